What follows belongs to an exercise in optimizing a design on an open flow for small area; a production flow would make more cautious choices. RTL that was checked went through simulation tests only; none was proved equivalent to the original. Order is by start time. A run may have started before the one above it ended, and the first run may already hold edits. Not every run is shown, and edits may drop behaviour that the tests do not exercise. The RTL of run 10 was laid out without a check of its function. In runs 12, 13, 15 to 21, 23 and 24 the design's own scripts or RTL, not TritonCTS, make the clock network. No driver is modelled on the clock port, so clock power and skew are understated where the tree is cut down; a real chip needs a root buffer or a tree.

--- flow/design.v ---
module Deserializador (
    input logic clk,
    input logic en,
    input logic reset,
    input logic data_in,
    input logic write_in,
    input logic ack_in,
    output logic [7:0] data_out,
    output logic data_ready,
    output logic status_out
);
    logic [7:0] buffer;
    logic [2:0] bit_count;
    typedef enum logic [1:0] {
        WAITING = 2'b00,
        RECEBA  = 2'b01,
        READY   = 2'b10
    } state_t;
    state_t state;
    always_ff @(posedge clk or posedge reset) begin
        if (reset) begin
            state       <= WAITING;
            buffer      <= 8'b0;
            bit_count   <= 3'b0;
            data_out    <= 8'b0;
            data_ready  <= 0;
            status_out  <= 0;
        end else if (en) begin
            case (state)
                WAITING: begin
                    status_out <= 0;
                    data_ready <= 0;
                    if (write_in) begin
                        buffer[0]  <= data_in;
                        bit_count  <= 3'd1;
                        state      <= RECEBA;
                    end
                end
                RECEBA: begin
                    if (write_in) begin
                        buffer[bit_count] <= data_in;
                        bit_count <= bit_count + 1;
                        if (bit_count == 3'd7) begin
                            data_out    <= {data_in, buffer[6:0]};
                            data_ready  <= 1;
                            status_out  <= 1;
                            state       <= READY;
                        end
                    end
                end
                READY: begin
                    if (ack_in) begin
                        buffer      <= 8'b0;
                        bit_count   <= 3'd0;
                        data_ready  <= 0;
                        status_out  <= 0;
                        state       <= WAITING;
                    end
                end
                default: state <= WAITING;
            endcase
        end
    end
endmodule
module Fila (
    input logic [7:0] data_in,
    input logic enqueue_in,
    input logic reset,
    input logic dequeue_in,
    input logic clock_10khz,
    input logic en,
    output logic accepted,
    output logic [7:0] len_out,
    output logic [7:0] data_out
);
    typedef enum logic [1:0] { 
        IDLE      = 2'b00,
        ENQUEUE   = 2'b01,
        DEQUEUE   = 2'b10
    } state_t;
    state_t current_state, next_state;
    logic [7:0] fila_mem [7:0];
    logic [7:0] internal_len;  
    logic [7:0] internal_data_out;  
    logic is_full;
    logic is_empty;
    always_comb begin
        is_full = (internal_len == 8);
        is_empty = (internal_len == 0);
    end
    always_comb begin
        next_state = IDLE;
        case (current_state)
            IDLE: begin
                if (enqueue_in && !is_full) begin
                    next_state = ENQUEUE;
                end else if (dequeue_in && !is_empty) begin
                    next_state = DEQUEUE;
                end else begin
                    next_state = IDLE;
                end
            end
            ENQUEUE: next_state = IDLE;
            DEQUEUE: next_state = IDLE;
        endcase
    end
    assign accepted = en && (next_state == ENQUEUE) && !is_full;
    always_ff @(posedge clock_10khz or posedge reset) begin
        if (reset) begin
            current_state <= IDLE;
            internal_len <= 8'b0;
            internal_data_out <= 8'b0;
            for (int i = 0; i < 8; i++) begin
                fila_mem[i] <= 8'b0;
            end
        end else if (en) begin
            current_state <= next_state; 
            case (next_state)
                ENQUEUE: begin
                if(!is_full) begin
                    fila_mem[internal_len[2:0]] <= data_in;
                    internal_len <= internal_len + 1;
                end
            end
                DEQUEUE: begin
                    internal_data_out <= fila_mem[0];
                    for (int i = 0; i < 7; i++) begin
                        fila_mem[i] <= fila_mem[i + 1];
                    end
                    fila_mem[internal_len[2:0] - 3'd1] <= 8'b0;
                    internal_len <= internal_len - 1;
                end
                IDLE: begin
                end
            endcase
        end
    end
    assign data_out = internal_data_out;
    assign len_out = internal_len;
endmodule
module Top (
    input logic clk_1MHz,
    input logic reset,
    input logic data_in,
    input logic write_in,
    input logic dequeue_in,
    output logic [7:0] fila_data_out,
    output logic [7:0] fila_len_out
);
    logic clk_100kHz;
    logic clk_10kHz;
    logic [3:0] clk_div_100kHz;
    logic [6:0] clk_div_10kHz;
    always_ff @(posedge clk_1MHz or posedge reset) begin
        if (reset) begin
            clk_div_100kHz <= 0;
            clk_100kHz <= 0;
        end else begin
            clk_div_100kHz <= clk_div_100kHz + 1;
            if (clk_div_100kHz == 4) begin  
                clk_100kHz <= ~clk_100kHz;
                clk_div_100kHz <= 0;
            end
        end
    end
    always_ff @(posedge clk_1MHz or posedge reset) begin
        if (reset) begin
            clk_div_10kHz <= 0;
            clk_10kHz <= 0;
        end else begin
            clk_div_10kHz <= clk_div_10kHz + 1;
            if (clk_div_10kHz == 49) begin  
                clk_10kHz <= ~clk_10kHz;
                clk_div_10kHz <= 0;
            end
        end
    end
    logic tick_100kHz;
    logic tick_10kHz;
    assign tick_100kHz = (clk_div_100kHz == 4) && !clk_100kHz;
    assign tick_10kHz  = (clk_div_10kHz == 49) && !clk_10kHz;
    logic [7:0] des_data_out;
    logic des_data_ready, des_status;
    logic ack_signal;
    logic enqueue_signal;
    logic fila_accepted;
    logic enq_done;
    always_ff @(posedge clk_1MHz or posedge reset) begin
        if (reset) begin
            enq_done <= 0;
        end else if (fila_accepted) begin
            enq_done <= 1;
        end else if (tick_100kHz && enqueue_signal && enq_done) begin
            enq_done <= 0;
        end
    end
    always_ff @(posedge clk_1MHz or posedge reset) begin
    if (reset) begin
        ack_signal <= 0;
        enqueue_signal <= 0;
    end else if (tick_100kHz) begin
        if (des_data_ready && !enqueue_signal && !ack_signal) begin
            enqueue_signal <= 1;   
        end else if (enqueue_signal && enq_done) begin
            enqueue_signal <= 0;    
            ack_signal <= 1;        
        end else begin
            ack_signal <= 0;
        end
    end
end
    Deserializador des (
        .clk(clk_1MHz),
        .en(tick_100kHz),
        .reset(reset),
        .data_in(data_in),
        .write_in(write_in),
        .ack_in(ack_signal),
        .data_out(des_data_out),
        .data_ready(des_data_ready),
        .status_out(des_status)
    );
    Fila fila (
        .data_in(des_data_out),
        .enqueue_in(enqueue_signal),
        .reset(reset),
        .dequeue_in(dequeue_in),
        .clock_10khz(clk_1MHz),
        .en(tick_10kHz),
        .accepted(fila_accepted),
        .len_out(fila_len_out),
        .data_out(fila_data_out)
    );
endmodule
--- flow/run.sh ---
#!/bin/bash
# synth_recipe.tcl (not shown) runs the flow's synth.tcl, then flattens the netlist and writes it again
# the make line also repeats each setting of config.mk as NAME=value (left out here)
make -C /OpenROAD-flow-scripts/flow DESIGN_CONFIG=/design/flow/config.mk WORK_HOME=/design/flow/orfs CLKGATE_MAP_FILE= SYNTH_SCRIPT=/design/flow/synth_recipe.tcl finish
--- flow/config.mk ---
export PLATFORM = sky130hd
export DESIGN_NAME = Top
export DESIGN_NICKNAME = Top
export VERILOG_FILES = /design/flow/design.v
export SDC_FILE = /design/flow/constraint.sdc
export NUM_CORES = 4
export LEC_CHECK = 0
export CAP_MARGIN = 20
export CORE_MARGIN = 2
export CORE_UTILIZATION = 40
export SLEW_MARGIN = 20
--- flow/constraint.sdc ---
create_clock -name core_clock -period 10.0 [get_ports {clk_1MHz}]
set_input_delay 2.0000 -clock core_clock [delete_from_list [all_inputs] [get_ports {clk_1MHz}]]
set_output_delay 2.0000 -clock core_clock [all_outputs]
set_load 0.01 [all_outputs]
==> metrics.md, run 1 <==
| Metric | Value |
|---|---|
| Root Buffer | `clkbuf_16` |
| Final Non-Filler Cells | `776` |
| Synth top area share | `51.5%` |
| Initial core utilization | `41.3%` |
| Share of cells above drive strength 1 | `12.1%` |
| CTS tree | `done` |
| IO Pins | `21` |
| Die extent in x | `124 um` |
| Synth top area cells | `dfrtp_1 (52%), a21oi_1 (8.3%), o21ai_0 (4.6%)` |
| Synth Instances | `574` |
| Clk latency of the worst-skew pair | `0.43 ns` |
| Sequential Area | `2980 um2` |
| WP data required | `10.28 ns` |
| Largest net degree at the start of global routing | `63` |
| CP Max Fanout | `27` |
| RSZ-0062 raised after global routing | `false` |
| Post-synthesis compound-gate area fraction | `17.9%` |
| XOR/XNOR share of the synthesized area | `1.82%` |
| Clock buffer depth | `2` |
| Post-synthesis mux area share | `6.15%` |
| Syn Std Cell Area | `5780 um2` |
| Fillers | `1296` |
| Hold WC Path Type | `reg2reg` |
| Via count | `4036` |
| Row Count | `43` |
| Worst setup SP type | `input pin` |
| Post-route setup TNS | `0 ns` |
| Worst-Margin Slew | `1.03 ns` |
| Initial DRC Count | `192` |
| Register area share after synthesis | `51.5%` |
| Simple-gate share of the synthesized area | `13.9%` |
| Multi-input logic area | `2580 um2` |
| Main flop type after synthesis | `dfrtp_1` |
| Die Height | `124 um` |
| Final-report hold violation count | `0` |
| Slew Viols, Final | `0` |
| Max Cap Viol | `0` |
| Vias in the first global route | `3985` |
| Layout Area Growth over Synthesis | `15.4%` |
| Worst slack at placement | `5.08 ns` |
| Core area | `14000 um2` |
| Final wirelength | `11300 um` |
| DIE AREA | `15400 um2` |
| Number of synthesized flops with an enable pin | `0` |
| Hold-fix buffers, CTS | `0` |
| Final ANT Viol Nets | `0` |
| TritonRoute pass-1 iters | `4` |
| Port-buffer cells | `20` |
| GP Congestion | `0.833` |
| Gr ovfl total | `0` |
| Yosys reg bits | `119` |
| First-pass GRT wire length | `19800 um` |
| Max-slew headroom | `31.0%` |
| # clock sinks | `119` |
| Largest family of logic cells by synthesized area | `compound AO/OA/AOI/OAI gates` |
| Worst Skew | `0.00958 ns` |
| Data arrival, critical path | `4.79 ns` |
| Post-DP HPWL | `7660 um` |
| Antenna Cells | `0` |
| # DRC | `0` |
| Post-CTS sizing | `0` |
| Fraction of registers with async set/reset | `100%` |
| Critical setup path kind | `in2reg` |
| Post-route cell area | `6670 um2` |
| Initial antenna violation count | `0` |
| Final worst path period need | `4.52 ns` |
| Post-CTS Setup Bufs | `0` |
| Ys Warns | `4` |
| CTS Buf Count | `17` |
| Adder-cell share of the synthesized area | `4.89%` |
| Final nets | `610` |
| Number of distinct library cells after synthesis | `58` |
| Final WS setup | `5.48 ns` |
| # setup viols final | `0` |
| Total GRT Usage | `15.7%` |
| Inst Count DP | `744` |
| Fmax | `0.221 GHz` |
| DR WL/cell | `14.6 um` |
| Drt via density | `5.20` |
| Placed inst area | `6080 um2` |
| Mean Syn Cell Area | `10.1 um2` |
| Fin crit share | `45.2%` |
| Status | `timing/DRC/antenna clean` |
| H-tree Lvls | `4` |
| CP Capture Type | `register` |
| Top cell type by total area after synthesis | `dfrtp_1` |
| Clock Pin Slew Worst Setup and Hold Paths | `0.06 ns` |
## logic make-up after synthesis
group | after synthesis
buffers and inverters | 51
XOR/XNOR | 12
adder cells (fa/ha/maj) | 22
AND/OR/NAND/NOR | 156
flip-flops | 119
multiplexers | 29
AO/OA/AOI/OAI | 185
## metal layers
metal  global-route usage (%)  wire (um)
met2                     25.1       5310
met4                     6.74        249
met1                     20.3       5460
met3                     4.00        290
met5                        0          0
## worst paths after layout
kind	start	to	slack, ns	cells after the start
worst max register to register	fila.internal_len[4]$_DFFE_PP0P_	fila.internal_len[6]$_DFFE_PP0P_	6.15	10
worst min register to register	fila.fila_mem[2][6]$_DFFE_PP0P_	fila.fila_mem[2][6]$_DFFE_PP0P_	0.48	2
worst min-delay path	fila.fila_mem[2][6]$_DFFE_PP0P_	fila.fila_mem[2][6]$_DFFE_PP0P_	0.48	2
max in group asynchronous	reset	fila.fila_mem[4][4]$_DFFE_PP0P_	6.72	3
min in group asynchronous	reset	fila.internal_len[2]$_DFFE_PP0P_	2.05	2
worst max-delay path	dequeue_in	fila.internal_len[6]$_DFFE_PP0P_	5.48	9
## layout make-up
class                           count  share of cell area, %
Multi-Input combinational cell    404                   38.8
Clock inverter                     14                   2.44
Inverter                           19                   1.11
Timing Repair Buffer               22                   3.23
Sequential cell                   119                   44.7
Clock buffer                       18                   6.44
Tap cell                          180                   3.38
## flip-flops by register name, indices dropped and copies added, names as in the netlist, 2 cells and up
signal,count
fila.fila_mem,64
clk_div_10kHz,7
des.buffer,7
des.data_out,8
fila.current_state,2
fila.internal_data_out,8
clk_div_100kHz,4
des.bit_count,3
fila.internal_len,8
des.state,2
## metrics by stage
step                utilization, %  hold slack (ns)
floorplan                        -            0.448
global placement              43.4            0.461
detailed placement            43.4            0.470
CTS                           47.7            0.484
global route                  47.7            0.495
finish                        47.7            0.479
## cells in the final DEF, fill, tap and decap left out, types with 2 or more instances in the layout
cell / instances
o21a_1: 4
inv_1: 18
and2_1: 3
o21bai_1: 3
a21o_1: 5
mux2_4: 8
nand3_1: 15
xor2_1: 6
ha_1: 21
a21oi_1: 96
nand4_1: 6
nand2_1: 53
dfrtp_1: 119
nor3_1: 3
inv_6: 5
nor2_1: 36
nor3b_1: 2
nor2b_1: 11
bufinv_16: 2
xnor2_1: 6
a22o_1: 2
o31ai_1: 2
or3b_2: 2
clkinv_4: 4
mux2_2: 20
clkbuf_16: 17
o211a_1: 2
buf_4: 2
nand2b_1: 7
and3_1: 4
o21ai_0: 53
a31oi_1: 8
clkdlybuf4s50_1: 20
## cell usage after synthesis (9+ instances only)
cell / n
inv_1: 19
a21oi_1: 96
mux2_2: 20
nor2_1: 36
buf_2: 9
o21ai_0: 53
nor2b_1: 11
nand2_1: 53
ha_1: 21
nand3_1: 15
buf_1: 12
dfrtp_1: 119
## worst max-delay path: stages
cell and delay (ns):
clkdlybuf4s50_1 0.46, o211a_1 0.17, ha_1 0.80, ha_1 0.44, a211oi_1 0.30, o21bai_1 0.13, a21oi_1 0.22, xor2_1 0.18
o21ai_0 0.09
Power of run 1 is not shown: the default activity estimate is doubtful for this run.
==> run 2: changes to the inputs <==
==> flow/design.v (replaced) <==
module Top (
    input  logic       clk_1MHz,
    input  logic       reset,
    input  logic       data_in,
    input  logic       write_in,
    input  logic       dequeue_in,
    output logic [7:0] fila_data_out,
    output logic [7:0] fila_len_out
);
    logic [3:0] a, b;
    logic       fast, slow;
    assign fast = a[3] & a[0];
    assign slow = a[2] & ~a[1] & ~a[0] & b[3] & b[0];
    always_ff @(posedge clk_1MHz or posedge reset) begin
        if (reset) begin
            a <= 4'd5;
            b <= 4'd4;
        end else begin
            a <= fast ? 4'd0 : a + 4'd1;
            if (fast) b <= (b[3] & b[0]) ? 4'd0 : b + 4'd1;
        end
    end
    logic [3:0] s;
    logic [7:0] buffer;
    logic       busy;
    logic [3:0] len;
    logic [7:0] mem [8];
    logic [7:0] dout;
    logic recv, req, full, empty, enq, deq, inc;
    assign recv  = ~s[3];
    assign req   = s[3] & ~s[1] & s[0];
    assign full  = len[3];
    assign empty = (len == 4'd0);
    assign enq   = slow & ~busy & req & ~full;
    assign deq   = slow & ~busy & ~(req & ~full) & dequeue_in & ~empty;
    assign inc   = (fast & (recv ? write_in : ~req)) | enq;
    always_ff @(posedge clk_1MHz or posedge reset) begin
        if (reset) begin
            s    <= 4'd0;
            busy <= 1'b0;
            len  <= 4'd0;
            dout <= 8'd0;
        end else begin
            if (inc) s <= (s[3] & s[1] & s[0]) ? 4'd0 : s + 4'd1;
            if (slow) busy <= ~busy & ((req & ~full) | (dequeue_in & ~empty));
            if (enq) len <= len + 4'd1;
            else if (deq) len <= len - 4'd1;
            if (deq) dout <= mem[len[2:0]];
        end
    end
    always_ff @(posedge clk_1MHz) begin
        if (fast & recv & write_in) buffer <= {data_in, buffer[7:1]};
        if (enq) begin
            mem[1] <= buffer;
            for (int i = 2; i < 8; i++) mem[i] <= mem[i - 1];
            mem[0] <= mem[7];
        end
    end
    assign fila_data_out = dout;
    assign fila_len_out  = {4'd0, len};
endmodule
==> run 2 against run 1 <==
Net effect:
- first-iteration DRC count down 39%
- utilization shrank 1.6 points
- final area fell by 33%
- sequential share of layout area grew 18 points
- area after synthesis is 32% lower
- wire length shrank 45%
- clock skew fell by 0.0016 ns
- critical endpoint is now fila_len_out[3]
- highest routed layer unchanged
==> metrics.md, run 2 <==
| Metric | Value |
|---|---|
| Status | `timing/DRC/antenna clean (unchanged)` |
| Antenna Cells | `0 (unchanged)` |
| DIE AREA | `10600 um2 (was 15400 um2)` |
| Final wirelength | `6260 um (was 11300 um)` |
| Root Buffer | `clkbuf_8 (was clkbuf_16)` |
| Final ANT Viol Nets | `0 (unchanged)` |
| Max reg flops | `64 (unchanged)` |
| CTS Buf Count | `9 (was 17)` |
| Total GRT Usage | `13.1% (was 15.7%)` |
| Max Cap Viol | `0 (unchanged)` |
| Initial DRC Count | `118 (was 192)` |
| Number of distinct library cells after synthesis | `41 (was 58)` |
| WP data required | `8.00 ns (was 10.28 ns)` |
| Most frequent cells in the layout | `edfxtp_1 (72), dfrtp_1 (22), clkdlybuf4s50_1 (16) (was dfrtp_1 (119), a21oi_1 (96), o21ai_0 (53), nand2_1 (53), nor2_1 (36))` |
| Most common cell after layout, fill and taps aside | `edfxtp_1 (was dfrtp_1)` |
| Top cell type by total area after synthesis | `edfxtp_1 (was dfrtp_1)` |
| Core area | `9640 um2 (was 14000 um2)` |
| Largest net degree at the start of global routing | `37 (was 63)` |
| Fillers | `857 (was 1296)` |
| Post-DP HPWL | `3960 um (was 7660 um)` |
| CTS tree | `done (unchanged)` |
| Layout Area Growth over Synthesis | `12.9% (was 15.4%)` |
| CP Capture Type | `output pin (was register)` |
| Initial core utilization | `40.8% (was 41.3%)` |
| Vias in the first global route | `1974 (was 3985)` |
| Final nets | `263 (was 610)` |
| Port-buffer cells | `16 (was 20)` |
| Mean Syn Cell Area | `17.0 um2 (was 10.1 um2)` |
| Most frequent cell after synthesis | `edfxtp_1 (was dfrtp_1)` |
| Max incr delay on CP | `0.57 ns (was 0.80 ns)` |
| Data arrival, critical path | `1.35 ns (was 4.79 ns)` |
| Fraction of registers with async set/reset | `25.8% (was 100%)` |
| Worst Skew | `0.00798 ns (was 0.00958 ns)` |
| Die Height | `103 um (was 124 um)` |
| First-pass GRT wire length | `10200 um (was 19800 um)` |
| Fin crit share | `33.5% (was 45.2%)` |
| CP Cell Sequence | `clkdlybuf4s50_1 (was clkdlybuf4s50_1 -> o211a_1 -> ha_1 -> ha_1 -> a211oi_1 -> o21bai_1 -> a21oi_1 -> xor2_1 -> o21ai_0)` |
| Gr ovfl total | `0 (unchanged)` |
| Post-CTS sizing | `0 (unchanged)` |
| Worst setup SP type | `register (was input pin)` |
| Clk latency of the worst-skew pair | `0.35 ns (was 0.43 ns)` |
| Hold-fix buffers, CTS | `0 (unchanged)` |
| GP Congestion | `0.764 (was 0.833)` |
| Share of cells above drive strength 1 | `20.3% (was 12.1%)` |
| IO Pins | `21 (unchanged)` |
| Initial antenna violation count | `0 (unchanged)` |
| CP Max Fanout | `5 (was 27)` |
| Synth top area cells | `edfxtp_1 (55%), dfrtp_1 (14%), mux4_2 (5.7%) (was dfrtp_1 (52%), a21oi_1 (8.3%), o21ai_0 (4.6%))` |
| Worst-Margin Slew | `0.609 ns (was 1.03 ns)` |
| Synth Instances | `232 (was 574)` |
| Drt via density | `4.97 (was 5.20)` |
| Commonest cells in the netlist | `edfxtp_1 (72), dfrtp_1 (22), mux2_2 (14) (was dfrtp_1 (119), a21oi_1 (96), nand2_1 (53), o21ai_0 (53), nor2_1 (36))` |
| RSZ-0062 raised after global routing | `false (unchanged)` |
| Post-route setup TNS | `0 ns (unchanged)` |
| Max-slew headroom | `59.3% (was 31.0%)` |
| Yosys reg bits | `97 (was 119)` |
| # DRC | `0 (unchanged)` |
| Final-report hold violation count | `0 (unchanged)` |
| Fmax | `0.299 GHz (was 0.221 GHz)` |
| Synth top area share | `54.9% (was 51.5%)` |
| Largest regs | `mem: 64 flops, buffer: 8 flops, dout: 8 flops` |
| Syn Std Cell Area | `3940 um2 (was 5780 um2)` |
| H-tree Lvls | `3 (was 4)` |
| Number of synthesized flops with an enable pin | `72 (was 0)` |
| CP Buf/Inv Count | `1 (unchanged)` |
| Row Count | `36 (was 43)` |
| TritonRoute pass-1 iters | `6 (was 4)` |
| # setup viols final | `0 (unchanged)` |
| Clock Pin Slew Worst Setup and Hold Paths | `0.09 ns (was 0.06 ns)` |
| Post-CTS Setup Bufs | `0 (unchanged)` |
| Ys Warns | `2 (was 4)` |
| Critical setup path kind | `reg2out (was in2reg)` |
| Clock buffer depth | `2 (unchanged)` |
| Final worst path period need | `3.35 ns (was 4.52 ns)` |
| Via count | `1935 (was 4036)` |
| Slew Viols, Final | `0 (unchanged)` |
| Critical Path Slowest Stage Cell | `clkdlybuf4s50_1 (was ha_1)` |
| Largest delay contributor family on the critical path | `buffers and inverters (was adder cells)` |
| # clock sinks | `97 (was 119)` |
| DR WL/cell | `16.1 um (was 14.6 um)` |
| Die extent in x | `103 um (was 124 um)` |
| Largest Register | `mem (was fila.fila_mem)` |
| Main flop type after synthesis | `edfxtp_1 (was dfrtp_1)` |
| Hold WC Path Type | `reg2reg (unchanged)` |
| Register area share after synthesis | `70.9% (was 51.5%)` |
## run 2: cell count changes after synthesis, moves of 12 or more
cell | before | now
nor2_1 | 36 | 2
o21ai_0 | 53 | 8
buf_1 | 12 | 0
nand2_1 | 53 | 11
ha_1 | 21 | 5
a21oi_1 | 96 | 5
inv_1 | 19 | 6
dfrtp_1 | 119 | 22
edfxtp_1 | 0 | 72
## run 2: stage by stage
stage               cell area (um2)  setup WS, ns  hold WS, ns  utilization, %  std cells
floorplan                      3950          6.81        0.400               -        235
global placement               4230          6.28        0.411            43.9        374
detailed placement             4230          6.17        0.419            43.9        374
CTS                            4440          6.55        0.432            46.0        389
global route                   4440          6.56        0.446            46.1        389
finish                         4440          6.65        0.430            46.1        389
## run 2: layout make-up
| cell class | instances | area [um2] | area share (%) |
|---|---|---|---|
| Clock inverter | 6 | 83.8 | 1.89 |
| Tap cell | 133 | 166 | 3.75 |
| Timing Repair Buffer | 20 | 190 | 4.28 |
| Inverter | 6 | 22.5 | 0.507 |
| Clock buffer | 9 | 124 | 2.79 |
| Multi-Input combinational cell | 118 | 1060 | 23.9 |
| Sequential cell | 97 | 2790 | 62.8 |
## run 2: cells by family (layout without fill, tap and decap cells)
group | count (synthesis) | after routing | synth area share, %
AO/OA/AOI/OAI | 26 | 26 | 4.29
other | 1 | 4 | 0.0953
adder cells (fa/ha/maj) | 6 | 6 | 2.10
buffers and inverters | 20 | 41 | 2.45
multiplexers | 34 | 34 | 12.3
flip-flops | 97 | 97 | 70.9
AND/OR/NAND/NOR | 42 | 42 | 6.52
XOR/XNOR | 6 | 6 | 1.34
## run 2: worst reg2reg max path: stages, from the launching register on
cell and delay, ns:
dfstp_2 0.56, or3b_1 0.38, nor3_1 0.49, nand2_1 0.26, inv_2 0.51, buf_4 0.53
## run 2: final timing paths
path,cells past startpoint,from,slack (ns),to
setup / recovery,1,len[3]$_DFFE_PP0P_,6.65,fila_len_out[3]
hold / removal,0,buffer[0]$_DFFE_PP_,0.43,mem[1][0]$_DFFE_PP_
setup reg to reg,5,a[2]$_DFF_PP1_,6.90,mem[3][0]$_DFFE_PP_
hold reg to reg,0,buffer[0]$_DFFE_PP_,0.43,mem[1][0]$_DFFE_PP_
max in group asynchronous,2,reset,7.59,dout[1]$_DFFE_PP0P_
min in group asynchronous,2,reset,2.02,b[3]$_DFFE_PP0P_
## run 2: routing by layer
layer	vias to the layer above	GRT usage [%]	share of wire [%]
li1	926	-	-
met1	975	19.1	49
met2	25	18.5	46
met3	9	3.36	3.1
met4	0	5.97	1.4
met5	-	0	0
Power of run 2 is not shown: the default activity estimate is doubtful for this run.
==> run 3: changes to the inputs <==
--- a/flow/config.mk
+++ b/flow/config.mk
@@ -7,5 +7,6 @@
 export LEC_CHECK = 0
 export CAP_MARGIN = 20
 export CORE_MARGIN = 2
-export CORE_UTILIZATION = 40
+export CORE_UTILIZATION = 75
+export PLACE_DENSITY = 0.8
 export SLEW_MARGIN = 20
==> run 3 against run 2 <==
Net effect:
- still clean on timing, DRC and antenna
- critical path depth stayed put
- synthesized cell count stayed put
- clock skew up 0.0029 ns
- global-route usage increased by 14 points
- die area fell by 45%
- area after synthesis did not move
- setup slack worse by 0.51 ns
- non-clock buffer count is 2 lower
- utilization increased by 39 points
- sequential share of layout area is 1.7 points higher
==> metrics.md, run 3 <==
| Metric | Value |
|---|---|
| Status | `timing/DRC/antenna clean (unchanged)` |
| Synth top area share | `54.9% (unchanged)` |
| IO Pins | `21 (unchanged)` |
| Final Non-Filler Cells | `325 (was 389)` |
| CP Buf/Inv Count | `1 (unchanged)` |
| Clock buffer depth | `2 (unchanged)` |
| Critical Path Slowest Stage Cell | `dfrtp_2 (was clkdlybuf4s50_1)` |
| Largest Register | `mem (unchanged)` |
| Synth Instances | `232 (unchanged)` |
| Root Buffer | `clkbuf_8 (unchanged)` |
| TritonRoute pass-1 iters | `5 (was 6)` |
| Syn Std Cell Area | `3940 um2 (unchanged)` |
| Inst Count DP | `309 (was 374)` |
| CP Cell Sequence | `clkdlybuf4s50_1 (unchanged)` |
| Yosys reg bits | `97 (unchanged)` |
| Largest family of logic cells by synthesized area | `multiplexers (unchanged)` |
| H-tree Lvls | `3 (unchanged)` |
| CTS tree | `done (unchanged)` |
| Data arrival, critical path | `1.86 ns (was 1.35 ns)` |
| Worst Skew | `0.0108 ns (was 0.00798 ns)` |
| Worst setup SP type | `register (unchanged)` |
| Worst slack at placement | `6.13 ns (was 6.17 ns)` |
| Fraction of registers with async set/reset | `25.8% (unchanged)` |
| XOR/XNOR share of the synthesized area | `1.34% (unchanged)` |
| Post-CTS Setup Bufs | `0 (unchanged)` |
| Antenna Cells | `0 (unchanged)` |
| CP Capture Type | `output pin (unchanged)` |
| Worst-Margin Slew | `0.782 ns (was 0.609 ns)` |
| Clk latency of the worst-skew pair | `0.36 ns (was 0.35 ns)` |
| Die Height | `76.4 um (was 103 um)` |
| Max incr delay on CP | `0.82 ns (was 0.57 ns)` |
| Most common cell after layout, fill and taps aside | `edfxtp_1 (unchanged)` |
| Post-route setup TNS | `0 ns (unchanged)` |
| Final nets | `261 (was 263)` |
| Critical setup path kind | `reg2out (unchanged)` |
| Max-slew headroom | `47.9% (was 59.3%)` |
| # DRC | `0 (unchanged)` |
| Total GRT Usage | `27.0% (was 13.1%)` |
| DIE AREA | `5840 um2 (was 10600 um2)` |
| Simple-gate share of the synthesized area | `6.52% (unchanged)` |
| First-pass GRT wire length | `11600 um (was 10200 um)` |
| Share of cells above drive strength 1 | `21.2% (was 20.3%)` |
| Top cell type by total area after synthesis | `edfxtp_1 (unchanged)` |
| WP data required | `8.00 ns (about the same)` |
| Core area | `5070 um2 (was 9640 um2)` |
| DR WL/cell | `21.3 um (was 16.1 um)` |
| RSZ-0062 raised after global routing | `false (unchanged)` |
| Ys Warns | `2 (unchanged)` |
| Final WS setup | `6.14 ns (was 6.65 ns)` |
| Adder-cell share of the synthesized area | `2.10% (unchanged)` |
| Number of synthesized flops with an enable pin | `72 (unchanged)` |
| Drt via density | `6.61 (was 4.97)` |
| Clock Pin Slew Worst Setup and Hold Paths | `0.10 ns (was 0.09 ns)` |
| Die extent in x | `76.4 um (was 103 um)` |
| Slew Viols, Final | `0 (unchanged)` |
| Largest net degree at the start of global routing | `65 (was 37)` |
| Most frequent cell after synthesis | `edfxtp_1 (unchanged)` |
| CP Max Fanout | `30 (was 5)` |
| Post-synthesis mux area share | `12.3% (unchanged)` |
| GP Congestion | `0.717 (was 0.764)` |
| Port-buffer cells | `16 (unchanged)` |
| Layout Area Growth over Synthesis | `9.98% (was 12.9%)` |
| Fmax | `0.259 GHz (was 0.299 GHz)` |
| Post-synthesis compound-gate area fraction | `4.29% (unchanged)` |
| Mean Syn Cell Area | `17.0 um2 (unchanged)` |
| Final wirelength | `6910 um (was 6260 um)` |
| Initial DRC Count | `265 (was 118)` |
| Hold WC Path Type | `reg2reg (unchanged)` |
| Row Count | `26 (was 36)` |
| Number of distinct library cells after synthesis | `41 (unchanged)` |
| Via count | `2149 (was 1935)` |
| Largest regs | `mem: 64 flops, buffer: 8 flops, dout: 8 flops (unchanged)` |
| Hold-fix buffers, CTS | `0 (unchanged)` |
| Post-CTS sizing | `0 (unchanged)` |
| Fillers | `245 (was 857)` |
| Final ANT Viol Nets | `0 (unchanged)` |
| CTS Buf Count | `9 (unchanged)` |
| Synth top area cells | `edfxtp_1 (55%), dfrtp_1 (14%), mux4_2 (5.7%) (unchanged)` |
| Commonest cells in the netlist | `edfxtp_1 (72), dfrtp_1 (22), mux2_2 (14) (unchanged)` |
| # clock sinks | `97 (unchanged)` |
| Final-report hold violation count | `0 (unchanged)` |
| Most frequent cells in the layout | `edfxtp_1 (72), dfrtp_1 (20), clkdlybuf4s50_1 (16) (was edfxtp_1 (72), dfrtp_1 (22), clkdlybuf4s50_1 (16))` |
| Main flop type after synthesis | `edfxtp_1 (unchanged)` |
| Post-DP HPWL | `4050 um (was 3960 um)` |
| Gr ovfl total | `0 (unchanged)` |
| Initial antenna violation count | `0 (unchanged)` |
| Max Cap Viol | `0 (unchanged)` |
| Register area share after synthesis | `70.9% (unchanged)` |
| Vias in the first global route | `2225 (was 1974)` |
| Initial core utilization | `77.5% (was 40.8%)` |
| Fin crit share | `38.6% (was 33.5%)` |
| Max reg flops | `64 (unchanged)` |
| Largest delay contributor family on the critical path | `flip-flops (was buffers and inverters)` |
| Final worst path period need | `3.86 ns (was 3.35 ns)` |
| # setup viols final | `0 (unchanged)` |
-- run 3: routing by layer --
layer | vias up | wire, um | GRT usage, %
li1 | 917 | - | -
met1 | 1091 | 2770 | 36.9
met2 | 124 | 3500 | 42.1
met3 | 17 | 497 | 8.41
met4 | 0 | 144 | 9.82
met5 | - | 0 | 0
-- run 3: final timing paths --
kind | start | end | slack, ns | cells after the start
setup / recovery | len[1]$_DFFE_PP0P_ | fila_len_out[1] | 6.14 | 1
hold / removal | buffer[0]$_DFFE_PP_ | mem[1][0]$_DFFE_PP_ | 0.45 | 0
setup reg to reg | a[2]$_DFF_PP1_ | len[3]$_DFFE_PP0P_ | 6.91 | 8
hold reg to reg | buffer[0]$_DFFE_PP_ | mem[1][0]$_DFFE_PP_ | 0.45 | 0
max in group asynchronous | reset | len[0]$_DFFE_PP0P_ | 7.59 | 2
min in group asynchronous | reset | dout[3]$_DFFE_PP0P_ | 2.02 | 2
-- run 3: area by class of cell --
| type | count | area (um2) | share of cell area (%) |
|---|---|---|---|
| Tap cell | 70 | 87.6 | 2.02 |
| Inverter | 6 | 22.5 | 0.520 |
| Sequential cell | 97 | 2790 | 64.6 |
| Multi-Input combinational cell | 118 | 1060 | 24.6 |
| Timing Repair Buffer | 18 | 175 | 4.05 |
| Clock buffer | 9 | 124 | 2.86 |
| Clock inverter | 7 | 61.3 | 1.42 |
-- run 3: cells by family after synthesis --
kind of cell               after synthesis
AOI/OAI and AO/OA                       26
xor gates and xnor gates                 6
adders and majority gates                6
buffers and inverters                   20
DFF                                     97
muxes                                   34
other                                    1
and+or+nand+nor                         42
-- run 3: per-stage QoR --
stage | instance area [um2] | util [%] | hold WS (ns)
2_1_floorplan | 3950 | - | 0.400
3_3_place_gp | 4140 | 81.5 | 0.422
3_5_place_dp | 4140 | 81.5 | 0.417
4_1_cts | 4320 | 85.1 | 0.447
5_1_grt | 4330 | 85.3 | 0.466
6_report | 4330 | 85.3 | 0.450
Power of run 3 is not shown: the default activity estimate is doubtful for this run.
==> run 4: changes to the inputs <==
--- a/flow/design.v
+++ b/flow/design.v
@@ -45,15 +45,18 @@
             if (slow) busy <= ~busy & ((req & ~full) | (dequeue_in & ~empty));
             if (enq) len <= len + 4'd1;
             else if (deq) len <= len - 4'd1;
-            if (deq) dout <= mem[len[2:0]];
+            if (deq) dout <= mem[6];
         end
     end
+    logic win, rot, ins;
+    assign win = s[3] & s[1] & s[0] & ~a[3];
+    assign rot = deq | win;
+    assign ins = win & (a[2:0] == len[2:0]);
     always_ff @(posedge clk_1MHz) begin
         if (fast & recv & write_in) buffer <= {data_in, buffer[7:1]};
-        if (enq) begin
-            mem[1] <= buffer;
-            for (int i = 2; i < 8; i++) mem[i] <= mem[i - 1];
-            mem[0] <= mem[7];
+        if (rot) begin
+            mem[0] <= ins ? buffer : mem[7];
+            for (int i = 1; i < 8; i++) mem[i] <= mem[i - 1];
         end
     end
     assign fila_data_out = dout;
==> run 4 against run 3 <==
Net effect:
- wire length fell by 19%
- critical path depth is 4 higher
- clock skew is essentially flat
==> metrics.md, run 4 <==
| Metric | Value |
|---|---|
| Status | `timing/DRC/antenna clean (unchanged)` |
| DR WL/cell | `20.3 um (was 21.3 um)` |
| Via count | `1685 (was 2149)` |
| Clock Pin Slew Worst Setup and Hold Paths | `0.10 ns (about the same)` |
| Initial DRC Count | `97 (was 265)` |
| Max-slew headroom | `39.9% (was 47.9%)` |
| First-pass GRT wire length | `8840 um (was 11600 um)` |
| Most common cell after layout, fill and taps aside | `edfxtp_1 (unchanged)` |
| Initial antenna violation count | `0 (unchanged)` |
| Die Height | `73.1 um (was 76.4 um)` |
| CTS Buf Count | `9 (unchanged)` |
| Drt via density | `6.08 (was 6.61)` |
| Share of cells above drive strength 1 | `21.5% (was 21.2%)` |
| Mean Syn Cell Area | `18.5 um2 (was 17.0 um2)` |
| TritonRoute pass-1 iters | `4 (was 5)` |
| Worst-Margin Slew | `0.896 ns (was 0.782 ns)` |
| Most frequent cells in the layout | `edfxtp_1 (72), dfrtp_1 (22), mux2_2 (20) (was edfxtp_1 (72), dfrtp_1 (20), clkdlybuf4s50_1 (16))` |
| Gr ovfl total | `0 (unchanged)` |
| Register area share after synthesis | `77.8% (was 70.9%)` |
| Vias in the first global route | `1734 (was 2225)` |
| Hold-fix buffers, CTS | `0 (unchanged)` |
| CTS tree | `done (unchanged)` |
| Final-report hold violation count | `0 (unchanged)` |
| Critical setup path kind | `in2reg (was reg2out)` |
| Top cell type by total area after synthesis | `edfxtp_1 (unchanged)` |
| Die extent in x | `73.1 um (was 76.4 um)` |
| Largest Register | `mem (unchanged)` |
| Synth Instances | `194 (was 232)` |
| Max reg flops | `64 (unchanged)` |
| Port-buffer cells | `16 (unchanged)` |
| Final nets | `229 (was 261)` |
| Clock buffer depth | `2 (unchanged)` |
| Syn Std Cell Area | `3590 um2 (was 3940 um2)` |
| Core area | `4660 um2 (was 5070 um2)` |
| Final ANT Viol Nets | `0 (unchanged)` |
| Row Count | `25 (was 26)` |
| H-tree Lvls | `3 (unchanged)` |
| Clk latency of the worst-skew pair | `0.37 ns (was 0.36 ns)` |
| Main flop type after synthesis | `edfxtp_1 (unchanged)` |
| Synth top area share | `60.3% (was 54.9%)` |
| # clock sinks | `97 (unchanged)` |
| Post-CTS sizing | `0 (unchanged)` |
| Most frequent cell after synthesis | `edfxtp_1 (unchanged)` |
| Initial core utilization | `76.9% (was 77.5%)` |
| Post-layout util | `86.1% (was 85.3%)` |
| CP Max Fanout | `33 (was 30)` |
| Post-route setup TNS | `0 ns (unchanged)` |
| Data arrival, critical path | `4.02 ns (was 1.86 ns)` |
| Number of distinct library cells after synthesis | `37 (was 41)` |
| Largest net degree at the start of global routing | `34 (was 65)` |
| Number of synthesized flops with an enable pin | `72 (unchanged)` |
| Layout Area Growth over Synthesis | `11.9% (was 9.98%)` |
| Total GRT Usage | `24.0% (was 27.0%)` |
| DIE AREA | `5350 um2 (was 5840 um2)` |
| # setup viols final | `0 (unchanged)` |
| # DRC | `0 (unchanged)` |
| Final worst path period need | `3.98 ns (was 3.86 ns)` |
| Root Buffer | `clkbuf_8 (unchanged)` |
| Commonest cells in the netlist | `edfxtp_1 (72), dfrtp_1 (22), mux2_2 (20) (was edfxtp_1 (72), dfrtp_1 (22), mux2_2 (14))` |
| Synth top area cells | `edfxtp_1 (60%), dfrtp_1 (15%), mux2_2 (6.3%) (was edfxtp_1 (55%), dfrtp_1 (14%), mux4_2 (5.7%))` |
| WP data required | `10.04 ns (was 8.00 ns)` |
| IO Pins | `21 (unchanged)` |
| Slew Viols, Final | `0 (unchanged)` |
| Yosys reg bits | `97 (unchanged)` |
| RSZ-0062 raised after global routing | `false (unchanged)` |
| Worst Skew | `0.0108 ns (about the same)` |
| Final wirelength | `5630 um (was 6910 um)` |
| Largest regs | `mem: 64 flops, buffer: 8 flops, dout: 8 flops (unchanged)` |
| Worst setup SP type | `input pin (was register)` |
| Post-CTS Setup Bufs | `0 (unchanged)` |
| Max Cap Viol | `0 (unchanged)` |
| Antenna Cells | `0 (unchanged)` |
| Fraction of registers with async set/reset | `25.8% (unchanged)` |
| Post-DP HPWL | `3460 um (was 4050 um)` |
| Fin crit share | `39.8% (was 38.6%)` |
| Ys Warns | `2 (unchanged)` |
| Hold WC Path Type | `reg2reg (unchanged)` |
| GP Congestion | `0.794 (was 0.717)` |
| Fmax | `0.251 GHz (was 0.259 GHz)` |
| CP Capture Type | `register (was output pin)` |
==> run 4: cell count changes after synthesis, moves of 4 or more <==
cell      before  now
o21ai_0        8    4
clkbuf_1       7    1
mux2i_1       10    1
mux2_2        14   20
mux4_2        10    0
==> run 4: layout make-up <==
type	instances	area (um2)
clock buffer	9	124
clock inverter	7	92.6
fill	195	648
inverter	3	11.3
multi-input combinational	90	758
sequential	97	2790
tap	54	67.6
timing repair buffer	17	168
==> run 4: path summary, 6_finish.rpt <==
kind / startpoint / cells after the start / to / slack, ns
hold reg to reg: mem[2][5]$_DFFE_PP_ / 0 / mem[3][5]$_DFFE_PP_ / 0.42
max in group asynchronous: reset / 2 / busy$_DFFE_PP0N_ / 7.57
hold / removal: mem[2][5]$_DFFE_PP_ / 0 / mem[3][5]$_DFFE_PP_ / 0.42
setup / recovery: dequeue_in / 5 / mem[6][3]$_DFFE_PP_ / 6.02
setup reg to reg: a[2]$_DFF_PP1_ / 5 / mem[6][3]$_DFFE_PP_ / 7.26
min in group asynchronous: reset / 2 / dout[1]$_DFFE_PP0P_ / 2.01
==> run 4: cells by family (layout without fill, tap and decap cells) <==
logic type                 Yosys count  count (layout)  share of synthesized area [%]
AOI/OAI and AO/OA                   13              13                           2.58
DFF                                 97              97                           77.8
and+or+nand+nor                     38              38                           6.87
other                                1               4                          0.105
adders and majority gates            6               6                           2.30
buffers and inverters               10              36                           1.78
xor gates and xnor gates             8               8                           1.95
muxes                               21              21                           6.56
==> run 4: critical path: stages <==
cell and delay, ns:
clkdlybuf4s50_1 0.48, o41ai_2 0.12, nor3_4 0.43, o21bai_4 0.48
buf_4 0.49
==> run 4: metal layers <==
metal	track usage, %	up-vias	part of all wire, %
met1	31.0	857	42
met4	9.67	0	1.8
met2	36.5	48	51
met3	9.81	10	5.3
met5	0	-	0
li1	-	770	-
==> run 4: metrics by stage <==
stage	hold slack, ns	std cells	area, um2	setup slack (ns)
finish	0.422	277	4010	6.02
global route	0.432	277	4010	5.86
CTS	0.430	277	4010	6.00
detailed placement	0.405	261	3790	5.56
global placement	0.401	261	3790	5.67
floorplan	0.400	197	3600	5.41
Power of run 4 is not shown: the default activity estimate is doubtful for this run.
==> run 5: changes to the inputs <==
--- a/flow/design.v
+++ b/flow/design.v
@@ -45,19 +45,22 @@
             if (slow) busy <= ~busy & ((req & ~full) | (dequeue_in & ~empty));
             if (enq) len <= len + 4'd1;
             else if (deq) len <= len - 4'd1;
-            if (deq) dout <= mem[6];
+            if (deq) dout <= head;
         end
     end
-    logic win, rot, ins;
-    assign win = s[3] & s[1] & s[0] & ~a[3];
-    assign rot = deq | win;
-    assign ins = win & (a[2:0] == len[2:0]);
+    logic [2:0] q;
+    logic [7:0] head;
+    logic       ins;
+    assign ins = ({1'b0, q} == len);
+    always_ff @(posedge clk_1MHz or posedge reset) begin
+        if (reset) q <= 3'd0;
+        else if (!deq) q <= q + 3'd1;
+    end
     always_ff @(posedge clk_1MHz) begin
         if (fast & recv & write_in) buffer <= {data_in, buffer[7:1]};
-        if (rot) begin
-            mem[0] <= ins ? buffer : mem[7];
-            for (int i = 1; i < 8; i++) mem[i] <= mem[i - 1];
-        end
+        mem[0] <= ins ? buffer : mem[7];
+        for (int i = 1; i < 8; i++) mem[i] <= mem[i - 1];
+        if (q == 3'd0) head <= mem[7];
     end
     assign fila_data_out = dout;
     assign fila_len_out  = {4'd0, len};
==> run 5 against run 4 <==
Net effect:
- synthesized cell count up 9.8%
- global-route usage decreased by 0.53 points
- critical endpoint is now fila_len_out[3]
- utilization about the same
- still clean
- largest cell class unchanged
- clock skew is 0.0018 ns lower
- critical path depth shrank 4
==> metrics.md, run 5 <==
| Metric | Value |
|---|---|
| # clock sinks | `108 (was 97)` |
| Worst Hold Slack | `0.334 ns (was 0.422 ns)` |
| Worst hold endpoint | `mem[6][5]$_DFF_P_ (was mem[3][5]$_DFFE_PP_)` |
| Register area share after synthesis | `73.8% (was 77.8%)` |
| XOR/XNOR share of the synthesized area | `2.62% (was 1.95%)` |
| Largest delay contributor family on the critical path | `buffers and inverters (unchanged)` |
| Die Height | `70.7 um (was 73.1 um)` |
| CP Buf/Inv Count | `1 (was 2)` |
| R2R depth | `7 (was 5)` |
| Total GRT Usage | `23.4% (was 24.0%)` |
| Largest Register | `mem (unchanged)` |
| Port-buffer cells | `16 (unchanged)` |
| Die extent in x | `70.7 um (was 73.1 um)` |
| Final ANT Viol Nets | `0 (unchanged)` |
| # setup viols final | `0 (unchanged)` |
| Hold Path Stages | `0 (unchanged)` |
| First-pass GRT wire length | `8540 um (was 8840 um)` |
| Final Non-Filler Cells | `295 (was 277)` |
| IO Pins | `21 (unchanged)` |
| CP Capture Type | `output pin (was register)` |
| Final nets | `251 (was 229)` |
| Largest family of logic cells by synthesized area | `simple AND/OR/NAND/NOR gates (unchanged)` |
| Layout Area Growth over Synthesis | `11.5% (was 11.9%)` |
| CTS Buf Count | `9 (unchanged)` |
| # DRC | `0 (unchanged)` |
| CP Max Fanout | `8 (was 33)` |
| Vias in the first global route | `1715 (was 1734)` |
| Clk latency of the worst-skew pair | `0.37 ns (about the same)` |
| Row Count | `24 (was 25)` |
| TritonRoute pass-1 iters | `4 (unchanged)` |
| Synth Instances | `213 (was 194)` |
| Hold-fix buffers, CTS | `0 (unchanged)` |
| Initial DRC Count | `91 (was 97)` |
| Clock buffer depth | `2 (unchanged)` |
| Syn Std Cell Area | `3340 um2 (was 3590 um2)` |
| Worst setup SP type | `register (was input pin)` |
| Synth top area cells | `dfxtp_1 (38%), dfrtp_1 (19%), edfxtp_1 (14%) (was edfxtp_1 (60%), dfrtp_1 (15%), mux2_2 (6.3%))` |
| Hold_sp | `mem[5][5]$_DFF_P_ (was mem[2][5]$_DFFE_PP_)` |
| Slew Viols, Final | `0 (unchanged)` |
| Share of cells above drive strength 1 | `21.0% (was 21.5%)` |
| Inst Count DP | `279 (was 261)` |
| Number of synthesized flops with an enable pin | `16 (was 72)` |
| Status | `timing/DRC/antenna clean (unchanged)` |
| WP data required | `8.00 ns (was 10.04 ns)` |
| Post-DP HPWL | `3520 um (was 3460 um)` |
| Initial antenna violation count | `0 (unchanged)` |
| Synth top area share | `38.4% (was 60.3%)` |
| Max incr delay on CP | `0.60 ns (was 0.49 ns)` |
| Antenna Cells | `0 (unchanged)` |
| CP Cell Sequence | `clkdlybuf4s50_1 (was clkdlybuf4s50_1 -> o41ai_2 -> nor3_4 -> o21bai_4 -> buf_4)` |
| Post-synthesis compound-gate area fraction | `3.82% (was 2.58%)` |
| DIE AREA | `5000 um2 (was 5350 um2)` |
| Critical Path Slowest Stage Cell | `clkdlybuf4s50_1 (was buf_4)` |
| GP Congestion | `0.735 (was 0.794)` |
| Fraction of registers with async set/reset | `25.9% (was 25.8%)` |
| Gr ovfl total | `0 (unchanged)` |
| Data arrival, critical path | `1.51 ns (was 4.02 ns)` |
| Initial core utilization | `77.2% (was 76.9%)` |
| Critical setup path kind | `reg2out (was in2reg)` |
| Post-synthesis mux area share | `6.86% (was 6.56%)` |
| Max Cap Viol | `0 (unchanged)` |
| Most common cell after layout, fill and taps aside | `dfxtp_1 (was edfxtp_1)` |
| Fmax | `0.285 GHz (was 0.251 GHz)` |
| RSZ-0062 raised after global routing | `false (unchanged)` |
| Max-slew headroom | `45.5% (was 39.9%)` |
| Main flop type after synthesis | `dfxtp_1 (was edfxtp_1)` |
| Via count | `1657 (was 1685)` |
| Adder-cell share of the synthesized area | `3.22% (was 2.30%)` |
| Yosys reg bits | `108 (was 97)` |
| Final wirelength | `5110 um (was 5630 um)` |
| Max reg flops | `64 (unchanged)` |
| Final worst path period need | `3.51 ns (was 3.98 ns)` |
| Top cell type by total area after synthesis | `dfxtp_1 (was edfxtp_1)` |
| RR Endpoint | `len[3]$_DFFE_PP0P_ (was mem[6][3]$_DFFE_PP_)` |
| Simple-gate share of the synthesized area | `7.72% (was 6.87%)` |
| Fin crit share | `35.1% (was 39.8%)` |
| Largest net degree at the start of global routing | `29 (was 34)` |
| Post-route setup TNS | `0 ns (unchanged)` |
| Clock Pin Slew Worst Setup and Hold Paths | `0.10 ns (about the same)` |
| Most frequent cells in the layout | `dfxtp_1 (64), dfrtp_1 (25), mux2_2 (19) (was edfxtp_1 (72), dfrtp_1 (22), mux2_2 (20))` |
| Commonest cells in the netlist | `dfxtp_1 (64), dfrtp_1 (25), mux2_2 (19) (was edfxtp_1 (72), dfrtp_1 (22), mux2_2 (20))` |
| Worst-Margin Slew | `0.815 ns (was 0.896 ns)` |
| Post-CTS Setup Bufs | `0 (unchanged)` |
| Mean Syn Cell Area | `15.7 um2 (was 18.5 um2)` |
| H-tree Lvls | `3 (unchanged)` |
| Number of distinct library cells after synthesis | `43 (was 37)` |
| Most frequent cell after synthesis | `dfxtp_1 (was edfxtp_1)` |
| CTS tree | `done (unchanged)` |
| Root Buffer | `clkbuf_8 (unchanged)` |
| Drt via density | `5.62 (was 6.08)` |
| Reg2reg start | `len[3]$_DFFE_PP0P_ (was a[2]$_DFF_PP1_)` |
| Post-CTS sizing | `0 (unchanged)` |
| DR WL/cell | `17.3 um (was 20.3 um)` |
| Ys Warns | `2 (unchanged)` |
| Hold WC Path Type | `reg2reg (unchanged)` |
| Worst Skew | `0.00897 ns (was 0.0108 ns)` |
| Core area | `4320 um2 (was 4660 um2)` |
| Flop-to-flop setup slack | `7.66 ns (was 7.26 ns)` |
| Final-report hold violation count | `0 (unchanged)` |
## run 5: cell types whose count changed in the layout (fill, tap and decap cells not counted), moves of 3 or more
cell / before / now
inv_1: 2 / 5
xor2_1: 1 / 5
edfxtp_1: 72 / 16
nand3b_1: 4 / 1
dfxtp_1: 0 / 64
dfrtp_1: 22 / 25
## run 5: layer usage
layer / up-vias / routed length [um] / part of all wire, % / GRT usage (%)
met2: 46 / 2540 / 50 / 37.5
met1: 816 / 2200 / 43 / 28.9
met4: 0 / 149 / 2.9 / 11.3
met5: - / 0 / 0 / 0
met3: 16 / 227 / 4.4 / 7.98
li1: 779 / - / - / -
## run 5: area by class of cell
class,count,area (um2)
sequential,108,2470
multi-input combinational,97,830
fill,181,599
timing repair buffer,16,160
clock buffer,10,128
tap,52,65.1
clock inverter,6,53.8
inverter,6,22.5
## run 5: kinds of logic after synthesis
logic type / Yosys count
adder cells (fa/ha/maj): 8
XOR/XNOR: 10
buffers and inverters: 11
AO/OA/AOI/OAI: 18
multiplexers: 20
AND/OR/NAND/NOR: 37
other: 1
flip-flops: 108
## run 5: how the worst max path moves through the flow
stage	startpoint	endpoint	slack, ns	cells past startpoint
after floorplan	write_in	buffer[0]$_DFFE_PP_	6.94	1
after global placement	write_in	buffer[4]$_DFFE_PP_	6.18	2
after detailed placement	write_in	buffer[6]$_DFFE_PP_	6.14	2
after CTS	len[3]$_DFFE_PP0P_	fila_len_out[3]	6.49	1
after global routing	len[3]$_DFFE_PP0P_	fila_len_out[3]	6.44	1
final	len[3]$_DFFE_PP0P_	fila_len_out[3]	6.49	1
## run 5: stage by stage
step / util [%] / worst slack [ns] / cell area, um2
detailed placement: 81.8 / 6.14 / 3540
CTS: 86.0 / 6.49 / 3720
global placement: 81.8 / 6.18 / 3540
floorplan: - / 6.94 / 3350
global route: 86.1 / 6.44 / 3720
finish: 86.1 / 6.49 / 3720
Power of run 5 is not shown: the default activity estimate is doubtful for this run.
==> run 6: changes to the inputs <==
==> flow/flow/run.sh (new file) <==
#!/bin/bash
# Standard ORFS layout with three changes: 1-drive port buffers, no CTS
# dummy loads, and downsizing of non-critical gates after global route.
set -euo pipefail
bash standard.sh \
  "BUFFER_PORTS_ARGS=-buffer_cell sky130_fd_sc_hd__buf_1" \
  "CTS_ARGS=-sink_clustering_enable -repair_clock_nets -dont_use_dummy_load" \
  RECOVER_POWER=100 \
  finish > make.log 2>&1
==> flow/standard.sh (new file) <==
#!/bin/bash
# synth_recipe.tcl (not shown) runs the flow's synth.tcl, then flattens the netlist and writes it again
# the make line also repeats each setting of config.mk as NAME=value (left out here)
make -C /OpenROAD-flow-scripts/flow DESIGN_CONFIG=/design/flow/config.mk WORK_HOME=/design/flow/orfs CLKGATE_MAP_FILE= SYNTH_SCRIPT=/design/flow/synth_recipe.tcl "${@:-finish}"
removed: flow/run.sh
==> run 6 against run 5 <==
Net effect:
- the layout now fails its checks (capacitance limit, slew limit)
- fmax up 4.7%
- critical path depth up 4
- first-iteration DRC count down 31%
- global-route usage down 0.71 points
- area after synthesis unchanged
- final area down 5.7%
- sequential cell count unchanged
- hold slack worse by 0.0088 ns
- setup slack better by 0.16 ns
- critical path type is now in2reg
- critical endpoint is now q[1]$_DFFE_PP0N_
- largest cell class unchanged
- highest routed layer unchanged
==> metrics.md, run 6 <==
| Metric | Value |
|---|---|
| CP Capture Type | `register (was output pin)` |
| GR Util met2 | `36.9% (was 37.5%)` |
| # clock sinks | `108 (unchanged)` |
| Post-CTS Setup Bufs | `0 (unchanged)` |
| Most frequent cell after synthesis | `dfxtp_1 (unchanged)` |
| CP Max Fanout | `10 (was 8)` |
| Synth Instances | `213 (unchanged)` |
| Final wirelength | `4970 um (was 5110 um)` |
| Post-route setup TNS | `0 ns (unchanged)` |
| Max incr delay on CP | `0.73 ns (was 0.60 ns)` |
| H-tree Lvls | `3 (unchanged)` |
| Worst setup SP type | `input pin (was register)` |
| Vias in the first global route | `1734 (was 1715)` |
| Yosys reg bits | `108 (unchanged)` |
| CTS tree | `done (unchanged)` |
| Root Buffer | `clkbuf_8 (unchanged)` |
| # setup viols final | `0 (unchanged)` |
| Max Cap Viol | `1 (was 0)` |
| Die Height | `70.7 um (unchanged)` |
| Final worst path period need | `3.35 ns (was 3.51 ns)` |
| Die extent in x | `70.7 um (unchanged)` |
| DIE AREA | `5000 um2 (unchanged)` |
| WP data required | `10.21 ns (was 8.00 ns)` |
| Antenna Cells | `0 (unchanged)` |
| Total GRT Usage | `22.7% (was 23.4%)` |
| Final ANT Viol Nets | `0 (unchanged)` |
| Port-buffer cells | `16 (unchanged)` |
| Worst-Margin Slew | `1.72 ns (was 0.815 ns)` |
| First-pass GRT wire length | `8450 um (was 8540 um)` |
| Clock buffer depth | `2 (unchanged)` |
| TritonRoute pass-1 iters | `4 (unchanged)` |
| Post-layout util | `81.2% (was 86.1%)` |
| Layout Area Growth over Synthesis | `5.17% (was 11.5%)` |
| Mean Syn Cell Area | `15.7 um2 (unchanged)` |
| Met1 Use GR | `29.7% (was 28.9%)` |
| Critical Path Slowest Stage Cell | `nor2_1 (was clkdlybuf4s50_1)` |
| Post-CTS sizing | `0 (unchanged)` |
| Data arrival, critical path | `3.56 ns (was 1.51 ns)` |
| Largest net degree at the start of global routing | `29 (unchanged)` |
| CP Cell Sequence | `buf_1 -> o41a_1 -> nand3_1 -> nor2_1 -> mux2_2 (was clkdlybuf4s50_1)` |
| IO Pins | `21 (unchanged)` |
| GRT Max-Usage Layer | `met2 (unchanged)` |
| Most common cell after layout, fill and taps aside | `dfxtp_1 (unchanged)` |
| Largest Register | `mem (unchanged)` |
| Via count | `1590 (was 1657)` |
| Fillers | `226 (was 181)` |
| Max-slew headroom | `-15.8% (was 45.5%)` |
| Gr ovfl total | `0 (unchanged)` |
| CTS Buf Count | `9 (unchanged)` |
| GRT met3 Usage | `7.41% (was 7.98%)` |
| Fraction of registers with async set/reset | `25.9% (unchanged)` |
| CP Buf/Inv Count | `1 (unchanged)` |
| Final-report hold violation count | `0 (unchanged)` |
| Clk latency of the worst-skew pair | `0.35 ns (was 0.37 ns)` |
| Hold-fix buffers, CTS | `0 (unchanged)` |
| # DRC | `0 (unchanged)` |
| Initial DRC Count | `63 (was 91)` |
| Number of synthesized flops with an enable pin | `16 (unchanged)` |
| Drt via density | `5.52 (was 5.62)` |
| DR WL/cell | `17.3 um (about the same)` |
| Fin crit share | `33.5% (was 35.1%)` |
| Initial core utilization | `77.2% (unchanged)` |
| Critical setup path kind | `in2reg (was reg2out)` |
| Largest delay contributor family on the critical path | `simple AND/OR/NAND/NOR gates (was buffers and inverters)` |
| Initial antenna violation count | `0 (unchanged)` |
| Final nets | `251 (unchanged)` |
| Row Count | `24 (unchanged)` |
| Fmax | `0.299 GHz (was 0.285 GHz)` |
| Most frequent cells in the layout | `dfxtp_1 (64), dfrtp_1 (25), mux2_2 (16), edfxtp_1 (16), buf_1 (16) (was dfxtp_1 (64), dfrtp_1 (25), mux2_2 (19))` |
| Synth top area share | `38.4% (unchanged)` |
| Share of cells above drive strength 1 | `14.4% (was 21.0%)` |
| Status | `complete, but fails checks (was timing/DRC/antenna clean)` |
| RSZ-0062 raised after global routing | `false (unchanged)` |
| Hold WC Path Type | `reg2reg (unchanged)` |
| Ys Warns | `2 (unchanged)` |
| Top cell type by total area after synthesis | `dfxtp_1 (unchanged)` |
| Clock Pin Slew Worst Setup and Hold Paths | `0.07 ns (was 0.10 ns)` |
| Commonest cells in the netlist | `dfxtp_1 (64), dfrtp_1 (25), mux2_2 (19) (unchanged)` |
| Violated Checks | `capacitance limit, slew limit` |
| Main flop type after synthesis | `dfxtp_1 (unchanged)` |
| Syn Std Cell Area | `3340 um2 (unchanged)` |
| Slew Viols, Final | `9 (was 0)` |
| Post-DP HPWL | `3500 um (was 3520 um)` |
| Core area | `4320 um2 (unchanged)` |
| Register area share after synthesis | `73.8% (unchanged)` |
| Number of distinct library cells after synthesis | `43 (unchanged)` |
| Max reg flops | `64 (unchanged)` |
| Synth top area cells | `dfxtp_1 (38%), dfrtp_1 (19%), edfxtp_1 (14%) (unchanged)` |
| GP Congestion | `0.777 (was 0.735)` |
| Worst Skew | `0.0259 ns (was 0.00897 ns)` |
## run 6: cell count changes in the layout (fill, tap and decap cells not counted), moves of 3 or more
cell | before | now
and2_1 | 3 | 0
and2_0 | 0 | 3
mux2_2 | 19 | 16
buf_1 | 0 | 16
mux2_1 | 0 | 4
clkdlybuf4s50_1 | 16 | 0
## run 6: cell type report
| type | count | area (um2) | area share (%) |
|---|---|---|---|
| multi-input cells | 97 | 774 | 22.1 |
| clock buffers | 9 | 124 | 3.53 |
| well taps | 52 | 65.1 | 1.85 |
| flip-flops and latches | 108 | 2470 | 70.2 |
| inverters | 6 | 22.5 | 0.641 |
| repair buffers | 16 | 60.1 | 1.71 |
## run 6: path summary, 6_finish.rpt
path | from | end | slack (ns) | cells after the start
setup / recovery | dequeue_in | q[1]$_DFFE_PP0N_ | 6.65 | 5
setup reg to reg | len[0]$_DFFE_PP0P_ | mem[0][0]$_DFF_P_ | 7.40 | 3
min in group asynchronous | reset | a[1]$_DFF_PP0_ | 1.89 | 2
max in group asynchronous | reset | dout[2]$_DFFE_PP0P_ | 7.44 | 2
hold reg to reg | mem[1][1]$_DFF_P_ | mem[2][1]$_DFF_P_ | 0.33 | 0
hold / removal | mem[1][1]$_DFF_P_ | mem[2][1]$_DFF_P_ | 0.33 | 0
## run 6: worst reg2reg max path, delay by kind of cell, from the launching register on
family / cells / cell delay [ns]
and+or+nand+nor: 1 / 1.40
xor gates and xnor gates: 1 / 0.18
muxes: 1 / 0.44
DFF: 1 / 0.48
## run 6: logic make-up (layout without fill, tap and decap cells)
family                     count (synthesis)  count (layout)  synth area share [%]
DFF                                      108             108                  73.8
and+or+nand+nor                           37              37                  7.72
muxes                                     20              20                  6.86
AOI/OAI and AO/OA                         18              18                  3.82
buffers and inverters                     11              31                  1.80
xor gates and xnor gates                  10              10                  2.62
adders and majority gates                  8               8                  3.22
other                                      1               4                 0.112
## run 6: routing by layer
metal	part of all wire, %	up-vias	wire length, um
met5	0	-	0
met4	1.4	0	70
met3	3.4	9	171
met2	50	37	2500
met1	45	777	2220
li1	-	767	-
## run 6: per-stage QoR
step	cells	instance area, um2	setup slack, ns	hold WS [ns]
after floorplan	216	3350	6.94	0.310
after global routing	288	3510	6.56	0.330
after CTS	288	3560	6.89	0.324
after global placement	279	3440	6.58	0.311
final	288	3510	6.65	0.325
after detailed placement	279	3440	6.53	0.312
Power of run 6 is not shown: the default activity estimate is doubtful for this run.
==> run 7: changes to the inputs <==
==> flow/flow/run.sh (replaced) <==
#!/bin/bash
# Standard ORFS layout with 1-drive port buffers and no CTS dummy loads.
set -euo pipefail
bash standard.sh \
  "BUFFER_PORTS_ARGS=-buffer_cell sky130_fd_sc_hd__buf_1" \
  "CTS_ARGS=-sink_clustering_enable -repair_clock_nets -dont_use_dummy_load -buf_list sky130_fd_sc_hd__clkbuf_8 -sink_clustering_size 30 -sink_clustering_max_diameter 100" \
  finish > make.log 2>&1
==> run 7 against run 6 <==
Net effect:
- the run now finishes clean
- wire length fell by 0.12%
- utilization rose by 1.3 points
- die area did not move
- critical path type is now reg2out
- cell count did not move
- fmax rose by 10%
- highest routed layer unchanged
- via count rose by 0.50%
- first-iteration DRC count did not move
- final area rose by 1.6%
==> metrics.md, run 7 <==
| Metric | Value |
|---|---|
| Status | `timing/DRC/antenna clean (was complete, but fails checks)` |
| CTS Buf Count | `9 (unchanged)` |
| Fin crit share | `30.4% (was 33.5%)` |
| Row Count | `24 (unchanged)` |
| Clock Pin Slew Worst Setup and Hold Paths | `0.07 ns (about the same)` |
| RR Endpoint | `len[3]$_DFFE_PP0P_ (was mem[0][0]$_DFF_P_)` |
| IO Pins | `21 (unchanged)` |
| Largest Register | `mem (unchanged)` |
| Slew Viols, Final | `0 (was 9)` |
| Drt via density | `5.55 (was 5.52)` |
| Post-CTS sizing | `0 (unchanged)` |
| Worst Skew | `0.0268 ns (was 0.0259 ns)` |
| Data arrival, critical path | `1.04 ns (was 3.56 ns)` |
| First-pass GRT wire length | `8450 um (unchanged)` |
| Max incr delay on CP | `0.52 ns (was 0.73 ns)` |
| Number of synthesized flops with an enable pin | `16 (unchanged)` |
| Post-CTS Setup Bufs | `0 (unchanged)` |
| Number of distinct library cells after synthesis | `43 (unchanged)` |
| Worst-Margin Slew | `0.749 ns (was 1.72 ns)` |
| Root Buffer | `clkbuf_8 (unchanged)` |
| Most frequent cell after synthesis | `dfxtp_1 (unchanged)` |
| Flop-to-flop setup slack | `7.72 ns (was 7.40 ns)` |
| Initial DRC Count | `63 (unchanged)` |
| Critical Path Slowest Stage Cell | `dfrtp_1 (was nor2_1)` |
| Syn Std Cell Area | `3340 um2 (unchanged)` |
| Worst setup SP type | `register (was input pin)` |
| Main flop type after synthesis | `dfxtp_1 (unchanged)` |
| Largest delay contributor family on the critical path | `flip-flops (was simple AND/OR/NAND/NOR gates)` |
| CP Capture Type | `output pin (was register)` |
| WP data required | `8.00 ns (was 10.21 ns)` |
| DR WL/cell | `17.2 um (was 17.3 um)` |
| Final worst path period need | `3.04 ns (was 3.35 ns)` |
| Total GRT Usage | `22.7% (unchanged)` |
| GP Congestion | `0.777 (unchanged)` |
| Core area | `4320 um2 (unchanged)` |
| TritonRoute pass-1 iters | `4 (unchanged)` |
| Most frequent cells in the layout | `dfxtp_1 (64), dfrtp_1 (25), mux2_2 (19) (was dfxtp_1 (64), dfrtp_1 (25), mux2_2 (16), edfxtp_1 (16), buf_1 (16))` |
| Max Cap Viol | `0 (was 1)` |
| Post-route setup TNS | `0 ns (unchanged)` |
| Top cell type by total area after synthesis | `dfxtp_1 (unchanged)` |
| Via count | `1598 (was 1590)` |
| RSZ-0062 raised after global routing | `false (unchanged)` |
| Most common cell after layout, fill and taps aside | `dfxtp_1 (unchanged)` |
| DIE AREA | `5000 um2 (unchanged)` |
| Critical setup path kind | `reg2out (was in2reg)` |
| Die Height | `70.7 um (unchanged)` |
| Final wirelength | `4970 um (about the same)` |
| Initial antenna violation count | `0 (unchanged)` |
| Worst hold endpoint | `mem[2][1]$_DFF_P_ (unchanged)` |
| Port-buffer cells | `16 (unchanged)` |
| Layout Area Growth over Synthesis | `6.82% (was 5.17%)` |
| # clock sinks | `108 (unchanged)` |
| Hold Path Stages | `0 (unchanged)` |
| Commonest cells in the netlist | `dfxtp_1 (64), dfrtp_1 (25), mux2_2 (19) (unchanged)` |
| Share of cells above drive strength 1 | `19.1% (was 14.4%)` |
| Synth top area cells | `dfxtp_1 (38%), dfrtp_1 (19%), edfxtp_1 (14%) (unchanged)` |
| CP Buf/Inv Count | `1 (unchanged)` |
| Gr ovfl total | `0 (unchanged)` |
| Fraction of registers with async set/reset | `25.9% (unchanged)` |
| Stages on the worst setup path | `1 (was 5)` |
| Fmax | `0.329 GHz (was 0.299 GHz)` |
| CP Max Fanout | `8 (was 10)` |
| Final ANT Viol Nets | `0 (unchanged)` |
| Synth top area share | `38.4% (unchanged)` |
| CP Cell Sequence | `buf_1 (was buf_1 -> o41a_1 -> nand3_1 -> nor2_1 -> mux2_2)` |
| Yosys reg bits | `108 (unchanged)` |
| Max reg flops | `64 (unchanged)` |
| Hold WC Path Type | `reg2reg (unchanged)` |
| # DRC | `0 (unchanged)` |
| Max-slew headroom | `50.0% (was -15.8%)` |
| Mean Syn Cell Area | `15.7 um2 (unchanged)` |
| Vias in the first global route | `1734 (unchanged)` |
| Hold_sp | `mem[1][1]$_DFF_P_ (unchanged)` |
| Register area share after synthesis | `73.8% (unchanged)` |
| Clk latency of the worst-skew pair | `0.35 ns (about the same)` |
| Reg2reg start | `a[2]$_DFF_PP1_ (was len[0]$_DFFE_PP0P_)` |
| Die extent in x | `70.7 um (unchanged)` |
| R2R depth | `6 (was 3)` |
| Initial core utilization | `77.2% (unchanged)` |
| Post-DP HPWL | `3500 um (unchanged)` |
| H-tree Lvls | `3 (unchanged)` |
| CTS tree | `done (unchanged)` |
| Antenna Cells | `0 (unchanged)` |
| Final nets | `251 (unchanged)` |
| # setup viols final | `0 (unchanged)` |
| Clock buffer depth | `2 (unchanged)` |
| Final-report hold violation count | `0 (unchanged)` |
| Hold-fix buffers, CTS | `0 (unchanged)` |
| Largest net degree at the start of global routing | `29 (unchanged)` |
| Synth Instances | `213 (unchanged)` |
| Ys Warns | `2 (unchanged)` |
## run 7: cell counts after synthesis
Identical to the previous run, type by type.
## run 7: layout make-up
type / instances / area, um2
fillers: 217 / 757
inverters: 6 / 22.5
well taps: 52 / 65.1
repair buffers: 16 / 60.1
clock buffers: 9 / 124
flip-flops and latches: 108 / 2470
multi-input cells: 97 / 830
## run 7: worst reg2reg max path, delay by kind of cell, from the launching register on
kind / cells / cell delay [ns]
AND/OR/NAND/NOR: 3 / 0.68
flip-flops: 1 / 0.57
AO/OA/AOI/OAI: 2 / 0.50
adder cells (fa/ha/maj): 1 / 0.39
## run 7: logic make-up after synthesis
kind of cell	count (synthesis)	share of synthesized area, %
compound gates	18	3.82
xor+xnor	10	2.62
fa+ha+maj	8	3.22
buf+inv	11	1.80
flops	108	73.8
mux	20	6.86
other cells	1	0.112
simple gates	37	7.72
## run 7: through the flow
stage | hold slack (ns) | utilization [%] | instance area [um2] | cells | setup slack [ns]
floorplan | 0.310 | - | 3350 | 216 | 6.94
global placement | 0.311 | 79.5 | 3440 | 279 | 6.58
detailed placement | 0.312 | 79.5 | 3440 | 279 | 6.53
CTS | 0.324 | 82.4 | 3560 | 288 | 6.89
global route | 0.330 | 82.5 | 3570 | 288 | 6.88
finish | 0.324 | 82.5 | 3570 | 288 | 6.96
## run 7: per-layer routing
metal  share of wire (%)  vias up  track usage, %
li1                    -      769               -
met1                  44      781            29.7
met2                  51       37            36.9
met3                 3.3       11            7.41
met4                 1.7        0            6.92
met5                   0        -               0
## run 7: how the worst max path moves through the flow
stage                             from                  end
finish              len[3]$_DFFE_PP0P_      fila_len_out[3]
global route        len[3]$_DFFE_PP0P_      fila_len_out[3]
CTS                           write_in  buffer[0]$_DFFE_PP_
detailed placement            write_in  buffer[0]$_DFFE_PP_
global placement              write_in  buffer[4]$_DFFE_PP_
floorplan                     write_in  buffer[0]$_DFFE_PP_
Power of run 7 is not shown: the default activity estimate is doubtful for this run.
==> run 8: changes to the inputs <==
==> flow/flow/run.sh (replaced) <==
#!/bin/bash
# Standard ORFS layout with 1-drive port buffers and no CTS dummy loads.
set -euo pipefail
bash standard.sh \
  "BUFFER_PORTS_ARGS=-buffer_cell sky130_fd_sc_hd__buf_1" \
  "CTS_ARGS=-sink_clustering_enable -repair_clock_nets -dont_use_dummy_load -buf_list sky130_fd_sc_hd__clkbuf_16 -sink_clustering_size 50 -sink_clustering_max_diameter 200" \
  finish > make.log 2>&1
==> run 8 against run 7 <==
Net effect:
- area after synthesis unchanged
- first-iteration DRC count increased by 29%
- setup slack gained 0.014 ns
- clock skew down 0.0067 ns
- fmax grew 0.45%
- non-clock buffer count unchanged
- die area unchanged
- via count grew 3.2%
- global-route usage is 2.6 points higher
==> metrics.md, run 8 <==
| Metric | Value |
|---|---|
| Reg2reg start | `a[2]$_DFF_PP1_ (unchanged)` |
| Total GRT Usage | `25.3% (was 22.7%)` |
| Simple-gate share of the synthesized area | `7.72% (unchanged)` |
| Core area | `4320 um2 (unchanged)` |
| Critical setup path kind | `reg2out (unchanged)` |
| Largest Register | `mem (unchanged)` |
| Sequential Area | `2470 um2 (unchanged)` |
| Mean Syn Cell Area | `15.7 um2 (unchanged)` |
| # clock sinks | `108 (unchanged)` |
| Vias in the first global route | `1814 (was 1734)` |
| Final nets | `251 (unchanged)` |
| Worst Skew | `0.0200 ns (was 0.0268 ns)` |
| Number of synthesized flops with an enable pin | `16 (unchanged)` |
| TritonRoute pass-1 iters | `4 (unchanged)` |
| RR Endpoint | `len[3]$_DFFE_PP0P_ (unchanged)` |
| Max reg flops | `64 (unchanged)` |
| Clk latency of the worst-skew pair | `0.33 ns (was 0.35 ns)` |
| GP Congestion | `0.777 (unchanged)` |
| Post-synthesis mux area share | `6.86% (unchanged)` |
| Most common cell after layout, fill and taps aside | `dfxtp_1 (unchanged)` |
| Synth top area share | `38.4% (unchanged)` |
| Post-CTS sizing | `0 (unchanged)` |
| Synth top area cells | `dfxtp_1 (38%), dfrtp_1 (19%), edfxtp_1 (14%) (unchanged)` |
| Initial DRC Count | `81 (was 63)` |
| Port-buffer cells | `16 (unchanged)` |
| Most frequent cell after synthesis | `dfxtp_1 (unchanged)` |
| Worst Setup EP | `fila_len_out[3] (unchanged)` |
| Initial antenna violation count | `0 (unchanged)` |
| IO Pins | `21 (unchanged)` |
| Adder-cell share of the synthesized area | `3.22% (unchanged)` |
| Drt via density | `5.73 (was 5.55)` |
| First-pass GRT wire length | `9190 um (was 8450 um)` |
| Layout Area Growth over Synthesis | `9.85% (was 6.82%)` |
| Post-route setup TNS | `0 ns (unchanged)` |
| Final worst path period need | `3.03 ns (was 3.04 ns)` |
| # setup viols final | `0 (unchanged)` |
| Root Buffer | `clkbuf_16 (was clkbuf_8)` |
| Fillers | `190 (was 217)` |
| Largest net degree at the start of global routing | `29 (unchanged)` |
| Largest family of logic cells by synthesized area | `simple AND/OR/NAND/NOR gates (unchanged)` |
| Placed inst area | `3440 um2 (unchanged)` |
| Yosys reg bits | `108 (unchanged)` |
| # DRC | `0 (unchanged)` |
| Fmax | `0.330 GHz (was 0.329 GHz)` |
| Stages on the worst setup path | `1 (unchanged)` |
| H-tree Lvls | `3 (unchanged)` |
| Ys Warns | `2 (unchanged)` |
| Largest delay contributor family on the critical path | `flip-flops (unchanged)` |
| Clock buffer depth | `2 (unchanged)` |
| Antenna Cells | `0 (unchanged)` |
| Hold WC Path Type | `reg2reg (unchanged)` |
| Max incr delay on CP | `0.52 ns (about the same)` |
| CP Max Fanout | `8 (unchanged)` |
| Worst-Margin Slew | `0.773 ns (was 0.749 ns)` |
| Fin crit share | `30.3% (was 30.4%)` |
| Commonest cells in the netlist | `dfxtp_1 (64), dfrtp_1 (25), mux2_2 (19) (unchanged)` |
| CP Cell Sequence | `buf_1 (unchanged)` |
| Initial core utilization | `77.2% (unchanged)` |
| WP data required | `8.00 ns (about the same)` |
| Clock Pin Slew Worst Setup and Hold Paths | `0.06 ns (was 0.07 ns)` |
| CTS Buf Count | `9 (unchanged)` |
| DIE AREA | `5000 um2 (unchanged)` |
| CP Buf/Inv Count | `1 (unchanged)` |
| DR WL/cell | `19.1 um (was 17.2 um)` |
| Max Cap Viol | `0 (unchanged)` |
| Flop-to-flop setup slack | `7.66 ns (was 7.72 ns)` |
| Fraction of registers with async set/reset | `25.9% (unchanged)` |
| Max-slew headroom | `48.4% (was 50.0%)` |
| Synth Instances | `213 (unchanged)` |
| Main flop type after synthesis | `dfxtp_1 (unchanged)` |
| RSZ-0062 raised after global routing | `false (unchanged)` |
| Final wirelength | `5510 um (was 4970 um)` |
| Final ANT Viol Nets | `0 (unchanged)` |
| CTS tree | `done (unchanged)` |
| Post-DP HPWL | `3500 um (unchanged)` |
| Worst setup SP type | `register (unchanged)` |
| Multi-input logic area | `830 um2 (unchanged)` |
| Post-synthesis compound-gate area fraction | `3.82% (unchanged)` |
| Critical Path Slowest Stage Cell | `dfrtp_1 (unchanged)` |
| Number of distinct library cells after synthesis | `43 (unchanged)` |
| Data arrival, critical path | `1.03 ns (was 1.04 ns)` |
| Row Count | `24 (unchanged)` |
| Slew Viols, Final | `0 (unchanged)` |
| Gr ovfl total | `0 (unchanged)` |
| Post-route cell area | `3670 um2 (was 3570 um2)` |
| R2R depth | `6 (unchanged)` |
| Die Height | `70.7 um (unchanged)` |
| Final-report hold violation count | `0 (unchanged)` |
| Status | `timing/DRC/antenna clean (unchanged)` |
| Die extent in x | `70.7 um (unchanged)` |
| Syn Std Cell Area | `3340 um2 (unchanged)` |
| Most frequent cells in the layout | `dfxtp_1 (64), dfrtp_1 (25), mux2_2 (19) (unchanged)` |
| Register area share after synthesis | `73.8% (unchanged)` |
| Post-CTS Setup Bufs | `0 (unchanged)` |
| Hold Path Stages | `0 (unchanged)` |
| Top cell type by total area after synthesis | `dfxtp_1 (unchanged)` |
| Via count | `1649 (was 1598)` |
| Critical path origin | `len[3]$_DFFE_PP0P_ (unchanged)` |
| XOR/XNOR share of the synthesized area | `2.62% (unchanged)` |
| Hold-fix buffers, CTS | `0 (unchanged)` |
| CP Capture Type | `output pin (unchanged)` |
| Share of cells above drive strength 1 | `19.1% (unchanged)` |
run 8: cell counts after synthesis:
Identical to the previous run, type by type.
run 8: worst min path at each step:
| stage | from | endpoint | slack, ns |
|---|---|---|---|
| finish | mem[2][0]$_DFF_P_ | mem[3][0]$_DFF_P_ | 0.33 |
| global route | mem[0][0]$_DFF_P_ | mem[1][0]$_DFF_P_ | 0.32 |
| CTS | mem[0][0]$_DFF_P_ | mem[1][0]$_DFF_P_ | 0.32 |
| detailed placement | mem[2][7]$_DFF_P_ | mem[3][7]$_DFF_P_ | 0.31 |
| global placement | mem[6][4]$_DFF_P_ | mem[7][4]$_DFF_P_ | 0.31 |
| floorplan | mem[0][0]$_DFF_P_ | mem[1][0]$_DFF_P_ | 0.31 |
run 8: layout make-up:
type                    count  share of cell area (%)
flip-flops and latches    108                    67.2
multi-input cells          97                    22.6
clock buffers               9                    6.14
well taps                  52                    1.77
repair buffers             16                    1.64
inverters                   6                   0.614
run 8: cell families after synthesis:
logic type / after synthesis
DFF: 108
and+or+nand+nor: 37
muxes: 20
AOI/OAI and AO/OA: 18
buffers and inverters: 11
xor gates and xnor gates: 10
adders and majority gates: 8
other: 1
run 8: per-layer routing:
metal  vias to the layer above  global-route usage (%)  routed length [um]
met4                         0                    12.2                 176
met1                       816                    30.3                2240
met3                        17                    7.83                 183
li1                        771                       -                   -
met2                        45                    42.1                2920
met5                         -                       0                   0
run 8: per-stage QoR:
step / std cells / setup slack [ns] / hold WS [ns] / utilization, %
CTS: 288 / 6.85 / 0.323 / 84.7
global placement: 279 / 6.58 / 0.311 / 79.5
floorplan: 216 / 6.94 / 0.310 / -
global route: 288 / 6.90 / 0.324 / 84.8
detailed placement: 279 / 6.53 / 0.312 / 79.5
finish: 288 / 6.97 / 0.325 / 84.8
Power of run 8 is not shown: the default activity estimate is doubtful for this run.
==> run 9: changes to the inputs <==
==> flow/flow/run.sh (replaced) <==
#!/bin/bash
# Standard ORFS layout with 1-drive port buffers, no CTS dummy loads, and
# every gate shrunk to its smallest size before the placement repair (which
# then resizes or buffers what needs it).
set -euo pipefail
here=$(pwd)
bash standard.sh \
  "BUFFER_PORTS_ARGS=-buffer_cell sky130_fd_sc_hd__buf_1" \
  "CTS_ARGS=-sink_clustering_enable -repair_clock_nets -dont_use_dummy_load" \
  "PRE_RESIZE_TCL=$here/flow/downsize.tcl" \
  finish > make.log 2>&1
==> flow/flow/downsize.tcl (new file) <==
# Swap every combinational cell for the smallest-footprint cell of the same
# function (same name up to the drive suffix). Registers and clock cells stay.
proc my_downsize {} {
  set db [ord::get_db]
  set block [ord::get_db_block]
  set n 0
  foreach inst [$block getInsts] {
    set m [$inst getMaster]
    set name [$m getName]
    if {![regexp {^(sky130_fd_sc_hd__([a-z0-9]+))_([0-9]+)$} $name -> base func drv]} { continue }
    if {[regexp {^(df|edf|sdf|dl|clk|tap|fill|decap|conb|lpflow|probe|diode)} $func]} { continue }
    set best $m
    foreach d {0 1 2} {
      set c [$db findMaster ${base}_$d]
      if {$c eq "NULL" || $c eq ""} { continue }
      if {[$c getWidth] < [$best getWidth]} { set best $c }
    }
    if {$best ne $m} {
      $inst swapMaster $best
      incr n
    }
  }
  puts "my_downsize: swapped $n cells"
}
my_downsize
==> run 9 against run 8 <==
Net effect:
- global-route usage down 2.6 points
- utilization down 3.6 points
- setup slack worse by 0.27 ns
- final area down 4.2%
- area after synthesis unchanged
- die area unchanged
- critical path type is now in2reg
- critical endpoint is now dout[2]$_DFFE_PP0P_
- largest cell class unchanged
- highest routed layer unchanged
==> metrics.md, run 9 <==
| Metric | Value |
|---|---|
| Core area | `4320 um2 (unchanged)` |
| Worst-Margin Slew | `0.892 ns (was 0.773 ns)` |
| Row Count | `24 (unchanged)` |
| Ys Warns | `2 (unchanged)` |
| Post-route setup TNS | `0 ns (unchanged)` |
| Die extent in x | `70.7 um (unchanged)` |
| Synth Instances | `213 (unchanged)` |
| Largest delay contributor family on the critical path | `simple AND/OR/NAND/NOR gates (was flip-flops)` |
| Mean Syn Cell Area | `15.7 um2 (unchanged)` |
| Final wirelength | `4930 um (was 5510 um)` |
| Reg2reg start | `a[2]$_DFF_PP1_ (unchanged)` |
| Top cell type by total area after synthesis | `dfxtp_1 (unchanged)` |
| Fmax | `0.303 GHz (was 0.330 GHz)` |
| Hold WC Path Type | `reg2reg (unchanged)` |
| Synth top area share | `38.4% (unchanged)` |
| Vias in the first global route | `1669 (was 1814)` |
| Fraction of registers with async set/reset | `25.9% (unchanged)` |
| RSZ-0062 raised after global routing | `false (unchanged)` |
| Most frequent cell after synthesis | `dfxtp_1 (unchanged)` |
| Layout Area Growth over Synthesis | `5.21% (was 9.85%)` |
| Slew Viols, Final | `0 (unchanged)` |
| CP Buf/Inv Count | `1 (unchanged)` |
| XOR/XNOR share of the synthesized area | `2.62% (unchanged)` |
| WP data required | `10.22 ns (was 8.00 ns)` |
| Clk latency of the worst-skew pair | `0.35 ns (was 0.33 ns)` |
| Max reg flops | `64 (unchanged)` |
| CTS Buf Count | `9 (unchanged)` |
| Clock buffer depth | `2 (unchanged)` |
| # clock sinks | `108 (unchanged)` |
| Die Height | `70.7 um (unchanged)` |
| # setup viols final | `0 (unchanged)` |
| Largest net degree at the start of global routing | `29 (unchanged)` |
| Syn Std Cell Area | `3340 um2 (unchanged)` |
| Initial antenna violation count | `0 (unchanged)` |
| Max incr delay on CP | `0.73 ns (was 0.52 ns)` |
| Largest family of logic cells by synthesized area | `simple AND/OR/NAND/NOR gates (unchanged)` |
| Most common cell after layout, fill and taps aside | `dfxtp_1 (unchanged)` |
| Synth top area cells | `dfxtp_1 (38%), dfrtp_1 (19%), edfxtp_1 (14%) (unchanged)` |
| DR WL/cell | `17.0 um (was 19.1 um)` |
| Final nets | `252 (was 251)` |
| IO Pins | `21 (unchanged)` |
| CP Max Fanout | `10 (was 8)` |
| Simple-gate share of the synthesized area | `7.72% (unchanged)` |
| Critical setup path kind | `in2reg (was reg2out)` |
| CP Capture Type | `register (was output pin)` |
| Initial core utilization | `77.2% (unchanged)` |
| CP Cell Sequence | `buf_1 -> o41a_1 -> nand3_1 -> nor2_1 -> mux2_2 (was buf_1)` |
| # DRC | `0 (unchanged)` |
| Gr ovfl total | `0 (unchanged)` |
| Most frequent cells in the layout | `dfxtp_1 (64), dfrtp_1 (25), mux2_2 (19) (unchanged)` |
| GP Congestion | `0.777 (unchanged)` |
| Critical path origin | `dequeue_in (was len[3]$_DFFE_PP0P_)` |
| Final-report hold violation count | `0 (unchanged)` |
| Antenna Cells | `0 (unchanged)` |
| Via count | `1623 (was 1649)` |
| Hold-fix buffers, CTS | `0 (unchanged)` |
| TritonRoute pass-1 iters | `4 (unchanged)` |
| Commonest cells in the netlist | `dfxtp_1 (64), dfrtp_1 (25), mux2_2 (19) (unchanged)` |
| Max Cap Viol | `0 (unchanged)` |
| Initial DRC Count | `79 (was 81)` |
| Final ANT Viol Nets | `0 (unchanged)` |
| Register area share after synthesis | `73.8% (unchanged)` |
| Data arrival, critical path | `3.52 ns (was 1.03 ns)` |
| Clock Pin Slew Worst Setup and Hold Paths | `0.08 ns (was 0.06 ns)` |
| Root Buffer | `clkbuf_8 (was clkbuf_16)` |
| CTS tree | `done (unchanged)` |
| Worst setup SP type | `input pin (was register)` |
| Worst Skew | `0.0274 ns (was 0.0200 ns)` |
| DIE AREA | `5000 um2 (unchanged)` |
| Post-synthesis compound-gate area fraction | `3.82% (unchanged)` |
| Post-CTS Setup Bufs | `0 (unchanged)` |
| Hold_sp | `mem[0][0]$_DFF_P_ (was mem[2][0]$_DFF_P_)` |
| Post-CTS sizing | `0 (unchanged)` |
| Adder-cell share of the synthesized area | `3.22% (unchanged)` |
| Largest Register | `mem (unchanged)` |
| H-tree Lvls | `3 (unchanged)` |
| Post-DP HPWL | `3450 um (was 3500 um)` |
| Placed inst area | `3380 um2 (was 3440 um2)` |
| Critical Path Slowest Stage Cell | `nor2_1 (was dfrtp_1)` |
| Final worst path period need | `3.30 ns (was 3.03 ns)` |
| Yosys reg bits | `108 (unchanged)` |
| Max-slew headroom | `40.3% (was 48.4%)` |
| Post-route cell area | `3510 um2 (was 3670 um2)` |
| Port-buffer cells | `16 (unchanged)` |
| Status | `timing/DRC/antenna clean (unchanged)` |
| Number of synthesized flops with an enable pin | `16 (unchanged)` |
| First-pass GRT wire length | `8340 um (was 9190 um)` |
| Post-synthesis mux area share | `6.86% (unchanged)` |
| Main flop type after synthesis | `dfxtp_1 (unchanged)` |
| Number of distinct library cells after synthesis | `43 (unchanged)` |
| Share of cells above drive strength 1 | `15.6% (was 19.1%)` |
| Total GRT Usage | `22.8% (was 25.3%)` |
| Drt via density | `5.62 (was 5.73)` |
| Fin crit share | `33.0% (was 30.3%)` |
[run 9: cell count changes in the layout (fill, tap and decap cells not counted), sizes merged]
| cell | previous run | this run |
|---|---|---|
| buf | 16 | 17 |
[run 9: path summary, 6_finish.rpt]
check / cells past startpoint / slack, ns / to
hold / removal: 0 / 0.33 / mem[1][0]$_DFF_P_
setup reg to reg: 4 / 7.41 / dout[2]$_DFFE_PP0P_
min in group asynchronous: 2 / 1.68 / a[3]$_DFF_PP0_
setup / recovery: 5 / 6.70 / dout[2]$_DFFE_PP0P_
max in group asynchronous: 2 / 7.90 / len[2]$_DFFE_PP0P_
hold reg to reg: 0 / 0.33 / mem[1][0]$_DFF_P_
[run 9: logic make-up after synthesis]
group / after synthesis
AO/OA/AOI/OAI: 18
XOR/XNOR: 10
adder cells (fa/ha/maj): 8
buffers and inverters: 11
flip-flops: 108
multiplexers: 20
other: 1
AND/OR/NAND/NOR: 37
[run 9: metrics by stage]
stage / setup WS, ns / utilization (%) / instances / hold slack, ns
after CTS: 6.69 / 81.1 / 289 / 0.330
after detailed placement: 6.33 / 78.3 / 280 / 0.312
after global routing: 6.56 / 81.3 / 289 / 0.334
after global placement: 6.58 / 79.5 / 279 / 0.311
final: 6.70 / 81.3 / 289 / 0.329
after floorplan: 6.94 / - / 216 / 0.310
[run 9: cell type report]
type | instances | area (um2)
timing repair buffer | 17 | 67.6
fill | 234 | 811
tap | 52 | 65.1
multi-input combinational | 97 | 768
clock buffer | 9 | 124
sequential | 108 | 2470
inverter | 6 | 22.5
[run 9: per-layer routing]
layer	up-vias	track usage [%]	routed length (um)
met3	9	8.69	262
met5	-	0	0
met1	795	29.6	2080
met4	0	7.97	82
met2	51	35.6	2500
li1	768	-	-
[run 9: worst reg2reg max path, stage by stage, from the launching register on]
cell	delay, ns
dfstp_2	0.56
nor3b_1	0.52
nand3_1	0.24
nor2_1	0.73
mux2_2	0.42
Power of run 9 is not shown: the default activity estimate is doubtful for this run.
==> run 10: changes to the inputs <==
--- a/flow/design.v
+++ b/flow/design.v
@@ -9,15 +9,18 @@
 );
     logic [3:0] a, b;
     logic       fast, slow;
-    assign fast = a[3] & a[0];
-    assign slow = a[2] & ~a[1] & ~a[0] & b[3] & b[0];
+    function automatic logic [3:0] step(input logic [3:0] v);
+        step = {v[2:0], v[3] ? ~(v[0] | v[1]) : v[0]};
+    endfunction
+    assign fast = ~a[2] & ~a[1] & ~a[0];
+    assign slow = a[2] & a[1] & ~a[0] & ~b[2] & ~b[1] & ~b[0];
     always_ff @(posedge clk_1MHz or posedge reset) begin
         if (reset) begin
-            a <= 4'd5;
-            b <= 4'd4;
+            a <= 4'd12;
+            b <= 4'd14;
         end else begin
-            a <= fast ? 4'd0 : a + 4'd1;
-            if (fast) b <= (b[3] & b[0]) ? 4'd0 : b + 4'd1;
+            a <= step(a);
+            if (fast) b <= step(b);
         end
     end
     logic [3:0] s;
==> run 10 against run 9 <==
Net effect:
- still clean on timing, DRC and antenna
- fmax grew 6.6%
- utilization shrank 0.73 points
- critical path depth shrank 1
==> metrics.md, run 10 <==
| Metric | Value |
|---|---|
| Status | `timing/DRC/antenna clean (unchanged)` |
| Clk latency of the worst-skew pair | `0.36 ns (was 0.35 ns)` |
| Synth top area share | `38.0% (was 38.4%)` |
| Fillers | `232 (was 234)` |
| Register area share after synthesis | `73.2% (was 73.8%)` |
| Post-layout util | `80.5% (was 81.3%)` |
| Worst-Margin Slew | `0.754 ns (was 0.892 ns)` |
| Commonest cells in the netlist | `dfxtp_1 (64), dfrtp_1 (23), mux2_2 (18) (was dfxtp_1 (64), dfrtp_1 (25), mux2_2 (19))` |
| Final WS setup | `6.90 ns (was 6.70 ns)` |
| Top cell type by total area after synthesis | `dfxtp_1 (unchanged)` |
| CTS Buf Count | `9 (unchanged)` |
| Highest routed layer | `met4 (unchanged)` |
| Critical setup path kind | `in2reg (unchanged)` |
| Sequential Area | `2470 um2 (about the same)` |
| CP Max Fanout | `12 (was 10)` |
| # clock sinks | `108 (unchanged)` |
| Clock buffer depth | `2 (unchanged)` |
| Ys Warns | `2 (unchanged)` |
| Port-buffer cells | `16 (unchanged)` |
| # DRC | `0 (unchanged)` |
| Hold WC Path Type | `reg2reg (unchanged)` |
| Initial core utilization | `77.5% (was 77.2%)` |
| Syn Std Cell Area | `3370 um2 (was 3340 um2)` |
| Final nets | `243 (was 252)` |
| GP Congestion | `0.806 (was 0.777)` |
| Most frequent cell after synthesis | `dfxtp_1 (unchanged)` |
| Drt via density | `5.57 (was 5.62)` |
| Number of distinct library cells after synthesis | `45 (was 43)` |
| Slew Viols, Final | `0 (unchanged)` |
| Row Count | `24 (unchanged)` |
| Critical Path Slowest Stage Cell | `mux2_1 (was nor2_1)` |
| Post-DP HPWL | `3220 um (was 3450 um)` |
| Max reg flops | `64 (unchanged)` |
| Max-slew headroom | `49.6% (was 40.3%)` |
| H-tree Lvls | `3 (unchanged)` |
| Max Cap Viol | `0 (unchanged)` |
| DIE AREA | `5050 um2 (was 5000 um2)` |
| Fmax | `0.323 GHz (was 0.303 GHz)` |
| Met2 wire len | `2450 um (was 2500 um)` |
| Fin crit share | `31.0% (was 33.0%)` |
| Yosys reg bits | `108 (unchanged)` |
| Post-route setup TNS | `0 ns (unchanged)` |
| Hold_sp | `mem[2][1]$_DFF_P_ (was mem[0][0]$_DFF_P_)` |
| Vias in the first global route | `1651 (was 1669)` |
| Data arrival, critical path | `3.31 ns (was 3.52 ns)` |
| Number of synthesized flops with an enable pin | `16 (unchanged)` |
| Root Buffer | `clkbuf_8 (unchanged)` |
| Hold-fix buffers, CTS | `0 (unchanged)` |
| Die extent in x | `71.1 um (was 70.7 um)` |
| Most frequent cells in the layout | `dfxtp_1 (64), dfrtp_1 (23), mux2_2 (18) (was dfxtp_1 (64), dfrtp_1 (25), mux2_2 (19))` |
| CP Capture Type | `register (unchanged)` |
| Via count | `1571 (was 1623)` |
| Core area | `4350 um2 (was 4320 um2)` |
| Die Height | `71.1 um (was 70.7 um)` |
| Initial DRC Count | `105 (was 79)` |
| Final wirelength | `4820 um (was 4930 um)` |
| Multi-input logic area | `753 um2 (was 768 um2)` |
| TritonRoute pass-1 iters | `4 (unchanged)` |
| Synth top area cells | `dfxtp_1 (38%), dfrtp_1 (17%), edfxtp_1 (14%) (was dfxtp_1 (38%), dfrtp_1 (19%), edfxtp_1 (14%))` |
| Antenna Cells | `0 (unchanged)` |
| Share of cells above drive strength 1 | `16.5% (was 15.6%)` |
| IO Pins | `21 (unchanged)` |
| Most common cell after layout, fill and taps aside | `dfxtp_1 (unchanged)` |
| Post-route cell area | `3510 um2 (about the same)` |
| Total GRT Usage | `22.0% (was 22.8%)` |
| # setup viols final | `0 (unchanged)` |
| Final ANT Viol Nets | `0 (unchanged)` |
| CP Cell Sequence | `buf_1 -> o41a_1 -> nand4b_1 -> mux2_1 (was buf_1 -> o41a_1 -> nand3_1 -> nor2_1 -> mux2_2)` |
| Worst slack at placement | `6.52 ns (was 6.33 ns)` |
| Synth Instances | `207 (was 213)` |
| RSZ-0062 raised after global routing | `false (unchanged)` |
| Largest net degree at the start of global routing | `29 (unchanged)` |
| Critical path origin | `dequeue_in (unchanged)` |
| Largest Register | `mem (unchanged)` |
| Main flop type after synthesis | `dfxtp_1 (unchanged)` |
| Reg2reg start | `a[0]$_DFFE_PP0P_ (was a[2]$_DFF_PP1_)` |
| Post-Route M1 WL | `2120 um (was 2080 um)` |
| First-pass GRT wire length | `8070 um (was 8340 um)` |
| Layout Area Growth over Synthesis | `3.93% (was 5.21%)` |
| Mean Syn Cell Area | `16.3 um2 (was 15.7 um2)` |
| Final-report hold violation count | `0 (unchanged)` |
| Initial antenna violation count | `0 (unchanged)` |
| Clock Pin Slew Worst Setup and Hold Paths | `0.08 ns (about the same)` |
| Post-CTS sizing | `0 (unchanged)` |
| WP data required | `10.21 ns (was 10.22 ns)` |
| CTS tree | `done (unchanged)` |
| Max incr delay on CP | `0.52 ns (was 0.73 ns)` |
| DR WL/cell | `17.1 um (was 17.0 um)` |
| Placed inst area | `3370 um2 (was 3380 um2)` |
| Worst Skew | `0.0274 ns (about the same)` |
| Final worst path period need | `3.10 ns (was 3.30 ns)` |
| Post-CTS Setup Bufs | `0 (unchanged)` |
| WL met3 | `191 um (was 262 um)` |
| Worst setup SP type | `input pin (unchanged)` |
| Gr ovfl total | `0 (unchanged)` |
| Fraction of registers with async set/reset | `25.9% (unchanged)` |
-- run 10: cell families after synthesis --
group | share of synthesized area, %
compound gates | 3.82
simple gates | 6.68
mux | 8.98
xor+xnor | 2.30
flops | 73.2
fa+ha+maj | 2.45
other cells | 0.111
buf+inv | 2.49
-- run 10: worst paths after layout --
check	endpoint	slack (ns)	cells after the start
worst min-delay path	mem[3][1]$_DFF_P_	0.33	0
worst min register to register	mem[3][1]$_DFF_P_	0.33	0
worst max-delay path	dout[7]$_DFFE_PP0P_	6.90	4
max in group asynchronous	a[3]$_DFF_PP1_	7.88	3
min in group asynchronous	dout[4]$_DFFE_PP0P_	1.59	2
worst max register to register	s[1]$_DFFE_PP0P_	7.75	4
-- run 10: through the flow --
stage / instances / hold WS (ns)
floorplan: 210 / 0.310
global placement: 271 / 0.310
detailed placement: 272 / 0.313
CTS: 281 / 0.326
global route: 282 / 0.338
finish: 282 / 0.328
-- run 10: per-layer routing --
layer / vias up / track usage, %
met5: - / 0
met1: 774 / 27.0
met2: 36 / 36.6
met3: 7 / 7.55
li1: 754 / -
met4: 0 / 7.76
-- run 10: final cells by class --
type,count,share of cell area [%]
clock buffer,9,3.53
sequential,108,70.4
inverter,4,0.428
multi-input combinational,91,21.5
timing repair buffer,18,2.28
tap,52,1.86
-- run 10: critical path: cells and delay by family --
kind / cells / cell delay, ns
mux: 1 / 0.52
simple gates: 1 / 0.50
compound gates: 1 / 0.17
buf+inv: 1 / 0.11
Power of run 10 is not shown: the default activity estimate is doubtful for this run.
==> run 11: changes to the inputs <==
--- a/flow/design.v
+++ b/flow/design.v
@@ -37,6 +37,18 @@
     assign enq   = slow & ~busy & req & ~full;
     assign deq   = slow & ~busy & ~(req & ~full) & dequeue_in & ~empty;
     assign inc   = (fast & (recv ? write_in : ~req)) | enq;
+    logic [3:0] ts, tl;
+    logic [2:0] tq;
+    logic       tb;
+    assign ts[0] = inc;
+    assign ts[1] = inc & s[0];
+    assign ts[2] = inc & s[0] & s[1] & ~s[3];
+    assign ts[3] = inc & s[0] & s[1] & (s[2] | s[3]);
+    assign tl[0] = enq | deq;
+    assign tl[1] = (enq & len[0]) | (deq & ~len[0]);
+    assign tl[2] = (enq & len[0] & len[1]) | (deq & ~len[0] & ~len[1]);
+    assign tl[3] = (enq & len[0] & len[1] & len[2]) | (deq & ~len[0] & ~len[1] & ~len[2]);
+    assign tb = slow & (busy | (req & ~full) | (dequeue_in & ~empty));
     always_ff @(posedge clk_1MHz or posedge reset) begin
         if (reset) begin
             s    <= 4'd0;
@@ -44,10 +56,9 @@
             len  <= 4'd0;
             dout <= 8'd0;
         end else begin
-            if (inc) s <= (s[3] & s[1] & s[0]) ? 4'd0 : s + 4'd1;
-            if (slow) busy <= ~busy & ((req & ~full) | (dequeue_in & ~empty));
-            if (enq) len <= len + 4'd1;
-            else if (deq) len <= len - 4'd1;
+            s    <= s ^ ts;
+            busy <= busy ^ tb;
+            len  <= len ^ tl;
             if (deq) dout <= head;
         end
     end
@@ -55,9 +66,12 @@
     logic [7:0] head;
     logic       ins;
     assign ins = ({1'b0, q} == len);
+    assign tq[0] = ~deq;
+    assign tq[1] = ~deq & q[0];
+    assign tq[2] = ~deq & q[0] & q[1];
     always_ff @(posedge clk_1MHz or posedge reset) begin
         if (reset) q <= 3'd0;
-        else if (!deq) q <= q + 3'd1;
+        else q <= q ^ tq;
     end
     always_ff @(posedge clk_1MHz) begin
         if (fast & recv & write_in) buffer <= {data_in, buffer[7:1]};
==> run 11 against run 10 <==
Net effect:
- still clean
- setup slack worse by 0.016 ns
- area after synthesis is 7.2% lower
- via count fell by 12%
- count of clock-buffer cells in the layout did not move
- die area decreased by 6.8%
- clock skew rose by 0.0051 ns
- utilization rose by 2.8 points
- final area decreased by 4.9%
- critical path type unchanged
- largest cell class unchanged
- highest routed layer unchanged
==> metrics.md, run 11 <==
| Metric | Value |
|---|---|
| CP Max Fanout | `11 (was 12)` |
| Port-buffer cells | `16 (unchanged)` |
| Clock Pin Slew Worst Setup and Hold Paths | `0.10 ns (was 0.08 ns)` |
| Antenna Cells | `0 (unchanged)` |
| Ys Warns | `2 (unchanged)` |
| Worst setup SP type | `input pin (unchanged)` |
| Top cell type by total area after synthesis | `dfxtp_1 (unchanged)` |
| Final wirelength | `4400 um (was 4820 um)` |
| Clock buffer depth | `2 (unchanged)` |
| TritonRoute pass-1 iters | `4 (unchanged)` |
| Fin crit share | `31.1% (was 31.0%)` |
| Max reg flops | `64 (unchanged)` |
| Initial antenna violation count | `0 (unchanged)` |
| Initial core utilization | `78.2% (was 77.5%)` |
| Via count | `1388 (was 1571)` |
| DIE AREA | `4710 um2 (was 5050 um2)` |
| Post-CTS Setup Bufs | `0 (unchanged)` |
| WP data required | `10.26 ns (was 10.21 ns)` |
| CTS Buf Count | `9 (unchanged)` |
| Number of distinct library cells after synthesis | `33 (was 45)` |
| Initial DRC Count | `61 (was 105)` |
| Final-report hold violation count | `0 (unchanged)` |
| Register area share after synthesis | `78.9% (was 73.2%)` |
| Hold WC Path Type | `reg2reg (unchanged)` |
| Data arrival, critical path | `3.37 ns (was 3.31 ns)` |
| Main flop type after synthesis | `dfxtp_1 (unchanged)` |
| # DRC | `0 (unchanged)` |
| Layout Area Growth over Synthesis | `6.56% (was 3.93%)` |
| Largest Register | `mem (unchanged)` |
| Worst-Margin Slew | `0.957 ns (was 0.754 ns)` |
| Mean Syn Cell Area | `17.0 um2 (was 16.3 um2)` |
| Critical setup path kind | `in2reg (unchanged)` |
| Syn Std Cell Area | `3130 um2 (was 3370 um2)` |
| Final ANT Viol Nets | `0 (unchanged)` |
| Most common cell after layout, fill and taps aside | `dfxtp_1 (unchanged)` |
| IO Pins | `21 (unchanged)` |
| # clock sinks | `108 (unchanged)` |
| Fmax | `0.321 GHz (was 0.323 GHz)` |
| Die Height | `68.6 um (was 71.1 um)` |
| Status | `timing/DRC/antenna clean (unchanged)` |
| Vias in the first global route | `1450 (was 1651)` |
| Most frequent cells in the layout | `dfxtp_1 (64), dfrtp_1 (23), mux2_2 (21) (was dfxtp_1 (64), dfrtp_1 (23), mux2_2 (18))` |
| Worst Skew | `0.0325 ns (was 0.0274 ns)` |
| Clk latency of the worst-skew pair | `0.36 ns (about the same)` |
| Synth Instances | `184 (was 207)` |
| Total GRT Usage | `22.5% (was 22.0%)` |
| Root Buffer | `clkbuf_8 (unchanged)` |
| H-tree Lvls | `3 (unchanged)` |
| Hold-fix buffers, CTS | `0 (unchanged)` |
| DR WL/cell | `17.2 um (was 17.1 um)` |
| Share of cells above drive strength 1 | `19.9% (was 16.5%)` |
| Largest net degree at the start of global routing | `29 (unchanged)` |
| Drt via density | `5.42 (was 5.57)` |
| Most frequent cell after synthesis | `dfxtp_1 (unchanged)` |
| Synth top area share | `40.9% (was 38.0%)` |
| RSZ-0062 raised after global routing | `false (unchanged)` |
| CTS tree | `done (unchanged)` |
| Synth top area cells | `dfxtp_1 (41%), dfrtp_1 (18%), edfxtp_1 (15%) (was dfxtp_1 (38%), dfrtp_1 (17%), edfxtp_1 (14%))` |
| Fraction of registers with async set/reset | `25.9% (unchanged)` |
| Slew Viols, Final | `0 (unchanged)` |
| Post-CTS sizing | `0 (unchanged)` |
| Number of synthesized flops with an enable pin | `16 (unchanged)` |
| Final nets | `217 (was 243)` |
| Row Count | `23 (was 24)` |
| Max-slew headroom | `35.8% (was 49.6%)` |
| Gr ovfl total | `0 (unchanged)` |
| Post-DP HPWL | `3040 um (was 3220 um)` |
| GP Congestion | `0.706 (was 0.806)` |
| Core area | `4000 um2 (was 4350 um2)` |
| Yosys reg bits | `108 (unchanged)` |
| First-pass GRT wire length | `7070 um (was 8070 um)` |
| Max Cap Viol | `0 (unchanged)` |
| Die extent in x | `68.6 um (was 71.1 um)` |
| Post-route setup TNS | `0 ns (unchanged)` |
| CP Capture Type | `register (unchanged)` |
| Commonest cells in the netlist | `dfxtp_1 (64), dfrtp_1 (23), mux2_2 (21) (was dfxtp_1 (64), dfrtp_1 (23), mux2_2 (18))` |
| Final worst path period need | `3.11 ns (was 3.10 ns)` |
| # setup viols final | `0 (unchanged)` |
-- run 11: cell types whose count changed in the layout (fill, tap and decap cells not counted), sizes merged, moves of 2 or more --
cell / delta
nor3: +2
nand2: -5
mux2: -3
nand4b: -2
a211oi: -2
inv: -2
o21ai: -4
nand3: -2
-- run 11: critical path: stages --
cell and delay [ns]:
buf_1 0.12, o41a_1 0.19, nand4_1 0.49, o22ai_1 0.42, xnor2_1 0.16
-- run 11: per-layer routing --
metal  vias up  routed length [um]  GRT usage, %
li1        665                   -             -
met1       682                1910          27.0
met2        37                2250          35.9
met3         4                 206          10.4
met4         0                  29          7.50
met5         -                   0             0
-- run 11: cell families (layout without fill, tap and decap cells) --
group / after synthesis / count (layout) / share of synthesized area (%)
flops: 108 / 108 / 78.9
simple gates: 24 / 24 / 5.16
mux: 23 / 23 / 8.20
buf+inv: 9 / 28 / 2.04
xor+xnor: 8 / 8 / 2.24
compound gates: 7 / 7 / 1.76
fa+ha+maj: 4 / 4 / 1.60
other cells: 1 / 4 / 0.120
-- run 11: layout make-up --
| type | instances | area (um2) |
|---|---|---|
| Fill cell | 198 | 666 |
| Tap cell | 50 | 62.6 |
| Inverter | 2 | 7.51 |
| Multi-Input combinational cell | 70 | 604 |
| Timing Repair Buffer | 17 | 67.6 |
| Clock buffer | 9 | 124 |
| Sequential cell | 108 | 2470 |
-- run 11: worst paths after layout --
check	from	to	slack [ns]	cells past startpoint
min in group asynchronous	reset	s[0]$_DFF_PP0_	1.72	2
max reg2reg	len[0]$_DFF_PP0_	mem[0][4]$_DFF_P_	7.98	4
min reg2reg	mem[6][3]$_DFF_P_	mem[7][3]$_DFF_P_	0.31	0
max	dequeue_in	len[2]$_DFF_PP0_	6.89	5
max in group asynchronous	reset	dout[6]$_DFFE_PP0P_	7.81	2
min	mem[6][3]$_DFF_P_	mem[7][3]$_DFF_P_	0.31	0
-- run 11: metrics by stage --
step | cell area, um2 | hold slack, ns | std cells | utilization [%] | setup slack [ns]
2_1_floorplan | 3140 | 0.310 | 187 | - | 7.08
3_3_place_gp | 3210 | 0.311 | 246 | 80.2 | 6.74
3_5_place_dp | 3210 | 0.312 | 247 | 80.1 | 6.57
4_1_cts | 3330 | 0.315 | 256 | 83.2 | 6.92
5_1_grt | 3330 | 0.317 | 256 | 83.4 | 6.79
6_report | 3330 | 0.314 | 256 | 83.4 | 6.89
Power of run 11 is not shown: the default activity estimate is doubtful for this run.
==> run 12: changes to the inputs <==
==> flow/flow/run.sh (replaced) <==
#!/bin/bash
# Standard ORFS layout with 1-drive port buffers, every gate shrunk to its
# smallest size before the placement repair (which then resizes or buffers
# what needs it), and CTS's tree replaced by a flat one of a few large
# clock buffers, each driving an equal share of the registers.
set -euo pipefail
here=$(pwd)
bash standard.sh \
  "BUFFER_PORTS_ARGS=-buffer_cell sky130_fd_sc_hd__buf_1" \
  "CTS_ARGS=-sink_clustering_enable -repair_clock_nets -dont_use_dummy_load" \
  "PRE_RESIZE_TCL=$here/flow/downsize.tcl" \
  "POST_CTS_TCL=$here/flow/handtree.tcl" \
  finish > make.log 2>&1
==> flow/flow/handtree.tcl (new file) <==
# Replace the clock tree that CTS built with a flat one: the clock port
# drives NX*NY clock buffers of type CELL, each driving the registers in one
# cell of an NX by NY grid that splits the registers into equal groups
# (columns by x, then rows by y within each column).
proc my_collect_clock {net bufs_var sinks_var} {
  upvar $bufs_var bufs
  upvar $sinks_var sinks
  foreach it [$net getITerms] {
    if {[$it isOutputSignal]} { continue }
    set inst [$it getInst]
    set m [[$inst getMaster] getName]
    if {[regexp {__clk(buf|inv)} $m] || [string match clkload* [$inst getName]]} {
      lappend bufs $inst
      foreach o [$inst getITerms] {
        if {[$o isOutputSignal] && [$o getNet] ne "NULL"} {
          my_collect_clock [$o getNet] bufs sinks
        }
      }
    } else {
      lappend sinks $it
    }
  }
}

proc my_hand_tree {nx ny cell} {
  set db [ord::get_db]
  set block [ord::get_db_block]
  set root [[$block findBTerm clk_1MHz] getNet]
  set bufs {}
  set sinks {}
  my_collect_clock $root bufs sinks
  foreach inst $bufs {
    foreach o [$inst getITerms] {
      set n [$o getNet]
      if {$n ne "NULL" && [$o isOutputSignal]} {
        $o disconnect
        if {[llength [$n getITerms]] == 0 || [$n getName] ne [$root getName]} {
          foreach x [$n getITerms] { $x disconnect }
          odb::dbNet_destroy $n
        }
      }
    }
    odb::dbInst_destroy $inst
  }
  set pts {}
  foreach it $sinks {
    $it connect $root
    set xy [$it getAvgXY]
    lappend pts [list [lindex $xy 1] [lindex $xy 2] $it]
  }
  set master [$db findMaster $cell]
  set pts [lsort -real -index 0 $pts]
  set n [llength $pts]
  set b 0
  for {set i 0} {$i < $nx} {incr i} {
    set col [lrange $pts [expr {$i * $n / $nx}] [expr {($i + 1) * $n / $nx - 1}]]
    set col [lsort -real -index 1 $col]
    set m [llength $col]
    for {set j 0} {$j < $ny} {incr j} {
      set grp [lrange $col [expr {$j * $m / $ny}] [expr {($j + 1) * $m / $ny - 1}]]
      set net [odb::dbNet_create $block clknet_hand_$b]
      $net setSigType CLOCK
      set inst [odb::dbInst_create $block $master clkbuf_hand_$b]
      set sx 0
      set sy 0
      foreach s $grp {
        set it [lindex $s 2]
        $it disconnect
        $it connect $net
        set sx [expr {$sx + [lindex $s 0]}]
        set sy [expr {$sy + [lindex $s 1]}]
      }
      set k [llength $grp]
      $inst setLocation [expr {int($sx / $k)}] [expr {int($sy / $k)}]
      $inst setPlacementStatus PLACED
      [$inst findITerm A] connect $root
      [$inst findITerm X] connect $net
      incr b
    }
  }
  puts "my_hand_tree: removed [llength $bufs] CTS cells, $n sinks on $b x $cell"
  detailed_placement
  check_placement
}
my_hand_tree 1 3 sky130_fd_sc_hd__clkbuf_16
==> run 12 against run 11 <==
Net effect:
- first-iteration DRC count fell by 39%
- critical path depth did not move
- utilization fell by 1.2 points
- highest routed layer unchanged
==> metrics.md, run 12 <==
| Metric | Value |
|---|---|
| Vias in the first global route | `1414 (was 1450)` |
| Largest Register | `mem (unchanged)` |
| Die extent in x | `68.6 um (unchanged)` |
| Share of cells above drive strength 1 | `17.5% (was 19.9%)` |
| Antenna Cells | `0 (unchanged)` |
| Final nets | `211 (was 217)` |
| Main flop type after synthesis | `dfxtp_1 (unchanged)` |
| Drt via density | `5.48 (was 5.42)` |
| Row Count | `23 (unchanged)` |
| Syn Std Cell Area | `3130 um2 (unchanged)` |
| Commonest cells in the netlist | `dfxtp_1 (64), dfrtp_1 (23), mux2_2 (21) (unchanged)` |
| Worst-Margin Slew | `0.955 ns (was 0.957 ns)` |
| Max-slew headroom | `35.9% (was 35.8%)` |
| Final Non-Filler Cells | `250 (was 256)` |
| Fmax | `0.306 GHz (was 0.321 GHz)` |
| Die Height | `68.6 um (unchanged)` |
| GP Congestion | `0.706 (unchanged)` |
| Final ANT Viol Nets | `0 (unchanged)` |
| Sequential Area | `2470 um2 (unchanged)` |
| Worst setup SP type | `input pin (unchanged)` |
| Slew Viols, Final | `0 (unchanged)` |
| # DRC | `0 (unchanged)` |
| Max reg flops | `64 (unchanged)` |
| Multi-input logic area | `604 um2 (unchanged)` |
| Register area share after synthesis | `78.9% (unchanged)` |
| Data arrival, critical path | `3.38 ns (was 3.37 ns)` |
| Gr ovfl total | `0 (unchanged)` |
| # setup viols final | `0 (unchanged)` |
| Post-DP HPWL | `3040 um (unchanged)` |
| Final wirelength | `4590 um (was 4400 um)` |
| Synth top area share | `40.9% (unchanged)` |
| Number of distinct library cells after synthesis | `33 (unchanged)` |
| Initial core utilization | `78.2% (unchanged)` |
| Synth top area cells | `dfxtp_1 (41%), dfrtp_1 (18%), edfxtp_1 (15%) (unchanged)` |
| WP data required | `10.11 ns (was 10.26 ns)` |
| Inst Count DP | `247 (unchanged)` |
| Hold WC Path Type | `reg2reg (unchanged)` |
| Total GRT Usage | `21.6% (was 22.5%)` |
| Synth Instances | `184 (unchanged)` |
| Fillers | `204 (was 198)` |
| First-pass GRT wire length | `7100 um (was 7070 um)` |
| Most frequent cells in the layout | `dfxtp_1 (64), dfrtp_1 (23), mux2_2 (21) (unchanged)` |
| Initial antenna violation count | `0 (unchanged)` |
| Core area | `4000 um2 (unchanged)` |
| Port-buffer cells | `16 (unchanged)` |
| Most common cell after layout, fill and taps aside | `dfxtp_1 (unchanged)` |
| Status | `timing/DRC/antenna clean (unchanged)` |
| DIE AREA | `4710 um2 (unchanged)` |
| CP Capture Type | `register (unchanged)` |
| Post-route setup TNS | `0 ns (unchanged)` |
| Worst Skew | `0.00533 ns (was 0.0325 ns)` |
| Top cell type by total area after synthesis | `dfxtp_1 (unchanged)` |
| TritonRoute pass-1 iters | `4 (unchanged)` |
| Via count | `1371 (was 1388)` |
| # clock sinks | `108 (unchanged)` |
| Clk latency of the worst-skew pair | `0.18 ns (was 0.36 ns)` |
| Most frequent cell after synthesis | `dfxtp_1 (unchanged)` |
| Fin crit share | `32.7% (was 31.1%)` |
| Critical setup path kind | `in2reg (unchanged)` |
| Yosys reg bits | `108 (unchanged)` |
| Clock Pin Slew Worst Setup and Hold Paths | `0.12 ns (was 0.10 ns)` |
| Final worst path period need | `3.27 ns (was 3.11 ns)` |
| Largest net degree at the start of global routing | `37 (was 29)` |
| Fraction of registers with async set/reset | `25.9% (unchanged)` |
| DR WL/cell | `18.3 um (was 17.2 um)` |
| RSZ-0062 raised after global routing | `false (unchanged)` |
| Layout Area Growth over Synthesis | `5.00% (was 6.56%)` |
| Initial DRC Count | `37 (was 61)` |
| Max Cap Viol | `0 (unchanged)` |
| CP Max Fanout | `11 (unchanged)` |
| Mean Syn Cell Area | `17.0 um2 (unchanged)` |
| Final-report hold violation count | `0 (unchanged)` |
| Ys Warns | `2 (unchanged)` |
| IO Pins | `21 (unchanged)` |
| Number of synthesized flops with an enable pin | `16 (unchanged)` |
==> run 12: worst paths after layout <==
| path | startpoint | end | slack [ns] | cells past startpoint |
|---|---|---|---|---|
| hold / removal | mem[6][3]$_DFF_P_ | mem[7][3]$_DFF_P_ | 0.34 | 0 |
| hold reg to reg | mem[6][3]$_DFF_P_ | mem[7][3]$_DFF_P_ | 0.34 | 0 |
| max in group asynchronous | reset | s[3]$_DFF_PP0_ | 7.68 | 2 |
| min in group asynchronous | reset | dout[2]$_DFFE_PP0P_ | 1.88 | 2 |
| setup / recovery | dequeue_in | len[2]$_DFF_PP0_ | 6.73 | 5 |
| setup reg to reg | len[0]$_DFF_PP0_ | mem[0][4]$_DFF_P_ | 7.89 | 4 |
==> run 12: final cells by class <==
type,count,share of cell area [%]
Multi-Input combinational cell,70,18.4
Sequential cell,108,75.1
Buffer,3,2.28
Tap cell,50,1.90
Timing Repair Buffer,17,2.06
Inverter,2,0.228
==> run 12: metal layers <==
metal	global-route usage, %	share of wire, %	vias to the layer above
li1	-	-	652
met1	28.5	46	684
met2	37.3	49	28
met3	2.44	2.8	7
met4	7.50	2.1	0
met5	0	0	-
==> run 12: critical path, stage by stage <==
cell and delay (ns):
buf_1 0.11, o41a_1 0.18, nand4_1 0.50, o22ai_1 0.42, xnor2_1 0.16
==> run 12: cell families after synthesis <==
kind of cell,share of synthesized area [%]
xor+xnor,2.24
compound gates,1.76
mux,8.20
simple gates,5.16
fa+ha+maj,1.60
flops,78.9
other cells,0.120
buf+inv,2.04
==> run 12: metrics by stage <==
stage	area, um2	hold WS (ns)	setup slack (ns)	util (%)
global route	3290	0.345	6.59	82.1
global placement	3210	0.311	6.74	80.2
finish	3290	0.340	6.73	82.1
detailed placement	3210	0.312	6.57	80.1
floorplan	3140	0.310	7.08	-
Power of run 12 is not shown: the default activity estimate is doubtful for this run.
==> run 13: changes to the inputs <==
--- a/flow/flow/handtree.tcl
+++ b/flow/flow/handtree.tcl
@@ -82,4 +82,4 @@
   detailed_placement
   check_placement
 }
-my_hand_tree 1 3 sky130_fd_sc_hd__clkbuf_16
+my_hand_tree 2 2 sky130_fd_sc_hd__clkbuf_16
==> run 13 against run 12 <==
Net effect:
- largest cell class unchanged
- hold slack worse by 0.013 ns
- critical path depth stayed put
- wire length is 1.2% higher
- global-route usage is 0.39 points higher
- still clean
- first-iteration DRC count is 92% higher
- sequential cell count stayed put
- register-to-register slack better by 0.02 ns
- die area stayed put
- cell count is 0.80% higher
==> metrics.md, run 13 <==
| Metric | Value |
|---|---|
| Layout Area Growth over Synthesis | `6.60% (was 5.00%)` |
| Worst Skew | `0.00940 ns (was 0.00533 ns)` |
| Total GRT Usage | `22.0% (was 21.6%)` |
| Clk latency of the worst-skew pair | `0.16 ns (was 0.18 ns)` |
| Largest Register | `mem (unchanged)` |
| RSZ-0062 raised after global routing | `false (unchanged)` |
| Final Non-Filler Cells | `252 (was 250)` |
| Worst setup SP type | `input pin (unchanged)` |
| Post-DP HPWL | `3040 um (unchanged)` |
| Status | `timing/DRC/antenna clean (unchanged)` |
| R2R depth | `4 (unchanged)` |
| Drt via density | `5.61 (was 5.48)` |
| Worst slack at placement | `6.57 ns (unchanged)` |
| Final-report hold violation count | `0 (unchanged)` |
| # setup viols final | `0 (unchanged)` |
| Via count | `1414 (was 1371)` |
| Fmax | `0.299 GHz (was 0.306 GHz)` |
| Flop-to-flop setup slack | `7.91 ns (was 7.89 ns)` |
| Synth top area share | `40.9% (unchanged)` |
| Number of synthesized flops with an enable pin | `16 (unchanged)` |
| Final wirelength | `4640 um (was 4590 um)` |
| Largest delay contributor family on the critical path | `compound AO/OA/AOI/OAI gates (unchanged)` |
| Die extent in x | `68.6 um (unchanged)` |
| Max-slew headroom | `52.4% (was 35.9%)` |
| Die Height | `68.6 um (unchanged)` |
| Register area share after synthesis | `78.9% (unchanged)` |
| Most frequent cell after synthesis | `dfxtp_1 (unchanged)` |
| Critical setup path kind | `in2reg (unchanged)` |
| Max incr delay on CP | `0.49 ns (was 0.50 ns)` |
| IO Pins | `21 (unchanged)` |
| Clock Pin Slew Worst Setup and Hold Paths | `0.10 ns (was 0.12 ns)` |
| Worst-Margin Slew | `0.707 ns (was 0.955 ns)` |
| RR Endpoint | `mem[0][4]$_DFF_P_ (unchanged)` |
| CP Buf/Inv Count | `1 (unchanged)` |
| CP Cell Sequence | `buf_1 -> o41a_1 -> nand4_1 -> o22ai_1 -> xnor2_1 (unchanged)` |
| Hold WC Path Type | `reg2reg (unchanged)` |
| Critical Path Slowest Stage Cell | `nand4_1 (unchanged)` |
| Most frequent cells in the layout | `dfxtp_1 (64), dfrtp_1 (23), mux2_2 (21) (unchanged)` |
| Final WS setup | `6.66 ns (was 6.73 ns)` |
| CP Max Fanout | `11 (unchanged)` |
| Initial core utilization | `78.2% (unchanged)` |
| # DRC | `0 (unchanged)` |
| DIE AREA | `4710 um2 (unchanged)` |
| First-pass GRT wire length | `7210 um (was 7100 um)` |
| Yosys reg bits | `108 (unchanged)` |
| Synth top area cells | `dfxtp_1 (41%), dfrtp_1 (18%), edfxtp_1 (15%) (unchanged)` |
| # clock sinks | `108 (unchanged)` |
| Slew Viols, Final | `0 (unchanged)` |
| Hold_sp | `mem[3][7]$_DFF_P_ (was mem[6][3]$_DFF_P_)` |
| Placed inst area | `3210 um2 (unchanged)` |
| Max reg flops | `64 (unchanged)` |
| GP Congestion | `0.706 (unchanged)` |
| Main flop type after synthesis | `dfxtp_1 (unchanged)` |
| Commonest cells in the netlist | `dfxtp_1 (64), dfrtp_1 (23), mux2_2 (21) (unchanged)` |
| Final nets | `213 (was 211)` |
| Initial antenna violation count | `0 (unchanged)` |
| Hold Path Stages | `0 (unchanged)` |
| WP data required | `10.08 ns (was 10.11 ns)` |
| Largest net degree at the start of global routing | `29 (was 37)` |
| Gr ovfl total | `0 (unchanged)` |
| Top cell type by total area after synthesis | `dfxtp_1 (unchanged)` |
| Most common cell after layout, fill and taps aside | `dfxtp_1 (unchanged)` |
| Ys Warns | `2 (unchanged)` |
| CP Capture Type | `register (unchanged)` |
| Fraction of registers with async set/reset | `25.9% (unchanged)` |
| Initial DRC Count | `71 (was 37)` |
| Inst Count DP | `247 (unchanged)` |
| Post-route cell area | `3340 um2 (was 3290 um2)` |
| Max Cap Viol | `0 (unchanged)` |
| Final worst path period need | `3.34 ns (was 3.27 ns)` |
| Data arrival, critical path | `3.42 ns (was 3.38 ns)` |
| Fillers | `183 (was 204)` |
| Fin crit share | `33.4% (was 32.7%)` |
| Share of cells above drive strength 1 | `18.3% (was 17.5%)` |
| Synth Instances | `184 (unchanged)` |
| DR WL/cell | `18.4 um (was 18.3 um)` |
| Port-buffer cells | `16 (unchanged)` |
| Reg2reg start | `len[0]$_DFF_PP0_ (unchanged)` |
| Vias in the first global route | `1408 (was 1414)` |
| Syn Std Cell Area | `3130 um2 (unchanged)` |
| Final ANT Viol Nets | `0 (unchanged)` |
| Row Count | `23 (unchanged)` |
| Post-route setup TNS | `0 ns (unchanged)` |
| Number of distinct library cells after synthesis | `33 (unchanged)` |
| Worst hold endpoint | `mem[4][7]$_DFF_P_ (was mem[7][3]$_DFF_P_)` |
| Mean Syn Cell Area | `17.0 um2 (unchanged)` |
| TritonRoute pass-1 iters | `4 (unchanged)` |
| Antenna Cells | `0 (unchanged)` |
| Core area | `4000 um2 (unchanged)` |
[run 13: kinds of logic after synthesis]
kind of cell,Yosys count,synth area share [%]
xor+xnor,8,2.24
fa+ha+maj,4,1.60
mux,23,8.20
compound gates,7,1.76
simple gates,24,5.16
other cells,1,0.120
flops,108,78.9
buf+inv,9,2.04
[run 13: area by class of cell]
class	count	area (um2)	share of cell area (%)
inverter	2	7.51	0.225
buffer	4	100	3.00
multi-input combinational	70	604	18.1
sequential	108	2470	74.0
timing repair buffer	18	92.6	2.78
tap	50	62.6	1.88
[run 13: routing by layer]
metal,GRT usage [%],part of all wire (%),vias to the layer above
li1,-,-,658
met1,28.1,44,715
met2,38.6,52,37
met3,4.87,3.3,4
met4,4.75,1.1,0
met5,0,0,-
[run 13: how the worst max path moves through the flow]
stage,start,to,slack [ns],cells after the start
after floorplan,dequeue_in,q[2]$_DFF_PP0_,7.08,5
final,dequeue_in,len[2]$_DFF_PP0_,6.66,5
after global routing,dequeue_in,len[2]$_DFF_PP0_,6.57,5
after global placement,dequeue_in,len[2]$_DFF_PP0_,6.74,5
after detailed placement,dequeue_in,len[2]$_DFF_PP0_,6.57,5
[run 13: metrics by stage]
step	hold slack (ns)	utilization (%)
after floorplan	0.310	-
after global placement	0.311	80.2
after detailed placement	0.312	80.1
after global routing	0.334	83.4
final	0.327	83.4
Power of run 13 is not shown: the default activity estimate is doubtful for this run.
==> run 14: changes to the inputs <==
--- a/flow/design.v
+++ b/flow/design.v
@@ -10,14 +10,14 @@
     logic [3:0] a, b;
     logic       fast, slow;
     function automatic logic [3:0] step(input logic [3:0] v);
-        step = {v[2:0], v[3] ? ~(v[0] | v[1]) : v[0]};
+        step = {v[2:0], v[3] ? v[0] : ~(v[0] & v[1])};
     endfunction
-    assign fast = ~a[2] & ~a[1] & ~a[0];
-    assign slow = a[2] & a[1] & ~a[0] & ~b[2] & ~b[1] & ~b[0];
+    assign fast = a[3] & a[2] & a[0];
+    assign slow = a[3] & ~a[2] & ~a[0] & b[3] & b[1] & b[0];
     always_ff @(posedge clk_1MHz or posedge reset) begin
         if (reset) begin
-            a <= 4'd12;
-            b <= 4'd14;
+            a <= 4'd0;
+            b <= 4'd0;
         end else begin
             a <= step(a);
             if (fast) b <= step(b);
--- a/flow/flow/handtree.tcl
+++ b/flow/flow/handtree.tcl
@@ -82,4 +82,4 @@
   detailed_placement
   check_placement
 }
-my_hand_tree 2 2 sky130_fd_sc_hd__clkbuf_16
+my_hand_tree 1 3 sky130_fd_sc_hd__clkbuf_16
--- a/flow/config.mk
+++ b/flow/config.mk
@@ -7,6 +7,6 @@
 export LEC_CHECK = 0
 export CAP_MARGIN = 20
 export CORE_MARGIN = 2
-export CORE_UTILIZATION = 75
-export PLACE_DENSITY = 0.8
+export CORE_UTILIZATION = 88
+export PLACE_DENSITY = 0.92
 export SLEW_MARGIN = 20
==> run 14 against run 13 <==
Net effect:
- the run now fails in detailed placement
- area after synthesis barely moved
- synthesized cell count fell by 0.54%
==> metrics.md, run 14 <==
| Metric | Value |
|---|---|
| Status | `did not finish (was timing/DRC/antenna clean)` |
| Failed at | `detailed placement` |
| First Err | `Error: detail_place.tcl, 38 bad optional access` |
| Fraction of registers with async set/reset | `25.9% (unchanged)` |
| Syn Std Cell Area | `3130 um2 (about the same)` |
| Yosys reg bits | `108 (unchanged)` |
| Port-buffer cells | `16 (unchanged)` |
| Synth top area share | `40.9% (about the same)` |
| IO Pins | `21 (unchanged)` |
| Most frequent cell after synthesis | `dfxtp_1 (unchanged)` |
| Synth top area cells | `dfxtp_1 (41%), dfrtp_1 (22%), edfxtp_1 (15%) (was dfxtp_1 (41%), dfrtp_1 (18%), edfxtp_1 (15%))` |
| Main flop type after synthesis | `dfxtp_1 (unchanged)` |
| Die Height | `63.6 um (was 68.6 um)` |
| Number of synthesized flops with an enable pin | `16 (unchanged)` |
| Top cell type by total area after synthesis | `dfxtp_1 (unchanged)` |
| Number of distinct library cells after synthesis | `32 (was 33)` |
| GP Congestion | `0.778 (was 0.706)` |
| Register area share after synthesis | `78.7% (was 78.9%)` |
| Commonest cells in the netlist | `dfxtp_1 (64), dfrtp_1 (28), mux2_2 (21) (was dfxtp_1 (64), dfrtp_1 (23), mux2_2 (21))` |
| Ys Warns | `2 (unchanged)` |
| Mean Syn Cell Area | `17.1 um2 (was 17.0 um2)` |
| Row Count | `21 (was 23)` |
| Die extent in x | `63.6 um (was 68.6 um)` |
| Initial core utilization | `92.4% (was 78.2%)` |
| Synth Instances | `183 (was 184)` |
-- run 14: worst max-delay path by stage --
stage / from / end / slack, ns / cells after the start
after floorplan: dequeue_in / q[2]$_DFF_PP0_ / 6.84 / 7
after global placement: dequeue_in / q[2]$_DFF_PP0_ / 6.76 / 8
-- run 14: metrics by stage --
stage                   worst slack (ns)  hold WS [ns]  instances
after floorplan                     6.84         0.310        186
after global placement              6.76         0.311        243
-- run 14: cells by family after synthesis --
group,Yosys count,share of synthesized area (%)
compound gates,7,1.56
xor+xnor,8,2.24
fa+ha+maj,4,1.60
buf+inv,9,2.16
flops,108,78.7
mux,23,8.19
other cells,1,0.120
simple gates,23,5.48
==> run 15: changes to the inputs <==
--- a/flow/config.mk
+++ b/flow/config.mk
@@ -7,6 +7,6 @@
 export LEC_CHECK = 0
 export CAP_MARGIN = 20
 export CORE_MARGIN = 2
-export CORE_UTILIZATION = 88
-export PLACE_DENSITY = 0.92
+export CORE_UTILIZATION = 75
+export PLACE_DENSITY = 0.8
 export SLEW_MARGIN = 20
==> run 15 against run 14 <==
Net effect:
- the run now finishes clean
- area after synthesis did not move
- synthesized cell count did not move
==> metrics.md, run 15 <==
| Metric | Value |
|---|---|
| Mean Syn Cell Area | `17.1 um2 (unchanged)` |
| CP Buf/Inv Count | `3` |
| Synth Instances | `183 (unchanged)` |
| Most common cell after layout, fill and taps aside | `dfxtp_1` |
| Gr ovfl total | `0` |
| Worst hold endpoint | `mem[4][2]$_DFF_P_` |
| Ys Warns | `2 (unchanged)` |
| Synth top area share | `40.9% (unchanged)` |
| IO Pins | `21 (unchanged)` |
| Register area share after synthesis | `78.7% (unchanged)` |
| Drt via density | `5.49` |
| Share of cells above drive strength 1 | `13.4%` |
| GP Congestion | `0.688 (was 0.778)` |
| Status | `timing/DRC/antenna clean (was did not finish)` |
| Post-route setup TNS | `0 ns` |
| Total GRT Usage | `21.4%` |
| Die extent in x | `68.6 um (was 63.6 um)` |
| Final-report hold violation count | `0` |
| Final worst path period need | `3.62 ns` |
| # setup viols final | `0` |
| Critical Path Slowest Stage Cell | `buf_1` |
| Most frequent cell after synthesis | `dfxtp_1 (unchanged)` |
| Final ANT Viol Nets | `0` |
| Clk latency of the worst-skew pair | `0.18 ns` |
| Hold_sp | `mem[3][2]$_DFF_P_` |
| Antenna Cells | `0` |
| First-pass GRT wire length | `7090 um` |
| Post-DP HPWL | `3030 um` |
| Syn Std Cell Area | `3130 um2 (unchanged)` |
| CP Max Fanout | `12` |
| Largest net degree at the start of global routing | `37` |
| Flop-to-flop setup slack | `7.56 ns` |
| Layout Area Growth over Synthesis | `4.88%` |
| Max reg flops | `64` |
| Max-slew headroom | `36.7%` |
| Final nets | `212` |
| # DRC | `0` |
| DR WL/cell | `18.2 um` |
| Die Height | `68.6 um (was 63.6 um)` |
| CP Cell Sequence | `buf_1 -> nand4b_1 -> nor4_1 -> buf_1 -> inv_1 -> ha_1 -> ha_1 -> xor2_1` |
| Worst-Margin Slew | `0.944 ns` |
| WP data required | `10.08 ns` |
| Vias in the first global route | `1382` |
| Fin crit share | `36.2%` |
| RR Endpoint | `q[2]$_DFF_PP0_` |
| Row Count | `23 (was 21)` |
| Port-buffer cells | `16 (unchanged)` |
| Main flop type after synthesis | `dfxtp_1 (unchanged)` |
| Largest Register | `mem` |
| Via count | `1379` |
| Number of synthesized flops with an enable pin | `16 (unchanged)` |
| Initial antenna violation count | `0` |
| Largest delay contributor family on the critical path | `buffers and inverters` |
| R2R depth | `7` |
| Hold Path Stages | `0` |
| # clock sinks | `108` |
| Placed inst area | `3200 um2` |
| Max Cap Viol | `0` |
| Reg2reg start | `a[0]$_DFFE_PP0N_` |
| Most frequent cells in the layout | `dfxtp_1 (64), dfrtp_1 (28), mux2_2 (21)` |
| Clock Pin Slew Worst Setup and Hold Paths | `0.12 ns` |
| Fillers | `192` |
| Fmax | `0.276 GHz` |
| Worst setup SP type | `input pin` |
| Initial DRC Count | `101` |
| Hold WC Path Type | `reg2reg` |
| CP Capture Type | `register` |
| Critical setup path kind | `in2reg` |
| Final wirelength | `4560 um` |
| TritonRoute pass-1 iters | `4` |
| Post-route cell area | `3280 um2` |
| Data arrival, critical path | `3.70 ns` |
| Max incr delay on CP | `0.57 ns` |
| Commonest cells in the netlist | `dfxtp_1 (64), dfrtp_1 (28), mux2_2 (21) (unchanged)` |
| Synth top area cells | `dfxtp_1 (41%), dfrtp_1 (22%), edfxtp_1 (15%) (unchanged)` |
| Number of distinct library cells after synthesis | `32 (unchanged)` |
| Worst Skew | `0.00529 ns` |
| Initial core utilization | `78.3% (was 92.4%)` |
| Core area | `4000 um2` |
| Fraction of registers with async set/reset | `25.9% (unchanged)` |
| DIE AREA | `4710 um2` |
| Yosys reg bits | `108 (unchanged)` |
| Slew Viols, Final | `0` |
| Top cell type by total area after synthesis | `dfxtp_1 (unchanged)` |
| RSZ-0062 raised after global routing | `false` |
-- run 15: cell families after synthesis --
family | after synthesis | synth area share (%)
buf+inv | 9 | 2.16
other cells | 1 | 0.120
compound gates | 7 | 1.56
xor+xnor | 8 | 2.24
flops | 108 | 78.7
simple gates | 23 | 5.48
fa+ha+maj | 4 | 1.60
mux | 23 | 8.19
-- run 15: cell type report --
class                      count  area, um2  area share [%]
multi-input combinational     69        601            18.3
timing repair buffer          19       75.1            2.29
tap                           50       62.6            1.91
inverter                       2       7.51           0.229
sequential                   108       2460            75.0
buffer                         3       75.1            2.29
-- run 15: worst max-delay path by stage --
stage,cells after the start,to,slack [ns],startpoint
after floorplan,7,q[2]$_DFF_PP0_,6.84,dequeue_in
after global placement,8,q[2]$_DFF_PP0_,6.76,dequeue_in
after global routing,8,q[2]$_DFF_PP0_,6.27,dequeue_in
final,8,q[2]$_DFF_PP0_,6.38,dequeue_in
after detailed placement,8,q[2]$_DFF_PP0_,6.28,dequeue_in
-- run 15: worst register-to-register path: cells and delay by family (launching register included) --
kind / cells / cell delay, ns
adders and majority gates: 2 / 0.45
DFF: 1 / 0.43
xor gates and xnor gates: 1 / 0.15
buffers and inverters: 2 / 0.74
and+or+nand+nor: 2 / 0.58
-- run 15: stage by stage --
stage | utilization [%] | hold WS, ns | setup slack, ns | std cells
after detailed placement | 80.1 | 0.312 | 6.28 | 248
after global routing | 82.1 | 0.340 | 6.27 | 251
after floorplan | - | 0.310 | 6.84 | 186
final | 82.1 | 0.340 | 6.38 | 251
after global placement | 80.5 | 0.311 | 6.76 | 247
-- run 15: metal layers --
| layer | wire (um) | vias up | global-route usage (%) | part of all wire (%) |
|---|---|---|---|---|
| met4 | 48 | 0 | 5.25 | 1.1 |
| met2 | 2400 | 34 | 38.5 | 53 |
| met3 | 120 | 5 | 2.60 | 2.6 |
| li1 | - | 650 | - | - |
| met1 | 1990 | 690 | 27.6 | 44 |
| met5 | 0 | - | 0 | 0 |
Power of run 15 is not shown: the default activity estimate is doubtful for this run.
==> run 16: changes to the inputs <==
--- a/flow/flow/run.sh
+++ b/flow/flow/run.sh
@@ -10,4 +10,5 @@
   "CTS_ARGS=-sink_clustering_enable -repair_clock_nets -dont_use_dummy_load" \
   "PRE_RESIZE_TCL=$here/flow/downsize.tcl" \
   "POST_CTS_TCL=$here/flow/handtree.tcl" \
+  SKIP_REPAIR_TIE_FANOUT=1 \
   finish > make.log 2>&1
==> run 16 against run 15 <==
Net effect:
- still clean
- fmax is 1.4% higher
- cell count is 1.6% lower
- setup slack better by 0.050 ns
- first-iteration DRC count is 15% lower
==> metrics.md, run 16 <==
| Metric | Value |
|---|---|
| Worst slack at placement | `6.29 ns (was 6.28 ns)` |
| Ys Warns | `2 (unchanged)` |
| CP Max Fanout | `12 (unchanged)` |
| Row Count | `23 (unchanged)` |
| Mean Syn Cell Area | `17.1 um2 (unchanged)` |
| Final Non-Filler Cells | `247 (was 251)` |
| Final WS setup | `6.43 ns (was 6.38 ns)` |
| Data arrival, critical path | `3.64 ns (was 3.70 ns)` |
| Most common cell after layout, fill and taps aside | `dfxtp_1 (unchanged)` |
| GRT Max-Usage Layer | `met2 (unchanged)` |
| Initial core utilization | `78.3% (unchanged)` |
| GRT met3 Usage | `3.08% (was 2.60%)` |
| # DRC | `0 (unchanged)` |
| Final-report hold violation count | `0 (unchanged)` |
| Worst setup SP type | `input pin (unchanged)` |
| Synth Instances | `183 (unchanged)` |
| Final nets | `208 (was 212)` |
| Fillers | `197 (was 192)` |
| Synth top area cells | `dfxtp_1 (41%), dfrtp_1 (22%), edfxtp_1 (15%) (unchanged)` |
| Post-DP HPWL | `3100 um (was 3030 um)` |
| Via count | `1386 (was 1379)` |
| Fraction of registers with async set/reset | `25.9% (unchanged)` |
| Critical path origin | `dequeue_in (unchanged)` |
| Inst Count DP | `244 (was 248)` |
| Worst-Margin Slew | `0.745 ns (was 0.944 ns)` |
| Max Cap Viol | `0 (unchanged)` |
| Layout Area Growth over Synthesis | `4.48% (was 4.88%)` |
| Largest net degree at the start of global routing | `37 (unchanged)` |
| Drt via density | `5.61 (was 5.49)` |
| DR WL/cell | `19.2 um (was 18.2 um)` |
| Commonest cells in the netlist | `dfxtp_1 (64), dfrtp_1 (28), mux2_2 (21) (unchanged)` |
| DIE AREA | `4710 um2 (unchanged)` |
| # clock sinks | `108 (unchanged)` |
| Antenna Cells | `0 (unchanged)` |
| Final ANT Viol Nets | `0 (unchanged)` |
| Clk latency of the worst-skew pair | `0.18 ns (about the same)` |
| WP data required | `10.07 ns (was 10.08 ns)` |
| Reg2reg start | `a[0]$_DFFE_PP0N_ (unchanged)` |
| Final worst path period need | `3.57 ns (was 3.62 ns)` |
| Max reg flops | `64 (unchanged)` |
| First-pass GRT wire length | `7160 um (was 7090 um)` |
| Fin crit share | `35.7% (was 36.2%)` |
| Max-slew headroom | `50.1% (was 36.7%)` |
| Core area | `4000 um2 (unchanged)` |
| Vias in the first global route | `1379 (was 1382)` |
| Clock Pin Slew Worst Setup and Hold Paths | `0.12 ns (about the same)` |
| Die extent in x | `68.6 um (unchanged)` |
| Critical setup path kind | `in2reg (unchanged)` |
| Initial DRC Count | `86 (was 101)` |
| TritonRoute pass-1 iters | `4 (unchanged)` |
| Total GRT Usage | `21.8% (was 21.4%)` |
| Post-route setup TNS | `0 ns (unchanged)` |
| # setup viols final | `0 (unchanged)` |
| Top cell type by total area after synthesis | `dfxtp_1 (unchanged)` |
| Fmax | `0.280 GHz (was 0.276 GHz)` |
| Hold WC Path Type | `reg2reg (unchanged)` |
| GP Congestion | `0.696 (was 0.688)` |
| IO Pins | `21 (unchanged)` |
| Gr ovfl total | `0 (unchanged)` |
| Hold_sp | `mem[2][6]$_DFF_P_ (was mem[3][2]$_DFF_P_)` |
| Die Height | `68.6 um (unchanged)` |
| Yosys reg bits | `108 (unchanged)` |
| Initial antenna violation count | `0 (unchanged)` |
| Most frequent cells in the layout | `dfxtp_1 (64), dfrtp_1 (28), mux2_2 (21) (unchanged)` |
| Port-buffer cells | `16 (unchanged)` |
| RSZ-0062 raised after global routing | `false (unchanged)` |
| Number of synthesized flops with an enable pin | `16 (unchanged)` |
| Register area share after synthesis | `78.7% (unchanged)` |
| GR Util met2 | `38.2% (was 38.5%)` |
| Main flop type after synthesis | `dfxtp_1 (unchanged)` |
| Met1 Use GR | `27.9% (was 27.6%)` |
| Status | `timing/DRC/antenna clean (unchanged)` |
| Share of cells above drive strength 1 | `14.7% (was 13.4%)` |
| Synth top area share | `40.9% (unchanged)` |
| Syn Std Cell Area | `3130 um2 (unchanged)` |
| Worst Skew | `0.0117 ns (was 0.00529 ns)` |
| Number of distinct library cells after synthesis | `32 (unchanged)` |
| Final wirelength | `4750 um (was 4560 um)` |
| Most frequent cell after synthesis | `dfxtp_1 (unchanged)` |
| CP Capture Type | `register (unchanged)` |
| Slew Viols, Final | `0 (unchanged)` |
| Largest Register | `mem (unchanged)` |
-- run 16: area by class of cell --
type | count | area, um2 | area share, %
buffer | 3 | 75.1 | 2.30
sequential | 108 | 2460 | 75.3
timing repair buffer | 18 | 68.8 | 2.10
tap | 50 | 62.6 | 1.91
multi-input combinational | 66 | 594 | 18.2
inverter | 2 | 7.51 | 0.230
-- run 16: layer usage --
metal | up-vias | share of wire (%) | wire length [um]
met5 | - | 0 | 0
met4 | 0 | 2.0 | 93
met3 | 10 | 3.2 | 152
met2 | 27 | 50 | 2400
met1 | 701 | 44 | 2110
li1 | 648 | - | -
-- run 16: worst paths after layout --
path / end / slack [ns] / cells past startpoint
min reg2reg: mem[3][6]$_DFF_P_ / 0.34 / 0
max: q[2]$_DFF_PP0_ / 6.43 / 8
max in group asynchronous: a[1]$_DFF_PP0_ / 7.78 / 2
max reg2reg: q[2]$_DFF_PP0_ / 7.58 / 7
min: mem[3][6]$_DFF_P_ / 0.34 / 0
min in group asynchronous: dout[3]$_DFFE_PP0P_ / 1.84 / 2
-- run 16: worst max-delay path, cell delays in order --
cell,delay [ns]
buf_1,0.09
nand4b_1,0.11
nor4_1,0.19
buf_1,0.54
inv_1,0.12
ha_1,0.23
ha_1,0.20
xor2_1,0.15
-- run 16: cell families (layout without fill, tap and decap cells) --
| kind of cell | Yosys count | in the layout | share of synthesized area [%] |
|---|---|---|---|
| adders and majority gates | 4 | 4 | 1.60 |
| DFF | 108 | 108 | 78.7 |
| muxes | 23 | 23 | 8.19 |
| other | 1 | 1 | 0.120 |
| buffers and inverters | 9 | 23 | 2.16 |
| AOI/OAI and AO/OA | 7 | 7 | 1.56 |
| xor gates and xnor gates | 8 | 8 | 2.24 |
| and+or+nand+nor | 23 | 23 | 5.48 |
-- run 16: per-stage QoR --
stage	hold WS [ns]	instance area, um2	utilization, %
final	0.339	3270	81.8
after global placement	0.312	3200	80.0
after floorplan	0.310	3130	-
after global routing	0.345	3270	81.8
after detailed placement	0.312	3190	79.8
Power of run 16 is not shown: the default activity estimate is doubtful for this run.
==> run 17: changes to the inputs <==
==> flow/flow/run.sh (replaced) <==
#!/bin/bash
# Standard ORFS layout (bash standard.sh) with these changes:
#  - port buffers are buf_1;
#  - every gate is shrunk to its smallest size before the placement repair,
#    which then resizes or buffers what needs it (flow/downsize.tcl);
#  - CTS's tree is replaced by a flat one: the clock port drives three
#    clkbuf_16, each driving a third of the registers (flow/handtree.tcl);
#  - the constant outputs share one tie cell.
# All tool output goes to make.log here and to ORFS's per-step logs under
# orfs/logs/.
set -euo pipefail
here=$(pwd)
bash standard.sh \
  "BUFFER_PORTS_ARGS=-buffer_cell sky130_fd_sc_hd__buf_1" \
  "CTS_ARGS=-sink_clustering_enable -repair_clock_nets -dont_use_dummy_load" \
  "PRE_RESIZE_TCL=$here/flow/downsize.tcl" \
  "POST_CTS_TCL=$here/flow/handtree.tcl" \
  SKIP_REPAIR_TIE_FANOUT=1 \
  finish > make.log 2>&1
--- a/flow/flow/handtree.tcl
+++ b/flow/flow/handtree.tcl
@@ -82,4 +82,33 @@
   detailed_placement
   check_placement
 }
-my_hand_tree 1 3 sky130_fd_sc_hd__clkbuf_16
+
+# Largest estimated clock-pin slew over all registers.
+proc my_max_clk_slew {} {
+  set_propagated_clock [all_clocks]
+  estimate_parasitics -placement
+  set worst 0
+  foreach pin [get_pins -hierarchical */CLK] {
+    set s [get_property $pin slew_max]
+    if {$s > $worst} { set worst $s }
+  }
+  return $worst
+}
+
+# Try the three buffers as three bands across and three bands down, and
+# keep the one with the smaller worst clock slew.
+set my_best ""
+set my_best_slew 1e9
+foreach cfg {{1 3} {3 1}} {
+  my_hand_tree {*}$cfg sky130_fd_sc_hd__clkbuf_16
+  set s [my_max_clk_slew]
+  puts "my_hand_tree: grid $cfg worst clock slew $s"
+  if {$s < $my_best_slew} {
+    set my_best $cfg
+    set my_best_slew $s
+  }
+}
+if {$my_best ne "3 1"} {
+  my_hand_tree {*}$my_best sky130_fd_sc_hd__clkbuf_16
+}
+puts "my_hand_tree: kept grid $my_best, worst clock slew [my_max_clk_slew]"
==> run 17 against run 16 <==
Net effect:
- still clean
- final area is the same
- via count is 1.2% higher
- cell count stayed put
- global-route usage rose by 0.21 points
- critical endpoint unchanged
==> metrics.md, run 17 <==
| Metric | Value |
|---|---|
| Post-DP HPWL | `3100 um (unchanged)` |
| RSZ-0062 raised after global routing | `false (unchanged)` |
| Critical setup path kind | `in2reg (unchanged)` |
| Worst Skew | `0.0128 ns (was 0.0117 ns)` |
| Port-buffer cells | `16 (unchanged)` |
| Largest Register | `mem (unchanged)` |
| Largest net degree at the start of global routing | `37 (unchanged)` |
| Initial antenna violation count | `0 (unchanged)` |
| Final-report hold violation count | `0 (unchanged)` |
| Via count | `1402 (was 1386)` |
| Fmax | `0.281 GHz (was 0.280 GHz)` |
| Synth Instances | `183 (unchanged)` |
| Die extent in x | `68.6 um (unchanged)` |
| Drt via density | `5.68 (was 5.61)` |
| CP Max Fanout | `12 (unchanged)` |
| First-pass GRT wire length | `7270 um (was 7160 um)` |
| Worst-Margin Slew | `0.737 ns (was 0.745 ns)` |
| DR WL/cell | `19.2 um (about the same)` |
| Slew Viols, Final | `0 (unchanged)` |
| Hold WC Path Type | `reg2reg (unchanged)` |
| Final wirelength | `4740 um (was 4750 um)` |
| Yosys reg bits | `108 (unchanged)` |
| Ys Warns | `2 (unchanged)` |
| Initial DRC Count | `84 (was 86)` |
| Number of synthesized flops with an enable pin | `16 (unchanged)` |
| Max Cap Viol | `0 (unchanged)` |
| Final nets | `208 (unchanged)` |
| Antenna Cells | `0 (unchanged)` |
| Largest delay contributor family on the critical path | `buffers and inverters (unchanged)` |
| Critical Path Slowest Stage Cell | `buf_1 (unchanged)` |
| Synth top area share | `40.9% (unchanged)` |
| Max-slew headroom | `50.6% (was 50.1%)` |
| Gr ovfl total | `0 (unchanged)` |
| DIE AREA | `4710 um2 (unchanged)` |
| Syn Std Cell Area | `3130 um2 (unchanged)` |
| Main flop type after synthesis | `dfxtp_1 (unchanged)` |
| IO Pins | `21 (unchanged)` |
| Final ANT Viol Nets | `0 (unchanged)` |
| Max incr delay on CP | `0.54 ns (about the same)` |
| WP data required | `10.07 ns (about the same)` |
| Most common cell after layout, fill and taps aside | `dfxtp_1 (unchanged)` |
| Core area | `4000 um2 (unchanged)` |
| Die Height | `68.6 um (unchanged)` |
| # clock sinks | `108 (unchanged)` |
| Max reg flops | `64 (unchanged)` |
| CP Capture Type | `register (unchanged)` |
| Total GRT Usage | `22.0% (was 21.8%)` |
| Row Count | `23 (unchanged)` |
| Initial core utilization | `78.3% (unchanged)` |
| # DRC | `0 (unchanged)` |
| Mean Syn Cell Area | `17.1 um2 (unchanged)` |
| Clk latency of the worst-skew pair | `0.18 ns (about the same)` |
| Share of cells above drive strength 1 | `14.7% (unchanged)` |
| CP Cell Sequence | `buf_1 -> nand4b_1 -> nor4_1 -> buf_1 -> inv_1 -> ha_1 -> ha_1 -> xor2_1 (unchanged)` |
| Top cell type by total area after synthesis | `dfxtp_1 (unchanged)` |
| # setup viols final | `0 (unchanged)` |
| Fin crit share | `35.5% (was 35.7%)` |
| Most frequent cell after synthesis | `dfxtp_1 (unchanged)` |
| GP Congestion | `0.696 (unchanged)` |
| Most frequent cells in the layout | `dfxtp_1 (64), dfrtp_1 (28), mux2_2 (21) (unchanged)` |
| Data arrival, critical path | `3.62 ns (was 3.64 ns)` |
| Fillers | `194 (was 197)` |
| Clock Pin Slew Worst Setup and Hold Paths | `0.12 ns (about the same)` |
| Synth top area cells | `dfxtp_1 (41%), dfrtp_1 (22%), edfxtp_1 (15%) (unchanged)` |
| Number of distinct library cells after synthesis | `32 (unchanged)` |
| Worst setup SP type | `input pin (unchanged)` |
| Layout Area Growth over Synthesis | `4.48% (unchanged)` |
| Post-route setup TNS | `0 ns (unchanged)` |
| Status | `timing/DRC/antenna clean (unchanged)` |
| Flop-to-flop setup slack | `7.60 ns (was 7.58 ns)` |
| CP Buf/Inv Count | `3 (unchanged)` |
| Vias in the first global route | `1396 (was 1379)` |
| Fraction of registers with async set/reset | `25.9% (unchanged)` |
| Register area share after synthesis | `78.7% (unchanged)` |
| Final worst path period need | `3.55 ns (was 3.57 ns)` |
| TritonRoute pass-1 iters | `5 (was 4)` |
| Commonest cells in the netlist | `dfxtp_1 (64), dfrtp_1 (28), mux2_2 (21) (unchanged)` |
[run 17: cell counts after synthesis]
Identical to the previous run, type by type.
[run 17: layout make-up]
cell class	instances	area (um2)	share of cell area, %
Sequential cell	108	2460	75.3
Multi-Input combinational cell	66	594	18.2
Buffer	3	75.1	2.30
Timing Repair Buffer	18	68.8	2.10
Tap cell	50	62.6	1.91
Inverter	2	7.51	0.230
[run 17: metal layers]
metal	GRT usage, %	wire length (um)	vias up
met2	40.5	2540	40
li1	-	-	646
met4	4.50	62	0
met3	3.90	179	8
met1	27.2	1970	708
met5	0	0	-
[run 17: per-stage QoR]
| stage | setup WS, ns | hold WS, ns | instances | util (%) | instance area, um2 |
|---|---|---|---|---|---|
| final | 6.45 | 0.334 | 247 | 81.8 | 3270 |
| after global placement | 6.59 | 0.312 | 243 | 80.0 | 3200 |
| after global routing | 6.36 | 0.341 | 247 | 81.8 | 3270 |
| after detailed placement | 6.29 | 0.312 | 244 | 79.8 | 3190 |
| after floorplan | 6.84 | 0.310 | 183 | - | 3130 |
[run 17: cells by family after synthesis]
kind of cell             share of synthesized area (%)
flip-flops                                        78.7
multiplexers                                      8.19
AND/OR/NAND/NOR                                   5.48
buffers and inverters                             2.16
XOR/XNOR                                          2.24
AO/OA/AOI/OAI                                     1.56
adder cells (fa/ha/maj)                           1.60
other                                            0.120
[run 17: worst register-to-register path, stage by stage, from the launching register on]
cell and delay (ns):
dfrtp_1 0.44, nand4bb_1 0.31, nor4_1 0.31, buf_1 0.54, inv_1 0.12, ha_1 0.23, ha_1 0.20, xor2_1 0.15
[run 17: path summary, 6_finish.rpt]
kind,startpoint,endpoint,depth (start not counted)
min reg2reg,mem[5][5]$_DFF_P_,mem[6][5]$_DFF_P_,0
min in group asynchronous,reset,q[0]$_DFF_PP0_,2
max reg2reg,a[0]$_DFFE_PP0N_,q[2]$_DFF_PP0_,7
max in group asynchronous,reset,dout[2]$_DFFE_PP0P_,2
min,mem[5][5]$_DFF_P_,mem[6][5]$_DFF_P_,0
max,dequeue_in,q[2]$_DFF_PP0_,8
Power of run 17 is not shown: the default activity estimate is doubtful for this run.
==> run 18: changes to the inputs <==
--- a/flow/design.v
+++ b/flow/design.v
@@ -27,7 +27,7 @@
     logic [7:0] buffer;
     logic       busy;
     logic [3:0] len;
-    logic [7:0] mem [8];
+    logic [7:0] mem [7];
     logic [7:0] dout;
     logic recv, req, full, empty, enq, deq, inc;
     assign recv  = ~s[3];
@@ -38,7 +38,6 @@
     assign deq   = slow & ~busy & ~(req & ~full) & dequeue_in & ~empty;
     assign inc   = (fast & (recv ? write_in : ~req)) | enq;
     logic [3:0] ts, tl;
-    logic [2:0] tq;
     logic       tb;
     assign ts[0] = inc;
     assign ts[1] = inc & s[0];
@@ -62,22 +61,30 @@
             if (deq) dout <= head;
         end
     end
-    logic [2:0] q;
+    logic [2:0] u;
     logic [7:0] head;
-    logic       ins;
-    assign ins = ({1'b0, q} == len);
-    assign tq[0] = ~deq;
-    assign tq[1] = ~deq & q[0];
-    assign tq[2] = ~deq & q[0] & q[1];
+    logic       hv, ld, ins, len7;
+    logic [2:0] tu;
+    assign len7 = (len == 4'd7);
+    assign ld   = ~hv & (u == 3'd0) & ~empty;
+    assign ins  = len7 ? (hv & (u == 3'd0)) : (~len[3] & (u == len[2:0]));
+    assign tu[0] = ~deq & ~(u[1] & u[2]);
+    assign tu[1] = ~deq & (u[0] | (u[1] & u[2]));
+    assign tu[2] = ~deq & u[1] & (u[0] | u[2]);
     always_ff @(posedge clk_1MHz or posedge reset) begin
-        if (reset) q <= 3'd0;
-        else q <= q ^ tq;
+        if (reset) begin
+            u  <= 3'd0;
+            hv <= 1'b0;
+        end else begin
+            u  <= u ^ tu;
+            hv <= hv ^ (ld | (hv & deq));
+        end
     end
     always_ff @(posedge clk_1MHz) begin
         if (fast & recv & write_in) buffer <= {data_in, buffer[7:1]};
-        mem[0] <= ins ? buffer : mem[7];
-        for (int i = 1; i < 8; i++) mem[i] <= mem[i - 1];
-        if (q == 3'd0) head <= mem[7];
+        mem[0] <= ins ? buffer : mem[6];
+        for (int i = 1; i < 7; i++) mem[i] <= mem[i - 1];
+        if (ld) head <= mem[6];
     end
     assign fila_data_out = dout;
     assign fila_len_out  = {4'd0, len};
==> run 18 against run 17 <==
Net effect:
- still clean on timing, DRC and antenna
- largest cell class unchanged
- die area fell by 1.5%
- utilization fell by 1.6 points
- global-route usage fell by 0.40 points
- register-to-register slack improved by 0.09 ns
==> metrics.md, run 18 <==
| Metric | Value |
|---|---|
| WP data required | `10.07 ns (about the same)` |
| Max-slew headroom | `40.5% (was 50.6%)` |
| Most common cell after layout, fill and taps aside | `dfxtp_1 (unchanged)` |
| Fmax | `0.294 GHz (was 0.281 GHz)` |
| Yosys reg bits | `101 (was 108)` |
| # setup viols final | `0 (unchanged)` |
| Synth top area cells | `dfxtp_1 (36%), dfrtp_1 (24%), edfxtp_1 (16%) (was dfxtp_1 (41%), dfrtp_1 (22%), edfxtp_1 (15%))` |
| Hold_sp | `mem[4][2]$_DFF_P_ (was mem[5][5]$_DFF_P_)` |
| First-pass GRT wire length | `7120 um (was 7270 um)` |
| Post-layout util | `80.2% (was 81.8%)` |
| Post-route cell area | `3180 um2 (was 3270 um2)` |
| Most frequent cell after synthesis | `dfxtp_1 (unchanged)` |
| CP Capture Type | `register (unchanged)` |
| Fraction of registers with async set/reset | `28.7% (was 25.9%)` |
| CP Max Fanout | `8 (was 12)` |
| DR WL/cell | `18.0 um (was 19.2 um)` |
| Placed inst area | `3100 um2 (was 3190 um2)` |
| Final ANT Viol Nets | `0 (unchanged)` |
| Share of cells above drive strength 1 | `13.4% (was 14.7%)` |
| Core area | `3970 um2 (was 4000 um2)` |
| Syn Std Cell Area | `3080 um2 (was 3130 um2)` |
| Ys Warns | `2 (unchanged)` |
| Final-report hold violation count | `0 (unchanged)` |
| Port-buffer cells | `16 (unchanged)` |
| Die Height | `68.1 um (was 68.6 um)` |
| Synth Instances | `189 (was 183)` |
| R2R depth | `7 (unchanged)` |
| Die extent in x | `68.1 um (was 68.6 um)` |
| Critical setup path kind | `in2reg (unchanged)` |
| Hold WC Path Type | `reg2reg (unchanged)` |
| Worst slack at placement | `6.45 ns (was 6.29 ns)` |
| RSZ-0062 raised after global routing | `false (unchanged)` |
| Reg2reg start | `a[0]$_DFFE_PP0N_ (unchanged)` |
| Row Count | `23 (unchanged)` |
| Largest Register | `mem (unchanged)` |
| Gr ovfl total | `0 (unchanged)` |
| Final wirelength | `4540 um (was 4740 um)` |
| Clk latency of the worst-skew pair | `0.18 ns (about the same)` |
| Post-route setup TNS | `0 ns (unchanged)` |
| Mean Syn Cell Area | `16.3 um2 (was 17.1 um2)` |
| Worst-Margin Slew | `0.893 ns (was 0.737 ns)` |
| Critical path origin | `dequeue_in (unchanged)` |
| Status | `timing/DRC/antenna clean (unchanged)` |
| Number of distinct library cells after synthesis | `39 (was 32)` |
| # clock sinks | `101 (was 108)` |
| Most frequent cells in the layout | `dfxtp_1 (56), dfrtp_1 (29), mux2_2 (20) (was dfxtp_1 (64), dfrtp_1 (28), mux2_2 (21))` |
| Largest net degree at the start of global routing | `35 (was 37)` |
| Top cell type by total area after synthesis | `dfxtp_1 (unchanged)` |
| Multi-input logic area | `637 um2 (was 594 um2)` |
| Slew Viols, Final | `0 (unchanged)` |
| Antenna Cells | `0 (unchanged)` |
| Fillers | `203 (was 194)` |
| Register area share after synthesis | `75.5% (was 78.7%)` |
| Max Cap Viol | `0 (unchanged)` |
| # DRC | `0 (unchanged)` |
| GP Congestion | `0.796 (was 0.696)` |
| Synth top area share | `36.4% (was 40.9%)` |
| Total GRT Usage | `21.6% (was 22.0%)` |
| Drt via density | `5.69 (was 5.68)` |
| Number of synthesized flops with an enable pin | `16 (unchanged)` |
| Main flop type after synthesis | `dfxtp_1 (unchanged)` |
| Max reg flops | `56 (was 64)` |
| TritonRoute pass-1 iters | `4 (was 5)` |
| Fin crit share | `34.0% (was 35.5%)` |
| Initial DRC Count | `66 (was 84)` |
| Final worst path period need | `3.40 ns (was 3.55 ns)` |
| Initial core utilization | `77.6% (was 78.3%)` |
| Vias in the first global route | `1432 (was 1396)` |
| Worst Skew | `0.00969 ns (was 0.0128 ns)` |
| Final WS setup | `6.60 ns (was 6.45 ns)` |
| Worst setup SP type | `input pin (unchanged)` |
| Sequential Area | `2330 um2 (was 2460 um2)` |
| DIE AREA | `4640 um2 (was 4710 um2)` |
| Clock Pin Slew Worst Setup and Hold Paths | `0.12 ns (about the same)` |
| Hold Path Stages | `0 (unchanged)` |
| Initial antenna violation count | `0 (unchanged)` |
| Layout Area Growth over Synthesis | `3.33% (was 4.48%)` |
| Final nets | `211 (was 208)` |
| Post-DP HPWL | `2930 um (was 3100 um)` |
| IO Pins | `21 (unchanged)` |
| Data arrival, critical path | `3.46 ns (was 3.62 ns)` |
| Commonest cells in the netlist | `dfxtp_1 (56), dfrtp_1 (29), mux2_2 (20) (was dfxtp_1 (64), dfrtp_1 (28), mux2_2 (21))` |
| Via count | `1435 (was 1402)` |
-- run 18: cell types whose count changed after synthesis, sizes merged, moves of 2 or more --
| cell | delta |
|---|---|
| dfxtp | -8 |
| o21ai | +3 |
| a21oi | +3 |
| o31ai | +2 |
| a2111oi | +2 |
| a21o | +2 |
| ha | -2 |
| a21boi | -2 |
| xor2 | -2 |
| and3 | -2 |
-- run 18: layout make-up --
| type | count | share of cell area (%) |
|---|---|---|
| inverter | 3 | 0.354 |
| buffer | 3 | 2.36 |
| sequential | 101 | 73.1 |
| timing repair buffer | 18 | 2.24 |
| multi-input combinational | 77 | 20.0 |
| tap | 50 | 1.96 |
-- run 18: final timing paths --
check	endpoint	slack [ns]
worst max-delay path	dout[5]$_DFFE_PP0P_	6.60
worst min-delay path	mem[5][2]$_DFF_P_	0.34
worst max register to register	s[2]$_DFF_PP0_	7.69
worst min register to register	mem[5][2]$_DFF_P_	0.34
max in group asynchronous	b[2]$_DFFE_PP0P_	7.74
min in group asynchronous	dout[3]$_DFFE_PP0P_	1.86
-- run 18: stage by stage --
step	std cells	hold slack, ns
final	252	0.338
after global routing	252	0.344
after detailed placement	249	0.313
after global placement	248	0.310
after floorplan	189	0.310
-- run 18: logic make-up (layout without fill, tap and decap cells) --
| group | Yosys count | count (layout) | synth area share [%] |
|---|---|---|---|
| DFF | 101 | 101 | 75.5 |
| and+or+nand+nor | 27 | 27 | 6.94 |
| muxes | 23 | 23 | 8.28 |
| AOI/OAI and AO/OA | 17 | 17 | 4.06 |
| buffers and inverters | 11 | 24 | 2.27 |
| xor gates and xnor gates | 7 | 7 | 1.99 |
| adders and majority gates | 2 | 2 | 0.812 |
| other | 1 | 1 | 0.122 |
-- run 18: layer usage --
metal / track usage (%) / part of all wire [%] / wire length, um / up-vias
met2: 36.5 / 51 / 2300 / 34
met5: 0 / 0 / 0 / -
met3: 2.47 / 3.0 / 134 / 9
li1: - / - / - / 680
met1: 29.0 / 44 / 2000 / 712
met4: 8.00 / 2.3 / 106 / 0
-- run 18: worst max-delay path, stage by stage --
cell      delay (ns)
buf_1           0.11
nand4b_1        0.13
nor4_2          0.59
buf_4           0.28
mux2_2          0.34
Power of run 18 is not shown: the default activity estimate is doubtful for this run.
==> run 19: changes to the inputs <==
--- a/flow/config.mk
+++ b/flow/config.mk
@@ -7,6 +7,6 @@
 export LEC_CHECK = 0
 export CAP_MARGIN = 20
 export CORE_MARGIN = 2
-export CORE_UTILIZATION = 75
-export PLACE_DENSITY = 0.8
+export CORE_UTILIZATION = 82
+export PLACE_DENSITY = 0.86
 export SLEW_MARGIN = 20
==> run 19 against run 18 <==
Net effect:
- critical endpoint is now dout[4]$_DFFE_PP0P_
- die area fell by 8.0%
- via count rose by 6.4%
- wire length rose by 30%
- sequential share of layout area rose by 0.057 points
- setup slack got worse by 0.17 ns
- hold slack improved by 0.0013 ns
- global-route usage rose by 9.1 points
- area after synthesis did not move
- critical path type unchanged
- first-iteration DRC count rose to 3.7 times the previous value
==> metrics.md, run 19 <==
| Metric | Value |
|---|---|
| RR Endpoint | `s[2]$_DFF_PP0_ (unchanged)` |
| Commonest cells in the netlist | `dfxtp_1 (56), dfrtp_1 (29), mux2_2 (20) (unchanged)` |
| Fin crit share | `35.7% (was 34.0%)` |
| Fraction of registers with async set/reset | `28.7% (unchanged)` |
| Fillers | `135 (was 203)` |
| Hold Path Stages | `0 (unchanged)` |
| Largest Register | `mem (unchanged)` |
| Synth top area cells | `dfxtp_1 (36%), dfrtp_1 (24%), edfxtp_1 (16%) (unchanged)` |
| RSZ-0062 raised after global routing | `false (unchanged)` |
| WP data required | `10.06 ns (was 10.07 ns)` |
| Most frequent cell after synthesis | `dfxtp_1 (unchanged)` |
| Number of distinct library cells after synthesis | `39 (unchanged)` |
| Share of cells above drive strength 1 | `13.4% (unchanged)` |
| Mean Syn Cell Area | `16.3 um2 (unchanged)` |
| Port-buffer cells | `16 (unchanged)` |
| Main flop type after synthesis | `dfxtp_1 (unchanged)` |
| Hold WC Path Type | `reg2reg (unchanged)` |
| Die extent in x | `65.3 um (was 68.1 um)` |
| Synth top area share | `36.4% (unchanged)` |
| # setup viols final | `0 (unchanged)` |
| Clk latency of the worst-skew pair | `0.17 ns (was 0.18 ns)` |
| Clock Pin Slew Worst Setup and Hold Paths | `0.11 ns (was 0.12 ns)` |
| Max-slew headroom | `32.3% (was 40.5%)` |
| Most common cell after layout, fill and taps aside | `dfxtp_1 (unchanged)` |
| Worst Skew | `0.00602 ns (was 0.00969 ns)` |
| Hold_sp | `mem[0][0]$_DFF_P_ (was mem[4][2]$_DFF_P_)` |
| # DRC | `0 (unchanged)` |
| TritonRoute pass-1 iters | `4 (unchanged)` |
| Yosys reg bits | `101 (unchanged)` |
| Most frequent cells in the layout | `dfxtp_1 (56), dfrtp_1 (29), mux2_2 (20) (unchanged)` |
| Ys Warns | `2 (unchanged)` |
| First-pass GRT wire length | `9210 um (was 7120 um)` |
| Flop-to-flop setup slack | `7.54 ns (was 7.69 ns)` |
| R2R depth | `7 (unchanged)` |
| Status | `timing/DRC/antenna clean (unchanged)` |
| IO Pins | `21 (unchanged)` |
| Row Count | `22 (was 23)` |
| Initial core utilization | `84.8% (was 77.6%)` |
| DIE AREA | `4260 um2 (was 4640 um2)` |
| Post-DP HPWL | `3370 um (was 2930 um)` |
| Register area share after synthesis | `75.5% (unchanged)` |
| Final nets | `211 (unchanged)` |
| Vias in the first global route | `1587 (was 1432)` |
| Antenna Cells | `0 (unchanged)` |
| Reg2reg start | `a[0]$_DFFE_PP0N_ (unchanged)` |
| Data arrival, critical path | `3.63 ns (was 3.46 ns)` |
| Max Cap Viol | `0 (unchanged)` |
| Largest net degree at the start of global routing | `35 (unchanged)` |
| Slew Viols, Final | `0 (unchanged)` |
| Final wirelength | `5910 um (was 4540 um)` |
| Final-report hold violation count | `0 (unchanged)` |
| Fmax | `0.280 GHz (was 0.294 GHz)` |
| Via count | `1527 (was 1435)` |
| Die Height | `65.3 um (was 68.1 um)` |
| Number of synthesized flops with an enable pin | `16 (unchanged)` |
| Synth Instances | `189 (unchanged)` |
| Initial antenna violation count | `0 (unchanged)` |
| GP Congestion | `0.787 (was 0.796)` |
| # clock sinks | `101 (unchanged)` |
| Worst setup SP type | `input pin (unchanged)` |
| Layout Area Growth over Synthesis | `3.25% (was 3.33%)` |
| Top cell type by total area after synthesis | `dfxtp_1 (unchanged)` |
| CP Capture Type | `register (unchanged)` |
| Post-route setup TNS | `0 ns (unchanged)` |
| Final ANT Viol Nets | `0 (unchanged)` |
| Total GRT Usage | `30.7% (was 21.6%)` |
| Critical setup path kind | `in2reg (unchanged)` |
| Core area | `3630 um2 (was 3970 um2)` |
| Initial DRC Count | `246 (was 66)` |
| Gr ovfl total | `0 (unchanged)` |
| DR WL/cell | `23.6 um (was 18.0 um)` |
| Syn Std Cell Area | `3080 um2 (unchanged)` |
| Drt via density | `6.11 (was 5.69)` |
| Worst-Margin Slew | `1.02 ns (was 0.893 ns)` |
| CP Max Fanout | `8 (unchanged)` |
| Max reg flops | `56 (unchanged)` |
| Worst hold endpoint | `mem[1][0]$_DFF_P_ (was mem[5][2]$_DFF_P_)` |
| Final worst path period need | `3.57 ns (was 3.40 ns)` |
| Worst Hold Slack | `0.339 ns (was 0.338 ns)` |
==> run 19: stage by stage <==
stage / std cells / utilization (%) / worst slack, ns / cell area [um2]
after global routing: 250 / 87.6 / 6.39 / 3180
after floorplan: 189 / - / 6.94 / 3080
final: 250 / 87.6 / 6.43 / 3180
after global placement: 246 / 86.7 / 6.60 / 3150
after detailed placement: 247 / 85.4 / 6.35 / 3100
==> run 19: metal layers <==
layer / vias to the layer above / GRT usage, % / wire [um] / share of wire (%)
li1: 674 / - / - / -
met1: 773 / 41.1 / 2390 / 40
met2: 66 / 54.1 / 3130 / 53
met3: 14 / 3.25 / 253 / 4.3
met4: 0 / 8.59 / 138 / 2.3
met5: - / 0 / 0 / 0
==> run 19: area by class of cell <==
class / instances / area (um2) / share of cell area [%]
timing repair buffer: 18 / 71.3 / 2.24
buffer: 3 / 75.1 / 2.36
inverter: 3 / 11.3 / 0.354
multi-input combinational: 77 / 637 / 20.0
sequential: 101 / 2330 / 73.1
tap: 48 / 60.1 / 1.89
==> run 19: worst max-delay path, cell delays in order <==
cell	delay (ns)
buf_1	0.13
nand4b_1	0.17
nor4_2	0.67
buf_4	0.30
mux2_2	0.35
==> run 19: cells by family (layout without fill, tap and decap cells) <==
kind of cell / count (synthesis) / count (layout) / synth area share [%]
mux: 23 / 23 / 8.28
xor+xnor: 7 / 7 / 1.99
compound gates: 17 / 17 / 4.06
other cells: 1 / 1 / 0.122
simple gates: 27 / 27 / 6.94
buf+inv: 11 / 24 / 2.27
fa+ha+maj: 2 / 2 / 0.812
flops: 101 / 101 / 75.5
==> run 19: worst max-delay path by stage <==
| stage | from | end | slack [ns] | depth (start not counted) |
|---|---|---|---|---|
| floorplan | write_in | buffer[0]$_DFFE_PP_ | 6.94 | 1 |
| global placement | write_in | buffer[4]$_DFFE_PP_ | 6.60 | 2 |
| detailed placement | dequeue_in | dout[6]$_DFFE_PP0P_ | 6.35 | 5 |
| global route | dequeue_in | dout[7]$_DFFE_PP0P_ | 6.39 | 5 |
| finish | dequeue_in | dout[4]$_DFFE_PP0P_ | 6.43 | 5 |
Power of run 19 is not shown: the default activity estimate is doubtful for this run.
==> run 20: changes to the inputs <==
==> flow/config.mk (replaced) <==
export PLATFORM = sky130hd
export DESIGN_NAME = Top
export DESIGN_NICKNAME = Top
export VERILOG_FILES = /design/flow/design.v
export SDC_FILE = /design/flow/constraint.sdc
export NUM_CORES = 4
export LEC_CHECK = 0
export CAP_MARGIN = 5
export CORE_MARGIN = 2
export CORE_UTILIZATION = 75
export PLACE_DENSITY = 0.8
export SLEW_MARGIN = 5
==> run 20 against run 19 <==
Net effect:
- hold slack worse by 0.0013 ns
- setup slack improved by 0.19 ns
- critical path type unchanged
- sequential cell count did not move
- largest cell class unchanged
- fmax increased by 5.6%
- first-iteration DRC count is 73% lower
- area after synthesis stayed put
- critical endpoint is now dout[6]$_DFFE_PP0P_
- wire length decreased by 23%
- register-to-register slack better by 0.14 ns
- die area rose by 8.7%
==> metrics.md, run 20 <==
| Metric | Value |
|---|---|
| # clock sinks | `101 (unchanged)` |
| Worst Setup EP | `dout[6]$_DFFE_PP0P_ (was dout[4]$_DFFE_PP0P_)` |
| Critical path origin | `dequeue_in (unchanged)` |
| Slew Viols, Final | `0 (unchanged)` |
| WP data required | `10.07 ns (was 10.06 ns)` |
| Number of distinct library cells after synthesis | `39 (unchanged)` |
| Port-buffer cells | `16 (unchanged)` |
| Adder-cell share of the synthesized area | `0.812% (unchanged)` |
| Mean Syn Cell Area | `16.3 um2 (unchanged)` |
| Post-route setup TNS | `0 ns (unchanged)` |
| Fin crit share | `33.8% (was 35.7%)` |
| Number of synthesized flops with an enable pin | `16 (unchanged)` |
| Register area share after synthesis | `75.5% (unchanged)` |
| Final ANT Viol Nets | `0 (unchanged)` |
| Fmax | `0.296 GHz (was 0.280 GHz)` |
| R2R depth | `7 (unchanged)` |
| Largest Register | `mem (unchanged)` |
| Main flop type after synthesis | `dfxtp_1 (unchanged)` |
| Layout Area Growth over Synthesis | `3.17% (was 3.25%)` |
| RSZ-0062 raised after global routing | `false (unchanged)` |
| Share of cells above drive strength 1 | `12.4% (was 13.4%)` |
| Max Cap Viol | `0 (unchanged)` |
| Largest family of logic cells by synthesized area | `multiplexers (unchanged)` |
| Data arrival, critical path | `3.44 ns (was 3.63 ns)` |
| Hold_sp | `mem[4][2]$_DFF_P_ (was mem[0][0]$_DFF_P_)` |
| Post-synthesis compound-gate area fraction | `4.06% (unchanged)` |
| Worst-Margin Slew | `1.19 ns (was 1.02 ns)` |
| Clk latency of the worst-skew pair | `0.17 ns (about the same)` |
| Hold WC Path Type | `reg2reg (unchanged)` |
| Synth top area cells | `dfxtp_1 (36%), dfrtp_1 (24%), edfxtp_1 (16%) (unchanged)` |
| CP Max Fanout | `8 (unchanged)` |
| Total GRT Usage | `21.6% (was 30.7%)` |
| Antenna Cells | `0 (unchanged)` |
| XOR/XNOR share of the synthesized area | `1.99% (unchanged)` |
| Fraction of registers with async set/reset | `28.7% (unchanged)` |
| IO Pins | `21 (unchanged)` |
| Initial DRC Count | `66 (was 246)` |
| Largest net degree at the start of global routing | `35 (unchanged)` |
| Flop-to-flop setup slack | `7.68 ns (was 7.54 ns)` |
| Reg2reg start | `a[0]$_DFFE_PP0N_ (unchanged)` |
| Synth top area share | `36.4% (unchanged)` |
| Worst Skew | `0.00692 ns (was 0.00602 ns)` |
| DIE AREA | `4640 um2 (was 4260 um2)` |
| Initial core utilization | `77.6% (was 84.8%)` |
| Commonest cells in the netlist | `dfxtp_1 (56), dfrtp_1 (29), mux2_2 (20) (unchanged)` |
| Final-report hold violation count | `0 (unchanged)` |
| Max-slew headroom | `20.3% (was 32.3%)` |
| Initial antenna violation count | `0 (unchanged)` |
| Die Height | `68.1 um (was 65.3 um)` |
| Clock Pin Slew Worst Setup and Hold Paths | `0.11 ns (about the same)` |
| Row Count | `23 (was 22)` |
| Critical setup path kind | `in2reg (unchanged)` |
| DR WL/cell | `18.0 um (was 23.6 um)` |
| Max reg flops | `56 (unchanged)` |
| Gr ovfl total | `0 (unchanged)` |
| CP Capture Type | `register (unchanged)` |
| RR Endpoint | `s[2]$_DFF_PP0_ (unchanged)` |
| Top cell type by total area after synthesis | `dfxtp_1 (unchanged)` |
| Via count | `1429 (was 1527)` |
| Final worst path period need | `3.38 ns (was 3.57 ns)` |
| Vias in the first global route | `1432 (was 1587)` |
| Post-synthesis mux area share | `8.28% (unchanged)` |
| Final wirelength | `4520 um (was 5910 um)` |
| Synth Instances | `189 (unchanged)` |
| Ys Warns | `2 (unchanged)` |
| Most common cell after layout, fill and taps aside | `dfxtp_1 (unchanged)` |
| Simple-gate share of the synthesized area | `6.94% (unchanged)` |
| Final nets | `211 (unchanged)` |
| Syn Std Cell Area | `3080 um2 (unchanged)` |
| Most frequent cells in the layout | `dfxtp_1 (56), dfrtp_1 (29), mux2_2 (20) (unchanged)` |
| Post-DP HPWL | `2930 um (was 3370 um)` |
| First-pass GRT wire length | `7120 um (was 9210 um)` |
| Drt via density | `5.67 (was 6.11)` |
| # setup viols final | `0 (unchanged)` |
| TritonRoute pass-1 iters | `4 (unchanged)` |
| Most frequent cell after synthesis | `dfxtp_1 (unchanged)` |
| Yosys reg bits | `101 (unchanged)` |
| GP Congestion | `0.796 (was 0.787)` |
| Die extent in x | `68.1 um (was 65.3 um)` |
| Status | `timing/DRC/antenna clean (unchanged)` |
| # DRC | `0 (unchanged)` |
| Core area | `3970 um2 (was 3630 um2)` |
| Worst setup SP type | `input pin (unchanged)` |
-- run 20: cell counts after synthesis --
No cell type changed its count.
-- run 20: worst min path at each step --
stage / depth (start not counted) / end
after global routing: 0 / mem[3][5]$_DFF_P_
after floorplan: 0 / mem[1][0]$_DFF_P_
final: 0 / mem[5][2]$_DFF_P_
after global placement: 0 / mem[6][6]$_DFF_P_
after detailed placement: 0 / mem[5][2]$_DFF_P_
-- run 20: cell families (layout without fill, tap and decap cells) --
family	after synthesis	count (layout)
DFF	101	101
and+or+nand+nor	27	27
muxes	23	23
AOI/OAI and AO/OA	17	17
buffers and inverters	11	24
xor gates and xnor gates	7	7
adders and majority gates	2	2
other	1	1
-- run 20: metal layers --
metal  share of wire [%]  vias up  track usage (%)
met5                   0        -                0
met4                 2.3        0             8.00
met3                 3.1        9             2.47
met2                  51       38             36.5
met1                  44      703             29.0
li1                    -      679                -
-- run 20: layout make-up --
class                           instances  area [um2]
Tap cell                               50        62.6
Buffer                                  3        75.1
Sequential cell                       101        2330
Inverter                                3        11.3
Multi-Input combinational cell         77         632
Fill cell                             203         792
Timing Repair Buffer                   18        71.3
-- run 20: critical path, cell delays in order --
cell      delay, ns
buf_1          0.09
nand4b_1       0.13
nor4_2         0.59
buf_4          0.29
mux2_2         0.35
-- run 20: through the flow --
| stage | util [%] | cells | hold slack (ns) | area [um2] | setup WS, ns |
|---|---|---|---|---|---|
| 2_1_floorplan | - | 189 | 0.310 | 3080 | 6.94 |
| 3_3_place_gp | 79.4 | 248 | 0.310 | 3150 | 6.58 |
| 3_5_place_dp | 78.2 | 249 | 0.313 | 3100 | 6.45 |
| 5_1_grt | 80.1 | 252 | 0.344 | 3180 | 6.51 |
| 6_report | 80.1 | 252 | 0.338 | 3180 | 6.62 |
Power of run 20 is not shown: the default activity estimate is doubtful for this run.
==> run 21: changes to the inputs <==
--- a/flow/config.mk
+++ b/flow/config.mk
@@ -7,6 +7,6 @@
 export LEC_CHECK = 0
 export CAP_MARGIN = 5
 export CORE_MARGIN = 2
-export CORE_UTILIZATION = 75
-export PLACE_DENSITY = 0.8
+export CORE_UTILIZATION = 82
+export PLACE_DENSITY = 0.86
 export SLEW_MARGIN = 5
==> run 21 against run 20 <==
Net effect:
- via count rose by 8.4%
- utilization rose by 7.5 points
- highest routed layer unchanged
- clock skew about the same
- area after synthesis did not move
- register-to-register slack got worse by 0.14 ns
- wire length up 30%
- largest cell class unchanged
- critical path depth stayed put
==> metrics.md, run 21 <==
| Metric | Value |
|---|---|
| WP data required | `10.06 ns (was 10.07 ns)` |
| Post-route cell area | `3180 um2 (about the same)` |
| Via count | `1549 (was 1429)` |
| Critical setup path kind | `in2reg (unchanged)` |
| Post-Route M1 WL | `2360 um (was 1990 um)` |
| Final wirelength | `5880 um (was 4520 um)` |
| Worst setup SP type | `input pin (unchanged)` |
| Top cell type by total area after synthesis | `dfxtp_1 (unchanged)` |
| CP Cell Sequence | `buf_1 -> nand4b_1 -> nor4_2 -> buf_4 -> mux2_2 (unchanged)` |
| Initial core utilization | `84.8% (was 77.6%)` |
| Post-layout util | `87.6% (was 80.1%)` |
| RSZ-0062 raised after global routing | `false (unchanged)` |
| Most frequent cell after synthesis | `dfxtp_1 (unchanged)` |
| Fin crit share | `35.5% (was 33.8%)` |
| Clock Pin Slew Worst Setup and Hold Paths | `0.11 ns (about the same)` |
| Inst Count DP | `247 (was 249)` |
| Yosys reg bits | `101 (unchanged)` |
| Max incr delay on CP | `0.66 ns (was 0.59 ns)` |
| Vias in the first global route | `1587 (was 1432)` |
| Synth top area share | `36.4% (unchanged)` |
| Final-report hold violation count | `0 (unchanged)` |
| Slew Viols, Final | `0 (unchanged)` |
| GP Congestion | `0.787 (was 0.796)` |
| Syn Std Cell Area | `3080 um2 (unchanged)` |
| Critical Path Slowest Stage Cell | `nor4_2 (unchanged)` |
| Max reg flops | `56 (unchanged)` |
| Drt via density | `6.20 (was 5.67)` |
| Largest net degree at the start of global routing | `35 (unchanged)` |
| Final worst path period need | `3.55 ns (was 3.38 ns)` |
| Synth Instances | `189 (unchanged)` |
| Layout Area Growth over Synthesis | `3.25% (was 3.17%)` |
| Flop-to-flop setup slack | `7.54 ns (was 7.68 ns)` |
| Port-buffer cells | `16 (unchanged)` |
| Core area | `3630 um2 (was 3970 um2)` |
| WL met3 | `246 um (was 139 um)` |
| Hold WC Path Type | `reg2reg (unchanged)` |
| Ys Warns | `2 (unchanged)` |
| Register area share after synthesis | `75.5% (unchanged)` |
| Final ANT Viol Nets | `0 (unchanged)` |
| CP Capture Type | `register (unchanged)` |
| Synth top area cells | `dfxtp_1 (36%), dfrtp_1 (24%), edfxtp_1 (16%) (unchanged)` |
| Gr ovfl total | `0 (unchanged)` |
| Placed inst area | `3100 um2 (about the same)` |
| Status | `timing/DRC/antenna clean (unchanged)` |
| Total GRT Usage | `30.7% (was 21.6%)` |
| Worst-Margin Slew | `1.10 ns (was 1.19 ns)` |
| Initial antenna violation count | `0 (unchanged)` |
| Die extent in x | `65.3 um (was 68.1 um)` |
| IO Pins | `21 (unchanged)` |
| Number of synthesized flops with an enable pin | `16 (unchanged)` |
| DR WL/cell | `23.5 um (was 18.0 um)` |
| Sequential Area | `2330 um2 (unchanged)` |
| Worst Skew | `0.00690 ns (was 0.00692 ns)` |
| Final nets | `211 (unchanged)` |
| Multi-input logic area | `637 um2 (was 632 um2)` |
| # clock sinks | `101 (unchanged)` |
| Met2 wire len | `3130 um (was 2290 um)` |
| # setup viols final | `0 (unchanged)` |
| Fraction of registers with async set/reset | `28.7% (unchanged)` |
| Max Cap Viol | `0 (unchanged)` |
| CP Max Fanout | `8 (unchanged)` |
| Post-route setup TNS | `0 ns (unchanged)` |
| # DRC | `0 (unchanged)` |
| Final Non-Filler Cells | `250 (was 252)` |
| Antenna Cells | `0 (unchanged)` |
| Most frequent cells in the layout | `dfxtp_1 (56), dfrtp_1 (29), mux2_2 (20) (unchanged)` |
| Max-slew headroom | `26.8% (was 20.3%)` |
| Die Height | `65.3 um (was 68.1 um)` |
| Fillers | `135 (was 203)` |
| Highest routed layer | `met4 (unchanged)` |
| Mean Syn Cell Area | `16.3 um2 (unchanged)` |
| Fmax | `0.281 GHz (was 0.296 GHz)` |
| TritonRoute pass-1 iters | `4 (unchanged)` |
| First-pass GRT wire length | `9210 um (was 7120 um)` |
| Main flop type after synthesis | `dfxtp_1 (unchanged)` |
| Post-DP HPWL | `3370 um (was 2930 um)` |
| Number of distinct library cells after synthesis | `39 (unchanged)` |
| Data arrival, critical path | `3.62 ns (was 3.44 ns)` |
| Initial DRC Count | `246 (was 66)` |
| Share of cells above drive strength 1 | `12.9% (was 12.4%)` |
| Largest Register | `mem (unchanged)` |
| DIE AREA | `4260 um2 (was 4640 um2)` |
| Commonest cells in the netlist | `dfxtp_1 (56), dfrtp_1 (29), mux2_2 (20) (unchanged)` |
| Clk latency of the worst-skew pair | `0.17 ns (about the same)` |
| Most common cell after layout, fill and taps aside | `dfxtp_1 (unchanged)` |
| Row Count | `22 (was 23)` |
-- run 21: cell counts after synthesis --
Identical to the previous run, type by type.
-- run 21: cell families after synthesis --
logic type	Yosys count	synth area share, %
muxes	23	8.28
adders and majority gates	2	0.812
AOI/OAI and AO/OA	17	4.06
other	1	0.122
xor gates and xnor gates	7	1.99
DFF	101	75.5
and+or+nand+nor	27	6.94
buffers and inverters	11	2.27
-- run 21: final cells by class --
class                   count  share of cell area [%]
plain buffers               3                    2.36
flip-flops and latches    101                    73.1
inverters                   3                   0.354
well taps                  48                    1.89
repair buffers             18                    2.24
multi-input cells          77                    20.0
-- run 21: per-stage QoR --
stage               hold slack [ns]  setup WS [ns]
finish                        0.339           6.45
global route                  0.345           6.39
detailed placement            0.312           6.35
global placement              0.311           6.60
floorplan                     0.310           6.94
-- run 21: path summary, 6_finish.rpt --
kind                                    from                  end  cells past startpoint
max in group asynchronous              reset     b[3]$_DFFE_PP0P_                      2
hold / removal             mem[0][0]$_DFF_P_    mem[1][0]$_DFF_P_                      0
setup reg to reg            a[0]$_DFFE_PP0N_       s[2]$_DFF_PP0_                      7
hold reg to reg            mem[0][0]$_DFF_P_    mem[1][0]$_DFF_P_                      0
setup / recovery                  dequeue_in  dout[2]$_DFFE_PP0P_                      5
min in group asynchronous              reset  dout[7]$_DFFE_PP0P_                      2
-- run 21: routing by layer --
metal,vias to the layer above,global-route usage (%)
li1,681,-
met1,785,41.1
met2,66,54.1
met3,17,3.25
met4,0,8.59
met5,-,0
-- run 21: critical path: cells and delay by family --
family / cells / cell delay (ns)
and+or+nand+nor: 2 / 0.83
muxes: 1 / 0.35
buffers and inverters: 2 / 0.43
Power of run 21 is not shown: the default activity estimate is doubtful for this run.
==> run 22: changes to the inputs <==
==> flow/run.sh (new file) <==
#!/bin/bash
# synth_recipe.tcl (not shown) runs the flow's synth.tcl, then flattens the netlist and writes it again
# the make line also repeats each setting of config.mk as NAME=value (left out here)
make -C /OpenROAD-flow-scripts/flow DESIGN_CONFIG=/design/flow/config.mk WORK_HOME=/design/flow/orfs CLKGATE_MAP_FILE= SYNTH_SCRIPT=/design/flow/synth_recipe.tcl finish
==> flow/config.mk (replaced) <==
export PLATFORM = sky130hd
export DESIGN_NAME = Top
export DESIGN_NICKNAME = Top
export VERILOG_FILES = /design/flow/design.v
export SDC_FILE = /design/flow/constraint.sdc
export NUM_CORES = 4
export LEC_CHECK = 0
export CAP_MARGIN = 20
export CORE_MARGIN = 2
export CORE_UTILIZATION = 75
export PLACE_DENSITY = 0.8
export SLEW_MARGIN = 20
removed: flow/flow/run.sh
removed: flow/flow/downsize.tcl
removed: flow/flow/handtree.tcl
removed: flow/standard.sh
==> run 22 against run 21 <==
Net effect:
- still clean
- die area is 8.7% higher
- register-to-register slack better by 0.05 ns
- critical path depth is 4 lower
- sequential share of layout area is 5.9 points lower
- global-route usage is 2.2 points lower
- via count is 0.58% lower
- cell count is 6.8% higher
- critical path type is now reg2out
==> metrics.md, run 22 <==
| Metric | Value |
|---|---|
| RSZ-0062 raised after global routing | `false (unchanged)` |
| Max-slew headroom | `46.6% (was 26.8%)` |
| DIE AREA | `4640 um2 (was 4260 um2)` |
| Hold WC Path Type | `reg2reg (unchanged)` |
| Yosys reg bits | `101 (unchanged)` |
| CP Max Fanout | `9 (was 8)` |
| Final wirelength | `5680 um (was 5880 um)` |
| Initial DRC Count | `133 (was 246)` |
| Main flop type after synthesis | `dfxtp_1 (unchanged)` |
| Most frequent cells in the layout | `dfxtp_1 (56), dfrtp_1 (29), mux2_2 (20) (unchanged)` |
| Largest delay contributor family on the critical path | `buffers and inverters (was simple AND/OR/NAND/NOR gates)` |
| Gr ovfl total | `0 (unchanged)` |
| Largest Register | `mem (unchanged)` |
| Synth top area cells | `dfxtp_1 (36%), dfrtp_1 (24%), edfxtp_1 (16%) (unchanged)` |
| CP Capture Type | `output pin (was register)` |
| Hold-fix buffers, CTS | `0` |
| Antenna Cells | `0 (unchanged)` |
| Most common cell after layout, fill and taps aside | `dfxtp_1 (unchanged)` |
| IO Pins | `21 (unchanged)` |
| # clock sinks | `101 (unchanged)` |
| Top cell type by total area after synthesis | `dfxtp_1 (unchanged)` |
| Initial antenna violation count | `0 (unchanged)` |
| Fin crit share | `35.4% (was 35.5%)` |
| Critical Path Slowest Stage Cell | `clkdlybuf4s50_1 (was nor4_2)` |
| Final ANT Viol Nets | `0 (unchanged)` |
| Port-buffer cells | `16 (unchanged)` |
| Ys Warns | `2 (unchanged)` |
| Number of distinct library cells after synthesis | `39 (unchanged)` |
| Clock buffer depth | `2` |
| Drt via density | `5.77 (was 6.20)` |
| Slew Viols, Final | `0 (unchanged)` |
| Core area | `3970 um2 (was 3630 um2)` |
| CP Cell Sequence | `clkdlybuf4s50_1 (was buf_1 -> nand4b_1 -> nor4_2 -> buf_4 -> mux2_2)` |
| Post-DP HPWL | `3350 um (was 3370 um)` |
| # setup viols final | `0 (unchanged)` |
| Root Buffer | `clkbuf_8` |
| Sequential Area | `2330 um2 (unchanged)` |
| Status | `timing/DRC/antenna clean (unchanged)` |
| Fmax | `0.282 GHz (was 0.281 GHz)` |
| Final worst path period need | `3.54 ns (was 3.55 ns)` |
| Fraction of registers with async set/reset | `28.7% (unchanged)` |
| Mean Syn Cell Area | `16.3 um2 (unchanged)` |
| Number of synthesized flops with an enable pin | `16 (unchanged)` |
| CTS Buf Count | `9` |
| CP Buf/Inv Count | `1 (was 2)` |
| Worst-Margin Slew | `0.794 ns (was 1.10 ns)` |
| Vias in the first global route | `1610 (was 1587)` |
| Max incr delay on CP | `0.61 ns (was 0.66 ns)` |
| Clk latency of the worst-skew pair | `0.36 ns (was 0.17 ns)` |
| TritonRoute pass-1 iters | `4 (unchanged)` |
| Final-report hold violation count | `0 (unchanged)` |
| Post-CTS sizing | `0` |
| Total GRT Usage | `28.5% (was 30.7%)` |
| Layout Area Growth over Synthesis | `12.3% (was 3.25%)` |
| Synth Instances | `189 (unchanged)` |
| Critical setup path kind | `reg2out (was in2reg)` |
| Worst setup SP type | `register (was input pin)` |
| H-tree Lvls | `3` |
| Worst Skew | `0.0107 ns (was 0.00690 ns)` |
| Die Height | `68.1 um (was 65.3 um)` |
| Syn Std Cell Area | `3080 um2 (unchanged)` |
| Row Count | `23 (was 22)` |
| Max reg flops | `56 (unchanged)` |
| Largest net degree at the start of global routing | `30 (was 35)` |
| DR WL/cell | `21.3 um (was 23.5 um)` |
| Register area share after synthesis | `75.5% (unchanged)` |
| Data arrival, critical path | `1.54 ns (was 3.62 ns)` |
| Die extent in x | `68.1 um (was 65.3 um)` |
| CTS tree | `done` |
| GP Congestion | `0.830 (was 0.787)` |
| Post-route setup TNS | `0 ns (unchanged)` |
| Post-CTS Setup Bufs | `0` |
| # DRC | `0 (unchanged)` |
| Fillers | `154 (was 135)` |
| Most frequent cell after synthesis | `dfxtp_1 (unchanged)` |
| First-pass GRT wire length | `8620 um (was 9210 um)` |
| Initial core utilization | `77.6% (was 84.8%)` |
| Synth top area share | `36.4% (unchanged)` |
| WP data required | `8.00 ns (was 10.06 ns)` |
| Share of cells above drive strength 1 | `20.3% (was 12.9%)` |
| Via count | `1540 (was 1549)` |
| Final nets | `219 (was 211)` |
| Multi-input logic area | `701 um2 (was 637 um2)` |
| Clock Pin Slew Worst Setup and Hold Paths | `0.10 ns (was 0.11 ns)` |
| Max Cap Viol | `0 (unchanged)` |
| Commonest cells in the netlist | `dfxtp_1 (56), dfrtp_1 (29), mux2_2 (20) (unchanged)` |
==> run 22: logic make-up (layout without fill, tap and decap cells) <==
logic type / after synthesis / after routing / share of synthesized area [%]
AO/OA/AOI/OAI: 17 / 17 / 4.06
AND/OR/NAND/NOR: 27 / 27 / 6.94
flip-flops: 101 / 101 / 75.5
XOR/XNOR: 7 / 7 / 1.99
adder cells (fa/ha/maj): 2 / 2 / 0.812
other: 1 / 4 / 0.122
multiplexers: 23 / 23 / 8.28
buffers and inverters: 11 / 36 / 2.27
==> run 22: final timing paths <==
path,start,to,slack (ns),cells past startpoint
setup / recovery,len[1]$_DFF_PP0_,fila_len_out[1],6.46,1
hold / removal,mem[3][4]$_DFF_P_,mem[4][4]$_DFF_P_,0.33,0
setup reg to reg,a[0]$_DFFE_PP0N_,s[2]$_DFF_PP0_,7.59,7
hold reg to reg,mem[3][4]$_DFF_P_,mem[4][4]$_DFF_P_,0.33,0
max in group asynchronous,reset,s[2]$_DFF_PP0_,7.56,2
min in group asynchronous,reset,dout[6]$_DFFE_PP0P_,2.05,2
==> run 22: through the flow <==
stage | util (%) | cells | worst slack [ns] | instance area (um2) | hold WS, ns
floorplan | - | 192 | 6.94 | 3090 | 0.310
CTS | 87.1 | 267 | 6.46 | 3460 | 0.332
global placement | 82.2 | 251 | 6.17 | 3260 | 0.311
finish | 87.1 | 267 | 6.46 | 3460 | 0.327
global route | 87.1 | 267 | 6.38 | 3460 | 0.338
detailed placement | 82.3 | 251 | 6.16 | 3270 | 0.312
==> run 22: cell type report <==
cell class	count	area share, %
clock buffers	12	3.91
clock inverters	4	1.59
inverters	3	0.325
multi-input cells	80	20.3
flip-flops and latches	101	67.3
well taps	50	1.81
repair buffers	17	4.85
==> run 22: routing by layer <==
metal,vias to the layer above,wire (um),GRT usage [%]
li1,700,-,-
met1,763,2270,32.6
met2,58,2960,47.5
met3,19,290,10.5
met4,0,161,13.8
met5,-,0,0
Power of run 22 is not shown: the default activity estimate is doubtful for this run.
==> run 23: changes to the inputs <==
--- a/flow/design.v
+++ b/flow/design.v
@@ -29,6 +29,7 @@
     logic [3:0] len;
     logic [7:0] mem [7];
     logic [7:0] dout;
+    logic [7:0] head;
     logic recv, req, full, empty, enq, deq, inc;
     assign recv  = ~s[3];
     assign req   = s[3] & ~s[1] & s[0];
@@ -62,7 +63,6 @@
         end
     end
     logic [2:0] u;
-    logic [7:0] head;
     logic       hv, ld, ins, len7;
     logic [2:0] tu;
     assign len7 = (len == 4'd7);
==> flow/flow/run.sh (new file) <==
#!/bin/bash
# Standard ORFS layout (bash standard.sh) with these changes:
#  - port buffers are buf_1;
#  - every gate is shrunk to its smallest size before the placement repair,
#    which then resizes or buffers what needs it (flow/downsize.tcl);
#  - CTS's tree is replaced by a flat one: the clock port drives three
#    clkbuf_16, each driving a third of the registers (flow/handtree.tcl);
#  - the constant outputs share one tie cell.
# All tool output goes to make.log here and to ORFS's per-step logs under
# orfs/logs/.
set -euo pipefail
here=$(pwd)
bash standard.sh \
  "BUFFER_PORTS_ARGS=-buffer_cell sky130_fd_sc_hd__buf_1" \
  "CTS_ARGS=-sink_clustering_enable -repair_clock_nets -dont_use_dummy_load" \
  "PRE_RESIZE_TCL=$here/flow/downsize.tcl" \
  "POST_CTS_TCL=$here/flow/handtree.tcl" \
  SKIP_REPAIR_TIE_FANOUT=1 \
  finish > make.log 2>&1
==> flow/flow/downsize.tcl (new file) <==
# Swap every combinational cell for the smallest-footprint cell of the same
# function (same name up to the drive suffix). Registers and clock cells stay.
proc my_downsize {} {
  set db [ord::get_db]
  set block [ord::get_db_block]
  set n 0
  foreach inst [$block getInsts] {
    set m [$inst getMaster]
    set name [$m getName]
    if {![regexp {^(sky130_fd_sc_hd__([a-z0-9]+))_([0-9]+)$} $name -> base func drv]} { continue }
    if {[regexp {^(df|edf|sdf|dl|clk|tap|fill|decap|conb|lpflow|probe|diode)} $func]} { continue }
    set best $m
    foreach d {0 1 2} {
      set c [$db findMaster ${base}_$d]
      if {$c eq "NULL" || $c eq ""} { continue }
      if {[$c getWidth] < [$best getWidth]} { set best $c }
    }
    if {$best ne $m} {
      $inst swapMaster $best
      incr n
    }
  }
  puts "my_downsize: swapped $n cells"
}
my_downsize
==> flow/flow/handtree.tcl: back to that of run 17 <==
==> flow/standard.sh (new file) <==
#!/bin/bash
# synth_recipe.tcl (not shown) runs the flow's synth.tcl, then flattens the netlist and writes it again
# the make line also repeats each setting of config.mk as NAME=value (left out here)
make -C /OpenROAD-flow-scripts/flow DESIGN_CONFIG=/design/flow/config.mk WORK_HOME=/design/flow/orfs CLKGATE_MAP_FILE= SYNTH_SCRIPT=/design/flow/synth_recipe.tcl "${@:-finish}"
removed: flow/run.sh
==> run 23 against run 22 <==
Net effect:
- area after synthesis unchanged
- sequential cell count stayed put
- register-to-register slack improved by 0.10 ns
- die area did not move
- critical endpoint is now dout[5]$_DFFE_PP0P_
- setup slack better by 0.14 ns
- fmax grew 4.2%
- cell count fell by 5.6%
- clock skew decreased by 0.00097 ns
- critical path type is now in2reg
- first-iteration DRC count decreased by 50%
- final area decreased by 8.0%
- wire length fell by 20%
==> metrics.md, run 23 <==
| Metric | Value |
|---|---|
| Status | `timing/DRC/antenna clean (unchanged)` |
| Initial antenna violation count | `0 (unchanged)` |
| Post-route setup TNS | `0 ns (unchanged)` |
| Clk latency of the worst-skew pair | `0.18 ns (was 0.36 ns)` |
| Critical setup path kind | `in2reg (was reg2out)` |
| Commonest cells in the netlist | `dfxtp_1 (56), dfrtp_1 (29), mux2_2 (20) (unchanged)` |
| GP Congestion | `0.796 (was 0.830)` |
| CP Max Fanout | `8 (was 9)` |
| Final ANT Viol Nets | `0 (unchanged)` |
| Clock Pin Slew Worst Setup and Hold Paths | `0.12 ns (was 0.10 ns)` |
| Syn Std Cell Area | `3080 um2 (unchanged)` |
| Ys Warns | `2 (unchanged)` |
| Data arrival, critical path | `3.46 ns (was 1.54 ns)` |
| DIE AREA | `4640 um2 (unchanged)` |
| Most frequent cells in the layout | `dfxtp_1 (56), dfrtp_1 (29), mux2_2 (20) (unchanged)` |
| Final-report hold violation count | `0 (unchanged)` |
| Final worst path period need | `3.40 ns (was 3.54 ns)` |
| First-pass GRT wire length | `7120 um (was 8620 um)` |
| Top cell type by total area after synthesis | `dfxtp_1 (unchanged)` |
| RR Endpoint | `s[2]$_DFF_PP0_ (unchanged)` |
| R2R depth | `7 (unchanged)` |
| Fillers | `203 (was 154)` |
| # setup viols final | `0 (unchanged)` |
| Yosys reg bits | `101 (unchanged)` |
| Antenna Cells | `0 (unchanged)` |
| Via count | `1435 (was 1540)` |
| Multi-input logic area | `637 um2 (was 701 um2)` |
| Initial DRC Count | `66 (was 133)` |
| Drt via density | `5.69 (was 5.77)` |
| Fmax | `0.294 GHz (was 0.282 GHz)` |
| Synth top area cells | `dfxtp_1 (36%), dfrtp_1 (24%), edfxtp_1 (16%) (unchanged)` |
| Worst-Margin Slew | `0.893 ns (was 0.794 ns)` |
| Hold_sp | `mem[4][2]$_DFF_P_ (was mem[3][4]$_DFF_P_)` |
| Most frequent cell after synthesis | `dfxtp_1 (unchanged)` |
| Critical path origin | `dequeue_in (was len[1]$_DFF_PP0_)` |
| Max incr delay on CP | `0.59 ns (was 0.61 ns)` |
| Initial core utilization | `77.6% (unchanged)` |
| Post-DP HPWL | `2930 um (was 3350 um)` |
| Flop-to-flop setup slack | `7.69 ns (was 7.59 ns)` |
| DR WL/cell | `18.0 um (was 21.3 um)` |
| # clock sinks | `101 (unchanged)` |
| Register area share after synthesis | `75.5% (unchanged)` |
| Max Cap Viol | `0 (unchanged)` |
| Hold Path Stages | `0 (unchanged)` |
| Gr ovfl total | `0 (unchanged)` |
| Synth Instances | `189 (unchanged)` |
| Sequential Area | `2330 um2 (unchanged)` |
| Number of distinct library cells after synthesis | `39 (unchanged)` |
| # DRC | `0 (unchanged)` |
| CP Capture Type | `register (was output pin)` |
| Critical Path Slowest Stage Cell | `nor4_2 (was clkdlybuf4s50_1)` |
| Max reg flops | `56 (unchanged)` |
| Share of cells above drive strength 1 | `13.4% (was 20.3%)` |
| Largest net degree at the start of global routing | `35 (was 30)` |
| Worst hold endpoint | `mem[5][2]$_DFF_P_ (was mem[4][4]$_DFF_P_)` |
| Total GRT Usage | `21.6% (was 28.5%)` |
| Inst Count DP | `249 (was 251)` |
| TritonRoute pass-1 iters | `4 (unchanged)` |
| Most common cell after layout, fill and taps aside | `dfxtp_1 (unchanged)` |
| Core area | `3970 um2 (unchanged)` |
| Slew Viols, Final | `0 (unchanged)` |
| Final nets | `211 (was 219)` |
| Hold WC Path Type | `reg2reg (unchanged)` |
| Port-buffer cells | `16 (unchanged)` |
| Worst slack at placement | `6.45 ns (was 6.16 ns)` |
| Max-slew headroom | `40.5% (was 46.6%)` |
| Fraction of registers with async set/reset | `28.7% (unchanged)` |
| Reg2reg start | `a[0]$_DFFE_PP0N_ (unchanged)` |
| Die extent in x | `68.1 um (unchanged)` |
| Final Non-Filler Cells | `252 (was 267)` |
| Fin crit share | `34.0% (was 35.4%)` |
| RSZ-0062 raised after global routing | `false (unchanged)` |
| Final WS setup | `6.60 ns (was 6.46 ns)` |
| Worst Skew | `0.00969 ns (was 0.0107 ns)` |
| Row Count | `23 (unchanged)` |
| Worst setup SP type | `input pin (was register)` |
| Mean Syn Cell Area | `16.3 um2 (unchanged)` |
| Main flop type after synthesis | `dfxtp_1 (unchanged)` |
| Synth top area share | `36.4% (unchanged)` |
| Layout Area Growth over Synthesis | `3.33% (was 12.3%)` |
| WP data required | `10.07 ns (was 8.00 ns)` |
| Largest Register | `mem (unchanged)` |
| Die Height | `68.1 um (unchanged)` |
| CP Cell Sequence | `buf_1 -> nand4b_1 -> nor4_2 -> buf_4 -> mux2_2 (was clkdlybuf4s50_1)` |
| Vias in the first global route | `1432 (was 1610)` |
| Worst Hold Slack | `0.338 ns (was 0.327 ns)` |
| Final wirelength | `4540 um (was 5680 um)` |
| IO Pins | `21 (unchanged)` |
| Number of synthesized flops with an enable pin | `16 (unchanged)` |
## run 23: cell counts after synthesis
No cell type changed its count.
## run 23: routing by layer
metal  up-vias  track usage, %  wire length [um]
li1        680               -                 -
met1       712            29.0              2000
met2        34            36.5              2300
met3         9            2.47               134
met4         0            8.00               106
met5         -               0                 0
## run 23: worst max-delay path, delay by kind of cell
family,cells,cell delay [ns]
buffers and inverters,2,0.39
muxes,1,0.34
and+or+nand+nor,2,0.72
## run 23: cell type report
cell class | instances | share of cell area (%)
well taps | 50 | 1.96
inverters | 3 | 0.354
multi-input cells | 77 | 20.0
flip-flops and latches | 101 | 73.1
repair buffers | 18 | 2.24
plain buffers | 3 | 2.36
## run 23: kinds of logic (layout without fill, tap and decap cells)
family                   count (synthesis)  after routing  synth area share (%)
AND/OR/NAND/NOR                         27             27                  6.94
XOR/XNOR                                 7              7                  1.99
other                                    1              1                 0.122
adder cells (fa/ha/maj)                  2              2                 0.812
flip-flops                             101            101                  75.5
AO/OA/AOI/OAI                           17             17                  4.06
multiplexers                            23             23                  8.28
buffers and inverters                   11             24                  2.27
## run 23: worst max path at each step
stage | to | depth (start not counted)
6_report | dout[5]$_DFFE_PP0P_ | 5
5_1_grt | dout[6]$_DFFE_PP0P_ | 5
3_5_place_dp | dout[5]$_DFFE_PP0P_ | 5
3_3_place_gp | buffer[4]$_DFFE_PP_ | 2
2_1_floorplan | buffer[0]$_DFFE_PP_ | 1
## run 23: through the flow
step	utilization, %	area [um2]
3_3_place_gp	79.4	3150
3_5_place_dp	78.2	3100
6_report	80.2	3180
5_1_grt	80.2	3180
2_1_floorplan	-	3080
Power of run 23 is not shown: the default activity estimate is doubtful for this run.
==> run 24: changes to the inputs <==
--- a/flow/design.v
+++ b/flow/design.v
@@ -7,20 +7,18 @@
     output logic [7:0] fila_data_out,
     output logic [7:0] fila_len_out
 );
-    logic [3:0] a, b;
+    logic [1:0] m;
+    logic [4:0] c;
     logic       fast, slow;
-    function automatic logic [3:0] step(input logic [3:0] v);
-        step = {v[2:0], v[3] ? v[0] : ~(v[0] & v[1])};
-    endfunction
-    assign fast = a[3] & a[2] & a[0];
-    assign slow = a[3] & ~a[2] & ~a[0] & b[3] & b[1] & b[0];
+    assign fast = ~m[0] & ~c[4] & ((c[1] & c[0]) | (~c[2] & ~c[0]));
+    assign slow = m[0] & ~m[1] & ~c[4] & ~c[3] & ~c[2];
     always_ff @(posedge clk_1MHz or posedge reset) begin
         if (reset) begin
-            a <= 4'd0;
-            b <= 4'd0;
+            m <= 2'd0;
+            c <= 5'd6;
         end else begin
-            a <= step(a);
-            if (fast) b <= step(b);
+            m <= {m[1] ^ m[0], ~m[0]};
+            c <= {c[3:0], c[4] ^ (c[2] & (c[0] ^ c[1]))};
         end
     end
     logic [3:0] s;
==> run 24 against run 23 <==
Net effect:
- global-route usage is 2.7 points higher
- register-to-register slack worse by 0.29 ns
- sequential share of layout area is 0.39 points higher
- wire length is 8.0% higher
- critical path type unchanged
==> metrics.md, run 24 <==
| Metric | Value |
|---|---|
| CP Capture Type | `register (unchanged)` |
| Max-slew headroom | `31.9% (was 40.5%)` |
| Final wirelength | `4910 um (was 4540 um)` |
| Clock Pin Slew Worst Setup and Hold Paths | `0.11 ns (was 0.12 ns)` |
| Fin crit share | `33.9% (was 34.0%)` |
| Clk latency of the worst-skew pair | `0.17 ns (was 0.18 ns)` |
| Via count | `1527 (was 1435)` |
| # setup viols final | `0 (unchanged)` |
| GP Congestion | `0.751 (was 0.796)` |
| Largest Register | `mem (unchanged)` |
| Die Height | `67.3 um (was 68.1 um)` |
| Layout Area Growth over Synthesis | `4.33% (was 3.33%)` |
| Final worst path period need | `3.39 ns (was 3.40 ns)` |
| First-pass GRT wire length | `7820 um (was 7120 um)` |
| Synth top area share | `37.3% (was 36.4%)` |
| Drt via density | `5.72 (was 5.69)` |
| Slew Viols, Final | `0 (unchanged)` |
| Share of cells above drive strength 1 | `9.22% (was 13.4%)` |
| Commonest cells in the netlist | `dfxtp_1 (56), nand2_1 (30), dfrtp_1 (26) (was dfxtp_1 (56), dfrtp_1 (29), mux2_2 (20))` |
| RSZ-0062 raised after global routing | `false (unchanged)` |
| # DRC | `0 (unchanged)` |
| Worst slack at placement | `6.44 ns (was 6.45 ns)` |
| CP Max Fanout | `12 (was 8)` |
| Critical setup path kind | `in2reg (unchanged)` |
| Fraction of registers with async set/reset | `28.0% (was 28.7%)` |
| Syn Std Cell Area | `3010 um2 (was 3080 um2)` |
| Final-report hold violation count | `0 (unchanged)` |
| DR WL/cell | `18.4 um (was 18.0 um)` |
| Synth Instances | `207 (was 189)` |
| Antenna Cells | `0 (unchanged)` |
| Initial core utilization | `76.8% (was 77.6%)` |
| Final nets | `227 (was 211)` |
| Worst-Margin Slew | `1.01 ns (was 0.893 ns)` |
| Number of distinct library cells after synthesis | `41 (was 39)` |
| DIE AREA | `4530 um2 (was 4640 um2)` |
| Data arrival, critical path | `3.45 ns (was 3.46 ns)` |
| Worst Skew | `0.00626 ns (was 0.00969 ns)` |
| Number of synthesized flops with an enable pin | `16 (unchanged)` |
| Initial antenna violation count | `0 (unchanged)` |
| Post-DP HPWL | `3000 um (was 2930 um)` |
| Core area | `3910 um2 (was 3970 um2)` |
| Max incr delay on CP | `0.80 ns (was 0.59 ns)` |
| Max Cap Viol | `0 (unchanged)` |
| Port-buffer cells | `16 (unchanged)` |
| Initial DRC Count | `308 (was 66)` |
| Main flop type after synthesis | `dfxtp_1 (unchanged)` |
| Hold WC Path Type | `reg2reg (unchanged)` |
| # clock sinks | `100 (was 101)` |
| Worst setup SP type | `input pin (unchanged)` |
| Gr ovfl total | `0 (unchanged)` |
| Most frequent cells in the layout | `dfxtp_1 (56), nand2_1 (30), dfrtp_1 (26) (was dfxtp_1 (56), dfrtp_1 (29), mux2_2 (20))` |
| WP data required | `10.06 ns (was 10.07 ns)` |
| Largest net degree at the start of global routing | `35 (unchanged)` |
| Yosys reg bits | `100 (was 101)` |
| CP Cell Sequence | `buf_1 -> o41ai_1 -> nor4_2 -> o2bb2a_1 -> xnor2_1 (was buf_1 -> nand4b_1 -> nor4_2 -> buf_4 -> mux2_2)` |
| Most common cell after layout, fill and taps aside | `dfxtp_1 (unchanged)` |
| Die extent in x | `67.3 um (was 68.1 um)` |
| Most frequent cell after synthesis | `dfxtp_1 (unchanged)` |
| Vias in the first global route | `1494 (was 1432)` |
| Total GRT Usage | `24.3% (was 21.6%)` |
| TritonRoute pass-1 iters | `4 (unchanged)` |
| Status | `timing/DRC/antenna clean (unchanged)` |
| Row Count | `23 (unchanged)` |
| Register area share after synthesis | `76.7% (was 75.5%)` |
| Critical Path Slowest Stage Cell | `nor4_2 (unchanged)` |
| Ys Warns | `2 (unchanged)` |
| Final WS setup | `6.61 ns (was 6.60 ns)` |
| Fmax | `0.295 GHz (was 0.294 GHz)` |
| Top cell type by total area after synthesis | `dfxtp_1 (unchanged)` |
| Synth top area cells | `dfxtp_1 (37%), dfrtp_1 (22%), edfxtp_1 (16%) (was dfxtp_1 (36%), dfrtp_1 (24%), edfxtp_1 (16%))` |
| Final ANT Viol Nets | `0 (unchanged)` |
| Mean Syn Cell Area | `14.5 um2 (was 16.3 um2)` |
| IO Pins | `21 (unchanged)` |
| Max reg flops | `56 (unchanged)` |
| Post-route setup TNS | `0 ns (unchanged)` |
-- run 24: cell types whose count changed in the layout (fill, tap and decap cells not counted), sizes merged, moves of 2 or more --
| cell | delta |
|---|---|
| nor3 | -2 |
| dfstp | +2 |
| mux2 | -12 |
| a21oi | +2 |
| mux2i | -2 |
| nand2b | -2 |
| xnor2 | +2 |
| nand3 | +2 |
| nand2 | +26 |
| dfrtp | -3 |
| inv | +3 |
| a2111oi | -2 |
| nand4bb | -2 |
-- run 24: cell type report --
class                      instances  area [um2]
sequential                       100        2300
fill                             222         777
inverter                           6        22.5
tap                               50        62.6
buffer                             3        75.1
multi-input combinational         91         607
timing repair buffer              17        65.1
-- run 24: final timing paths --
| kind | from | end | slack, ns | cells past startpoint |
|---|---|---|---|---|
| min in group asynchronous | reset | c[3]$_DFF_PP0_ | 1.84 | 2 |
| max in group asynchronous | reset | dout[0]$_DFFE_PP0P_ | 7.77 | 2 |
| min | mem[4][7]$_DFF_P_ | mem[5][7]$_DFF_P_ | 0.34 | 0 |
| max reg2reg | m[0]$_DFF_PP0_ | len[2]$_DFF_PP0_ | 7.40 | 5 |
| max | dequeue_in | len[2]$_DFF_PP0_ | 6.61 | 5 |
| min reg2reg | mem[4][7]$_DFF_P_ | mem[5][7]$_DFF_P_ | 0.34 | 0 |
-- run 24: critical path, delay by kind of cell --
family / cells / cell delay, ns
AND/OR/NAND/NOR: 1 / 0.80
AO/OA/AOI/OAI: 2 / 0.46
XOR/XNOR: 1 / 0.12
buffers and inverters: 1 / 0.07
-- run 24: cell families (layout without fill, tap and decap cells) --
kind of cell,Yosys count,count (layout),share of synthesized area (%)
other,1,1,0.125
xor gates and xnor gates,10,10,2.91
muxes,9,9,3.33
buffers and inverters,16,26,2.95
AOI/OAI and AO/OA,17,17,3.87
adders and majority gates,3,3,1.25
DFF,100,100,76.7
and+or+nand+nor,51,51,8.91
-- run 24: stage by stage --
stage	hold slack [ns]	instance area, um2	cells	utilization (%)
2_1_floorplan	0.310	3010	207	-
3_3_place_gp	0.310	3070	263	78.4
3_5_place_dp	0.312	3060	264	78.1
5_1_grt	0.344	3140	267	80.1
6_report	0.335	3140	267	80.1
-- run 24: routing by layer --
layer | part of all wire [%] | wire, um | track usage [%] | vias up
met2 | 52 | 2550 | 42.9 | 62
met3 | 4.6 | 227 | 3.00 | 13
li1 | - | - | - | 708
met4 | 2.5 | 123 | 6.63 | 0
met1 | 41 | 2000 | 32.0 | 744
met5 | 0 | 0 | 0 | -
Power of run 24 is not shown: the default activity estimate is doubtful for this run.

re-timing with driven ports:
Ports are ideal in the flow. The routed layouts listed here were re-timed in OpenROAD.
Step 1: set_driving_cell puts a clkbuf_16 on clk_1MHz and a buf_2 on each other input, an assumption about the parent block.
Step 2, shift: input delay + t, output delay - t, t = (earliest + latest rising clock arrival at the registers) / 2. This alone moves slack from input paths to output paths.
a / b / c = ideal / step 1 / step 2; a / b = the first two.
run	shift t [ns]	slack for setup (ns)	worst data-port slew with drivers (ns)	pins driven straight from the clock port
run 1	0.463	5.484 / 5.495 / 5.032	0.03	1
run 2	0.374	6.652 / 6.622 / 6.352	0.03	1
run 3	0.385	6.137 / 6.108 / 6.305	0.03	1
run 4	0.389	6.015 / 6.013 / 5.624	0.04	1
run 5	0.389	6.493 / 6.467 / 6.468	0.03	1
run 6	0.363	6.651 / 6.653 / 6.290	0.03	1
run 7	0.364	6.961 / 6.934 / 6.808	0.03	1
run 8	0.357	6.974 / 6.940 / 6.800	0.03	1
run 9	0.362	6.702 / 6.704 / 6.341	0.03	1
run 10	0.368	6.905 / 6.904 / 6.536	0.03	1
run 11	0.366	6.889 / 6.885 / 6.519	0.03	1
run 12	0.227	6.730 / 6.756 / 6.529	0.03	3
run 13	0.224	6.659 / 6.699 / 6.475	0.04	4
run 15	0.231	6.379 / 6.414 / 6.183	0.04	3
run 16	0.231	6.429 / 6.461 / 6.230	0.03	3
run 17	0.224	6.446 / 6.476 / 6.252	0.03	3
run 18	0.224	6.604 / 6.629 / 6.405	0.03	3
run 19	0.223	6.434 / 6.436 / 6.213	0.05	3
run 20	0.223	6.623 / 6.649 / 6.426	0.03	3
run 21	0.223	6.448 / 6.451 / 6.228	0.06	3
run 22	0.389	6.460 / 6.429 / 6.109	0.04	1
run 23	0.224	6.604 / 6.629 / 6.405	0.03	3
run 24	0.224	6.610 / 6.640 / 6.416	0.03	3
For run 1, which loses most, drivers alone change the setup slack by +0.011 ns; drivers and shift together by -0.452 ns.
